Source: an optimization exercise on an open RTL-to-GDS flow (aim: small area and a short achievable clock period). Production flows keep margins and buffers that such runs may drop. In this exercise RTL edits were held to simulation tests only and were not proved equivalent to the original. The runs stand in the order in which they began. Some may have run side by side, so a run need not build on the results above it, and the first need not be the original design. Some runs may be left out. An edit can pass the tests and still lose a function that they never use. Power figures rest on the tool's default switching activity, not on a simulated workload.

==> flow/design.v <==
module fifo_ram #(
    DATA_WIDTH              =        8,
    RAM_DEPTH               =        16
)(
    input                                                   clk,
    input                                                   r_en,
    input                   [RAM_DEPTH-1:0]                 r_sel,
    output      reg         [DATA_WIDTH - 1 : 0]            r_data,
    input                                                   w_en,
    input                   [RAM_DEPTH-1:0]                 w_sel,
    input                   [DATA_WIDTH - 1 : 0]            w_data
);
    wire                    [DATA_WIDTH*RAM_DEPTH-1:0]      mem_flat;
    genvar g;
    generate
        for (g = 0; g < RAM_DEPTH; g = g + 1) begin : row
            reg [DATA_WIDTH-1:0] word;
            always @(posedge clk) begin
                if (w_en & w_sel[g])
                    word <= w_data;
            end
            assign mem_flat[g*DATA_WIDTH +: DATA_WIDTH] = word;
        end
    endgenerate
    reg                     [DATA_WIDTH - 1 : 0]            rd;
    integer i;
    always @* begin
        rd = {DATA_WIDTH{1'b0}};
        for (i = 0; i < RAM_DEPTH; i = i + 1)
            rd = rd | (mem_flat[i*DATA_WIDTH +: DATA_WIDTH] & {DATA_WIDTH{r_sel[i]}});
    end
    always @(posedge clk) begin
        if (r_en)
            r_data <= rd;
    end
endmodule
module syn_fifo #(
    DATA_WIDTH              =        8,
    FIFO_DEPTH              =        16,
    ADDR_WIDTH              =        4
) (
    input                                                   clk,
    input                                                   rst_n,
    input                                                   w_en,
    input                   [DATA_WIDTH - 1 : 0]            w_data,
    input                                                   r_en,
    output                  [DATA_WIDTH - 1 : 0]            r_data,
    output      reg                                         is_empty,
    output      reg                                         is_full
);
    reg                     [ADDR_WIDTH : 0]                w_ptr;
    reg                     [ADDR_WIDTH : 0]                r_ptr;
    wire                    [ADDR_WIDTH : 0]                w_ptr_nxt = w_ptr + w_en;
    wire                    [ADDR_WIDTH : 0]                r_ptr_nxt = r_ptr + r_en;
    reg                     [FIFO_DEPTH-1:0]                w_oh;
    reg                     [FIFO_DEPTH-1:0]                r_oh;
    always @(posedge clk) begin
        if (!rst_n) begin
            w_ptr    <= 0;
            r_ptr    <= 0;
            w_oh     <= 1;
            r_oh     <= 1;
            is_full  <= 1'b0;
            is_empty <= 1'b1;
        end
        else begin
            w_ptr    <= w_ptr_nxt;
            r_ptr    <= r_ptr_nxt;
            if (w_en) w_oh <= {w_oh[FIFO_DEPTH-2:0], w_oh[FIFO_DEPTH-1]};
            if (r_en) r_oh <= {r_oh[FIFO_DEPTH-2:0], r_oh[FIFO_DEPTH-1]};
            is_full  <= (w_ptr_nxt[ADDR_WIDTH-1:0] == r_ptr_nxt[ADDR_WIDTH-1:0]) &  (w_ptr_nxt[ADDR_WIDTH] ^ r_ptr_nxt[ADDR_WIDTH]);
            is_empty <= (w_ptr_nxt[ADDR_WIDTH-1:0] == r_ptr_nxt[ADDR_WIDTH-1:0]) & ~(w_ptr_nxt[ADDR_WIDTH] ^ r_ptr_nxt[ADDR_WIDTH]);
        end
    end
    fifo_ram #(
        .DATA_WIDTH(DATA_WIDTH),
        .RAM_DEPTH(FIFO_DEPTH)
    ) fifo_ram_ins (
        .clk(clk),
        .r_en(r_en),
        .r_sel(r_oh),
        .r_data(r_data),
        .w_en(w_en),
        .w_sel(w_oh),
        .w_data(w_data)
    );
endmodule
module tlp_demux #(
    DOUBLE_WORD             =        32,
    HEADER_SIZE             =        4*DOUBLE_WORD,
    TLP_DATA_WIDTH          =        8*DOUBLE_WORD
) (
    input       wire                                        clk,
    input       wire                                        rst_n,
    input       wire        [TLP_DATA_WIDTH-1:0]            in_data,
    input       wire        [HEADER_SIZE-1:0]               in_hdr,
    input       wire                                        in_sop,
    input       wire                                        in_eop,
    input       wire                                        in_valid,
    output      reg                                         in_ready,
    output      reg         [HEADER_SIZE-1:0]               r_out_hdr,
    output      reg                                         r_out_sop,
    output      reg                                         r_out_valid,
    output      reg         [TLP_DATA_WIDTH-1:0]            w_out_data,
    output      wire        [HEADER_SIZE-1:0]               w_out_hdr,
    output      reg                                         w_out_sop,
    output      reg                                         w_out_eop,
    output      reg                                         w_out_valid
);
    localparam RD_FMT_TYPE = 8'b001_00000;
    localparam WR_FMT_TYPE = 8'b011_00000;
    wire islegal = (in_hdr[HEADER_SIZE-1-:8] == RD_FMT_TYPE) || (in_hdr[HEADER_SIZE-1-:8] == WR_FMT_TYPE);
    wire wr_rd   = in_hdr[HEADER_SIZE-2];
    wire in_acc  = in_ready & in_valid & islegal;
    wire in_to_w = in_acc & wr_rd & ~w_out_valid;
    wire in_to_r = in_acc & ~wr_rd & ~r_out_valid;
    reg                                                     w_ep;
    reg                     [2:0]                           w_off;
    reg                     [HEADER_SIZE-1:0]               w_hdr_q;
    always @(posedge clk) begin
        if (!rst_n) begin
            in_ready    <= 1'b0;
            r_out_valid <= 1'b0;
            w_out_valid <= 1'b0;
            w_ep        <= 1'b0;
            w_off       <= 3'b0;
        end
        else begin
            in_ready    <= ~in_acc;
            r_out_valid <= in_to_r;
            w_out_valid <= in_to_w;
            if (in_to_w) begin
                w_ep  <= in_hdr[110];
                w_off <= in_hdr[4:2];
            end
        end
    end
    always @(posedge clk) begin
        w_out_data <= in_data;
        w_hdr_q    <= in_hdr;
        w_out_sop  <= in_sop;
        w_out_eop  <= in_eop;
        r_out_hdr  <= in_hdr;
        r_out_sop  <= in_sop;
    end
    assign w_out_hdr = {w_hdr_q[127:111], w_ep, w_hdr_q[109:5], w_off, w_hdr_q[1:0]};
endmodule
module wr_tlp_axi #(
    DOUBLE_WORD             =        32,
    HEADER_SIZE             =        4*DOUBLE_WORD,
    TLP_DATA_WIDTH          =        8*DOUBLE_WORD,
    AXI_DATA_WIDTH          =        TLP_DATA_WIDTH,
    AXI_ADDR_WIDTH          =        64,
    AXI_STRB_WIDTH          =        AXI_DATA_WIDTH/8,
    AXI_ID_WIDTH            =        8
) (
    input                                                   clk,
    input                                                   rst_n,
    input       wire        [HEADER_SIZE-1:0]               tlp_hdr,
    input       wire        [TLP_DATA_WIDTH-1:0]            tlp_data,
    input       wire                                        tlp_sop,
    input       wire                                        tlp_eop,
    input       wire                                        tlp_valid,
    output      reg                                         tlp_ready,
    output      wire        [AXI_ID_WIDTH-1:0]              axi_awid,
    output      reg         [AXI_ADDR_WIDTH-1:0]            axi_awaddr,
    output      reg         [7:0]                           axi_awlen,
    output      wire        [2:0]                           axi_awsize,
    output      wire        [1:0]                           axi_awburst,
    output      wire                                        axi_awlock,
    output      wire        [3:0]                           axi_awcache,
    output      wire        [2:0]                           axi_awprot,
    output      reg                                         axi_awvalid,
    input       wire                                        axi_awready,
    output      wire        [AXI_DATA_WIDTH-1:0]            axi_wdata,
    output      reg                                         axi_wvalid,
    output      reg         [AXI_STRB_WIDTH-1:0]            axi_wstrb,
    output      reg                                         axi_wlast,
    input       wire                                        axi_wready,
    output      reg                                         axi_bready,
    output                                                  tlp_error
);
    assign axi_awid    = {AXI_ID_WIDTH{1'b0}};
    assign axi_awsize  = 3'd5;
    assign axi_awburst = 2'b01;
    assign axi_awlock  = 1'b0;
    assign axi_awcache = 4'b0011;
    assign axi_awprot  = 3'b010;
    wire                                                    hdr_ep = tlp_hdr[110];
    wire                                                    effc_tlp_valid = tlp_valid & ~hdr_ep;
    assign tlp_error = hdr_ep;
    wire                                                    is_full;
    wire                                                    is_empty;
    wire                                                    w_en;
    reg                                                     r_en;
    wire                    [AXI_DATA_WIDTH-1:0]            data_to_fifo;
    localparam RX_BUSY       = 2'b00;
    localparam RX_WAITE      = 2'b01;
    localparam RX_STORE_LAST = 2'b10;
    reg                     [1:0]                           rx_status;
    reg                     [2:0]                           addr_offset;
    reg                     [TLP_DATA_WIDTH-1:0]            tlp_data_in;
    reg                     [HEADER_SIZE-1:0]               tlp_hdr_in;
    reg                                                     start_tx_tmp, start_tx;
    reg                                                     clr_tx;
    wire rx_busy = (rx_status == RX_BUSY);
    wire rx_last = (rx_status == RX_STORE_LAST);
    wire rx_wait = (rx_status == RX_WAITE);
    wire acc     = rx_busy & tlp_ready & effc_tlp_valid;
    assign w_en  = acc | (rx_last & ~is_full);
    always @(posedge clk) begin
        if (!rst_n) begin
            rx_status    <= RX_WAITE;
            start_tx_tmp <= 1'b0;
            start_tx     <= 1'b0;
            tlp_ready    <= 1'b0;
            tlp_data_in  <= {TLP_DATA_WIDTH{1'b0}};
            addr_offset  <= 3'b0;
        end
        else begin
            case (rx_status)
                RX_BUSY: begin
                    tlp_ready   <= ~acc & (tlp_ready | ~is_full);
                    addr_offset <= tlp_hdr[4:2];
                    if (acc & tlp_eop)
                        rx_status <= (addr_offset == 3'b0) ? RX_WAITE : RX_STORE_LAST;
                end
                RX_STORE_LAST: begin
                    if (!is_full)
                        rx_status <= RX_WAITE;
                end
                RX_WAITE: begin
                    tlp_ready <= 1'b0;
                    if (!start_tx)
                        rx_status <= RX_BUSY;
                end
                default:;
            endcase
            if (acc)
                tlp_data_in <= tlp_data;
            start_tx_tmp <= ~clr_tx & (start_tx_tmp | (acc & tlp_sop));
            start_tx     <= start_tx_tmp;
        end
    end
    always @(posedge clk) begin
        if (acc & tlp_sop)
            tlp_hdr_in <= tlp_hdr;
    end
    wire [2:0]                  sh_o = rx_last ? addr_offset : tlp_hdr[4:2];
    wire [TLP_DATA_WIDTH-1:0]   sh_a = rx_last ? tlp_data_in : tlp_data;
    wire [TLP_DATA_WIDTH-1:0]   sh_b = rx_last ? {TLP_DATA_WIDTH{1'b0}} : tlp_data_in;
    wire [2*TLP_DATA_WIDTH-1:0] sh_c = {sh_a, sh_b};
    assign data_to_fifo = sh_c[(8 - sh_o)*DOUBLE_WORD +: TLP_DATA_WIDTH];
    localparam IDLE_IDX      = 0;
    localparam TRANSFER_IDX  = 1;
    localparam WAITE_END_IDX = 2;
    localparam IDLE          = 3'b001;
    localparam TRANSFER      = 3'b010;
    localparam WAITE_END     = 3'b100;
    localparam START_TR      = 1'b0;
    localparam CONTINUE_TR   = 1'b1;
    reg                     [2:0]                           status;
    reg                                                     tr_status;
    reg                     [7:0]                           burst_cnt;
    reg                     [2:0]                           offset_lock;
    wire                    [9:0]                           hdr_lock_length = tlp_hdr_in[105:96] - 1'b1;
    wire                    [3:0]                           hdr_lock_last_be  = tlp_hdr_in[71:68];
    wire                    [3:0]                           hdr_lock_first_be = tlp_hdr_in[67:64];
    reg                     [1:0]                           first_be_offset;
    always @* begin
        casez (hdr_lock_first_be)
            4'b0000: first_be_offset = 2'b00;
            4'bzzz1: first_be_offset = 2'b00;
            4'bzz10: first_be_offset = 2'b01;
            4'bz100: first_be_offset = 2'b10;
            4'b1000: first_be_offset = 2'b11;
            default: first_be_offset = 2'b00;
        endcase
    end
    wire w_hs   = axi_wvalid & axi_wready;
    wire b_one  = (burst_cnt == 8'd1);
    wire b_zero = (burst_cnt == 8'd0);
    wire in_tr  = status[TRANSFER_IDX] & ~status[IDLE_IDX];
    wire in_idle = status[IDLE_IDX];
    wire w_act  = in_tr & ((tr_status == START_TR) | ~b_zero);
    always @* begin
        clr_tx = 1'b0;
        if (in_tr) begin
            if (tr_status == START_TR)
                clr_tx = b_one & w_hs;
            else
                clr_tx = b_zero;
        end
    end
    always @(posedge clk) begin
        if (!rst_n) begin
            status      <= WAITE_END;
            tr_status   <= START_TR;
            burst_cnt   <= 8'd0;
            offset_lock <= 3'd0;
            r_en        <= 1'b0;
            axi_awaddr  <= 64'd0;
            axi_awlen   <= 8'd0;
            axi_awvalid <= 1'b0;
            axi_wlast   <= 1'b0;
            axi_wvalid  <= 1'b0;
            axi_bready  <= 1'b0;
        end
        else begin
            axi_bready <= 1'b1;
            if (in_idle) begin
                axi_awaddr  <= {tlp_hdr_in[63:2], first_be_offset};
                offset_lock <= tlp_hdr_in[4:2];
                axi_awlen   <= {1'b0, hdr_lock_length[9:3]};
                burst_cnt   <= {1'b0, hdr_lock_length[9:3]} + 1'b1;
                if (start_tx) begin
                    axi_awvalid <= 1'b1;
                    status      <= TRANSFER;
                    tr_status   <= START_TR;
                end
            end
            else if (in_tr) begin
                if (axi_awready & axi_awvalid)
                    axi_awvalid <= 1'b0;
                if (w_act) begin
                    if (r_en)
                        r_en <= 1'b0;
                    else if (is_empty)
                        r_en <= 1'b0;
                    else if (!w_hs)
                        r_en <= 1'b1;
                end
                if (tr_status == START_TR) begin
                    if (b_one) begin
                        if (w_hs) begin
                            status     <= WAITE_END;
                            axi_wvalid <= 1'b0;
                            axi_wlast  <= 1'b0;
                        end
                        else begin
                            axi_wlast  <= 1'b1;
                            if (r_en) axi_wvalid <= 1'b1;
                        end
                    end
                    else begin
                        if (w_hs) begin
                            tr_status  <= CONTINUE_TR;
                            axi_wvalid <= 1'b0;
                            burst_cnt  <= burst_cnt - 1'b1;
                        end
                        else if (r_en)
                            axi_wvalid <= 1'b1;
                    end
                end
                else begin
                    if (b_zero)
                        status <= WAITE_END;
                    else begin
                        if (w_hs) begin
                            axi_wvalid <= 1'b0;
                            axi_wlast  <= (burst_cnt == 8'd2);
                            burst_cnt  <= burst_cnt - 1'b1;
                        end
                        else if (r_en)
                            axi_wvalid <= 1'b1;
                    end
                end
            end
            else if (status[WAITE_END_IDX]) begin
                status <= IDLE;
            end
        end
    end
    always @(posedge clk) begin
        if (w_act & r_en) begin
            if (tr_status == START_TR)
                axi_wstrb <= {{(AXI_STRB_WIDTH-4){1'b1}}, hdr_lock_first_be} << {offset_lock[0], 2'b00};  
            else
                axi_wstrb <= b_one ? ({hdr_lock_last_be, {(AXI_STRB_WIDTH-4){1'b1}}} >> {offset_lock[0], 2'b00})
                                   : {AXI_STRB_WIDTH{1'b1}};
        end
    end
    syn_fifo #(
        .DATA_WIDTH(TLP_DATA_WIDTH),
        .FIFO_DEPTH(16),
        .ADDR_WIDTH(4)
    ) data_fifo (
        .clk(clk),
        .rst_n(rst_n),
        .w_en(w_en),
        .w_data(data_to_fifo),
        .r_en(r_en),
        .r_data(axi_wdata),
        .is_empty(is_empty),
        .is_full(is_full)
    );
endmodule
module rd_tlp_axi #(
    DOUBLE_WORD             =        32,
    HEADER_SIZE             =        4*DOUBLE_WORD,
    TLP_DATA_WIDTH          =        8*DOUBLE_WORD,
    AXI_ID_WIDTH            =        8,
    AXI_DATA_WIDTH          =        TLP_DATA_WIDTH,
    AXI_ADDR_WIDTH          =        64,
    AXI_STRB_WIDTH          =        AXI_DATA_WIDTH/8,
    TLP_STRB_WIDTH          =        TLP_DATA_WIDTH/8
) (
    input       wire                                        clk,
    input       wire                                        rst_n,
    input       wire        [HEADER_SIZE-1:0]               req_tlp_hdr,
    input       wire                                        req_tlp_sop,
    input       wire                                        req_tlp_eop,
    input       wire                                        req_tlp_valid,
    output      reg                                         req_tlp_ready,
    output      wire        [HEADER_SIZE-1:0]               cpl_tlp_hdr,
    output      reg         [TLP_STRB_WIDTH-1:0]            cpl_tlp_strb,
    output      reg         [TLP_DATA_WIDTH-1:0]            cpl_tlp_data,
    output      reg                                         cpl_tlp_sop,
    output      reg                                         cpl_tlp_eop,
    output      reg                                         cpl_tlp_valid,
    input       wire                                        cpl_tlp_ready,
    output      wire        [AXI_ID_WIDTH-1:0]              axi_arid,
    output      reg         [AXI_ADDR_WIDTH-1:0]            axi_araddr,
    output      wire        [2:0]                           axi_arsize,
    output      reg         [7:0]                           axi_arlen,
    output      wire        [1:0]                           axi_arburst,
    output      wire        [2:0]                           axi_arprot,
    output      wire                                        axi_arlock,
    output      wire        [3:0]                           axi_arcache,
    output      reg                                         axi_arvalid,
    input       wire                                        axi_arready,
    input       wire        [AXI_DATA_WIDTH-1:0]            axi_rdata,
    input       wire        [AXI_STRB_WIDTH-1:0]            axi_rstrb,
    input       wire                                        axi_rlast,
    input       wire                                        axi_rvalid,
    output      reg                                         axi_rready,
    input       wire        [15:0]                          completer_id,
    output                                                  tlp_error
);
    reg                                                     req_tlp_ready_nxt;
    reg                     [HEADER_SIZE-1:0]               req_tlp_hdr_in,req_tlp_hdr_in_nxt;
    reg                     [HEADER_SIZE-1:0]               cpl_tlp_hdr_nxt;
    reg                     [TLP_DATA_WIDTH-1:0]            cpl_tlp_data_nxt;
    reg                     [TLP_STRB_WIDTH-1:0]            cpl_tlp_strb_nxt;
    reg                                                     cpl_tlp_sop_nxt;
    reg                                                     cpl_tlp_eop_nxt;
    reg                                                     cpl_tlp_valid_nxt;
    reg                     [AXI_ID_WIDTH-1:0]              axi_arid_nxt;
    reg                     [AXI_ADDR_WIDTH-1:0]            axi_araddr_nxt;
    reg                     [2:0]                           axi_arsize_nxt;
    reg                     [7:0]                           axi_arlen_nxt;
    reg                     [1:0]                           axi_arburst_nxt;
    reg                     [2:0]                           axi_arprot_nxt;
    reg                     [3:0]                           axi_arcache_nxt;
    reg                                                     axi_arlock_nxt;
    reg                                                     axi_arvalid_nxt;
    reg                                                     axi_rready_nxt;
    assign tlp_error = 1'b0;
    reg                                                     req_busy,req_busy_nxt;
    reg                                                     start_ar,start_ar_nxt;     
    reg                                                     busy_r,busy_r_nxt;     
    reg                                                     cpl_first,cpl_first_nxt;
    localparam RCB              = 128;  
    localparam AXI_DW_WIDTH     = AXI_DATA_WIDTH/DOUBLE_WORD;  
    localparam AXI_DW_WIDTH_LOG = $clog2(AXI_DW_WIDTH);
    wire                    [2:0]                           req_fmt;
    wire                    [4:0]                           req_type;
    wire                    [2:0]                           req_tc;
    wire                    [2:0]                           req_attr;
    wire                                                    req_ln;
    wire                                                    req_th;
    wire                                                    req_td;
    wire                                                    req_ep;
    wire                    [1:0]                           req_at;
    wire                    [10:0]                          req_length;
    wire                    [15:0]                          req_req_id;
    wire                    [9:0]                           req_tag;
    wire                    [3:0]                           req_first_be;
    wire                    [3:0]                           req_last_be;
    wire                    [63:0]                          req_addr;
    wire                    [1:0]                           req_ph;
    assign req_fmt      = req_tlp_hdr_in[127:125];
    assign req_type     = req_tlp_hdr_in[124:120];
    assign req_tc       = req_tlp_hdr_in[118:116];
    assign req_attr     = {req_tlp_hdr_in[114],req_tlp_hdr_in[109:108]};
    assign req_ln       = req_tlp_hdr_in[113];
    assign req_th       = req_tlp_hdr_in[112];
    assign req_td       = req_tlp_hdr_in[111];
    assign req_ep       = req_tlp_hdr_in[110];
    assign req_at       = req_tlp_hdr_in[107:106];
    assign req_length   = {req_tlp_hdr_in[105:96] == 10'b0, req_tlp_hdr_in[105:96]} - 1'b1;  
    assign req_req_id   = req_tlp_hdr_in[95:80];
    assign req_tag      = {req_tlp_hdr_in[119], req_tlp_hdr_in[115], req_tlp_hdr_in[79:72]};
    assign req_last_be  = req_tlp_hdr_in[71:68];
    assign req_first_be = req_tlp_hdr_in[67:64];
    assign req_addr     = {req_tlp_hdr_in[63:2], 2'b0};
    assign req_ph       = req_fmt[0] ? req_tlp_hdr_in[1:0] : req_tlp_hdr_in[33:32];
    reg                     [2:0]                           single_dword_len;
    reg                     [1:0]                           last_be_offset;
    reg                     [1:0]                           first_be_offset;
    localparam AXI_REQ_BURST_LEN = 1024*DOUBLE_WORD/AXI_DATA_WIDTH;
    localparam BURST_CNT_LOG     = $clog2(AXI_REQ_BURST_LEN)+1;
    localparam AXI_SIZE          = $clog2(AXI_DATA_WIDTH/8);
    localparam RCB_CNT_DEFAULT   = RCB/(AXI_DATA_WIDTH>>3);
    localparam CPL_CNT_LOG       = $clog2(RCB_CNT_DEFAULT);
    reg                     [BURST_CNT_LOG-1:0]             globle_tr_cnt,globle_tr_cnt_nxt;     
    reg                     [8:0]                           burst_cnt,burst_cnt_nxt;     
    reg                                                     axi_first,axi_first_nxt;
    reg                     [CPL_CNT_LOG:0]                 rcb_cnt,rcb_cnt_nxt;
    reg                     [AXI_DATA_WIDTH-1:0]            axi_rdata_in,axi_rdata_in_nxt;
    reg                     [AXI_STRB_WIDTH-1:0]            axi_rstrb_in,axi_rstrb_in_nxt;
    reg                                                     axi_rvalid_in,axi_rvalid_in_nxt;
    reg                     [2:0]                           cpl_fmt;
    reg                     [4:0]                           cpl_type;
    reg                     [2:0]                           cpl_tc;
    reg                     [9:0]                           cpl_tag;
    reg                     [2:0]                           cpl_attr;
    reg                                                     cpl_ln;
    reg                                                     cpl_th;
    reg                                                     cpl_ep;
    reg                                                     cpl_td;
    reg                     [1:0]                           cpl_at;
    reg                     [9:0]                           cpl_length;
    reg                     [15:0]                          cpl_com_id;
    reg                     [2:0]                           cpl_com_status;
    reg                                                     cpl_bcm;
    reg                     [11:0]                          cpl_byte_cnt,cpl_byte_cnt_nxt;
    reg                     [15:0]                          cpl_req_id;
    reg                     [6:0]                           cpl_lower_addr,cpl_lower_addr_q;
    reg                     [9:0]                           cpl_length_q;
    wire                    [2*AXI_DATA_WIDTH-1:0]          axi_shift;
    assign axi_shift = {axi_rdata, axi_rdata_in}<<(~axi_araddr[AXI_SIZE-1:0]);
    always @* begin
        cpl_first_nxt      = cpl_first;
        req_tlp_ready_nxt  = req_tlp_ready;
        req_busy_nxt       = req_busy;
        start_ar_nxt       = start_ar;
        req_tlp_hdr_in_nxt = req_tlp_hdr_in;
        if (!req_busy) begin
            req_tlp_ready_nxt = 1'b1;
        end
        if (req_tlp_valid & req_tlp_ready & req_tlp_sop) begin
            req_tlp_ready_nxt  = 1'b0;
            req_busy_nxt       = 1'b1;
            start_ar_nxt       = 1'b1;
            req_tlp_hdr_in_nxt = req_tlp_hdr;
        end
        casez (req_first_be)
            4'b1zz1: single_dword_len = 3'h4;
            4'b01z1: single_dword_len = 3'h3;
            4'b1z10: single_dword_len = 3'h3;
            4'b0011: single_dword_len = 3'h2;
            4'b0110: single_dword_len = 3'h2;
            4'b1100: single_dword_len = 3'h2;
            4'b0001: single_dword_len = 3'h1;
            4'b0010: single_dword_len = 3'h1;
            4'b0100: single_dword_len = 3'h1;
            4'b1000: single_dword_len = 3'h1;
            4'b0000: single_dword_len = 3'h1;
            default: single_dword_len = 3'h1;
        endcase
        casez (req_last_be)
            4'b0000: last_be_offset = 2'b00;
            4'b0001: last_be_offset = 2'b11;
            4'b001z: last_be_offset = 2'b10;
            4'b01zz: last_be_offset = 2'b01;
            4'b1zzz: last_be_offset = 2'b00;
            default: last_be_offset = 2'b00;
        endcase
        casez (req_first_be)
            4'b0000: first_be_offset = 2'b00;
            4'bzzz1: first_be_offset = 2'b00;
            4'bzz10: first_be_offset = 2'b01;
            4'bz100: first_be_offset = 2'b10;
            4'b1000: first_be_offset = 2'b11;
            default: first_be_offset = 2'b00;
        endcase
        axi_araddr_nxt  = axi_araddr;
        axi_arlen_nxt   = axi_arlen;
        axi_arvalid_nxt = axi_arvalid;
        globle_tr_cnt_nxt = globle_tr_cnt;
        busy_r_nxt        = busy_r;
        axi_first_nxt     = axi_first;
        rcb_cnt_nxt       = rcb_cnt;
        if (req_busy & start_ar) begin
            start_ar_nxt = 1'b0;
            globle_tr_cnt_nxt = (req_length >> AXI_DW_WIDTH_LOG) + 1'b1;
            axi_arvalid_nxt = 1'b1;
            axi_araddr_nxt  = {req_addr[63:2], first_be_offset};  
            if (globle_tr_cnt_nxt <= 256) begin
                axi_arlen_nxt = (req_length >> AXI_DW_WIDTH_LOG);
            end
            else begin
                axi_arlen_nxt = 8'hff;
            end
            axi_first_nxt = 1'b1;
            cpl_first_nxt = 1'b1;
            rcb_cnt_nxt   = ~(req_addr[7:AXI_SIZE+1])+1'b1;  
        end
        if (busy_r & axi_rlast) begin
            if (|globle_tr_cnt_nxt) begin
                if (globle_tr_cnt <= 256) begin
                    axi_arlen_nxt = globle_tr_cnt - 1'b1;
                end
                else begin
                    axi_arlen_nxt = 8'hff;
                end
                axi_araddr_nxt  = axi_araddr[63:AXI_SIZE] + 256*AXI_DATA_WIDTH/8;
                axi_arvalid_nxt = 1'b1;
            end
            else begin  
                busy_r_nxt = 1'b0;
            end
        end
        if (axi_arvalid & axi_arready) begin
            axi_arvalid_nxt = 1'b0;
            busy_r_nxt      = 1'b1;
        end
        axi_rdata_in_nxt  = axi_rdata_in;
        axi_rstrb_in_nxt  = axi_rstrb_in;
        axi_rready_nxt    = busy_r_nxt & ((cpl_tlp_ready & cpl_tlp_valid) | ~cpl_tlp_valid);
        if (axi_rvalid & axi_rready) begin
            axi_first_nxt     = 1'b0;
            axi_rready_nxt    = 1'b0;
            axi_rdata_in_nxt  = axi_rdata;
            axi_rstrb_in_nxt  = axi_rstrb;
            globle_tr_cnt_nxt = globle_tr_cnt - 1'b1;
        end
        cpl_fmt          = (|req_length) ? 3'b010 : 3'b000;  
        cpl_type         = 5'b01010;
        cpl_tc           = 3'b0;
        cpl_ln           = 1'b0;
        cpl_th           = 1'b0;
        cpl_ep           = 1'b0;
        cpl_td           = 1'b0;
        cpl_at           = 2'b0;
        cpl_tag          = req_tag;
        cpl_req_id       = req_req_id;
        cpl_com_id       = completer_id;
        cpl_com_status   = 3'b0;
        cpl_attr         = req_attr;
        cpl_byte_cnt_nxt = cpl_byte_cnt;
        cpl_bcm          = 1'b0;
        cpl_lower_addr   = cpl_lower_addr_q;
        cpl_length       = cpl_length_q;
        cpl_tlp_hdr_nxt[127:125] = cpl_fmt;
        cpl_tlp_hdr_nxt[124:120] = cpl_type;
        cpl_tlp_hdr_nxt[119]     = cpl_tag[9];
        cpl_tlp_hdr_nxt[118:116] = cpl_tc;
        cpl_tlp_hdr_nxt[115]     = cpl_tag[8];
        cpl_tlp_hdr_nxt[114]     = cpl_attr[2];
        cpl_tlp_hdr_nxt[113]     = cpl_ln;
        cpl_tlp_hdr_nxt[112]     = cpl_th;
        cpl_tlp_hdr_nxt[111]     = cpl_td;
        cpl_tlp_hdr_nxt[110]     = cpl_ep;
        cpl_tlp_hdr_nxt[109:108] = cpl_attr[1:0];
        cpl_tlp_hdr_nxt[107:106] = cpl_at;
        cpl_tlp_hdr_nxt[105:96]  = cpl_length;  
        cpl_tlp_hdr_nxt[95:80]   = cpl_com_id;
        cpl_tlp_hdr_nxt[79:77]   = cpl_com_status;
        cpl_tlp_hdr_nxt[76]      = cpl_bcm;
        cpl_tlp_hdr_nxt[75:64]   = cpl_byte_cnt_nxt;  
        cpl_tlp_hdr_nxt[63:48]   = cpl_req_id;
        cpl_tlp_hdr_nxt[47:40]   = cpl_tag;
        cpl_tlp_hdr_nxt[39]      = 1'b0;
        cpl_tlp_hdr_nxt[38:32]   = cpl_lower_addr;  
        cpl_tlp_hdr_nxt[31:0]    = 32'b0;
        cpl_tlp_data_nxt  = cpl_tlp_data;
        cpl_tlp_strb_nxt  = cpl_tlp_strb;
        cpl_tlp_valid_nxt = cpl_tlp_valid;
        cpl_tlp_sop_nxt   = cpl_tlp_sop;
        cpl_tlp_eop_nxt   = cpl_tlp_eop;
        if (req_busy) begin
            if (cpl_tlp_eop) begin
                cpl_first_nxt = 1'b0;
                rcb_cnt_nxt   = RCB_CNT_DEFAULT;
            end
            if (cpl_tlp_valid & cpl_tlp_ready) begin
                cpl_tlp_valid_nxt = 1'b0;
                cpl_tlp_sop_nxt   = 1'b0;
                cpl_tlp_eop_nxt   = 1'b0;
                rcb_cnt_nxt       = cpl_first ? (rcb_cnt - 1'b1) : rcb_cnt;
            end
            if (axi_rready & axi_rvalid) begin
                if (axi_first) begin
                    cpl_byte_cnt_nxt = ((req_length-1'b1)<<4)+single_dword_len;  
                end
                else begin
                    cpl_tlp_valid_nxt = 1'b1;
                    if (cpl_first) begin
                        cpl_tlp_data_nxt = axi_shift[2*AXI_DATA_WIDTH-1:AXI_DATA_WIDTH];
                        if (rcb_cnt == (~(req_addr[6:AXI_SIZE])+1'b1)) begin
                            cpl_tlp_sop_nxt = 1'b1;
                        end
                    end
                    else begin
                        cpl_tlp_data_nxt = axi_rdata_in;
                        if (rcb_cnt == RCB_CNT_DEFAULT) begin
                            cpl_tlp_sop_nxt = 1'b1;
                        end
                    end
                end
            end
            if (cpl_tlp_sop_nxt) begin
                if (cpl_first) begin
                    cpl_lower_addr   = axi_araddr[6:0];
                    cpl_length       = ~req_addr[6:2]+1'b1;
                    cpl_byte_cnt_nxt = cpl_byte_cnt - (~axi_araddr[6:0]+1'b1);
                end
                else begin
                    cpl_lower_addr   = 0;
                    cpl_length       = (cpl_byte_cnt > RCB) ? (RCB>>2) : (cpl_byte_cnt>>2);
                    cpl_byte_cnt_nxt = cpl_byte_cnt - RCB;
                end
            end
            if (rcb_cnt == 1'b1) begin
                if (axi_rvalid & axi_rready & ~axi_first) begin
                    cpl_tlp_eop_nxt = 1'b1;
                end
            end
            if (globle_tr_cnt == 0) begin
                if (~cpl_tlp_valid & ~cpl_tlp_ready) begin
                    cpl_tlp_eop_nxt   = 1'b1;
                    cpl_tlp_strb_nxt  = axi_rstrb_in;
                    cpl_tlp_data_nxt  = axi_rdata_in;
                    cpl_tlp_valid_nxt = 1'b1;
                end
            end
            if (cpl_first & cpl_tlp_eop_nxt) begin  
                cpl_tlp_strb_nxt = {TLP_STRB_WIDTH{1'b1}}>>(~axi_araddr[AXI_SIZE-1:0]+1'b1);
            end
            else begin
                cpl_tlp_strb_nxt = cpl_tlp_valid_nxt ? axi_rstrb_in : cpl_tlp_strb;
            end
            req_busy_nxt = ~(~(|globle_tr_cnt)&cpl_tlp_valid&cpl_tlp_ready&cpl_tlp_eop);
        end
    end
    always @(posedge clk) begin
        if (!rst_n) begin
            req_tlp_ready  <= 0;
            req_busy       <= 0;
            start_ar       <= 1'b0;
        end
        else begin
            req_tlp_ready  <= req_tlp_ready_nxt;
            req_busy       <= req_busy_nxt;
            start_ar       <= start_ar_nxt;
        end
    end
    always @(posedge clk) begin
        req_tlp_hdr_in <= req_tlp_hdr_in_nxt;
    end
    assign axi_arid    = {AXI_ID_WIDTH{1'b0}};
    assign axi_arsize  = 3'h5;
    assign axi_arburst = 2'b1;
    assign axi_arprot  = 3'b010;
    assign axi_arlock  = 1'b0;
    assign axi_arcache = 4'b0011;
    always @(posedge clk) begin
        if (!rst_n) begin
            axi_araddr    <= 0;
            axi_arlen     <= 0;
            axi_arvalid   <= 0;
            globle_tr_cnt <= 0;
            busy_r        <= 0;
            axi_first     <= 0;
            rcb_cnt       <= 0;
        end
        else begin
            axi_araddr    <= axi_araddr_nxt;
            axi_arlen     <= axi_arlen_nxt;
            axi_arvalid   <= axi_arvalid_nxt;
            globle_tr_cnt <= globle_tr_cnt_nxt;
            busy_r        <= busy_r_nxt;
            axi_first     <= axi_first_nxt;
            rcb_cnt       <= rcb_cnt_nxt;
        end
    end
    always @(posedge clk) begin
        if (!rst_n) begin
            axi_rdata_in  <= 0;
            axi_rstrb_in  <= 0;
            axi_rready    <= 0;
        end
        else begin
            axi_rdata_in  <= axi_rdata_in_nxt;
            axi_rstrb_in  <= axi_rstrb_in_nxt;
            axi_rready    <= axi_rready_nxt;
        end
    end
    reg                     [HEADER_SIZE-1:0]               cpl_hdr_q;
    always @(posedge clk) begin
        cpl_hdr_q    <= cpl_tlp_hdr_nxt;
        cpl_tlp_data <= cpl_tlp_data_nxt;
        cpl_tlp_strb <= cpl_tlp_strb_nxt;
    end
    assign cpl_tlp_hdr = {1'b0, cpl_hdr_q[126], 1'b0, 5'b01010, cpl_hdr_q[119], 3'b0, cpl_hdr_q[115:114], 4'b0,
                          cpl_hdr_q[109:108], 2'b0, cpl_hdr_q[105:96], cpl_hdr_q[95:80], 4'b0, cpl_hdr_q[75:64],
                          cpl_hdr_q[63:40], 1'b0, cpl_hdr_q[38:32], 32'b0};
    always @(posedge clk) begin
        if (!rst_n) begin
            cpl_tlp_sop   <= 0;
            cpl_tlp_eop   <= 0;
            cpl_tlp_valid <= 0;
            cpl_first     <= 0;
            cpl_byte_cnt  <= 0;
            cpl_lower_addr_q <= 0;
            cpl_length_q  <= 0;
        end
        else begin
            cpl_tlp_valid <= cpl_tlp_valid_nxt;
            cpl_tlp_sop   <= cpl_tlp_sop_nxt;
            cpl_tlp_eop   <= cpl_tlp_eop_nxt;
            cpl_first     <= cpl_first_nxt;
            cpl_byte_cnt  <= cpl_byte_cnt_nxt;
            cpl_lower_addr_q <= cpl_lower_addr;
            cpl_length_q  <= cpl_length;
        end
    end
endmodule
module pcie_axi_m #(
    PORTS                   =        2,
    DOUBLE_WORD             =        32,
    HEADER_SIZE             =        4*DOUBLE_WORD,
    TLP_DATA_WIDTH          =        8*DOUBLE_WORD,
    TLP_STRB_WIDTH          =        TLP_DATA_WIDTH/8,
    AXI_DATA_WIDTH          =        TLP_DATA_WIDTH,
    AXI_ADDR_WIDTH          =        64,
    AXI_STRB_WIDTH          =        AXI_DATA_WIDTH/8,
    AXI_ID_WIDTH            =        8,
    AXI_MAX_BURST_LEN       =        256
) (
    input                                                   clk,
    input                                                   rst_n,
    input                   [TLP_DATA_WIDTH-1:0]            req_tlp_data,
    input                   [HEADER_SIZE-1:0]               req_tlp_hdr,
    input                   [TLP_STRB_WIDTH-1:0]            req_tlp_strb,
    input                                                   req_tlp_sop,
    input                                                   req_tlp_eop,
    input                                                   req_tlp_valid,
    output                                                  req_tlp_ready,
    output                  [TLP_DATA_WIDTH-1:0]            cpl_tlp_data,
    output                  [HEADER_SIZE-1:0]               cpl_tlp_hdr,
    output                  [TLP_STRB_WIDTH-1:0]            cpl_tlp_strb,
    output                                                  cpl_tlp_sop,
    output                                                  cpl_tlp_eop,
    output                                                  cpl_tlp_valid,
    input                                                   cpl_tlp_ready,
    output                  [AXI_ID_WIDTH-1:0]              axi_awid,
    output                  [AXI_ADDR_WIDTH-1:0]            axi_awaddr,
    output                  [7:0]                           axi_awlen,
    output                  [2:0]                           axi_awsize,
    output                  [1:0]                           axi_awburst,
    output                  [2:0]                           axi_awprot,
    output                  [3:0]                           axi_awcache,
    output                                                  axi_awlock,
    output                                                  axi_awvalid,
    input                                                   axi_awready,
    output                  [AXI_DATA_WIDTH-1:0]            axi_wdata,
    output                  [AXI_STRB_WIDTH-1:0]            axi_wstrb,
    output                                                  axi_wlast,
    output                                                  axi_wvalid,
    input                                                   axi_wready,
    input                   [AXI_ID_WIDTH-1:0]              axi_bid,
    input                   [1:0]                           axi_bresp,
    input                                                   axi_bvalid,
    output                                                  axi_bready,
    output                  [AXI_ID_WIDTH-1:0]              axi_arid,
    output                  [AXI_ADDR_WIDTH-1:0]            axi_araddr,
    output                  [7:0]                           axi_arlen,
    output                  [2:0]                           axi_arsize,
    output                  [1:0]                           axi_arburst,
    output                  [3:0]                           axi_arcache,
    output                                                  axi_arlock,
    output                  [2:0]                           axi_arprot,
    output                                                  axi_arvalid,
    input                                                   axi_arready,
    input                   [AXI_DATA_WIDTH-1:0]            axi_rdata,
    input                   [AXI_STRB_WIDTH-1:0]            axi_rstrb,
    input                                                   axi_rlast,
    input                                                   axi_rvalid,
    output                                                  axi_rready,
    input                                                   demux_en,
    input                 [15:0]                            completer_id,
    output                                                  tlp_error
);
    wire                    [HEADER_SIZE-1:0]               w_out_hdr;
    wire                    [TLP_DATA_WIDTH-1:0]            w_out_data;
    wire                                                    w_out_sop;
    wire                                                    w_out_eop;
    wire                                                    w_out_valid;
    wire                                                    w_out_ready;
    wire                    [HEADER_SIZE-1:0]               r_out_hdr;
    wire                                                    r_out_sop;
    wire                                                    r_out_valid;
    wire                                                    r_out_ready;
    wire                                                    w_tlp_error;
    wire                                                    r_tlp_error;
    assign tlp_error = w_tlp_error | r_tlp_error;
    tlp_demux #(
        .DOUBLE_WORD(DOUBLE_WORD),
        .HEADER_SIZE(HEADER_SIZE),
        .TLP_DATA_WIDTH(TLP_DATA_WIDTH)
    ) tlp_demux_ins (
        .clk(clk),
        .rst_n(rst_n),
        .in_data(req_tlp_data),
        .in_hdr(req_tlp_hdr),
        .in_sop(req_tlp_sop),
        .in_eop(req_tlp_eop),
        .in_valid(req_tlp_valid),
        .in_ready(req_tlp_ready),
        .r_out_hdr(r_out_hdr),
        .r_out_sop(r_out_sop),
        .r_out_valid(r_out_valid),
        .w_out_data(w_out_data),
        .w_out_hdr(w_out_hdr),
        .w_out_sop(w_out_sop),
        .w_out_eop(w_out_eop),
        .w_out_valid(w_out_valid)
    );
    wr_tlp_axi #(
        .DOUBLE_WORD(DOUBLE_WORD),
        .HEADER_SIZE(HEADER_SIZE),
        .TLP_DATA_WIDTH(TLP_DATA_WIDTH),
        .AXI_DATA_WIDTH(AXI_DATA_WIDTH),
        .AXI_ADDR_WIDTH(AXI_ADDR_WIDTH),
        .AXI_STRB_WIDTH(AXI_STRB_WIDTH),
        .AXI_ID_WIDTH(AXI_ID_WIDTH)
    ) wr_tlp_axi_ins (
        .clk(clk),
        .rst_n(rst_n),
        .tlp_hdr(w_out_hdr),
        .tlp_data(w_out_data),
        .tlp_sop(w_out_sop),
        .tlp_eop(w_out_eop),
        .tlp_valid(w_out_valid),
        .tlp_ready(w_out_ready),
        .axi_awid(axi_awid),
        .axi_awaddr(axi_awaddr),
        .axi_awlen(axi_awlen),
        .axi_awsize(axi_awsize),
        .axi_awburst(axi_awburst),
        .axi_awlock(axi_awlock),
        .axi_awcache(axi_awcache),
        .axi_awprot(axi_awprot),
        .axi_awvalid(axi_awvalid),
        .axi_awready(axi_awready),
        .axi_wdata(axi_wdata),
        .axi_wvalid(axi_wvalid),
        .axi_wstrb(axi_wstrb),
        .axi_wlast(axi_wlast),
        .axi_wready(axi_wready),
        .axi_bready(axi_bready),
        .tlp_error(w_tlp_error)
    );
    rd_tlp_axi #(
        .DOUBLE_WORD(DOUBLE_WORD),
        .HEADER_SIZE(HEADER_SIZE),
        .TLP_DATA_WIDTH(TLP_DATA_WIDTH),
        .AXI_ID_WIDTH(AXI_ID_WIDTH),
        .AXI_DATA_WIDTH(AXI_DATA_WIDTH),
        .AXI_ADDR_WIDTH(AXI_ADDR_WIDTH),
        .AXI_STRB_WIDTH(AXI_STRB_WIDTH),
        .TLP_STRB_WIDTH(TLP_STRB_WIDTH)
    ) rd_tlp_axi_ins (
        .clk(clk),
        .rst_n(rst_n),
        .req_tlp_hdr(r_out_hdr),
        .req_tlp_sop(r_out_sop),
        .req_tlp_eop(1'b0),
        .req_tlp_valid(r_out_valid),
        .req_tlp_ready(r_out_ready),
        .cpl_tlp_hdr(cpl_tlp_hdr),
        .cpl_tlp_strb(cpl_tlp_strb),
        .cpl_tlp_data(cpl_tlp_data),
        .cpl_tlp_sop(cpl_tlp_sop),
        .cpl_tlp_eop(cpl_tlp_eop),
        .cpl_tlp_valid(cpl_tlp_valid),
        .cpl_tlp_ready(cpl_tlp_ready),
        .axi_arid(axi_arid),
        .axi_araddr(axi_araddr),
        .axi_arsize(axi_arsize),
        .axi_arlen(axi_arlen),
        .axi_arburst(axi_arburst),
        .axi_arprot(axi_arprot),
        .axi_arlock(axi_arlock),
        .axi_arcache(axi_arcache),
        .axi_arvalid(axi_arvalid),
        .axi_arready(axi_arready),
        .axi_rdata(axi_rdata),
        .axi_rstrb(axi_rstrb),
        .axi_rlast(axi_rlast),
        .axi_rvalid(axi_rvalid),
        .axi_rready(axi_rready),
        .completer_id(completer_id),
        .tlp_error(r_tlp_error)
    );
endmodule
==> flow/run.sh <==
#!/bin/bash
# synth_recipe.tcl (not shown) runs the flow's synth.tcl, then flattens the netlist and writes it again
# the make line also repeats each setting of config.mk as NAME=value (left out here)
make -C /OpenROAD-flow-scripts/flow DESIGN_CONFIG=/design/flow/config.mk WORK_HOME=/design/flow/orfs CLKGATE_MAP_FILE= SYNTH_SCRIPT=/design/flow/synth_recipe.tcl finish
==> flow/config.mk <==
export PLATFORM = sky130hd
export DESIGN_NAME = pcie_axi_m
export DESIGN_NICKNAME = pcie_axi_m
export VERILOG_FILES = /design/flow/design.v
export SDC_FILE = /design/flow/constraint.sdc
export NUM_CORES = 4
export LEC_CHECK = 0
export CAP_MARGIN = 20
export CORE_MARGIN = 2
export CORE_UTILIZATION = 50
export PLACE_DENSITY = 0.65
export SETUP_SLACK_MARGIN = 2.5
export SLEW_MARGIN = 20
export SYNTH_MEMORY_MAX_BITS = 8192
==> flow/constraint.sdc <==
create_clock -name core_clock -period 7.0 [get_ports {clk}]
set_input_delay 1.4000 -clock core_clock [delete_from_list [all_inputs] [get_ports {clk}]]
set_output_delay 1.4000 -clock core_clock [all_outputs]
set_load 0.01 [all_outputs]
==> summary.md, run 1 <==
| Metric | Value |
|---|---|
| Final Cycle Share | 63.54% |
| Die Span X | 709.5 um |
| GP Congestion | 0.9574 |
| Async set-reset flop share out of synthesis | 0% |
| P&R area growth vs syn | 17.91% |
| Htree depth | 6 |
| Syn Area/Cell | 14.16 um2 |
| Yosys cell types | 84 |
| Final non-filler cell total | 26230 |
| IO Pins | 1644 |
| Most used cell, CP | ha_4 |
| Sw Share | 22.07% |
| Die ar. | 503400 um2 |
| Final Critical Period | 4.448 ns |
| Clk pin slew, worst setup/hold paths | 0.07 ns |
| DR DRC count | 0 |
| Nets@finish | 19580 |
| Area of the mapped netlist | 248800 um2 |
| Top_reg_cell synth | edfxtp_1 |
| Clock Sinks | 6097 |
| Crit path cell chain | ha_4 > mux2i_2 > ha_4 > buf_4 > buf_8 > mux4_2 > nand2_1 > o22ai_1 > a221o_1 |
| Vias/cell | 6.588 |
| Max-Cap Viols | 0 |
| All-Layer GR Usage | 36.39% |
| Final wirelength | 949000 um |
| Outcome | complete, no violations |
| DR pass1 iterations | 8 |
| Crit Path Class | flip-flop to flip-flop |
| Startpoint Class | flip-flop |
| Vias in the first global route | 158400 |
| PD cells | 255.7 nW/um2 |
| CP Buf/Inv Count | 2 |
| Worst-margin pin slew | 1.232 ns |
| Crit path capture type | flip-flop |
| Ratio of cells with drive above 1 in the final layout | 12.03% |
| Skew final | 0.1281 ns |
| Fmax | 224.8 MHz |
| Flops & latches, synth | 6097 |
| Die height | 709.5 um |
| Placed cell count | 24800 |
| Num CTS Buffers | 620 |
| Overflow left after global routing | 0 |
| Min-Delay Path Class | flip-flop to flip-flop |
| Final critical-path setup slack | 2.552 ns |
| Number of synthesis warnings | 5 |
| Antenna Nets Post-Route | 0 |
| Max VDD drop | 0.2910 mV |
| Row count | 259 |
| Most frequent cell after synthesis | edfxtp_1 |
| Part of the power in registers | 52.6% |
| Initial DRC count | 24640 |
| Routed WL per cell | 36.19 um |
| Post-Syn Instances | 17580 |
| Setup TNS | 0 ns |
| Slew HR | 17.85% |
| Crit-path slowest cell | mux2i_2 |
| CP arrival | 5.18 ns |
| Port Buffers | 1477 |
| Final Hold Fails | 0 |
| Core area | 496500 um2 |
| Antenna violations before repair | 209 |
| Worst-path fanout max | 47 |
| Top delay family on crit path | multiplexers |
| Place WS | 1.890 ns |
| Post-synth top area cell | edfxtp_1 |
| Vias after detailed routing | 172800 |
| Post-synth EDFFs | 4841 |
| Switching pwr | 0.01656 W |
| Worst stage delay on the critical path | 0.69 ns |
| Commonest cells in the netlist | edfxtp_1 (4841), nand2_1 (2262), dfxtp_1 (1256), a21oi_1 (1185), clkbuf_1 (1176) |
| HPWL after detailed placement | 602800 um |
| Crit path required time | 7.73 ns |
| Starting Density | 50.12% |
| First-pass GRT wire length | 1287000 um |
| Synth top area cells | edfxtp_1 (58%), dfxtp_1 (10%), mux4_2 (4.5%) |
| Area fraction of the dominant cell type after synthesis | 58.42% |
| Clock power share | 43.9% |
| Logic pwr share | 3.5% |
| CTS tree | yes |
| Final setup violation count | 0 |
| P_leak | 96.48 nW |
| Register area share after synthesis | 68.52% |
| Clk buf depth | 4 |
| Root Driver | clkbuf_16 |
| RSZ-0062 raised after global routing | yes |
| Slew Limit Fails | 0 |
| Clk latency of the worst-skew pair | 1.16 ns |
| Internal power | 0.05846 W |
| Largest net degree at the start of global routing | 211 |
-- per-layer routing --
| metal | routed length (um) | global-route usage [%] | part of all wire [%] | vias to the layer above |
|---|---|---|---|---|
| met5 | 599 | 0 | 0.063 | - |
| met1 | 341400 | 47.54 | 36 | 87880 |
| met4 | 72530 | 23.81 | 7.6 | 90 |
| met3 | 117100 | 10.12 | 12 | 1811 |
| met2 | 417400 | 53.48 | 44 | 11050 |
| li1 | - | - | - | 71960 |
-- worst paths after layout --
| path | from | to | slack [ns] | cells past startpoint |
|---|---|---|---|---|
| max | wr_tlp_axi_ins.rx_status[1] | flip-flop | 2.55 | 9 |
| max reg2reg | wr_tlp_axi_ins.rx_status[1] | flip-flop | 2.55 | 9 |
| min | rd_tlp_axi_ins.req_tlp_hdr_in[74] | rd_tlp_axi_ins.cpl_hdr_q[42] | 0.34 | 0 |
| min reg2reg | rd_tlp_axi_ins.req_tlp_hdr_in[74] | rd_tlp_axi_ins.cpl_hdr_q[42] | 0.34 | 0 |
-- area by class of cell --
class                   instances  area [um2]
fillers                     38820      203000
flip-flops and latches       6097      170600
multi-input cells            9972       73250
repair buffers               2001       19980
clock buffers                 787       16590
well taps                    6655        8327
clock inverters               351        3510
diodes                        257       643.1
inverters                     103       499.2
repair inverters                3       15.01
-- registers in the layout (all words and copies together) (netlist names), 10 cells and up --
register and count:
wr_tlp_axi_ins.data_fifo.fifo_ram_ins.row.word 4096, wr_tlp_axi_ins.axi_awaddr 64, rd_tlp_axi_ins.axi_rstrb_in 32, rd_tlp_axi_ins.cpl_byte_cnt 12, tlp_demux_ins.r_out_hdr 109, wr_tlp_axi_ins.axi_wstrb 16, wr_tlp_axi_ins.tlp_data_in 256, rd_tlp_axi_ins.axi_araddr 64
wr_tlp_axi_ins.data_fifo.fifo_ram_ins.r_data 256, wr_tlp_axi_ins.tlp_hdr_in 80, rd_tlp_axi_ins.cpl_tlp_data 256, rd_tlp_axi_ins.cpl_length_q 10, rd_tlp_axi_ins.cpl_tlp_strb 32, wr_tlp_axi_ins.data_fifo.w_oh 16, rd_tlp_axi_ins.cpl_hdr_q 75, rd_tlp_axi_ins.axi_rdata_in 256
rd_tlp_axi_ins.req_tlp_hdr_in 105, tlp_demux_ins.w_out_data 256, wr_tlp_axi_ins.data_fifo.r_oh 16
-- through the flow --
step                area [um2]  hold WS [ns]  util [%]  total power (W)
floorplan               249500        0.3233         -          0.04106
global placement        272100        0.3307     54.80          0.04270
detailed placement      272100        0.3283     54.81          0.04274
CTS                     292500        0.3454     58.92          0.07513
global route            293300        0.3478     59.08          0.07663
finish                  293400        0.3418     59.10          0.07502
-- cell usage in the layout (no fill, tap or decap), types with 112 or more instances in the layout --
cell type,count
edfxtp_1,4841
nand2_1,2248
clkdlybuf4s50_1,1476
dfxtp_1,1229
a21oi_1,1175
a221oi_1,1087
a22o_1,1024
mux2i_1,958
nor2_1,758
clkbuf_16,630
mux4_2,495
buf_4,420
o22ai_1,299
nand4_1,273
diode_2,257
mux2_2,227
o21ai_0,186
nor3_1,149
clkbuf_1,133
clkinv_1,131
conb_1,112
-- cell families after synthesis --
family / Yosys count / share of synthesized area (%)
xor+xnor: 103 / 0.3681
fa+ha+maj: 39 / 0.1991
flops: 6097 / 68.52
other cells: 2 / 0.003018
mux: 1682 / 9.369
compound gates: 4317 / 12.68
simple gates: 3716 / 6.207
buf+inv: 1621 / 2.650
-- repair_timing --
action	CTS	global route
hold buffers	0	0
endpoints found under the setup margin	1893	971
cloned	3	3
setup buffers	11	12
endpoints found under the hold margin	0	0
pin swaps	7	0
gates resized for setup	24	12
-- power by group through the flow --
stage	combinational, W	sequential [W]	clock [W]
floorplan	0.00103	0.0400	0
global placement	0.00250	0.0402	0
detailed placement	0.00254	0.0402	0
CTS	0.00256	0.0394	0.0331
global route	0.00273	0.0394	0.0345
finish	0.00264	0.0394	0.0329
==> run 2, diff against run 1 <==
--- a/flow/design.v
+++ b/flow/design.v
@@ -43,4 +43,5 @@
     input                                                   rst_n,
     input                                                   w_en,
+    input                                                   mem_we,       
     input                   [DATA_WIDTH - 1 : 0]            w_data,
     input                                                   r_en,
@@ -81,5 +82,5 @@
         .r_sel(r_oh),
         .r_data(r_data),
-        .w_en(w_en),
+        .w_en(mem_we),
         .w_sel(w_oh),
         .w_data(w_data)
@@ -102,5 +103,5 @@
     output      reg                                         r_out_sop,
     output      reg                                         r_out_valid,
-    output      reg         [TLP_DATA_WIDTH-1:0]            w_out_data,
+    output      wire                                        w_pre,        
     output      wire        [HEADER_SIZE-1:0]               w_out_hdr,
     output      reg                                         w_out_sop,
@@ -137,5 +138,4 @@
     end
     always @(posedge clk) begin
-        w_out_data <= in_data;
         w_hdr_q    <= in_hdr;
         w_out_sop  <= in_sop;
@@ -144,4 +144,5 @@
         r_out_sop  <= in_sop;
     end
+    assign w_pre = in_to_w & ~in_hdr[110];
     assign w_out_hdr = {w_hdr_q[127:111], w_ep, w_hdr_q[109:5], w_off, w_hdr_q[1:0]};
 endmodule
@@ -158,5 +159,7 @@
     input                                                   rst_n,
     input       wire        [HEADER_SIZE-1:0]               tlp_hdr,
-    input       wire        [TLP_DATA_WIDTH-1:0]            tlp_data,
+    input       wire        [TLP_DATA_WIDTH-1:0]            in_data,      
+    input       wire                                        w_pre,        
+    input       wire        [2:0]                           w_pre_off,    
     input       wire                                        tlp_sop,
     input       wire                                        tlp_eop,
@@ -193,4 +196,5 @@
     wire                                                    is_empty;
     wire                                                    w_en;
+    wire                                                    mem_we;
     reg                                                     r_en;
     wire                    [AXI_DATA_WIDTH-1:0]            data_to_fifo;
@@ -209,4 +213,6 @@
     wire acc     = rx_busy & tlp_ready & effc_tlp_valid;
     assign w_en  = acc | (rx_last & ~is_full);
+    wire acc_pre = w_pre & rx_busy & (tlp_ready | ~is_full);
+    assign mem_we = acc_pre | (rx_last & ~is_full);
     always @(posedge clk) begin
         if (!rst_n) begin
@@ -237,6 +243,6 @@
                 default:;
             endcase
-            if (acc)
-                tlp_data_in <= tlp_data;
+            if (acc_pre)
+                tlp_data_in <= in_data;
             start_tx_tmp <= ~clr_tx & (start_tx_tmp | (acc & tlp_sop));
             start_tx     <= start_tx_tmp;
@@ -247,9 +253,12 @@
             tlp_hdr_in <= tlp_hdr;
     end
-    wire [2:0]                  sh_o = rx_last ? addr_offset : tlp_hdr[4:2];
-    wire [TLP_DATA_WIDTH-1:0]   sh_a = rx_last ? tlp_data_in : tlp_data;
+    wire [2:0]                  sh_o = rx_last ? addr_offset : w_pre_off;
+    wire [TLP_DATA_WIDTH-1:0]   sh_a = rx_last ? tlp_data_in : in_data;
     wire [TLP_DATA_WIDTH-1:0]   sh_b = rx_last ? {TLP_DATA_WIDTH{1'b0}} : tlp_data_in;
-    wire [2*TLP_DATA_WIDTH-1:0] sh_c = {sh_a, sh_b};
-    assign data_to_fifo = sh_c[(8 - sh_o)*DOUBLE_WORD +: TLP_DATA_WIDTH];
+    wire [15*DOUBLE_WORD-1:0]   sh_d  = {sh_a, sh_b[TLP_DATA_WIDTH-1:DOUBLE_WORD]};
+    wire [2:0]                  sh_n  = ~sh_o;
+    wire [11*DOUBLE_WORD-1:0]   sh_s1 = sh_n[2] ? sh_d[15*DOUBLE_WORD-1:4*DOUBLE_WORD] : sh_d[11*DOUBLE_WORD-1:0];
+    wire [9*DOUBLE_WORD-1:0]    sh_s2 = sh_n[1] ? sh_s1[11*DOUBLE_WORD-1:2*DOUBLE_WORD] : sh_s1[9*DOUBLE_WORD-1:0];
+    assign data_to_fifo               = sh_n[0] ? sh_s2[9*DOUBLE_WORD-1:DOUBLE_WORD] : sh_s2[8*DOUBLE_WORD-1:0];
     localparam IDLE_IDX      = 0;
     localparam TRANSFER_IDX  = 1;
@@ -389,4 +398,5 @@
         .rst_n(rst_n),
         .w_en(w_en),
+        .mem_we(mem_we),
         .w_data(data_to_fifo),
         .r_en(r_en),
@@ -529,6 +539,10 @@
     reg                     [6:0]                           cpl_lower_addr,cpl_lower_addr_q;
     reg                     [9:0]                           cpl_length_q;
-    wire                    [2*AXI_DATA_WIDTH-1:0]          axi_shift;
-    assign axi_shift = {axi_rdata, axi_rdata_in}<<(~axi_araddr[AXI_SIZE-1:0]);
+    wire                    [AXI_DATA_WIDTH+30:0]           sh_e  = {axi_rdata, axi_rdata_in[AXI_DATA_WIDTH-1:AXI_DATA_WIDTH-31]};
+    wire                    [AXI_DATA_WIDTH+14:0]           sh_s1 = axi_araddr[4] ? sh_e[AXI_DATA_WIDTH+30:16] : sh_e[AXI_DATA_WIDTH+14:0];
+    wire                    [AXI_DATA_WIDTH+6:0]            sh_s2 = axi_araddr[3] ? sh_s1[AXI_DATA_WIDTH+14:8] : sh_s1[AXI_DATA_WIDTH+6:0];
+    wire                    [AXI_DATA_WIDTH+2:0]            sh_s3 = axi_araddr[2] ? sh_s2[AXI_DATA_WIDTH+6:4] : sh_s2[AXI_DATA_WIDTH+2:0];
+    wire                    [AXI_DATA_WIDTH:0]              sh_s4 = axi_araddr[1] ? sh_s3[AXI_DATA_WIDTH+2:2] : sh_s3[AXI_DATA_WIDTH:0];
+    wire                    [AXI_DATA_WIDTH-1:0]            axi_shift_hi = axi_araddr[0] ? sh_s4[AXI_DATA_WIDTH:1] : sh_s4[AXI_DATA_WIDTH-1:0];
     always @* begin
         cpl_first_nxt      = cpl_first;
@@ -588,10 +602,5 @@
             axi_arvalid_nxt = 1'b1;
             axi_araddr_nxt  = {req_addr[63:2], first_be_offset};  
-            if (globle_tr_cnt_nxt <= 256) begin
-                axi_arlen_nxt = (req_length >> AXI_DW_WIDTH_LOG);
-            end
-            else begin
-                axi_arlen_nxt = 8'hff;
-            end
+            axi_arlen_nxt   = (req_length >> AXI_DW_WIDTH_LOG);
             axi_first_nxt = 1'b1;
             cpl_first_nxt = 1'b1;
@@ -599,11 +608,6 @@
         end
         if (busy_r & axi_rlast) begin
-            if (|globle_tr_cnt_nxt) begin
-                if (globle_tr_cnt <= 256) begin
-                    axi_arlen_nxt = globle_tr_cnt - 1'b1;
-                end
-                else begin
-                    axi_arlen_nxt = 8'hff;
-                end
+            if ((req_busy & start_ar) | (|globle_tr_cnt)) begin
+                axi_arlen_nxt = globle_tr_cnt - 1'b1;
                 axi_araddr_nxt  = axi_araddr[63:AXI_SIZE] + 256*AXI_DATA_WIDTH/8;
                 axi_arvalid_nxt = 1'b1;
@@ -689,5 +693,5 @@
                     cpl_tlp_valid_nxt = 1'b1;
                     if (cpl_first) begin
-                        cpl_tlp_data_nxt = axi_shift[2*AXI_DATA_WIDTH-1:AXI_DATA_WIDTH];
+                        cpl_tlp_data_nxt = axi_shift_hi;
                         if (rcb_cnt == (~(req_addr[6:AXI_SIZE])+1'b1)) begin
                             cpl_tlp_sop_nxt = 1'b1;
@@ -886,5 +890,5 @@
 );
     wire                    [HEADER_SIZE-1:0]               w_out_hdr;
-    wire                    [TLP_DATA_WIDTH-1:0]            w_out_data;
+    wire                                                    w_pre;
     wire                                                    w_out_sop;
     wire                                                    w_out_eop;
@@ -914,5 +918,5 @@
         .r_out_sop(r_out_sop),
         .r_out_valid(r_out_valid),
-        .w_out_data(w_out_data),
+        .w_pre(w_pre),
         .w_out_hdr(w_out_hdr),
         .w_out_sop(w_out_sop),
@@ -932,5 +936,7 @@
         .rst_n(rst_n),
         .tlp_hdr(w_out_hdr),
-        .tlp_data(w_out_data),
+        .in_data(req_tlp_data),
+        .w_pre(w_pre),
+        .w_pre_off(req_tlp_hdr[4:2]),
         .tlp_sop(w_out_sop),
         .tlp_eop(w_out_eop),
==> flow/flow/run.sh (new file) <==
#!/bin/bash
# Standard layout (standard.sh, unchanged synthesis and steps), with a smaller buffer
# cell on the input and output ports instead of the default delay buffer.
set -euo pipefail
cd "$(dirname "$0")/.."
export BUFFER_PORTS_ARGS="-buffer_cell sky130_fd_sc_hd__buf_2"
bash standard.sh finish > make_finish.log 2>&1
==> flow/standard.sh (new file) <==
#!/bin/bash
# synth_recipe.tcl (not shown) runs the flow's synth.tcl, then flattens the netlist and writes it again
# the make line also repeats each setting of config.mk as NAME=value (left out here)
make -C /OpenROAD-flow-scripts/flow DESIGN_CONFIG=/design/flow/config.mk WORK_HOME=/design/flow/orfs CLKGATE_MAP_FILE= SYNTH_SCRIPT=/design/flow/synth_recipe.tcl "${@:-finish}"
--- a/flow/config.mk
+++ b/flow/config.mk
@@ -9,6 +9,7 @@
 export CORE_MARGIN = 2
 export CORE_UTILIZATION = 50
+export CTS_BUF_LIST = sky130_fd_sc_hd__clkbuf_8
 export PLACE_DENSITY = 0.65
-export SETUP_SLACK_MARGIN = 2.5
+export SETUP_SLACK_MARGIN = 3.0
 export SLEW_MARGIN = 20
 export SYNTH_MEMORY_MAX_BITS = 8192
removed: flow/run.sh
==> summary.md, run 2 <==
| Metric | Value |
|---|---|
| All-Layer GR Usage | 38.32% |
| Slew HR | 10.45% |
| Worst stage delay on the critical path | 1.05 ns |
| Die height | 689.4 um |
| Area fraction of the dominant cell type after synthesis | 61.89% |
| Port Buffers | 1477 |
| Root Driver | clkbuf_8 |
| Most common cell after layout, fill and taps aside | edfxtp_1 |
| Async set-reset flop share out of synthesis | 0% |
| Max-Cap Viols | 0 |
| Number of synthesis warnings | 5 |
| Placed cell area | 250800 um2 |
| Top delay family on crit path | flip-flops |
| Clk latency of the worst-skew pair | 1.45 ns |
| Final Critical Period | 4.132 ns |
| Initial DRC count | 25080 |
| Crit path capture type | output pin |
| CP Buf/Inv Count | 1 |
| Flops & latches, synth | 5841 |
| Post-synth top area cell | edfxtp_1 |
| Startpoint Class | flip-flop |
| Outcome | complete, no violations |
| Clock Sinks | 5841 |
| Fin area | 272100 um2 |
| Clk buf depth | 4 |
| Crit path required time | 5.60 ns |
| DR pass1 iterations | 8 |
| Antenna Nets Post-Route | 0 |
| HPWL after detailed placement | 613900 um |
| Final Hold Fails | 0 |
| Yosys cell types | 85 |
| Max VDD drop | 0.2497 mV |
| P&R area growth vs syn | 15.85% |
| DR DRC count | 0 |
| Num CTS Buffers | 912 |
| Crit-path slowest cell | edfxtp_1 |
| Area of the mapped netlist | 234900 um2 |
| Syn Area/Cell | 14.26 um2 |
| Final Cycle Share | 59.03% |
| Register area share after synthesis | 70.41% |
| Vias/cell | 6.435 |
| Slew Limit Fails | 0 |
| Post-Syn Instances | 16470 |
| Min-Delay Path Class | primary input to flip-flop |
| Antenna violations before repair | 357 |
| Largest net degree at the start of global routing | 194 |
| Row count | 251 |
| Routed WL per cell | 36.03 um |
| Clk pin slew, worst setup/hold paths | 0.06 ns |
| Synth top area cells | edfxtp_1 (62%), dfxtp_1 (8.5%), a22o_1 (4.7%) |
| Die Span X | 689.4 um |
| Core area | 467600 um2 |
| IO Pins | 1644 |
| Nets@finish | 18980 |
| Max reg flops | 4096 |
| Worst-path fanout max | 22 |
| Commonest cells in the netlist | edfxtp_1 (4841), nand2_1 (2157), a22o_1 (1254), clkbuf_1 (1046), a221oi_1 (1036) |
| Most frequent cell after synthesis | edfxtp_1 |
| Crit path cell chain | buf_2 |
| Setup TNS | 0 ns |
| Htree depth | 6 |
| Skew final | 0.1816 ns |
| Vias after detailed routing | 168800 |
| Overflow left after global routing | 0 |
| Starting Density | 50.23% |
| CP arrival | 2.73 ns |
| Top_reg_cell synth | edfxtp_1 |
| PD cells | 252.4 nW/um2 |
| CTS tree | yes |
| RSZ-0062 raised after global routing | yes |
| Post-synth EDFFs | 4841 |
| Vias in the first global route | 151400 |
| Most flop-heavy register | wr_tlp_axi_ins.data_fifo.fifo_ram_ins.row.word |
| Final setup violation count | 0 |
| GP Congestion | 1.088 |
| Final wirelength | 945000 um |
| Ratio of cells with drive above 1 in the final layout | 20.03% |
| Worst-margin pin slew | 1.343 ns |
| First-pass GRT wire length | 1259000 um |
| Fmax | 242.0 MHz |
| Die ar. | 475300 um2 |
| Commonest non-fill, non-tap cells in the layout | edfxtp_1 (4841), nand2_1 (2151), buf_2 (1474) |
| Crit Path Class | flip-flop to output pin |
| P_leak | 93.35 nW |
-- run 2: cell count changes after synthesis, moves of 133 or more --
cell	before	now
a31oi_1	6	139
a211oi_1	56	251
a21oi_1	1185	967
dfxtp_1	1256	1000
mux4_2	495	295
mux2i_1	959	692
a22o_1	1024	1254
-- run 2: kinds of logic after synthesis --
family	share of synthesized area [%]
compound gates	13.50
fa+ha+maj	0.2056
buf+inv	2.636
flops	70.41
simple gates	6.580
mux	6.285
other cells	0.003197
xor+xnor	0.3803
-- run 2: power breakdown --
group | internal, W | leakage [nW] | switching (W)
Combinational | 0.000815 | 31.2 | 0.00239
Sequential | 0.0379 | 52.1 | 0.0000884
Clock | 0.0135 | 10.0 | 0.0140
-- run 2: cell type report --
| class | count | area (um2) |
|---|---|---|
| diodes | 1042 | 2608 |
| clock buffers | 976 | 13430 |
| clock inverters | 724 | 3832 |
| fillers | 37380 | 195500 |
| inverters | 83 | 339.1 |
| multi-input cells | 9272 | 64560 |
| flip-flops and latches | 5841 | 165500 |
| well taps | 6198 | 7755 |
| repair buffers | 2092 | 14130 |
-- run 2: stage by stage --
step,setup WS [ns],power [W],std cells,hold WS (ns),util [%]
floorplan,2.123,0.04001,16580,0.3233,-
global placement,1.293,0.04164,23380,0.3316,53.62
detailed placement,1.275,0.04169,23380,0.3285,53.63
CTS,2.784,0.06865,25180,0.0003664,57.57
global route,2.954,0.07038,25980,0.04446,58.06
finish,2.868,0.06869,26230,0.06070,58.19
-- run 2: metal layers --
| metal | global-route usage, % | vias up | routed length [um] |
|---|---|---|---|
| met1 | 48.57 | 84890 | 331800 |
| met5 | 0 | - | 976 |
| met2 | 53.80 | 11970 | 401500 |
| li1 | - | 69580 | - |
| met4 | 26.94 | 144 | 75300 |
| met3 | 15.05 | 2196 | 135400 |
-- run 2: path summary, 6_finish.rpt --
path,from,to,slack (ns),depth (start not counted)
max,rd_tlp_axi_ins.cpl_tlp_strb[4],cpl_tlp_strb[4],2.87,1
min,completer_id[4],rd_tlp_axi_ins.cpl_hdr_q[84],0.06,1
max reg2reg,wr_tlp_axi_ins.rx_status[0],flip-flop,2.94,8
min reg2reg,rd_tlp_axi_ins.req_tlp_hdr_in[89],rd_tlp_axi_ins.cpl_hdr_q[57],0.29,0
-- run 2: worst reg2reg max path, delay by kind of cell, from the launching register on --
kind / cells / cell delay [ns]
AOI/OAI and AO/OA: 2 / 1.07
adders and majority gates: 1 / 0.54
muxes: 1 / 0.95
buffers and inverters: 2 / 0.58
DFF: 1 / 0.33
and+or+nand+nor: 2 / 0.19
-- run 2: repair_timing --
item / in CTS / in global routing
hold buffers: 33 / 0
setup endpoints to repair: 3589 / 725
setup buffers: 57 / 6
gates cloned: 10 / 0
hold endpoints to repair: 33 / 0
pin swaps: 16 / 0
resized for setup: 12 / 23
==> run 3, diff against run 2 <==
==> flow/run.sh (new file) <==
#!/bin/bash
# synth_recipe.tcl (not shown) runs the flow's synth.tcl, then flattens the netlist and writes it again
# the make line also repeats each setting of config.mk as NAME=value (left out here)
make -C /OpenROAD-flow-scripts/flow DESIGN_CONFIG=/design/flow/config.mk WORK_HOME=/design/flow/orfs CLKGATE_MAP_FILE= SYNTH_SCRIPT=/design/flow/synth_recipe.tcl finish
--- a/flow/config.mk
+++ b/flow/config.mk
@@ -8,7 +8,6 @@
 export CAP_MARGIN = 20
 export CORE_MARGIN = 2
-export CORE_UTILIZATION = 50
-export CTS_BUF_LIST = sky130_fd_sc_hd__clkbuf_8
-export PLACE_DENSITY = 0.65
+export CORE_UTILIZATION = 62
+export PLACE_DENSITY = 0.72
 export SETUP_SLACK_MARGIN = 3.0
 export SLEW_MARGIN = 20
removed: flow/flow/run.sh
removed: flow/standard.sh
==> summary.md, run 3 <==
| Metric | Value |
|---|---|
| Final critical-path setup slack | 2.795 ns |
| Post-Syn Instances | 16470 |
| Async set-reset flop share out of synthesis | 0% |
| All-Layer GR Usage | 45.44% |
| Worst-path fanout max | 38 |
| CP arrival | 4.91 ns |
| Antenna Nets Post-Route | 0 |
| P&R area growth vs syn | 18.45% |
| Final Hold Fails | 0 |
| Register area share after synthesis | 70.41% |
| HPWL after detailed placement | 571200 um |
| Min-Delay Path Class | flip-flop to flip-flop |
| Starting Density | 62.13% |
| Htree depth | 6 |
| Initial DRC count | 28990 |
| Row count | 226 |
| Place WS | 1.174 ns |
| Final Cycle Share | 60.07% |
| Flops & latches, synth | 5841 |
| Nets@finish | 18580 |
| Filler instances | 23720 |
| Port Buffers | 1477 |
| Antenna violations before repair | 281 |
| Most frequent cell after synthesis | edfxtp_1 |
| Final wirelength | 900000 um |
| Register Area | 165500 um2 |
| Fmax | 237.8 MHz |
| Final Critical Period | 4.205 ns |
| Total Power | 0.07284 W |
| IO Pins | 1644 |
| Commonest cells in the netlist | edfxtp_1 (4841), nand2_1 (2157), a22o_1 (1254), clkbuf_1 (1046), a221oi_1 (1036) |
| Clock Sinks | 5841 |
| Slew Limit Fails | 0 |
| Crit path required time | 7.70 ns |
| Placed cell count | 22170 |
| Number of synthesis warnings | 5 |
| CTS tree | yes |
| Post-synth top area cell | edfxtp_1 |
| Max reg flops | 4096 |
| Most flop-heavy register | wr_tlp_axi_ins.data_fifo.fifo_ram_ins.row.word |
| Cts hold-fix bufs | 0 |
| Area of the mapped netlist | 234900 um2 |
| Max VDD drop | 0.2870 mV |
| RSZ-0062 raised after global routing | yes |
| Vias in the first global route | 152500 |
| Setup TNS | 0 ns |
| Top_reg_cell synth | edfxtp_1 |
| Syn Area/Cell | 14.26 um2 |
| Crit path capture type | flip-flop |
| Die ar. | 383800 um2 |
| Root Driver | clkbuf_16 |
| Num CTS Buffers | 580 |
| Startpoint Class | primary input |
| GP Congestion | 1.171 |
| Outcome | complete, no violations |
| Max-Cap Viols | 0 |
| First-pass GRT wire length | 1210000 um |
| Hold_ws | 0.3204 ns |
| Core area | 378100 um2 |
| Die height | 619.5 um |
| Clk buf depth | 4 |
| Yosys cell types | 85 |
| Worst-margin pin slew | 1.390 ns |
| Crit Path Class | primary input to flip-flop |
| DR pass1 iterations | 12 |
| Commonest non-fill, non-tap cells in the layout | edfxtp_1 (4841), nand2_1 (2151), clkdlybuf4s50_1 (1474) |
| Clk latency of the worst-skew pair | 1.13 ns |
| Most common cell after layout, fill and taps aside | edfxtp_1 |
| Routed WL per cell | 37.84 um |
| Vias/cell | 7.095 |
| Area occupied by multi-input gates | 64600 um2 |
| P_leak | 91.85 nW |
| Synth top area cells | edfxtp_1 (62%), dfxtp_1 (8.5%), a22o_1 (4.7%) |
| Die Span X | 619.5 um |
| Overflow left after global routing | 0 |
| Vias after detailed routing | 168800 |
| PD cells | 261.8 nW/um2 |
| DR DRC count | 0 |
| Slew HR | 6.930% |
| Area fraction of the dominant cell type after synthesis | 61.89% |
| Post-synth EDFFs | 4841 |
| Ratio of cells with drive above 1 in the final layout | 10.98% |
| Skew final | 0.09178 ns |
| Largest net degree at the start of global routing | 177 |
| Final setup violation count | 0 |
| Clk pin slew, worst setup/hold paths | 0.06 ns |
| Final non-filler cell total | 23790 |
[run 3: logic make-up (layout without fill, tap and decap cells)]
logic type                 Yosys count  after routing  share of synthesized area [%]
muxes                             1093           1094                          6.285
DFF                               5841           5841                          70.41
xor gates and xnor gates           102            102                         0.3803
and+or+nand+nor                   3640           3646                          6.580
adders and majority gates           38             38                         0.2056
other                                2            600                       0.003197
AOI/OAI and AO/OA                 4277           4277                          13.50
buffers and inverters             1475           3173                          2.636
[run 3: layout make-up]
| class | instances | share of cell area [%] |
|---|---|---|
| Clock inverter | 307 | 1.287 |
| Tap cell | 5016 | 2.256 |
| Timing Repair Buffer | 2025 | 7.596 |
| Inverter | 83 | 0.1223 |
| Antenna cell | 488 | 0.4389 |
| Clock buffer | 758 | 5.611 |
| Multi-Input combinational cell | 9269 | 23.22 |
| Sequential cell | 5841 | 59.47 |
[run 3: where the power goes]
group          total, W  leakage (nW)  internal, W  switching, W
Clock            0.0316          9.29       0.0176        0.0139
Combinational   0.00332          30.4      0.00101       0.00231
Sequential       0.0380          52.1       0.0379     0.0000938
Total            0.0728          91.9       0.0565        0.0163
[run 3: per-layer routing]
layer | global-route usage [%] | routed length [um] | share of wire, %
met3 | 18.81 | 148200 | 16
met4 | 33.57 | 78760 | 8.8
met1 | 57.25 | 292500 | 32
met5 | 0 | 1121 | 0.12
met2 | 63.04 | 379400 | 42
[run 3: stage by stage]
| stage | cell area [um2] | utilization, % |
|---|---|---|
| floorplan | 235400 | - |
| global placement | 256400 | 67.82 |
| detailed placement | 256500 | 67.86 |
| CTS | 276100 | 73.02 |
| global route | 278100 | 73.55 |
| finish | 278200 | 73.60 |
[run 3: worst max-delay path, cell delays in order]
cell	delay, ns
clkdlybuf4s50_1	0.97
nand2_2	0.35
nand2_4	0.63
buf_4	0.51
a211oi_1	0.13
a21oi_2	0.80
[run 3: worst paths after layout]
check                                    start                           end  slack, ns  cells after the start
max                             req_tlp_hdr[2]                     flip-flop       2.79                      6
min          rd_tlp_axi_ins.req_tlp_hdr_in[90]  rd_tlp_axi_ins.cpl_hdr_q[58]       0.32                      0
max reg2reg        wr_tlp_axi_ins.rx_status[0]                     flip-flop       2.94                      7
min reg2reg  rd_tlp_axi_ins.req_tlp_hdr_in[90]  rd_tlp_axi_ins.cpl_hdr_q[58]       0.32                      0
[run 3: what timing repair did]
item / CTS / global route
pin swaps: 7 / 5
cloned: 5 / 3
gates resized for setup: 28 / 34
setup buffers: 15 / 40
setup endpoints to repair: 5209 / 1803
==> run 4, diff against run 3 <==
--- a/flow/design.v
+++ b/flow/design.v
@@ -7,5 +7,4 @@
     input                   [RAM_DEPTH-1:0]                 r_sel,
     output      reg         [DATA_WIDTH - 1 : 0]            r_data,
-    input                                                   w_en,
     input                   [RAM_DEPTH-1:0]                 w_sel,
     input                   [DATA_WIDTH - 1 : 0]            w_data
@@ -17,5 +16,5 @@
             reg [DATA_WIDTH-1:0] word;
             always @(posedge clk) begin
-                if (w_en & w_sel[g])
+                if (w_sel[g])
                     word <= w_data;
             end
@@ -43,5 +42,8 @@
     input                                                   rst_n,
     input                                                   w_en,
-    input                                                   mem_we,       
+    input                                                   k_nxt,        
+    input                                                   w_match,      
+    input                                                   last_we,      
+    output                                                  is_full_nxt,
     input                   [DATA_WIDTH - 1 : 0]            w_data,
     input                                                   r_en,
@@ -56,4 +58,8 @@
     reg                     [FIFO_DEPTH-1:0]                w_oh;
     reg                     [FIFO_DEPTH-1:0]                r_oh;
+    wire                    [FIFO_DEPTH-1:0]                w_oh_nxt = w_en ? {w_oh[FIFO_DEPTH-2:0], w_oh[FIFO_DEPTH-1]} : w_oh;
+    reg                     [FIFO_DEPTH-1:0]                rowk;
+    wire                    [FIFO_DEPTH-1:0]                row_we = (rowk & {FIFO_DEPTH{w_match}}) | (w_oh & {FIFO_DEPTH{last_we}});
+    assign is_full_nxt = (w_ptr_nxt[ADDR_WIDTH-1:0] == r_ptr_nxt[ADDR_WIDTH-1:0]) & (w_ptr_nxt[ADDR_WIDTH] ^ r_ptr_nxt[ADDR_WIDTH]);
     always @(posedge clk) begin
         if (!rst_n) begin
@@ -61,4 +67,5 @@
             r_ptr    <= 0;
             w_oh     <= 1;
+            rowk     <= 0;
             r_oh     <= 1;
             is_full  <= 1'b0;
@@ -68,7 +75,8 @@
             w_ptr    <= w_ptr_nxt;
             r_ptr    <= r_ptr_nxt;
-            if (w_en) w_oh <= {w_oh[FIFO_DEPTH-2:0], w_oh[FIFO_DEPTH-1]};
+            w_oh     <= w_oh_nxt;
+            rowk     <= w_oh_nxt & {FIFO_DEPTH{k_nxt}};
             if (r_en) r_oh <= {r_oh[FIFO_DEPTH-2:0], r_oh[FIFO_DEPTH-1]};
-            is_full  <= (w_ptr_nxt[ADDR_WIDTH-1:0] == r_ptr_nxt[ADDR_WIDTH-1:0]) &  (w_ptr_nxt[ADDR_WIDTH] ^ r_ptr_nxt[ADDR_WIDTH]);
+            is_full  <= is_full_nxt;
             is_empty <= (w_ptr_nxt[ADDR_WIDTH-1:0] == r_ptr_nxt[ADDR_WIDTH-1:0]) & ~(w_ptr_nxt[ADDR_WIDTH] ^ r_ptr_nxt[ADDR_WIDTH]);
         end
@@ -82,6 +90,5 @@
         .r_sel(r_oh),
         .r_data(r_data),
-        .w_en(mem_we),
-        .w_sel(w_oh),
+        .w_sel(row_we),
         .w_data(w_data)
     );
@@ -103,5 +110,6 @@
     output      reg                                         r_out_sop,
     output      reg                                         r_out_valid,
-    output      wire                                        w_pre,        
+    output      wire                                        in_acc,       
+    output      wire                                        w_match,      
     output      wire        [HEADER_SIZE-1:0]               w_out_hdr,
     output      reg                                         w_out_sop,
@@ -113,5 +121,5 @@
     wire islegal = (in_hdr[HEADER_SIZE-1-:8] == RD_FMT_TYPE) || (in_hdr[HEADER_SIZE-1-:8] == WR_FMT_TYPE);
     wire wr_rd   = in_hdr[HEADER_SIZE-2];
-    wire in_acc  = in_ready & in_valid & islegal;
+    assign in_acc = in_ready & in_valid & islegal;
     wire in_to_w = in_acc & wr_rd & ~w_out_valid;
     wire in_to_r = in_acc & ~wr_rd & ~r_out_valid;
@@ -144,5 +152,5 @@
         r_out_sop  <= in_sop;
     end
-    assign w_pre = in_to_w & ~in_hdr[110];
+    assign w_match = in_valid & (in_hdr[HEADER_SIZE-1-:8] == WR_FMT_TYPE) & ~in_hdr[110];
     assign w_out_hdr = {w_hdr_q[127:111], w_ep, w_hdr_q[109:5], w_off, w_hdr_q[1:0]};
 endmodule
@@ -160,5 +168,6 @@
     input       wire        [HEADER_SIZE-1:0]               tlp_hdr,
     input       wire        [TLP_DATA_WIDTH-1:0]            in_data,      
-    input       wire                                        w_pre,        
+    input       wire                                        in_acc,       
+    input       wire                                        w_match,      
     input       wire        [2:0]                           w_pre_off,    
     input       wire                                        tlp_sop,
@@ -196,11 +205,8 @@
     wire                                                    is_empty;
     wire                                                    w_en;
-    wire                                                    mem_we;
     reg                                                     r_en;
     wire                    [AXI_DATA_WIDTH-1:0]            data_to_fifo;
-    localparam RX_BUSY       = 2'b00;
-    localparam RX_WAITE      = 2'b01;
-    localparam RX_STORE_LAST = 2'b10;
-    reg                     [1:0]                           rx_status;
+    reg                                                     rx_b, rx_w, rx_l;
+    reg                                                     rx_nl;        
     reg                     [2:0]                           addr_offset;
     reg                     [TLP_DATA_WIDTH-1:0]            tlp_data_in;
@@ -208,14 +214,22 @@
     reg                                                     start_tx_tmp, start_tx;
     reg                                                     clr_tx;
-    wire rx_busy = (rx_status == RX_BUSY);
-    wire rx_last = (rx_status == RX_STORE_LAST);
-    wire rx_wait = (rx_status == RX_WAITE);
-    wire acc     = rx_busy & tlp_ready & effc_tlp_valid;
-    assign w_en  = acc | (rx_last & ~is_full);
-    wire acc_pre = w_pre & rx_busy & (tlp_ready | ~is_full);
-    assign mem_we = acc_pre | (rx_last & ~is_full);
+    wire                                                    is_full_nxt;
+    wire acc       = rx_b & tlp_ready & effc_tlp_valid;
+    wire acc_eop   = acc & tlp_eop;
+    wire last_we   = rx_l & ~is_full;
+    assign w_en    = acc | last_we;
+    wire rx_b_nxt  = (rx_b & ~acc_eop) | (rx_w & ~start_tx);
+    wire rx_l_nxt  = (rx_b & acc_eop & (addr_offset != 3'b0)) | (rx_l & is_full);
+    wire rx_w_nxt  = (rx_b & acc_eop & (addr_offset == 3'b0)) | last_we | (rx_w & start_tx);
+    wire ready_nxt = (rx_b & ~acc & (tlp_ready | ~is_full)) | (rx_l & tlp_ready);
+    reg                                                     k;
+    wire k_nxt     = ~in_acc & rx_b_nxt & (ready_nxt | ~is_full_nxt);
+    wire acc_pre   = k & w_match;
     always @(posedge clk) begin
         if (!rst_n) begin
-            rx_status    <= RX_WAITE;
+            rx_b         <= 1'b0;
+            rx_w         <= 1'b1;
+            rx_l         <= 1'b0;
+            rx_nl        <= 1'b1;
             start_tx_tmp <= 1'b0;
             start_tx     <= 1'b0;
@@ -223,24 +237,15 @@
             tlp_data_in  <= {TLP_DATA_WIDTH{1'b0}};
             addr_offset  <= 3'b0;
+            k            <= 1'b0;
         end
         else begin
-            case (rx_status)
-                RX_BUSY: begin
-                    tlp_ready   <= ~acc & (tlp_ready | ~is_full);
-                    addr_offset <= tlp_hdr[4:2];
-                    if (acc & tlp_eop)
-                        rx_status <= (addr_offset == 3'b0) ? RX_WAITE : RX_STORE_LAST;
-                end
-                RX_STORE_LAST: begin
-                    if (!is_full)
-                        rx_status <= RX_WAITE;
-                end
-                RX_WAITE: begin
-                    tlp_ready <= 1'b0;
-                    if (!start_tx)
-                        rx_status <= RX_BUSY;
-                end
-                default:;
-            endcase
+            rx_b         <= rx_b_nxt;
+            rx_w         <= rx_w_nxt;
+            rx_l         <= rx_l_nxt;
+            rx_nl        <= rx_b_nxt | rx_w_nxt;
+            tlp_ready    <= ready_nxt;
+            k            <= k_nxt;
+            if (rx_b)
+                addr_offset <= tlp_hdr[4:2];
             if (acc_pre)
                 tlp_data_in <= in_data;
@@ -253,7 +258,7 @@
             tlp_hdr_in <= tlp_hdr;
     end
-    wire [2:0]                  sh_o = rx_last ? addr_offset : w_pre_off;
-    wire [TLP_DATA_WIDTH-1:0]   sh_a = rx_last ? tlp_data_in : in_data;
-    wire [TLP_DATA_WIDTH-1:0]   sh_b = rx_last ? {TLP_DATA_WIDTH{1'b0}} : tlp_data_in;
+    wire [2:0]                  sh_o = rx_l ? addr_offset : w_pre_off;
+    wire [TLP_DATA_WIDTH-1:0]   sh_a = rx_l ? tlp_data_in : in_data;
+    wire [TLP_DATA_WIDTH-1:0]   sh_b = tlp_data_in & {TLP_DATA_WIDTH{rx_nl}};
     wire [15*DOUBLE_WORD-1:0]   sh_d  = {sh_a, sh_b[TLP_DATA_WIDTH-1:DOUBLE_WORD]};
     wire [2:0]                  sh_n  = ~sh_o;
@@ -398,5 +403,8 @@
         .rst_n(rst_n),
         .w_en(w_en),
-        .mem_we(mem_we),
+        .k_nxt(k_nxt),
+        .w_match(w_match),
+        .last_we(last_we),
+        .is_full_nxt(is_full_nxt),
         .w_data(data_to_fifo),
         .r_en(r_en),
@@ -890,5 +898,6 @@
 );
     wire                    [HEADER_SIZE-1:0]               w_out_hdr;
-    wire                                                    w_pre;
+    wire                                                    in_acc;
+    wire                                                    w_match;
     wire                                                    w_out_sop;
     wire                                                    w_out_eop;
@@ -918,5 +927,6 @@
         .r_out_sop(r_out_sop),
         .r_out_valid(r_out_valid),
-        .w_pre(w_pre),
+        .in_acc(in_acc),
+        .w_match(w_match),
         .w_out_hdr(w_out_hdr),
         .w_out_sop(w_out_sop),
@@ -937,5 +947,6 @@
         .tlp_hdr(w_out_hdr),
         .in_data(req_tlp_data),
-        .w_pre(w_pre),
+        .in_acc(in_acc),
+        .w_match(w_match),
         .w_pre_off(req_tlp_hdr[4:2]),
         .tlp_sop(w_out_sop),
==> flow/flow/run.sh (new file) <==
#!/bin/bash
# Standard layout (standard.sh, unchanged synthesis and steps), with a smaller buffer
# cell on the input and output ports instead of the default delay buffer.
set -euo pipefail
cd "$(dirname "$0")/.."
export BUFFER_PORTS_ARGS="-buffer_cell sky130_fd_sc_hd__buf_2"
bash standard.sh finish > make_finish.log 2>&1
==> flow/standard.sh (new file) <==
#!/bin/bash
# synth_recipe.tcl (not shown) runs the flow's synth.tcl, then flattens the netlist and writes it again
# the make line also repeats each setting of config.mk as NAME=value (left out here)
make -C /OpenROAD-flow-scripts/flow DESIGN_CONFIG=/design/flow/config.mk WORK_HOME=/design/flow/orfs CLKGATE_MAP_FILE= SYNTH_SCRIPT=/design/flow/synth_recipe.tcl "${@:-finish}"
--- a/flow/config.mk
+++ b/flow/config.mk
@@ -9,6 +9,8 @@
 export CORE_MARGIN = 2
 export CORE_UTILIZATION = 62
+export CTS_CLUSTER_DIAMETER = 80
+export CTS_CLUSTER_SIZE = 22
 export PLACE_DENSITY = 0.72
-export SETUP_SLACK_MARGIN = 3.0
+export SETUP_SLACK_MARGIN = 3.4
 export SLEW_MARGIN = 20
 export SYNTH_MEMORY_MAX_BITS = 8192
removed: flow/run.sh
==> summary.md, run 4 <==
| Metric | Value |
|---|---|
| Top delay family on crit path | multiplexers |
| Final setup violation count | 0 |
| Clk pin slew, worst setup/hold paths | 0.09 ns |
| Worst setup path start | req_tlp_hdr[3] |
| DR pass1 iterations | 7 |
| Die Span X | 616.7 um |
| Placed cell count | 21320 |
| Final wirelength | 896300 um |
| Starting Density | 62.39% |
| Final non-filler cell total | 22280 |
| Top_reg_cell synth | edfxtp_1 |
| CP Buf/Inv Count | 2 |
| Crit path capture type | flip-flop |
| CTS tree | yes |
| Nets@finish | 17460 |
| Overflow left after global routing | 0 |
| P&R area growth vs syn | 10.99% |
| Max VDD drop | 0.2120 mV |
| Vias/cell | 7.251 |
| Clk latency of the worst-skew pair | 1.03 ns |
| Routed WL per cell | 40.23 um |
| IO Pins | 1644 |
| Htree depth | 5 |
| P_leak | 85.71 nW |
| DR DRC count | 0 |
| Crit path required time | 7.65 ns |
| Largest net degree at the start of global routing | 180 |
| Fmax | 266.2 MHz |
| Crit-path slowest cell | buf_4 |
| Final Cycle Share | 53.66% |
| Skew final | 0.05852 ns |
| Most frequent cell after synthesis | edfxtp_1 |
| Most common cell after layout, fill and taps aside | edfxtp_1 |
| Final Hold Fails | 0 |
| Worst-path fanout max | 80 |
| Min-Delay Path Class | flip-flop to flip-flop |
| Yosys cell types | 81 |
| R2r startpoint | wr_tlp_axi_ins.addr_offset[1] |
| Filler instances | 25300 |
| Register Area | 165900 um2 |
| Antenna violations before repair | 332 |
| Max-Cap Viols | 0 |
| Row count | 224 |
| Crit path cell chain | buf_2 > mux2_8 > buf_4 > mux2i_1 > mux2i_2 |
| HPWL after detailed placement | 578300 um |
| Area fraction of the dominant cell type after synthesis | 62.46% |
| Vias in the first global route | 144000 |
| Vias after detailed routing | 161500 |
| Die ar. | 380300 um2 |
| Number of synthesis warnings | 5 |
| Slew HR | 12.48% |
| Setup TNS | 0 ns |
| Root Driver | clkbuf_16 |
| Area of the mapped netlist | 232700 um2 |
| Startpoint Class | primary input |
| Syn Area/Cell | 14.80 um2 |
| Critical hold path startpoint | rd_tlp_axi_ins.req_tlp_hdr_in[75] |
| Register area share after synthesis | 71.22% |
| Post-synth top area cell | edfxtp_1 |
| Num CTS Buffers | 317 |
| Port Buffers | 1477 |
| Commonest non-fill, non-tap cells in the layout | edfxtp_1 (4841), nand2_1 (2134), buf_2 (1476) |
| Commonest cells in the netlist | edfxtp_1 (4841), nand2_1 (2139), a221oi_1 (1281), a22o_1 (1072), clkbuf_1 (1034) |
| Post-Syn Instances | 15730 |
| Max reg flops | 4096 |
| Die height | 616.7 um |
| PD cells | 238.9 nW/um2 |
| Ratio of cells with drive above 1 in the final layout | 17.21% |
| Most flop-heavy register | wr_tlp_axi_ins.data_fifo.fifo_ram_ins.row.word |
| Synth top area cells | edfxtp_1 (62%), dfxtp_1 (8.8%), a221oi_1 (4.8%) |
| Worst stage delay on the critical path | 0.86 ns |
| CP arrival | 4.40 ns |
| Slew Limit Fails | 0 |
| First-pass GRT wire length | 1201000 um |
| Flops & latches, synth | 5860 |
| Antenna Nets Post-Route | 0 |
| Area occupied by multi-input gates | 63740 um2 |
| Final Critical Period | 3.756 ns |
| GP Congestion | 1.132 |
| Crit Path Class | primary input to flip-flop |
| Outcome | complete, no violations |
| RSZ-0062 raised after global routing | yes |
| Post-synth EDFFs | 4841 |
| Async set-reset flop share out of synthesis | 0% |
| Core area | 373000 um2 |
| Worst-margin pin slew | 1.304 ns |
| Clk buf depth | 4 |
| Initial DRC count | 27410 |
| Clock Sinks | 5860 |
| All-Layer GR Usage | 45.95% |
run 4: cell types whose count changed in the layout (fill, tap and decap cells not counted), sizes merged, moves of 92 or more:
| cell | delta |
|---|---|
| a31oi | -92 |
| mux2 | -98 |
| diode | -103 |
| mux2i | +126 |
| nor2b | -127 |
| a21oi | -195 |
| nor2 | -419 |
| a22o | -182 |
| a221oi | +245 |
| clkinv | -193 |
| buf | +1318 |
| clkdlybuf4s50 | -1474 |
| clkbuf | -256 |
run 4: final timing paths:
check	depth (start not counted)	slack, ns	end
hold / removal	0	0.35	rd_tlp_axi_ins.cpl_hdr_q[43]
setup / recovery	5	3.24	flip-flop
hold reg to reg	0	0.35	rd_tlp_axi_ins.cpl_hdr_q[43]
setup reg to reg	4	3.31	flip-flop
run 4: cell type report:
| type | count | share of cell area, % |
|---|---|---|
| antenna | 385 | 0.3730 |
| timing repair buffer | 1871 | 4.578 |
| inverter | 43 | 0.07120 |
| tap | 4972 | 2.408 |
| sequential | 5860 | 64.21 |
| clock buffer | 501 | 3.399 |
| multi-input combinational | 8593 | 24.68 |
| clock inverter | 52 | 0.2867 |
run 4: worst register-to-register path: stages (launching register included):
cell	delay [ns]
dfxtp_1	0.51
mux2_8	0.63
buf_4	0.87
mux2i_1	0.91
mux2i_2	0.43
run 4: repair_timing:
item,in CTS,in global routing
gates resized for setup,209,57
hold buffers,0,0
cloned,2,3
endpoints found under the setup margin,3931,2981
buffers inserted,8,7
run 4: metrics by stage:
stage	worst slack (ns)	area (um2)	hold WS, ns	utilization (%)	total power, W
floorplan	2.619	233400	0.3233	-	0.04020
global placement	1.807	245900	0.3273	65.92	0.04169
detailed placement	1.777	246000	0.3269	65.95	0.04176
CTS	3.172	256800	0.3503	68.84	0.06137
global route	3.274	257900	0.3577	69.12	0.06279
finish	3.244	258300	0.3486	69.25	0.06170
run 4: per-layer routing:
metal | GRT usage, % | vias up | wire [um]
li1 | - | 64760 | -
met1 | 59.38 | 80940 | 298800
met2 | 65.40 | 13350 | 385600
met3 | 12.06 | 2373 | 120800
met4 | 38.73 | 98 | 90110
met5 | 0 | - | 1045
run 4: cell families after synthesis:
group | share of synthesized area [%]
AND/OR/NAND/NOR | 5.777
adder cells (fa/ha/maj) | 0.1860
multiplexers | 6.993
other | 0.003227
flip-flops | 71.22
AO/OA/AOI/OAI | 12.99
XOR/XNOR | 0.3720
buffers and inverters | 2.459
run 4: power by group:
part           switching [W]  internal [W]  total, W
Clock                 0.0115       0.00894    0.0204
Sequential         0.0000867        0.0380    0.0381
Combinational        0.00236      0.000877   0.00324
Total                 0.0139        0.0478    0.0617
==> run 5, diff against run 4 <==
--- a/flow/config.mk
+++ b/flow/config.mk
@@ -9,6 +9,4 @@
 export CORE_MARGIN = 2
 export CORE_UTILIZATION = 62
-export CTS_CLUSTER_DIAMETER = 80
-export CTS_CLUSTER_SIZE = 22
 export PLACE_DENSITY = 0.72
 export SETUP_SLACK_MARGIN = 3.4
==> summary.md, run 5 <==
| Metric | Value |
|---|---|
| Vias in the first global route | 149300 |
| Setup TNS | 0 ns |
| Most common cell after layout, fill and taps aside | edfxtp_1 |
| Ratio of cells with drive above 1 in the final layout | 19.36% |
| Die Span X | 616.7 um |
| Starting Density | 62.39% |
| R2r startpoint | wr_tlp_axi_ins.rx_l |
| Routed WL per cell | 39.86 um |
| Post-synth EDFFs | 4841 |
| Final Hold Fails | 0 |
| Async set-reset flop share out of synthesis | 0% |
| HPWL after detailed placement | 578300 um |
| Most frequent cell after synthesis | edfxtp_1 |
| Most flop-heavy register | wr_tlp_axi_ins.data_fifo.fifo_ram_ins.row.word |
| Antenna Nets Post-Route | 0 |
| Slew Limit Fails | 0 |
| CTS tree | yes |
| Outcome | complete, no violations |
| Min-Delay Path Class | flip-flop to flip-flop |
| DR pass1 iterations | 7 |
| Area fraction of the dominant cell type after synthesis | 62.46% |
| Area of the mapped netlist | 232700 um2 |
| Core area | 373000 um2 |
| Hold Crit Depth | 0 |
| CP arrival | 4.55 ns |
| Largest net degree at the start of global routing | 180 |
| Filler instances | 24000 |
| Flops & latches, synth | 5860 |
| Die ar. | 380300 um2 |
| Commonest cells in the netlist | edfxtp_1 (4841), nand2_1 (2139), a221oi_1 (1281), a22o_1 (1072), clkbuf_1 (1034) |
| Number of synthesis warnings | 5 |
| First-pass GRT wire length | 1223000 um |
| Crit path required time | 7.65 ns |
| P&R area growth vs syn | 15.14% |
| All-Layer GR Usage | 46.73% |
| RSZ-0062 raised after global routing | yes |
| Top_reg_cell synth | edfxtp_1 |
| Skew final | 0.04799 ns |
| Worst-margin pin slew | 1.434 ns |
| Final Critical Period | 3.896 ns |
| Worst-path fanout max | 47 |
| Overflow left after global routing | 0 |
| Num CTS Buffers | 582 |
| Post-Syn Instances | 15730 |
| Port Buffers | 1477 |
| Clock Sinks | 5860 |
| Startpoint Class | flip-flop |
| Crit Path Class | flip-flop to flip-flop |
| Final setup violation count | 0 |
| Max VDD drop | 0.2996 mV |
| Die height | 616.7 um |
| Cells on worst reg2reg path | 6 |
| Clk buf depth | 4 |
| Final wirelength | 910400 um |
| Fmax | 256.7 MHz |
| Hold_ws | 0.3422 ns |
| IO Pins | 1644 |
| Antenna violations before repair | 342 |
| Clk pin slew, worst setup/hold paths | 0.06 ns |
| P_leak | 90.44 nW |
| Slew HR | 3.740% |
| Final Cycle Share | 55.65% |
| DR DRC count | 0 |
| Htree depth | 6 |
| Clk latency of the worst-skew pair | 1.11 ns |
| Max-Cap Viols | 0 |
| Commonest non-fill, non-tap cells in the layout | edfxtp_1 (4841), nand2_1 (2133), buf_2 (1476) |
| Register area share after synthesis | 71.22% |
| Row count | 224 |
| GP Congestion | 1.132 |
| Initial DRC count | 27760 |
| PD cells | 271.8 nW/um2 |
| Cts hold-fix bufs | 0 |
| Post-synth top area cell | edfxtp_1 |
| Worst setup path start | wr_tlp_axi_ins.rx_l |
| Vias after detailed routing | 164500 |
| Root Driver | clkbuf_16 |
| Reg2Reg Setup Slack | 3.10 ns |
| Nets@finish | 17730 |
| Synth top area cells | edfxtp_1 (62%), dfxtp_1 (8.8%), a221oi_1 (4.8%) |
| Crit path capture type | flip-flop |
| Syn Area/Cell | 14.80 um2 |
| Yosys cell types | 81 |
| Max reg flops | 4096 |
| Vias/cell | 7.203 |
-- run 5: cell counts after synthesis --
Identical to the previous run, type by type.
-- run 5: area by class of cell --
cell class | instances | area, um2 | share of cell area, %
Multi-Input combinational cell | 8593 | 63740 | 23.79
Inverter | 43 | 183.9 | 0.06863
Timing Repair Buffer | 1873 | 11880 | 4.433
Antenna cell | 433 | 1084 | 0.4043
Sequential cell | 5860 | 165900 | 61.89
Clock buffer | 753 | 15700 | 5.859
Tap cell | 4972 | 6221 | 2.321
Clock inverter | 310 | 3309 | 1.235
-- run 5: where the power goes --
| part | switching (W) | internal (W) | total [W] |
|---|---|---|---|
| logic | 0.00237 | 0.000881 | 0.00326 |
| clock network | 0.0138 | 0.0177 | 0.0315 |
| registers | 0.0000879 | 0.0380 | 0.0381 |
| total | 0.0163 | 0.0566 | 0.0728 |
-- run 5: cell families after synthesis --
| kind of cell | Yosys count | share of synthesized area [%] |
|---|---|---|
| AO/OA/AOI/OAI | 4004 | 12.99 |
| AND/OR/NAND/NOR | 3163 | 5.777 |
| buffers and inverters | 1389 | 2.459 |
| flip-flops | 5860 | 71.22 |
| adder cells (fa/ha/maj) | 34 | 0.1860 |
| multiplexers | 1181 | 6.993 |
| XOR/XNOR | 98 | 0.3720 |
| other | 2 | 0.003227 |
-- run 5: worst min path at each step --
| stage | start | end |
|---|---|---|
| 2_1_floorplan | rd_tlp_axi_ins.req_tlp_hdr_in[108] | rd_tlp_axi_ins.cpl_hdr_q[108] |
| 3_3_place_gp | rd_tlp_axi_ins.req_tlp_hdr_in[83] | rd_tlp_axi_ins.cpl_hdr_q[51] |
| 3_5_place_dp | rd_tlp_axi_ins.req_tlp_hdr_in[81] | rd_tlp_axi_ins.cpl_hdr_q[49] |
| 4_1_cts | rd_tlp_axi_ins.req_tlp_hdr_in[75] | rd_tlp_axi_ins.cpl_hdr_q[43] |
| 5_1_grt | rd_tlp_axi_ins.req_tlp_hdr_in[74] | rd_tlp_axi_ins.cpl_hdr_q[42] |
| 6_report | rd_tlp_axi_ins.req_tlp_hdr_in[75] | rd_tlp_axi_ins.cpl_hdr_q[43] |
-- run 5: per-stage QoR --
step                      utilization [%]  total power [W]  instances  area (um2)  worst slack, ns
after detailed placement            65.95          0.04176      21320      246000            1.777
after CTS                           71.38          0.07252      22390      266300            3.147
after floorplan                         -          0.04020      15840      233400            2.619
after global placement              65.92          0.04169      21310      245900            1.807
after global routing                71.69          0.07412      22610      267400            3.211
final                               71.84          0.07283      22840      268000            3.104
-- run 5: timing repair --
| action | in CTS | in global routing |
|---|---|---|
| gates cloned | 2 | 4 |
| pin swaps | 1 | 1 |
| buffers inserted | 11 | 5 |
| endpoints found under the setup margin | 3986 | 3459 |
| gates resized for setup | 198 | 63 |
-- run 5: routing by layer --
metal / routed length, um / up-vias / GRT usage [%]
li1: - / 65650 / -
met1: 299400 / 81990 / 59.22
met2: 390900 / 14080 / 66.52
met3: 127000 / 2681 / 13.56
met4: 92450 / 94 / 39.99
met5: 607 / - / 0
-- run 5: worst max-delay path, stage by stage (launching register included) --
cell and delay [ns]:
dfxtp_4 0.41, buf_8 0.37, mux2_4 0.59, nand3_1 0.17
o21ai_0 0.12, o21ai_1 1.12, mux2i_2 0.59
==> run 6, diff against run 5 <==
--- a/flow/design.v
+++ b/flow/design.v
@@ -547,10 +547,19 @@
     reg                     [6:0]                           cpl_lower_addr,cpl_lower_addr_q;
     reg                     [9:0]                           cpl_length_q;
+    reg                     [6:0]                           ara_n;
+    reg                                                     rready_n;
+    wire                    [6:0]                           ara_lo   = ~ara_n;
+    wire                                                    rready_i = ~rready_n;
+    reg                                                     valid_n, sop_n, eop_n, arvalid_n;
+    wire                                                    valid_i   = ~valid_n;
+    wire                                                    sop_i     = ~sop_n;
+    wire                                                    eop_i     = ~eop_n;
+    wire                                                    arvalid_i = ~arvalid_n;
     wire                    [AXI_DATA_WIDTH+30:0]           sh_e  = {axi_rdata, axi_rdata_in[AXI_DATA_WIDTH-1:AXI_DATA_WIDTH-31]};
-    wire                    [AXI_DATA_WIDTH+14:0]           sh_s1 = axi_araddr[4] ? sh_e[AXI_DATA_WIDTH+30:16] : sh_e[AXI_DATA_WIDTH+14:0];
-    wire                    [AXI_DATA_WIDTH+6:0]            sh_s2 = axi_araddr[3] ? sh_s1[AXI_DATA_WIDTH+14:8] : sh_s1[AXI_DATA_WIDTH+6:0];
-    wire                    [AXI_DATA_WIDTH+2:0]            sh_s3 = axi_araddr[2] ? sh_s2[AXI_DATA_WIDTH+6:4] : sh_s2[AXI_DATA_WIDTH+2:0];
-    wire                    [AXI_DATA_WIDTH:0]              sh_s4 = axi_araddr[1] ? sh_s3[AXI_DATA_WIDTH+2:2] : sh_s3[AXI_DATA_WIDTH:0];
-    wire                    [AXI_DATA_WIDTH-1:0]            axi_shift_hi = axi_araddr[0] ? sh_s4[AXI_DATA_WIDTH:1] : sh_s4[AXI_DATA_WIDTH-1:0];
+    wire                    [AXI_DATA_WIDTH+14:0]           sh_s1 = ara_n[4] ? sh_e[AXI_DATA_WIDTH+14:0] : sh_e[AXI_DATA_WIDTH+30:16];
+    wire                    [AXI_DATA_WIDTH+6:0]            sh_s2 = ara_n[3] ? sh_s1[AXI_DATA_WIDTH+6:0] : sh_s1[AXI_DATA_WIDTH+14:8];
+    wire                    [AXI_DATA_WIDTH+2:0]            sh_s3 = ara_n[2] ? sh_s2[AXI_DATA_WIDTH+2:0] : sh_s2[AXI_DATA_WIDTH+6:4];
+    wire                    [AXI_DATA_WIDTH:0]              sh_s4 = ara_n[1] ? sh_s3[AXI_DATA_WIDTH:0] : sh_s3[AXI_DATA_WIDTH+2:2];
+    wire                    [AXI_DATA_WIDTH-1:0]            axi_shift_hi = ara_n[0] ? sh_s4[AXI_DATA_WIDTH-1:0] : sh_s4[AXI_DATA_WIDTH:1];
     always @* begin
         cpl_first_nxt      = cpl_first;
@@ -600,5 +609,5 @@
         axi_araddr_nxt  = axi_araddr;
         axi_arlen_nxt   = axi_arlen;
-        axi_arvalid_nxt = axi_arvalid;
+        axi_arvalid_nxt = arvalid_i;
         globle_tr_cnt_nxt = globle_tr_cnt;
         busy_r_nxt        = busy_r;
@@ -625,5 +634,5 @@
             end
         end
-        if (axi_arvalid & axi_arready) begin
+        if (arvalid_i & axi_arready) begin
             axi_arvalid_nxt = 1'b0;
             busy_r_nxt      = 1'b1;
@@ -631,6 +640,6 @@
         axi_rdata_in_nxt  = axi_rdata_in;
         axi_rstrb_in_nxt  = axi_rstrb_in;
-        axi_rready_nxt    = busy_r_nxt & ((cpl_tlp_ready & cpl_tlp_valid) | ~cpl_tlp_valid);
-        if (axi_rvalid & axi_rready) begin
+        axi_rready_nxt    = busy_r_nxt & ((cpl_tlp_ready & valid_i) | ~valid_i);
+        if (axi_rvalid & rready_i) begin
             axi_first_nxt     = 1'b0;
             axi_rready_nxt    = 1'b0;
@@ -680,13 +689,13 @@
         cpl_tlp_data_nxt  = cpl_tlp_data;
         cpl_tlp_strb_nxt  = cpl_tlp_strb;
-        cpl_tlp_valid_nxt = cpl_tlp_valid;
-        cpl_tlp_sop_nxt   = cpl_tlp_sop;
-        cpl_tlp_eop_nxt   = cpl_tlp_eop;
+        cpl_tlp_valid_nxt = valid_i;
+        cpl_tlp_sop_nxt   = sop_i;
+        cpl_tlp_eop_nxt   = eop_i;
         if (req_busy) begin
-            if (cpl_tlp_eop) begin
+            if (eop_i) begin
                 cpl_first_nxt = 1'b0;
                 rcb_cnt_nxt   = RCB_CNT_DEFAULT;
             end
-            if (cpl_tlp_valid & cpl_tlp_ready) begin
+            if (valid_i & cpl_tlp_ready) begin
                 cpl_tlp_valid_nxt = 1'b0;
                 cpl_tlp_sop_nxt   = 1'b0;
@@ -694,5 +703,5 @@
                 rcb_cnt_nxt       = cpl_first ? (rcb_cnt - 1'b1) : rcb_cnt;
             end
-            if (axi_rready & axi_rvalid) begin
+            if (rready_i & axi_rvalid) begin
                 if (axi_first) begin
                     cpl_byte_cnt_nxt = ((req_length-1'b1)<<4)+single_dword_len;  
@@ -716,7 +725,7 @@
             if (cpl_tlp_sop_nxt) begin
                 if (cpl_first) begin
-                    cpl_lower_addr   = axi_araddr[6:0];
+                    cpl_lower_addr   = ara_lo;
                     cpl_length       = ~req_addr[6:2]+1'b1;
-                    cpl_byte_cnt_nxt = cpl_byte_cnt - (~axi_araddr[6:0]+1'b1);
+                    cpl_byte_cnt_nxt = cpl_byte_cnt - (~ara_lo+1'b1);
                 end
                 else begin
@@ -727,10 +736,10 @@
             end
             if (rcb_cnt == 1'b1) begin
-                if (axi_rvalid & axi_rready & ~axi_first) begin
+                if (axi_rvalid & rready_i & ~axi_first) begin
                     cpl_tlp_eop_nxt = 1'b1;
                 end
             end
             if (globle_tr_cnt == 0) begin
-                if (~cpl_tlp_valid & ~cpl_tlp_ready) begin
+                if (~valid_i & ~cpl_tlp_ready) begin
                     cpl_tlp_eop_nxt   = 1'b1;
                     cpl_tlp_strb_nxt  = axi_rstrb_in;
@@ -740,10 +749,10 @@
             end
             if (cpl_first & cpl_tlp_eop_nxt) begin  
-                cpl_tlp_strb_nxt = {TLP_STRB_WIDTH{1'b1}}>>(~axi_araddr[AXI_SIZE-1:0]+1'b1);
+                cpl_tlp_strb_nxt = {TLP_STRB_WIDTH{1'b1}}>>(~ara_lo[AXI_SIZE-1:0]+1'b1);
             end
             else begin
                 cpl_tlp_strb_nxt = cpl_tlp_valid_nxt ? axi_rstrb_in : cpl_tlp_strb;
             end
-            req_busy_nxt = ~(~(|globle_tr_cnt)&cpl_tlp_valid&cpl_tlp_ready&cpl_tlp_eop);
+            req_busy_nxt = ~(~(|globle_tr_cnt)&valid_i&cpl_tlp_ready&eop_i);
         end
     end
@@ -772,6 +781,8 @@
         if (!rst_n) begin
             axi_araddr    <= 0;
+            ara_n         <= 7'h7f;
             axi_arlen     <= 0;
             axi_arvalid   <= 0;
+            arvalid_n     <= 1'b1;
             globle_tr_cnt <= 0;
             busy_r        <= 0;
@@ -781,6 +792,8 @@
         else begin
             axi_araddr    <= axi_araddr_nxt;
+            ara_n         <= ~axi_araddr_nxt[6:0];
             axi_arlen     <= axi_arlen_nxt;
             axi_arvalid   <= axi_arvalid_nxt;
+            arvalid_n     <= ~axi_arvalid_nxt;
             globle_tr_cnt <= globle_tr_cnt_nxt;
             busy_r        <= busy_r_nxt;
@@ -794,4 +807,5 @@
             axi_rstrb_in  <= 0;
             axi_rready    <= 0;
+            rready_n      <= 1'b1;
         end
         else begin
@@ -799,4 +813,5 @@
             axi_rstrb_in  <= axi_rstrb_in_nxt;
             axi_rready    <= axi_rready_nxt;
+            rready_n      <= ~axi_rready_nxt;
         end
     end
@@ -815,4 +830,7 @@
             cpl_tlp_eop   <= 0;
             cpl_tlp_valid <= 0;
+            valid_n       <= 1'b1;
+            sop_n         <= 1'b1;
+            eop_n         <= 1'b1;
             cpl_first     <= 0;
             cpl_byte_cnt  <= 0;
@@ -824,4 +842,7 @@
             cpl_tlp_sop   <= cpl_tlp_sop_nxt;
             cpl_tlp_eop   <= cpl_tlp_eop_nxt;
+            valid_n       <= ~cpl_tlp_valid_nxt;
+            sop_n         <= ~cpl_tlp_sop_nxt;
+            eop_n         <= ~cpl_tlp_eop_nxt;
             cpl_first     <= cpl_first_nxt;
             cpl_byte_cnt  <= cpl_byte_cnt_nxt;
--- a/flow/config.mk
+++ b/flow/config.mk
@@ -9,6 +9,8 @@
 export CORE_MARGIN = 2
 export CORE_UTILIZATION = 62
+export CTS_CLUSTER_DIAMETER = 80
+export CTS_CLUSTER_SIZE = 22
 export PLACE_DENSITY = 0.72
-export SETUP_SLACK_MARGIN = 3.4
+export SETUP_SLACK_MARGIN = 3.5
 export SLEW_MARGIN = 20
 export SYNTH_MEMORY_MAX_BITS = 8192
==> summary.md, run 6 <==
| Metric | Value |
|---|---|
| Htree depth | 5 |
| Initial DRC count | 27540 |
| Number of synthesis warnings | 5 |
| Nets@finish | 17840 |
| Fmax | 273.3 MHz |
| RSZ-0062 raised after global routing | no |
| Synth top area cells | edfxtp_1 (62%), dfxtp_1 (8.8%), a22o_1 (4.9%) |
| First-pass GRT wire length | 1194000 um |
| Clock Sinks | 5872 |
| Row count | 225 |
| Final non-filler cell total | 22580 |
| Crit path depth | 5 |
| Vias/cell | 7.203 |
| GP Congestion | 1.036 |
| Max-Cap Viols | 0 |
| Die height | 618.4 um |
| Most used cell, CP | mux2i_2 |
| Commonest non-fill, non-tap cells in the layout | edfxtp_1 (4841), nand2_1 (2114), buf_2 (1477) |
| Crit path required time | 7.60 ns |
| Placed cell area | 248100 um2 |
| Hold_ws | 0.3455 ns |
| Flops & latches, synth | 5872 |
| Blocking Checks | antenna violations |
| Antenna violations before repair | 298 |
| Clk latency of the worst-skew pair | 1.00 ns |
| Commonest cells in the netlist | edfxtp_1 (4841), nand2_1 (2118), a22o_1 (1314), a221oi_1 (1033), dfxtp_1 (1031) |
| P_leak | 88.09 nW |
| Worst stage delay on the critical path | 0.96 ns |
| R2r startpoint | wr_tlp_axi_ins.data_fifo.r_oh[0] |
| PD cells | 238.8 nW/um2 |
| Die ar. | 382400 um2 |
| Crit path capture type | flip-flop |
| Routed WL per cell | 39.39 um |
| Vias in the first global route | 145200 |
| Async set-reset flop share out of synthesis | 0% |
| Final Cycle Share | 52.27% |
| Skew final | 0.05382 ns |
| Root Driver | clkbuf_16 |
| Fin area | 260500 um2 |
| DR DRC count | 0 |
| Most common cell after layout, fill and taps aside | edfxtp_1 |
| Cells on worst reg2reg path | 5 |
| CP arrival | 4.26 ns |
| Outcome | finished with violations |
| HPWL after detailed placement | 568400 um |
| Top delay family on crit path | multiplexers |
| Placed cell count | 21690 |
| CP Buf/Inv Count | 2 |
| Reg2Reg Setup Slack | 3.41 ns |
| Core area | 375500 um2 |
| Worst-path fanout max | 52 |
| Post-Syn Instances | 16010 |
| Port Buffers | 1477 |
| Startpoint Class | primary input |
| Final Hold Fails | 0 |
| Vias after detailed routing | 162600 |
| Register area share after synthesis | 70.94% |
| Hold Crit Depth | 0 |
| Worst-margin pin slew | 1.217 ns |
| Starting Density | 62.32% |
| All-Layer GR Usage | 45.27% |
| IO Pins | 1644 |
| Max reg flops | 4096 |
| Yosys cell types | 84 |
| Setup TNS | 0 ns |
| Slew HR | 18.84% |
| Final setup violation count | 0 |
| Num CTS Buffers | 320 |
| Post-synth top area cell | edfxtp_1 |
| Largest net degree at the start of global routing | 188 |
| Antenna Nets Post-Route | 1 |
| Die Span X | 618.4 um |
| P&R area growth vs syn | 11.33% |
| Most frequent cell after synthesis | edfxtp_1 |
| Crit Path Class | primary input to flip-flop |
| CTS tree | yes |
| Area of the mapped netlist | 234000 um2 |
| Clk buf depth | 4 |
| Clk pin slew, worst setup/hold paths | 0.09 ns |
| Overflow left after global routing | 0 |
| Min-Delay Path Class | flip-flop to flip-flop |
| Slew Limit Fails | 0 |
| Post-synth EDFFs | 4841 |
| Worst setup path start | req_tlp_hdr[3] |
| Syn Area/Cell | 14.62 um2 |
| Max VDD drop | 0.2018 mV |
| Final Critical Period | 3.659 ns |
| Worst reg2reg path endpoint | wr_tlp_axi_ins.data_fifo.fifo_ram_ins.r_data[3] |
| Top_reg_cell synth | edfxtp_1 |
| Most flop-heavy register | wr_tlp_axi_ins.data_fifo.fifo_ram_ins.row.word |
| Final wirelength | 889300 um |
| Area fraction of the dominant cell type after synthesis | 62.12% |
| Ratio of cells with drive above 1 in the final layout | 17.45% |
| Crit-path slowest cell | mux2i_2 |
| DR pass1 iterations | 11 |
| Crit path cell chain | buf_2 > mux2_8 > buf_16 > mux2i_2 > mux2i_2 |
==> run 6: changes by cell type in the layout (fill, tap and decap cells not counted), moves of 21 or more <==
cell / change
a22o_1: +251
buf_4: +43
nor2_1: +250
a221oi_1: -248
clkinv_2: -89
clkinv_1: -96
clkbuf_16: -266
mux2i_2: +24
mux2i_4: -29
clkbuf_8: -21
buf_12: +26
bufinv_16: -36
diode_2: -132
==> run 6: cell families (layout without fill, tap and decap cells) <==
family                     count (synthesis)  in the layout  share of synthesized area, %
other                                      2            413                      0.003209
xor gates and xnor gates                 103            103                        0.3855
adders and majority gates                 34             34                        0.1850
AOI/OAI and AO/OA                       4012           4016                         12.92
muxes                                   1172           1175                         6.935
DFF                                     5872           5872                         70.94
and+or+nand+nor                         3412           3414                         6.162
buffers and inverters                   1400           2555                         2.477
==> run 6: layout make-up <==
cell class | instances | area [um2]
inverters | 60 | 244.0
well taps | 4994 | 6248
clock inverters | 55 | 877.1
repair buffers | 1959 | 12960
multi-input cells | 8854 | 64500
fillers | 25710 | 115000
diodes | 301 | 753.2
clock buffers | 481 | 8855
flip-flops and latches | 5872 | 166100
==> run 6: worst min path at each step <==
stage / startpoint / endpoint / slack, ns
after floorplan: rd_tlp_axi_ins.req_tlp_hdr_in[108] / rd_tlp_axi_ins.cpl_hdr_q[108] / 0.32
after global placement: rd_tlp_axi_ins.req_tlp_hdr_in[81] / rd_tlp_axi_ins.cpl_hdr_q[49] / 0.33
after detailed placement: rd_tlp_axi_ins.req_tlp_hdr_in[109] / rd_tlp_axi_ins.cpl_hdr_q[109] / 0.33
after CTS: rd_tlp_axi_ins.cpl_lower_addr_q[4] / rd_tlp_axi_ins.cpl_hdr_q[36] / 0.33
after global routing: rd_tlp_axi_ins.cpl_lower_addr_q[4] / rd_tlp_axi_ins.cpl_hdr_q[36] / 0.34
final: rd_tlp_axi_ins.req_tlp_hdr_in[109] / rd_tlp_axi_ins.cpl_hdr_q[109] / 0.35
==> run 6: per-stage QoR <==
| stage | total power [W] | setup WS (ns) | util, % |
|---|---|---|---|
| after floorplan | 0.04027 | 2.649 | - |
| after global placement | 0.04182 | 1.764 | 66.04 |
| after detailed placement | 0.04188 | 1.724 | 66.06 |
| after CTS | 0.06189 | 3.212 | 68.97 |
| after global routing | 0.06334 | 3.483 | 69.24 |
| final | 0.06221 | 3.341 | 69.38 |
==> run 6: what timing repair did <==
action                     in CTS  in global routing
resized for setup             190                 63
setup endpoints to repair    5401               2927
hold buffers                    0                  0
pin swaps                       4                  7
gates cloned                   10                  5
setup buffers                  10                 25
==> run 6: power breakdown <==
| group | internal, W | switching, W |
|---|---|---|
| clock network | 0.00930 | 0.0115 |
| logic | 0.000883 | 0.00242 |
| registers | 0.0380 | 0.0000864 |
| total | 0.0482 | 0.0140 |
==> run 6: metal layers <==
| metal | vias to the layer above | global-route usage, % | share of wire [%] |
|---|---|---|---|
| met5 | - | 0 | 0.13 |
| met4 | 102 | 32.85 | 8.8 |
| met3 | 2359 | 12.98 | 14 |
| met2 | 13320 | 65.16 | 43 |
| met1 | 81410 | 59.25 | 34 |
| li1 | 65440 | - | - |
==> run 7, diff against run 6 <==
--- a/flow/design.v
+++ b/flow/design.v
@@ -42,7 +42,5 @@
     input                                                   rst_n,
     input                                                   w_en,
-    input                                                   k_nxt,        
-    input                                                   w_match,      
-    input                                                   last_we,      
+    input                                                   we_nxt,       
     output                                                  is_full_nxt,
     input                   [DATA_WIDTH - 1 : 0]            w_data,
@@ -59,6 +57,5 @@
     reg                     [FIFO_DEPTH-1:0]                r_oh;
     wire                    [FIFO_DEPTH-1:0]                w_oh_nxt = w_en ? {w_oh[FIFO_DEPTH-2:0], w_oh[FIFO_DEPTH-1]} : w_oh;
-    reg                     [FIFO_DEPTH-1:0]                rowk;
-    wire                    [FIFO_DEPTH-1:0]                row_we = (rowk & {FIFO_DEPTH{w_match}}) | (w_oh & {FIFO_DEPTH{last_we}});
+    reg                     [FIFO_DEPTH-1:0]                row_we;
     assign is_full_nxt = (w_ptr_nxt[ADDR_WIDTH-1:0] == r_ptr_nxt[ADDR_WIDTH-1:0]) & (w_ptr_nxt[ADDR_WIDTH] ^ r_ptr_nxt[ADDR_WIDTH]);
     always @(posedge clk) begin
@@ -67,5 +64,5 @@
             r_ptr    <= 0;
             w_oh     <= 1;
-            rowk     <= 0;
+            row_we   <= 0;
             r_oh     <= 1;
             is_full  <= 1'b0;
@@ -76,5 +73,5 @@
             r_ptr    <= r_ptr_nxt;
             w_oh     <= w_oh_nxt;
-            rowk     <= w_oh_nxt & {FIFO_DEPTH{k_nxt}};
+            row_we   <= w_oh_nxt & {FIFO_DEPTH{we_nxt}};
             if (r_en) r_oh <= {r_oh[FIFO_DEPTH-2:0], r_oh[FIFO_DEPTH-1]};
             is_full  <= is_full_nxt;
@@ -110,6 +107,6 @@
     output      reg                                         r_out_sop,
     output      reg                                         r_out_valid,
-    output      wire                                        in_acc,       
-    output      wire                                        w_match,      
+    output      reg         [TLP_DATA_WIDTH-1:0]            w_out_data,
+    output      wire                                        w_take,       
     output      wire        [HEADER_SIZE-1:0]               w_out_hdr,
     output      reg                                         w_out_sop,
@@ -121,5 +118,5 @@
     wire islegal = (in_hdr[HEADER_SIZE-1-:8] == RD_FMT_TYPE) || (in_hdr[HEADER_SIZE-1-:8] == WR_FMT_TYPE);
     wire wr_rd   = in_hdr[HEADER_SIZE-2];
-    assign in_acc = in_ready & in_valid & islegal;
+    wire in_acc  = in_ready & in_valid & islegal;
     wire in_to_w = in_acc & wr_rd & ~w_out_valid;
     wire in_to_r = in_acc & ~wr_rd & ~r_out_valid;
@@ -146,4 +143,5 @@
     end
     always @(posedge clk) begin
+        w_out_data <= in_data;
         w_hdr_q    <= in_hdr;
         w_out_sop  <= in_sop;
@@ -152,5 +150,5 @@
         r_out_sop  <= in_sop;
     end
-    assign w_match = in_valid & (in_hdr[HEADER_SIZE-1-:8] == WR_FMT_TYPE) & ~in_hdr[110];
+    assign w_take = in_to_w & ~in_hdr[110];
     assign w_out_hdr = {w_hdr_q[127:111], w_ep, w_hdr_q[109:5], w_off, w_hdr_q[1:0]};
 endmodule
@@ -167,8 +165,7 @@
     input                                                   rst_n,
     input       wire        [HEADER_SIZE-1:0]               tlp_hdr,
-    input       wire        [TLP_DATA_WIDTH-1:0]            in_data,      
-    input       wire                                        in_acc,       
-    input       wire                                        w_match,      
-    input       wire        [2:0]                           w_pre_off,    
+    input       wire        [TLP_DATA_WIDTH-1:0]            tlp_data,
+    input       wire        [2:0]                           in_off,       
+    input       wire                                        w_take,       
     input       wire                                        tlp_sop,
     input       wire                                        tlp_eop,
@@ -214,5 +211,4 @@
     reg                                                     start_tx_tmp, start_tx;
     reg                                                     clr_tx;
-    wire                                                    is_full_nxt;
     wire acc       = rx_b & tlp_ready & effc_tlp_valid;
     wire acc_eop   = acc & tlp_eop;
@@ -223,7 +219,9 @@
     wire rx_w_nxt  = (rx_b & acc_eop & (addr_offset == 3'b0)) | last_we | (rx_w & start_tx);
     wire ready_nxt = (rx_b & ~acc & (tlp_ready | ~is_full)) | (rx_l & tlp_ready);
-    reg                                                     k;
-    wire k_nxt     = ~in_acc & rx_b_nxt & (ready_nxt | ~is_full_nxt);
-    wire acc_pre   = k & w_match;
+    wire [2:0] addr_offset_nxt = rx_b ? tlp_hdr[4:2] : addr_offset;
+    wire                                                    is_full_nxt;
+    wire we_nxt    = (rx_b_nxt & ready_nxt & w_take) | (rx_l_nxt & ~is_full_nxt);
+    reg                     [2:0]                           sh_n;
+    wire                    [2:0]                           sh_o_nxt = rx_l_nxt ? addr_offset_nxt : in_off;
     always @(posedge clk) begin
         if (!rst_n) begin
@@ -237,5 +235,4 @@
             tlp_data_in  <= {TLP_DATA_WIDTH{1'b0}};
             addr_offset  <= 3'b0;
-            k            <= 1'b0;
         end
         else begin
@@ -245,9 +242,7 @@
             rx_nl        <= rx_b_nxt | rx_w_nxt;
             tlp_ready    <= ready_nxt;
-            k            <= k_nxt;
-            if (rx_b)
-                addr_offset <= tlp_hdr[4:2];
-            if (acc_pre)
-                tlp_data_in <= in_data;
+            addr_offset  <= addr_offset_nxt;
+            if (acc)
+                tlp_data_in <= tlp_data;
             start_tx_tmp <= ~clr_tx & (start_tx_tmp | (acc & tlp_sop));
             start_tx     <= start_tx_tmp;
@@ -257,10 +252,9 @@
         if (acc & tlp_sop)
             tlp_hdr_in <= tlp_hdr;
+        sh_n   <= ~sh_o_nxt;
     end
-    wire [2:0]                  sh_o = rx_l ? addr_offset : w_pre_off;
-    wire [TLP_DATA_WIDTH-1:0]   sh_a = rx_l ? tlp_data_in : in_data;
+    wire [TLP_DATA_WIDTH-1:0]   sh_a = rx_l ? tlp_data_in : tlp_data;
     wire [TLP_DATA_WIDTH-1:0]   sh_b = tlp_data_in & {TLP_DATA_WIDTH{rx_nl}};
     wire [15*DOUBLE_WORD-1:0]   sh_d  = {sh_a, sh_b[TLP_DATA_WIDTH-1:DOUBLE_WORD]};
-    wire [2:0]                  sh_n  = ~sh_o;
     wire [11*DOUBLE_WORD-1:0]   sh_s1 = sh_n[2] ? sh_d[15*DOUBLE_WORD-1:4*DOUBLE_WORD] : sh_d[11*DOUBLE_WORD-1:0];
     wire [9*DOUBLE_WORD-1:0]    sh_s2 = sh_n[1] ? sh_s1[11*DOUBLE_WORD-1:2*DOUBLE_WORD] : sh_s1[9*DOUBLE_WORD-1:0];
@@ -403,7 +397,5 @@
         .rst_n(rst_n),
         .w_en(w_en),
-        .k_nxt(k_nxt),
-        .w_match(w_match),
-        .last_we(last_we),
+        .we_nxt(we_nxt),
         .is_full_nxt(is_full_nxt),
         .w_data(data_to_fifo),
@@ -919,6 +911,6 @@
 );
     wire                    [HEADER_SIZE-1:0]               w_out_hdr;
-    wire                                                    in_acc;
-    wire                                                    w_match;
+    wire                    [TLP_DATA_WIDTH-1:0]            w_out_data;
+    wire                                                    w_take;
     wire                                                    w_out_sop;
     wire                                                    w_out_eop;
@@ -948,6 +940,6 @@
         .r_out_sop(r_out_sop),
         .r_out_valid(r_out_valid),
-        .in_acc(in_acc),
-        .w_match(w_match),
+        .w_out_data(w_out_data),
+        .w_take(w_take),
         .w_out_hdr(w_out_hdr),
         .w_out_sop(w_out_sop),
@@ -967,8 +959,7 @@
         .rst_n(rst_n),
         .tlp_hdr(w_out_hdr),
-        .in_data(req_tlp_data),
-        .in_acc(in_acc),
-        .w_match(w_match),
-        .w_pre_off(req_tlp_hdr[4:2]),
+        .tlp_data(w_out_data),
+        .in_off(req_tlp_hdr[4:2]),
+        .w_take(w_take),
         .tlp_sop(w_out_sop),
         .tlp_eop(w_out_eop),
--- a/flow/config.mk
+++ b/flow/config.mk
@@ -12,5 +12,5 @@
 export CTS_CLUSTER_SIZE = 22
 export PLACE_DENSITY = 0.72
-export SETUP_SLACK_MARGIN = 3.5
+export SETUP_SLACK_MARGIN = 3.6
 export SLEW_MARGIN = 20
 export SYNTH_MEMORY_MAX_BITS = 8192
==> summary.md, run 7 <==
| Metric | Value |
|---|---|
| Syn Area/Cell | 14.80 um2 |
| Reg2Reg Setup Slack | 3.41 ns |
| Max-Cap Viols | 0 |
| Part of the power in registers | 62.0% |
| Crit path capture type | flip-flop |
| Vias/cell | 7.215 |
| Filler instances | 26250 |
| Worst-path fanout max | 41 |
| P&R area growth vs syn | 10.14% |
| Register area share after synthesis | 71.55% |
| Crit Path Class | flip-flop to flip-flop |
| Core area | 384800 um2 |
| Die ar. | 390900 um2 |
| Final Cycle Share | 51.25% |
| Setup TNS | 0 ns |
| DR DRC count | 0 |
| IO Pins | 1644 |
| Clk latency of the worst-skew pair | 1.02 ns |
| R2r startpoint | wr_tlp_axi_ins.sh_n[2] |
| Post-Syn Instances | 16170 |
| Place WS | 2.925 ns |
| Worst-margin pin slew | 1.321 ns |
| Port Buffers | 1477 |
| Skew final | 0.07386 ns |
| Max VDD drop | 0.2228 mV |
| Min-Delay Path Class | flip-flop to flip-flop |
| Internal power | 0.04968 W |
| Die Span X | 625.2 um |
| Critical hold path startpoint | rd_tlp_axi_ins.cpl_length_q[8] |
| Worst stage delay on the critical path | 1.04 ns |
| Initial DRC count | 28920 |
| Overflow left after global routing | 0 |
| Final setup violation count | 0 |
| Global Route met3 Usage | 10.52% |
| Commonest cells in the netlist | edfxtp_1 (4841), nand2_1 (2378), dfxtp_1 (1289), a221oi_1 (1247), a22o_1 (1056) |
| P_leak | 88.96 nW |
| RSZ-0062 raised after global routing | yes |
| Num CTS Buffers | 328 |
| Placed cell count | 21830 |
| Startpoint Class | flip-flop |
| Most flop-heavy register | wr_tlp_axi_ins.data_fifo.fifo_ram_ins.row.word |
| Ratio of cells with drive above 1 in the final layout | 17.41% |
| Area of the mapped netlist | 239300 um2 |
| Outcome | complete, no violations |
| Nets@finish | 17900 |
| Slew HR | 11.95% |
| Number of synthesis warnings | 5 |
| Async set-reset flop share out of synthesis | 0% |
| Crit path cell chain | buf_4 > o21ai_0 > mux2i_1 > mux2i_2 |
| Area fraction of the dominant cell type after synthesis | 60.76% |
| Final wirelength | 897900 um |
| Routed WL per cell | 39.57 um |
| Final Hold Fails | 0 |
| Final Critical Period | 3.588 ns |
| Vias after detailed routing | 163700 |
| Die height | 625.2 um |
| Most common cell after layout, fill and taps aside | edfxtp_1 |
| Antenna violations before repair | 295 |
| CP arrival | 4.24 ns |
| Sw Share | 22.53% |
| Fmax | 278.7 MHz |
| Placed cell area | 252000 um2 |
| Met1 GRT Util | 60.26% |
| All-Layer GR Usage | 44.75% |
| HPWL after detailed placement | 580200 um |
| Crit-path slowest cell | o21ai_0 |
| Yosys cell types | 78 |
| Largest net degree at the start of global routing | 181 |
| Switching pwr | 0.01445 W |
| PD cells | 243.4 nW/um2 |
| Top_reg_cell synth | edfxtp_1 |
| Post-synth top area cell | edfxtp_1 |
| Cts hold-fix bufs | 0 |
| Crit path required time | 7.65 ns |
| Antenna Nets Post-Route | 0 |
| Most frequent cell after synthesis | edfxtp_1 |
| Synth top area cells | edfxtp_1 (61%), dfxtp_1 (11%), a221oi_1 (4.6%) |
| Max reg flops | 4096 |
| Final critical-path setup slack | 3.412 ns |
| Worst setup path start | wr_tlp_axi_ins.sh_n[2] |
| Vias in the first global route | 146000 |
| Final non-filler cell total | 22690 |
| Row count | 228 |
| Clock power share | 32.9% |
| Clock Sinks | 6130 |
| Htree depth | 5 |
| Flops & latches, synth | 6130 |
| Met2 Use GR | 64.47% |
| Post-synth EDFFs | 4841 |
| GRT busiest layer | met2 |
| Clk buf depth | 4 |
| CTS tree | yes |
| Root Driver | clkbuf_16 |
| Fin area | 263500 um2 |
| Register Area | 171300 um2 |
| Clk pin slew, worst setup/hold paths | 0.10 ns |
| Total Power | 0.06413 W |
| DR pass1 iterations | 9 |
| First-pass GRT wire length | 1205000 um |
| Starting Density | 62.17% |
| Commonest non-fill, non-tap cells in the layout | edfxtp_1 (4841), nand2_1 (2373), buf_2 (1475) |
| Logic pwr share | 5.0% |
| Slew Limit Fails | 0 |
| GP Congestion | 1.021 |
| Area occupied by multi-input gates | 63780 um2 |
[run 7: layout make-up]
type                    count  share of cell area, %
clock inverters            61                 0.3685
diodes                    303                 0.2878
inverters                  56                0.08547
clock buffers             479                  3.370
repair buffers           1840                  4.255
multi-input cells        8764                  24.21
flip-flops and latches   6130                  65.02
well taps                5060                  2.403
[run 7: layer usage]
layer	wire (um)	share of wire, %
met4	78580	8.8
met1	309100	34
met2	389500	43
met3	120400	13
met5	359	0.040
[run 7: through the flow]
step           hold slack [ns]  utilization, %
6_report                0.3381           68.47
5_1_grt                 0.3505           68.38
4_1_cts                 0.3379           68.14
3_5_place_dp            0.3279           65.48
3_3_place_gp            0.3297           65.46
2_1_floorplan           0.3233               -
[run 7: kinds of logic after synthesis]
kind of cell | count (synthesis) | share of synthesized area (%)
and+or+nand+nor | 3324 | 5.840
buffers and inverters | 1390 | 2.401
adders and majority gates | 34 | 0.1809
muxes | 1209 | 7.183
other | 2 | 0.003139
xor gates and xnor gates | 98 | 0.3619
DFF | 6130 | 71.55
AOI/OAI and AO/OA | 3984 | 12.48
[run 7: what timing repair did]
action                      CTS  global route
buffers inserted              1             5
setup endpoints to repair  1695          1070
gates cloned                  3             2
gates resized for setup      61            49
pin swaps                     2             3
[run 7: worst paths after layout]
| check | end | cells past startpoint |
|---|---|---|
| worst max-delay path | flip-flop | 4 |
| worst min-delay path | rd_tlp_axi_ins.cpl_hdr_q[104] | 0 |
| worst max register to register | flip-flop | 4 |
| worst min register to register | rd_tlp_axi_ins.cpl_hdr_q[104] | 0 |
[run 7: power groups by stage]
| stage | combinational, W | sequential (W) | clock [W] |
|---|---|---|---|
| finish | 0.00323 | 0.0398 | 0.0211 |
| global route | 0.00327 | 0.0398 | 0.0223 |
| CTS | 0.00302 | 0.0398 | 0.0211 |
| detailed placement | 0.00299 | 0.0406 | 0 |
| global placement | 0.00293 | 0.0406 | 0 |
| floorplan | 0.00141 | 0.0405 | 0 |
[run 7: critical path, delay by kind of cell (launching register included)]
kind / cells / cell delay, ns
muxes: 2 / 1.25
AOI/OAI and AO/OA: 1 / 1.04
DFF: 1 / 0.54
buffers and inverters: 1 / 0.38
==> run 8, diff against run 7 <==
--- a/flow/design.v
+++ b/flow/design.v
@@ -223,4 +223,5 @@
     wire we_nxt    = (rx_b_nxt & ready_nxt & w_take) | (rx_l_nxt & ~is_full_nxt);
     reg                     [2:0]                           sh_n;
+    reg                     [2:0]                           sh_p;         
     wire                    [2:0]                           sh_o_nxt = rx_l_nxt ? addr_offset_nxt : in_off;
     always @(posedge clk) begin
@@ -253,11 +254,15 @@
             tlp_hdr_in <= tlp_hdr;
         sh_n   <= ~sh_o_nxt;
+        sh_p   <= sh_o_nxt;
     end
     wire [TLP_DATA_WIDTH-1:0]   sh_a = rx_l ? tlp_data_in : tlp_data;
     wire [TLP_DATA_WIDTH-1:0]   sh_b = tlp_data_in & {TLP_DATA_WIDTH{rx_nl}};
     wire [15*DOUBLE_WORD-1:0]   sh_d  = {sh_a, sh_b[TLP_DATA_WIDTH-1:DOUBLE_WORD]};
-    wire [11*DOUBLE_WORD-1:0]   sh_s1 = sh_n[2] ? sh_d[15*DOUBLE_WORD-1:4*DOUBLE_WORD] : sh_d[11*DOUBLE_WORD-1:0];
-    wire [9*DOUBLE_WORD-1:0]    sh_s2 = sh_n[1] ? sh_s1[11*DOUBLE_WORD-1:2*DOUBLE_WORD] : sh_s1[9*DOUBLE_WORD-1:0];
-    assign data_to_fifo               = sh_n[0] ? sh_s2[9*DOUBLE_WORD-1:DOUBLE_WORD] : sh_s2[8*DOUBLE_WORD-1:0];
+    wire [11*DOUBLE_WORD-1:0]   sh_s1 = {sh_p[2] ? sh_d[11*DOUBLE_WORD-1:6*DOUBLE_WORD] : sh_d[15*DOUBLE_WORD-1:10*DOUBLE_WORD],
+                                         sh_n[2] ? sh_d[10*DOUBLE_WORD-1:4*DOUBLE_WORD] : sh_d[6*DOUBLE_WORD-1:0]};
+    wire [9*DOUBLE_WORD-1:0]    sh_s2 = {sh_p[1] ? sh_s1[9*DOUBLE_WORD-1:5*DOUBLE_WORD] : sh_s1[11*DOUBLE_WORD-1:7*DOUBLE_WORD],
+                                         sh_n[1] ? sh_s1[7*DOUBLE_WORD-1:2*DOUBLE_WORD] : sh_s1[5*DOUBLE_WORD-1:0]};
+    assign data_to_fifo               = {sh_p[0] ? sh_s2[4*DOUBLE_WORD-1+4*DOUBLE_WORD:4*DOUBLE_WORD] : sh_s2[9*DOUBLE_WORD-1:5*DOUBLE_WORD],
+                                         sh_n[0] ? sh_s2[5*DOUBLE_WORD-1:DOUBLE_WORD] : sh_s2[4*DOUBLE_WORD-1:0]};
     localparam IDLE_IDX      = 0;
     localparam TRANSFER_IDX  = 1;
--- a/flow/config.mk
+++ b/flow/config.mk
@@ -12,5 +12,5 @@
 export CTS_CLUSTER_SIZE = 22
 export PLACE_DENSITY = 0.72
-export SETUP_SLACK_MARGIN = 3.6
+export SETUP_SLACK_MARGIN = 3.5
 export SLEW_MARGIN = 20
 export SYNTH_MEMORY_MAX_BITS = 8192
==> summary.md, run 8 <==
| Metric | Value |
|---|---|
| Post-synth top area cell | edfxtp_1 |
| CTS tree | yes |
| Number of synthesis warnings | 5 |
| Post-synth EDFFs | 4841 |
| Htree depth | 5 |
| Post-Syn Instances | 16240 |
| Most common cell after layout, fill and taps aside | edfxtp_1 |
| Overflow left after global routing | 0 |
| Final Critical Period | 3.584 ns |
| Antenna Nets Post-Route | 3 |
| Outcome | finished with violations |
| Fmax | 279.0 MHz |
| Final Cycle Share | 51.20% |
| DR DRC count | 0 |
| Port Buffers | 1477 |
| Syn Area/Cell | 14.86 um2 |
| GRT busiest layer | met2 |
| Clock Sinks | 6133 |
| GP Congestion | 1.072 |
| Worst-path fanout max | 74 |
| Vias/cell | 7.080 |
| Routed WL per cell | 39.24 um |
| First-pass GRT wire length | 1211000 um |
| Blocking Checks | antenna violations |
| Min-Delay Path Class | flip-flop to flip-flop |
| PD cells | 241.1 nW/um2 |
| Commonest cells in the netlist | edfxtp_1 (4841), nand2_1 (2291), dfxtp_1 (1292), a22o_1 (1067), a221oi_1 (1039) |
| Initial DRC count | 27660 |
| Fin area | 266300 um2 |
| P&R area growth vs syn | 10.37% |
| Clk pin slew, worst setup/hold paths | 0.09 ns |
| Root Driver | clkbuf_16 |
| Die ar. | 394200 um2 |
| Max-Cap Viols | 1 |
| Clk latency of the worst-skew pair | 1.00 ns |
| Final setup violation count | 0 |
| Final Hold Fails | 0 |
| Placed cell area | 254700 um2 |
| RSZ-0062 raised after global routing | yes |
| Area fraction of the dominant cell type after synthesis | 60.25% |
| Startpoint Class | flip-flop |
| Skew final | 0.05120 ns |
| P_leak | 90.18 nW |
| Final wirelength | 908000 um |
| Top_reg_cell synth | edfxtp_1 |
| DR pass1 iterations | 8 |
| Clk buf depth | 4 |
| Core area | 388200 um2 |
| Crit path capture type | flip-flop |
| Synth top area cells | edfxtp_1 (60%), dfxtp_1 (11%), mux4_2 (3.9%) |
| Max reg flops | 4096 |
| Nets@finish | 17980 |
| Starting Density | 62.15% |
| Worst-margin pin slew | 1.479 ns |
| Met2 Use GR | 64.41% |
| Area of the mapped netlist | 241300 um2 |
| Ratio of cells with drive above 1 in the final layout | 18.79% |
| Max VDD drop | 0.2343 mV |
| Yosys cell types | 83 |
| Final core utilization | 68.59% |
| Row count | 229 |
| Total Power | 0.06420 W |
| IO Pins | 1644 |
| Global Route met3 Usage | 11.69% |
| Commonest non-fill, non-tap cells in the layout | edfxtp_1 (4841), nand2_1 (2288), buf_2 (1476) |
| HPWL after detailed placement | 587500 um |
| Flops & latches, synth | 6133 |
| All-Layer GR Usage | 44.82% |
| Largest net degree at the start of global routing | 183 |
| Register area share after synthesis | 70.97% |
| Async set-reset flop share out of synthesis | 0% |
| Crit path required time | 7.65 ns |
| Crit Path Class | flip-flop to flip-flop |
| Most flop-heavy register | wr_tlp_axi_ins.data_fifo.fifo_ram_ins.row.word |
| Vias in the first global route | 146800 |
| Slew HR | 0.6721% |
| Place WS | 2.576 ns |
| Die Span X | 627.8 um |
| Final critical-path setup slack | 3.416 ns |
| Die height | 627.8 um |
| Slew Limit Fails | 0 |
| Vias after detailed routing | 163800 |
| Num CTS Buffers | 331 |
| Met1 GRT Util | 58.87% |
| Setup TNS | 0 ns |
| Antenna violations before repair | 330 |
| CP arrival | 4.24 ns |
| Most frequent cell after synthesis | edfxtp_1 |
## run 8: cell count changes after synthesis, moves of 31 or more
| cell | previous run | this run |
|---|---|---|
| nand2b_1 | 56 | 21 |
| o21ai_0 | 335 | 272 |
| mux4_2 | 388 | 419 |
| o211ai_1 | 82 | 18 |
| mux2_2 | 184 | 337 |
| a22oi_1 | 35 | 2 |
| a221oi_1 | 1247 | 1039 |
| o32ai_1 | 3 | 232 |
| o22ai_1 | 254 | 32 |
| nand2_1 | 2378 | 2291 |
| mux2i_1 | 637 | 804 |
| nor2_1 | 316 | 368 |
| a211oi_1 | 52 | 21 |
| a21oi_1 | 771 | 975 |
## run 8: per-stage QoR
stage | hold slack [ns] | cells
2_1_floorplan | 0.3233 | 16350
3_5_place_dp | 0.3269 | 22070
5_1_grt | 0.3538 | 22920
6_report | 0.3476 | 23140
3_3_place_gp | 0.3265 | 22060
4_1_cts | 0.3496 | 22630
## run 8: cells by family (layout without fill, tap and decap cells)
family / after synthesis / after routing / synth area share [%]
AO/OA/AOI/OAI: 3778 / 3781 / 11.70
XOR/XNOR: 99 / 99 / 0.3594
adder cells (fa/ha/maj): 34 / 34 / 0.1794
buffers and inverters: 1392 / 2476 / 2.372
flip-flops: 6133 / 6133 / 70.97
multiplexers: 1560 / 1560 / 8.819
other: 2 / 619 / 0.003113
AND/OR/NAND/NOR: 3242 / 3242 / 5.596
## run 8: worst max-delay path, stage by stage (launching register included)
cell and delay (ns):
dfxtp_4 0.59, buf_12 0.41, nor2b_4 0.72, buf_4 0.56, a22o_1 0.86
## run 8: path summary, 6_finish.rpt
path / cells past startpoint / start / slack, ns / to
setup / recovery: 4 / wr_tlp_axi_ins.rx_nl / 3.42 / flip-flop
hold / removal: 0 / rd_tlp_axi_ins.req_tlp_hdr_in[83] / 0.35 / rd_tlp_axi_ins.cpl_hdr_q[51]
setup reg to reg: 4 / wr_tlp_axi_ins.rx_nl / 3.42 / flip-flop
hold reg to reg: 0 / rd_tlp_axi_ins.req_tlp_hdr_in[83] / 0.35 / rd_tlp_axi_ins.cpl_hdr_q[51]
## run 8: routing by layer
metal	wire length (um)	vias up
met4	86270	58
met2	391400	13300
li1	-	66120
met1	305700	81980
met5	1232	-
met3	123400	2394
## run 8: what timing repair did
item,in CTS,in global routing
endpoints found under the setup margin,1444,842
hold buffers,0,0
buffers inserted,1,1
hold endpoints to repair,0,0
gates resized for setup,36,41
pin swaps,0,3
cloned,0,3
## run 8: final cells by class
cell class,count,area [um2]
clock inverters,55,773.2
multi-input cells,8828,65840
repair buffers,1852,11210
inverters,61,244.0
well taps,5197,6502
diodes,507,1269
flip-flops and latches,6133,171400
fillers,26560,121900
clock buffers,508,9056
## run 8: power by group
part	internal (W)	switching (W)	leakage, nW
registers	0.0396	0.000231	54.6
logic	0.000899	0.00240	30.9
clock network	0.00923	0.0119	4.70

-- static timing again, ports no longer ideal --
The results above use ideal ports. As a check the final layouts listed here were re-extracted and re-timed, cells and wires unchanged.
Step 1: set_driving_cell puts a clkbuf_16 on clk and a buf_2 on each other input, an assumption about the parent block.
Step 2 also shifts input and output timing later by t, the mid clock arrival at the registers, as if the neighbouring blocks saw the same clock.
Three values: no drivers, after step 1, after step 2; two values: the first two.
run | shift t [ns] | slack for setup (ns) | worst hold slack (ns) | worst setup path at the end
run 1 | 1.239 | 2.552 / 2.552 / 1.893 | 0.342 / 0.342 / 0.342 | input to register
run 2 | 1.495 | 2.868 / 2.733 / 1.601 | 0.061 / -0.051 / 0.286 | input to register
run 3 | 1.216 | 2.795 / 2.840 / 1.624 | 0.320 / 0.320 / 0.320 | input to register
run 4 | 1.130 | 3.244 / 3.021 / 1.891 | 0.349 / 0.349 / 0.349 | input to register
run 5 | 1.219 | 3.104 / 3.104 / 1.976 | 0.342 / 0.280 / 0.342 | input to register
run 6 | 1.115 | 3.341 / 3.137 / 2.022 | 0.345 / 0.345 / 0.345 | input to register
run 7 | 1.123 | 3.412 / 3.412 / 2.699 | 0.338 / 0.338 / 0.338 | input to register
run 8 | 1.119 | 3.416 / 3.416 / 2.582 | 0.348 / 0.348 / 0.348 | input to register
The setup slack of run 4, which loses most, moves by -0.223 ns with the drivers and by -1.353 ns with both steps.
